This design comes from an exercise in tuning for small area on the open sky130 flow, not from production work. At most, simulation tests tie the RTL to the original design; equivalence was not proved. The runs stand in the order in which they began. Some may have run side by side, so a run need not build on the results above it, and the first need not be the original design. The series may have gaps, and a smaller design here may also do less where the tests do not look. For runs 1 to 5, only the layout was checked, not whether the RTL still works. The flow treats the clock pin as an ideal source. Dropping or thinning the clock tree relies on that and would not hold on a real chip. Power and IR drop assume default switching activity.

[design/flow/design.v]
`timescale 1ns / 1ps
module Perceptron (
    input clk,
    input reset,
    input  [7:0] input1,
    input [7:0] input2,
    input  [7:0] weight1,
    input  [7:0] weight2,
    input [7:0] bias,
    output reg [15:0] output_neuron
);
    wire [15:0] product1, product2;
    reg  [15:0] sum;
    ApproxMultiplier mult1 (
        .A(input1),
        .B(weight1),
        .result(product1)
    );
    ApproxMultiplier mult2 (
        .A(input2),
        .B(weight2),
        .result(product2)
    );
    always @(posedge clk or posedge reset) begin
        if (reset) begin
            sum <= 16'd0;
            output_neuron <= 16'd0;
        end else begin
            sum <= product1 + product2 + bias;
            output_neuron <= log_sigmoid(sum);
        end
    end
    function [15:0] log_sigmoid;
        input [15:0] x;
        begin
            log_sigmoid = (x > 0) ? 16'd1 : 16'd0;
        end
    endfunction
endmodule
module ApproxMultiplier (
    input  [7:0] A,
    input  [7:0] B,
    output wire [15:0] result
);
    wire [3:0] AL_BL [0:3];
    wire [3:0] AH_BH [0:3];
	wire [3:0] AH_BL [0:3];
	wire [3:0] AL_BH [0:3];
    wire [7:0] result1;
    wire [7:0] result2;
    wire [7:0] result3;
    wire [7:0] result4;
    assign  AL_BL[0] =  A[3:0] & {4{B[0]}};
    assign  AL_BL[1] = A[3:0] & {4{B[1]}};
    assign  AL_BL[2] = A[3:0] & {4{B[2]}};
    assign  AL_BL[3] = A[3:0] & {4{B[3]}};
    assign  AH_BH[0] = A[7:4] & {4{B[4]}};
    assign  AH_BH[1] = A[7:4] & {4{B[5]}};
    assign  AH_BH[2] = A[7:4] & {4{B[6]}};
    assign  AH_BH[3] = A[7:4] & {4{B[7]}};
    assign  AL_BH[0] =  {A[3:0] & {4{B[4]}}};
    assign  AL_BH[1] = {A[3:0] & {4{B[5]}}};
    assign  AL_BH[2] = {A[3:0] & {4{B[6]}}};
    assign  AL_BH[3] = {A[3:0] & {4{B[7]}}};
    assign  AH_BL[0] =  {A[7:4] & {4{B[0]}}};
    assign  AH_BL[1] = {A[7:4] & {4{B[1]}}};
    assign  AH_BL[2] = {A[7:4] & {4{B[2]}}};
    assign  AH_BL[3] = {A[7:4] & {4{B[3]}}};
    assign result1[0] = AL_BL[0][0];
	assign result1[1] = AL_BL[1][0] | AL_BL[0][1];
	assign result1[2] = AL_BL[2][0] | AL_BL[1][1] | AL_BL[0][2] ;
	assign result1[3] = AL_BL[3][0] | AL_BL[2][1] | AL_BL[1][2] | AL_BL[0][3];
	assign result1[4] = AL_BL[3][1] | AL_BL[2][2] | AL_BL[1][3] ;
	assign result1[5] = AL_BL[2][3] ^ AL_BL[3][2] ^ (AL_BL[1][3] | AL_BL[3][1] & AL_BL[2][2]); 
    assign result1[6] =(AL_BL[3][3] & (~(AL_BL[2][2]))) | ((~(AL_BL[3][3]) & (AL_BL[2][2])) & (AL_BL[1][3] | AL_BL[3][1]));
    assign result1[7] = AL_BL[3][3] & AL_BL[2][2];    
    assign result2[7:0] = AH_BL[0][3:0] + {AH_BL[1][3:0] , 1'b0} + {AH_BL[2][3:0], 2'b0} + {AH_BL[3][3:0], 3'b0};
    assign result3[7:0] = AL_BH[0][3:0] + {AL_BH[1][3:0] , 1'b0} + {AL_BH[2][3:0], 2'b0} + {AL_BH[3][3:0], 3'b0};        
    assign result4[7:0] = AH_BH[0][3:0] + {AH_BH[1][3:0] , 1'b0} + {AH_BH[2][3:0], 2'b0} + {AH_BH[3][3:0], 3'b0};  
    assign result = { {result4[7:0] , 1'b0} + result3[7:3] + result2[7:3] , result1[6] | result2[2] | result3[2] , result1[5] | result2[1] | result3[1] , result1[4] | result2[0] | result3[0] , result1[3:0]};
endmodule
[design/flow/run.sh]
#!/bin/bash
# synth_recipe.tcl (not shown) runs the flow's synth.tcl, then flattens the netlist and writes it again
# the make line also repeats each setting of config.mk as NAME=value (left out here)
make -C /OpenROAD-flow-scripts/flow DESIGN_CONFIG=/design/flow/config.mk WORK_HOME=/design/flow/orfs CLKGATE_MAP_FILE= SYNTH_SCRIPT=/design/flow/synth_recipe.tcl finish
[design/flow/constraint.sdc]
create_clock -name core_clock -period 8.0 [get_ports {clk}]
set_input_delay 1.6000 -clock core_clock [delete_from_list [all_inputs] [get_ports {clk}]]
set_output_delay 1.6000 -clock core_clock [all_outputs]
set_load 0.01 [all_outputs]
[design/flow/config.mk]
export PLATFORM = sky130hd
export DESIGN_NAME = Perceptron
export DESIGN_NICKNAME = Perceptron
export VERILOG_FILES = /design/flow/design.v
export SDC_FILE = /design/flow/constraint.sdc
export NUM_CORES = 4
export LEC_CHECK = 0
export CAP_MARGIN = 20
export CORE_MARGIN = 2
export CORE_UTILIZATION = 40
export SLEW_MARGIN = 20
==> results.toml, run 1 <==
[status]
status = "finished clean"

[cts]
cts_resized = 0
clockBufferDepth = 2
clkTransAtPathRegs_ns = 0.05
htreeDepth = 1
cts-root-buf = "clkbuf_16"
cts_setup_buffers = 0
numCtsBuffers = 3
cts_tree = "built"
cts.sinks = 17
hold_buffers = 0
clk_latency_ns = 0.25

[grt]
grt_pass1_wl_mm = 17.5
grt_usage = 0.167
grt_pass1_vias = 3825
grt_overflow = 0
grt_max_degree = 18
antenna_found_initial = 0

[placement]
io_buffers = 42
gp_congestion = 0.845
place_worst_setup_slack_ns = 0.272
hpwlAfterDp_mm = 8.89

[critical_path]
worst_setup_path_start_kind = "primary input"
critPathKind = "primary input to flip-flop"
crit_fanout = 12
end_kind = "flip-flop"
ff2ff_setup_slack_ns = 7.03
worstPathArrival_ns = 7.62
required_ns = 8.17

[power_and_ir_drop]
clock_power_share = 0.054
p_int_w = 0.000933
ir_drop_mv = 0.291
power_frac_seq = 0.091
p_sw_frac = 0.478
power_density_mw_per_mm2 = 333
power_leakage_nw = 2.82
switching_power_w = 0.000855
pwr-share-comb = 0.855

[floorplanning]
die_w_um = 113
dieArea_mm2 = 0.0127
die_h_um = 113
start_util = 0.412
rows = 39
core_mm2 = 0.0115
pin_count = 58

[logic_synthesis]
synth_cell_types = 44
postSynthCellCount = 526
yosys_warnings = 2
ys_seq_elements = 17
yosysSeqAreaShare = 0.0901
syn_area_mm2 = 0.00472
syn_area_per_cell_um2 = 8.97

[timing]
clock.fmax_mhz = 134
tightest_slew_ns = 0.719
fin_crit_ns = 7.45
slew_headroom = 0.520
finalSetupTns_ns = 0
setup_viol = 0
finalHoldViolCount = 0
fin_worst_skew_ns = 0.00245
period_share = 0.932
timing.final.max_slew_violations = 0
rsz0062_at_grt = "no"
fin_ws_ns = 0.546

[finish]
seq_area_um2 = 425
n_antenna_cell = 0
fillers = 1111
multiInputGateArea_mm2 = 0.00402
drive_gt1_frac = 0.0404
fin_nets = 743
areaGrowthSynthToFinish_pct = 13.8

[route]
postRouteAntennaNets = 0
first_pass_iters = 5
drt_wl_total_mm = 10.0
num_vias = 3633
viasPerCell = 5.10
route.detailed.wl_per_inst_um = 14.0
drcViolationCount = 0
drtIter0Drc = 91

[worst_hold_path]
hold_path_class = "flip-flop to flip-flop"

[job]
maxCapViolCount = 0
[through the flow]
step           hold WS (ns)  instances  area [um^2]  utilization  total power [W]
2_1_floorplan         0.423        540         4770            -          0.00138
3_3_place_gp          0.440        709         5290        0.461          0.00167
3_5_place_dp          0.449        709         5290        0.461          0.00170
4_1_cts               0.459        713         5370        0.468          0.00181
5_1_grt               0.472        713         5370        0.468          0.00202
6_report              0.451        713         5370        0.468          0.00179
[layout by cell type (no fill, tap or decap), types with 5 or more instances in the layout]
cell             synthesis  final
fa_1                    49     49
nor2_1                   6      6
or2_2                    6      6
ha_1                    81     81
xnor2_1                 26     26
nor4_1                   6      6
xor2_1                  22     22
and2_1                  67     67
inv_1                   46     46
conb_1                   1     15
dfrtp_1                 17     17
buf_4                   15      9
a22oi_1                  5      5
nand2_1                 41     41
o21a_1                   5      5
nand3_1                  5      5
and3_1                   5      5
clkdlybuf4s50_1          0     42
o21ai_0                 10     10
a21o_1                  29     29
a211oi_1                 6      6
a21oi_1                 39     39
[Yosys cell counts (all sizes together)]
cell type	instances	area share
a221oi	1	0.0019
o211ai	1	0.0016
a211oi	6	0.0095
nor2	6	0.0048
inv	46	0.037
nand2	41	0.033
dfrtp	17	0.090
fa	49	0.21
a221o	1	0.0021
o31ai	1	0.0016
buf	15	0.024
a211o	1	0.0019
nand3b	1	0.0016
a21boi	1	0.0016
o21bai	3	0.0048
and2	68	0.090
a22o	1	0.0019
a311oi	1	0.0032
nor2b	3	0.0040
o22ai	2	0.0027
o21ai	10	0.011
conb	1	0.00079
or2	6	0.0080
a21o	30	0.048
and3	5	0.0066
o21a	5	0.0080
a31o	1	0.0019
nor3	2	0.0021
nand3	5	0.0053
a222oi	2	0.0042
a22oi	5	0.0080
o31a	1	0.0019
a31oi	1	0.0013
ha	81	0.21
xnor2	26	0.048
a21oi	39	0.041
nor4	6	0.0080
xor2	22	0.041
nand4	1	0.0013
xnor3	1	0.0048
clkbuf	10	0.0080
nor4b	1	0.0019
[worst max-delay path: stages]
cell	delay (ns)
clkdlybuf4s50_1	0.61
and2_1	0.25
ha_1	0.20
fa_1	0.41
xor2_1	0.18
fa_1	0.50
ha_1	0.24
fa_1	0.51
fa_1	0.42
ha_1	0.26
fa_1	0.41
a21o_1	0.17
a21oi_1	0.21
xnor2_1	0.16
ha_1	0.25
ha_1	0.38
a21oi_1	0.17
o22ai_1	0.11
o21a_1	0.19
a311oi_2	0.25
xor2_1	0.16
[kinds of logic (layout without fill, tap and decap cells)]
group / after synthesis / in the layout / synth area share
AO/OA/AOI/OAI: 113 / 113 / 0.158
buffers and inverters: 71 / 101 / 0.0684
XOR/XNOR: 49 / 49 / 0.0938
other: 1 / 15 / 0.000795
flip-flops: 17 / 17 / 0.0901
AND/OR/NAND/NOR: 145 / 145 / 0.166
adder cells (fa/ha/maj): 130 / 130 / 0.423
[final cells by class]
type                    instances  area share
clock buffers                   3      0.0140
flip-flops and latches         17      0.0792
multi-input cells             452       0.749
repair buffers                 51      0.0909
inverters                      46      0.0322
clock inverters                 1    0.000932
well taps                     143      0.0333
[flip-flops by register name, indices dropped and copies added (netlist names)]
signal	flops
output_neuron	1
sum	16
[per-layer routing]
layer / wire length (um) / track usage / up-vias
li1: - / - / 1845
met1: 4740 / 0.224 / 1721
met2: 4980 / 0.305 / 61
met3: 224 / 0.0103 / 6
met4: 66 / 0.0228 / 0
met5: 0 / 0 / -
[power by group through the flow]
stage                     sequential (W)  combinational [W]   clock, W
after CTS                       0.000163            0.00155   0.000100
after detailed placement        0.000164            0.00154          0
after global placement          0.000163            0.00151          0
after global routing            0.000166            0.00175   0.000105
after floorplan                 0.000161            0.00122          0
final                           0.000163            0.00153  0.0000972
[final timing paths]
kind / from / end / cells past startpoint
setup / recovery: weight1[1] / sum[15] / 21
hold / removal: sum[10] / output_neuron[0] / 2
setup reg to reg: sum[11] / output_neuron[0] / 2
hold reg to reg: sum[10] / output_neuron[0] / 2
max in group asynchronous: reset / sum[9] / 2
min in group asynchronous: reset / output_neuron[0] / 2
==> inputs of run 2 (changes only) <==
==> design/flow/design.v (replaced) <==
`timescale 1ns / 1ps
module Perceptron (
    input clk,
    input reset,
    input  [7:0] input1,
    input  [7:0] input2,
    input  [7:0] weight1,
    input  [7:0] weight2,
    input  [7:0] bias,
    output reg [15:0] output_neuron
);
    wire nz;
    reg  nz_q;
    wire t1, t2, t3, t4, g5, g6, g7, t8, t9, t10, s11, c12, g13, t14, t15, t16, t17, t18, t19, t20, t21, t22, t23, t24, g25, g26, g27, t28, t29, t30, s31, c32, g33, t34, t35, t36, t37, t38, t39, t40, t41, t42, t43, t44, t45, t46, t47, t48, t49, t50, t51, t52, t53, t54, t55, t56, t57, t58, t59, t60, t61, t62, t63, t64, t65, t66, t67, g68, g69, g70, t71, t72, t73, s74, c75, g76, t77, t78, t79, t80, t81, t82, t83, t84, t85, t86, t87, g88, g89, g90, t91, t92, t93, s94, c95, g96, t97, t98, t99, t100, t101, t102, t103, t104, t105, t106, t107, t108, t109, t110, t111, t112, t113, t114, t115, t116, t117, t118, t119, t120, t121, t122, t123, t124, t125, t126, t127, t128, t129, t130, t131, t132, t133, t134, s135, c136, s137, c138, s139, c140, s141, c142, s143, c144, s145, c146, s147, c148, s149, c150, s151, c152, s153, c154, s155, c156, s157, c158, s159, c160, s161, c162, s163, c164, s165, c166, s167, c168, s169, c170, s171, c172, s173, c174, s175, c176, s177, c178, s179, c180, s181, c182, s183, c184, s185, c186, s187, c188, s189, c190, s191, c192, s193, c194, s195, c196, s197, c198, s199, c200, s201, c202, s203, c204, s205, c206, s207, c208, s209, c210, s211, c212, s213, c214, s215, c216, s217, c218, s219, c220, s221, c222, s223, c224, s225, c226, s227, c228, s229, c230, s231, c232, s233, c234, s235, c236, s237, c238, s239, c240, s241, c242, s243, c244, s245, c246, s247, c248, s249, c250, s251, c252, s253, c254, s255, c256, s257, c258, s259, c260, s261, c262, s263, c264, s265, c266, s267, c268, s269, c270, s271, c272, s273, c274, s275, c276, s277, c278, s279, c280, s281, c282, s283, c284, s285, c286, s287, c288, s289, c290, s291, c292, s293, c294, s295, c296, s297, c298, s299, c300, o301, o302, o303, o304, o305, o306, o307, o308, o309, o310, o311, o312, o313, o314, o315, o316;
    assign t1 = ~((weight1[0] & input1[0]));
    assign t2 = ~(((weight1[1] & input1[0]) | (weight1[0] & input1[1])));
    assign t3 = ~(((weight1[2] & input1[0]) | (weight1[1] & input1[1]) | (weight1[0] & input1[2])));
    assign t4 = ~(((weight1[3] & input1[0]) | (weight1[2] & input1[1]) | (weight1[1] & input1[2]) | (weight1[0] & input1[3])));
    assign g5 = (weight1[0] & input1[4]);
    assign g6 = (weight1[0] & input1[5]) ^ (weight1[1] & input1[4]);
    assign g7 = (weight1[0] & input1[5]) & (weight1[1] & input1[4]);
    assign t8 = ~((weight1[0] & input1[6]));
    assign t9 = ~((weight1[1] & input1[5]));
    assign t10 = ~((weight1[2] & input1[4]));
    assign {c12, s11} = t8 + t9 + t10;
    assign g13 = ~s11 ^ g7;
    assign t14 = ~(~s11 & g7);
    assign t15 = ~((weight1[0] & input1[7]));
    assign t16 = ~((weight1[1] & input1[6]));
    assign t17 = ~((weight1[1] & input1[7]));
    assign t18 = ~((weight1[2] & input1[5]));
    assign t19 = ~((weight1[2] & input1[6]));
    assign t20 = ~((weight1[2] & input1[7]));
    assign t21 = ~((weight1[3] & input1[4]));
    assign t22 = ~((weight1[3] & input1[5]));
    assign t23 = ~((weight1[3] & input1[6]));
    assign t24 = ~((weight1[3] & input1[7]));
    assign g25 = (weight1[4] & input1[0]);
    assign g26 = (weight1[4] & input1[1]) ^ (weight1[5] & input1[0]);
    assign g27 = (weight1[4] & input1[1]) & (weight1[5] & input1[0]);
    assign t28 = ~((weight1[4] & input1[2]));
    assign t29 = ~((weight1[5] & input1[1]));
    assign t30 = ~((weight1[6] & input1[0]));
    assign {c32, s31} = t28 + t29 + t30;
    assign g33 = ~s31 ^ g27;
    assign t34 = ~(~s31 & g27);
    assign t35 = ~((weight1[4] & input1[3]));
    assign t36 = ~((weight1[5] & input1[2]));
    assign t37 = ~((weight1[5] & input1[3]));
    assign t38 = ~((weight1[6] & input1[1]));
    assign t39 = ~((weight1[6] & input1[2]));
    assign t40 = ~((weight1[6] & input1[3]));
    assign t41 = ~((weight1[7] & input1[0]));
    assign t42 = ~((weight1[7] & input1[1]));
    assign t43 = ~((weight1[7] & input1[2]));
    assign t44 = ~((weight1[7] & input1[3]));
    assign t45 = ~(((weight1[3] & input1[1]) | (weight1[2] & input1[2]) | (weight1[1] & input1[3])) | g5 | g25);
    assign t46 = ~(((weight1[2] & input1[3]) ^ (weight1[3] & input1[2]) ^ ((weight1[1] & input1[3]) | (weight1[3] & input1[1]) & (weight1[2] & input1[2]))) | g6 | g26);
    assign t47 = ~((((weight1[3] & input1[3]) & ~(weight1[2] & input1[2])) | (~(weight1[3] & input1[3]) & (weight1[2] & input1[2]) & ((weight1[1] & input1[3]) | (weight1[3] & input1[1])))) | g13 | g33);
    assign t48 = ~((weight1[4] & input1[4]));
    assign t49 = ~((weight1[4] & input1[5]));
    assign t50 = ~((weight1[4] & input1[6]));
    assign t51 = ~((weight1[4] & input1[7]));
    assign t52 = ~((weight1[5] & input1[4]));
    assign t53 = ~((weight1[5] & input1[5]));
    assign t54 = ~((weight1[5] & input1[6]));
    assign t55 = ~((weight1[5] & input1[7]));
    assign t56 = ~((weight1[6] & input1[4]));
    assign t57 = ~((weight1[6] & input1[5]));
    assign t58 = ~((weight1[6] & input1[6]));
    assign t59 = ~((weight1[6] & input1[7]));
    assign t60 = ~((weight1[7] & input1[4]));
    assign t61 = ~((weight1[7] & input1[5]));
    assign t62 = ~((weight1[7] & input1[6]));
    assign t63 = ~((weight1[7] & input1[7]));
    assign t64 = ~((weight2[0] & input2[0]));
    assign t65 = ~(((weight2[1] & input2[0]) | (weight2[0] & input2[1])));
    assign t66 = ~(((weight2[2] & input2[0]) | (weight2[1] & input2[1]) | (weight2[0] & input2[2])));
    assign t67 = ~(((weight2[3] & input2[0]) | (weight2[2] & input2[1]) | (weight2[1] & input2[2]) | (weight2[0] & input2[3])));
    assign g68 = (weight2[0] & input2[4]);
    assign g69 = (weight2[0] & input2[5]) ^ (weight2[1] & input2[4]);
    assign g70 = (weight2[0] & input2[5]) & (weight2[1] & input2[4]);
    assign t71 = ~((weight2[0] & input2[6]));
    assign t72 = ~((weight2[1] & input2[5]));
    assign t73 = ~((weight2[2] & input2[4]));
    assign {c75, s74} = t71 + t72 + t73;
    assign g76 = ~s74 ^ g70;
    assign t77 = ~(~s74 & g70);
    assign t78 = ~((weight2[0] & input2[7]));
    assign t79 = ~((weight2[1] & input2[6]));
    assign t80 = ~((weight2[1] & input2[7]));
    assign t81 = ~((weight2[2] & input2[5]));
    assign t82 = ~((weight2[2] & input2[6]));
    assign t83 = ~((weight2[2] & input2[7]));
    assign t84 = ~((weight2[3] & input2[4]));
    assign t85 = ~((weight2[3] & input2[5]));
    assign t86 = ~((weight2[3] & input2[6]));
    assign t87 = ~((weight2[3] & input2[7]));
    assign g88 = (weight2[4] & input2[0]);
    assign g89 = (weight2[4] & input2[1]) ^ (weight2[5] & input2[0]);
    assign g90 = (weight2[4] & input2[1]) & (weight2[5] & input2[0]);
    assign t91 = ~((weight2[4] & input2[2]));
    assign t92 = ~((weight2[5] & input2[1]));
    assign t93 = ~((weight2[6] & input2[0]));
    assign {c95, s94} = t91 + t92 + t93;
    assign g96 = ~s94 ^ g90;
    assign t97 = ~(~s94 & g90);
    assign t98 = ~((weight2[4] & input2[3]));
    assign t99 = ~((weight2[5] & input2[2]));
    assign t100 = ~((weight2[5] & input2[3]));
    assign t101 = ~((weight2[6] & input2[1]));
    assign t102 = ~((weight2[6] & input2[2]));
    assign t103 = ~((weight2[6] & input2[3]));
    assign t104 = ~((weight2[7] & input2[0]));
    assign t105 = ~((weight2[7] & input2[1]));
    assign t106 = ~((weight2[7] & input2[2]));
    assign t107 = ~((weight2[7] & input2[3]));
    assign t108 = ~(((weight2[3] & input2[1]) | (weight2[2] & input2[2]) | (weight2[1] & input2[3])) | g68 | g88);
    assign t109 = ~(((weight2[2] & input2[3]) ^ (weight2[3] & input2[2]) ^ ((weight2[1] & input2[3]) | (weight2[3] & input2[1]) & (weight2[2] & input2[2]))) | g69 | g89);
    assign t110 = ~((((weight2[3] & input2[3]) & ~(weight2[2] & input2[2])) | (~(weight2[3] & input2[3]) & (weight2[2] & input2[2]) & ((weight2[1] & input2[3]) | (weight2[3] & input2[1])))) | g76 | g96);
    assign t111 = ~((weight2[4] & input2[4]));
    assign t112 = ~((weight2[4] & input2[5]));
    assign t113 = ~((weight2[4] & input2[6]));
    assign t114 = ~((weight2[4] & input2[7]));
    assign t115 = ~((weight2[5] & input2[4]));
    assign t116 = ~((weight2[5] & input2[5]));
    assign t117 = ~((weight2[5] & input2[6]));
    assign t118 = ~((weight2[5] & input2[7]));
    assign t119 = ~((weight2[6] & input2[4]));
    assign t120 = ~((weight2[6] & input2[5]));
    assign t121 = ~((weight2[6] & input2[6]));
    assign t122 = ~((weight2[6] & input2[7]));
    assign t123 = ~((weight2[7] & input2[4]));
    assign t124 = ~((weight2[7] & input2[5]));
    assign t125 = ~((weight2[7] & input2[6]));
    assign t126 = ~((weight2[7] & input2[7]));
    assign t127 = ~(bias[0]);
    assign t128 = ~(bias[1]);
    assign t129 = ~(bias[2]);
    assign t130 = ~(bias[3]);
    assign t131 = ~(bias[4]);
    assign t132 = ~(bias[5]);
    assign t133 = ~(bias[6]);
    assign t134 = ~(bias[7]);
    assign {c136, s135} = c12 + t14 + t15;
    assign {c138, s137} = t16 + t18 + t21;
    assign {c140, s139} = c32 + t34 + t35;
    assign {c142, s141} = t36 + t38 + t41;
    assign {c144, s143} = c75 + t77 + t78;
    assign {c146, s145} = t79 + t81 + t84;
    assign {c148, s147} = c136 + c138 + c140;
    assign {c150, s149} = t17 + t19 + t22;
    assign {c152, s151} = t37 + t39 + t42;
    assign s153 = ~(t48 ^ t80);
    assign c154 = t48 | t80;
    assign {c156, s155} = t20 + t23 + t40;
    assign s157 = ~(t43 ^ t49);
    assign c158 = t43 | t49;
    assign {c160, s159} = c95 + t97 + t98;
    assign {c162, s161} = t99 + t101 + t104;
    assign {c164, s163} = c142 + c144 + c146;
    assign {c166, s165} = t82 + t85 + t100;
    assign {c168, s167} = t102 + t105 + t111;
    assign {c170, s169} = c148 + c150 + c152;
    assign {c172, s171} = c154 + t52 + t83;
    assign {c174, s173} = t86 + t103 + t106;
    assign s175 = ~(t112 ^ t115);
    assign c176 = t112 | t115;
    assign {c178, s177} = c156 + c158 + t24;
    assign {c180, s179} = t44 + t50 + t53;
    assign {c182, s181} = t56 + t87 + t107;
    assign s183 = ~(t113 ^ t116);
    assign c184 = t113 | t116;
    assign {c186, s185} = t51 + t54 + t57;
    assign s187 = ~(t60 ^ t114);
    assign c188 = t60 | t114;
    assign {c190, s189} = t134 + s135 + s137;
    assign s191 = ~(s139 ^ s141);
    assign c192 = s139 | s141;
    assign {c194, s193} = c160 + c162 + s147;
    assign {c196, s195} = s149 + s151 + s153;
    assign s197 = ~(s163 ^ s165);
    assign c198 = s163 | s165;
    assign {c200, s199} = c164 + c166 + c168;
    assign {c202, s201} = s155 + s157 + s169;
    assign {c204, s203} = s171 + s173 + s175;
    assign {c206, s205} = c170 + c172 + c174;
    assign {c208, s207} = c176 + t119 + s177;
    assign {c210, s209} = s179 + s181 + s183;
    assign {c212, s211} = c178 + c180 + c182;
    assign {c214, s213} = c184 + t117 + t120;
    assign {c216, s215} = t123 + s185 + s187;
    assign {c218, s217} = c186 + c188 + t55;
    assign {c220, s219} = t58 + t61 + t118;
    assign s221 = ~(t121 ^ t124);
    assign c222 = t121 | t124;
    assign s223 = ~(t59 ^ t62);
    assign c224 = t59 | t62;
    assign {c226, s225} = s143 + s145 + s159;
    assign {c228, s227} = c190 + c192 + s167;
    assign s229 = ~(s193 ^ s195);
    assign c230 = s193 | s195;
    assign {c232, s231} = c194 + c196 + c198;
    assign {c234, s233} = s199 + s201 + s203;
    assign {c236, s235} = c200 + c202 + c204;
    assign {c238, s237} = s205 + s207 + s209;
    assign {c240, s239} = c206 + c208 + c210;
    assign {c242, s241} = s211 + s213 + s215;
    assign {c244, s243} = c212 + c214 + c216;
    assign {c246, s245} = s217 + s219 + s221;
    assign {c248, s247} = c218 + c220 + c222;
    assign {c250, s249} = t122 + t125 + s223;
    assign s251 = ~(c224 ^ t63);
    assign c252 = c224 | t63;
    assign s253 = ~(s161 ^ s189);
    assign c254 = s161 | s189;
    assign {c256, s255} = c226 + s197 + s227;
    assign {c258, s257} = c228 + c230 + s231;
    assign {c260, s259} = c232 + c234 + s235;
    assign {c262, s261} = c236 + c238 + s239;
    assign {c264, s263} = c240 + c242 + s243;
    assign {c266, s265} = c244 + c246 + s247;
    assign {c268, s267} = c248 + c250 + t126;
    assign s269 = ~(t1 ^ t64);
    assign c270 = t1 | t64;
    assign {c272, s271} = t2 + t65 + t128;
    assign {c274, s273} = t3 + t66 + t129;
    assign {c276, s275} = t4 + t67 + t130;
    assign {c278, s277} = t45 + t108 + t131;
    assign {c280, s279} = t46 + t109 + t132;
    assign {c282, s281} = t47 + t110 + t133;
    assign {c284, s283} = s191 + s225 + s253;
    assign {c286, s285} = c254 + s229 + s255;
    assign {c288, s287} = c256 + s233 + s257;
    assign {c290, s289} = c258 + s237 + s259;
    assign {c292, s291} = c260 + s241 + s261;
    assign {c294, s293} = c262 + s245 + s263;
    assign {c296, s295} = c264 + s249 + s265;
    assign {c298, s297} = c266 + s251 + s267;
    assign s299 = ~(c268 ^ c252);
    assign c300 = c268 | c252;
    assign o301 = ~(t127 & s269);
    assign o302 = ~(c270 & s271);
    assign o303 = ~(c272 & s273);
    assign o304 = ~(c274 & s275);
    assign o305 = ~(c276 & s277);
    assign o306 = ~(c278 & s279);
    assign o307 = ~(c280 & s281);
    assign o308 = ~(c282 & s283);
    assign o309 = ~(c284 & s285);
    assign o310 = ~(c286 & s287);
    assign o311 = ~(c288 & s289);
    assign o312 = ~(c290 & s291);
    assign o313 = ~(c292 & s293);
    assign o314 = ~(c294 & s295);
    assign o315 = ~(c296 & s297);
    assign o316 = ~(c298 & s299);
    assign nz = ((t127 ^ s269) ^ 1'b0) | ((c270 ^ s271) ^ o301) | ((c272 ^ s273) ^ o302) | ((c274 ^ s275) ^ o303) | ((c276 ^ s277) ^ o304) | ((c278 ^ s279) ^ o305) | ((c280 ^ s281) ^ o306) | ((c282 ^ s283) ^ o307) | ((c284 ^ s285) ^ o308) | ((c286 ^ s287) ^ o309) | ((c288 ^ s289) ^ o310) | ((c290 ^ s291) ^ o311) | ((c292 ^ s293) ^ o312) | ((c294 ^ s295) ^ o313) | ((c296 ^ s297) ^ o314) | ((c298 ^ s299) ^ o315);
    always @(posedge clk or posedge reset) begin
        if (reset) begin
            nz_q <= 1'b0;
            output_neuron <= 16'd0;
        end else begin
            nz_q <= nz;
            output_neuron <= {15'd0, nz_q};
        end
    end
endmodule
==> results.toml, run 2 <==
[logic_synthesis]
syn_area_mm2 = 0.00355
synth_edf_count = 0
synthArstFlopShare = 1.00
postSynthCellCount = 382
ys_seq_elements = 2
ys_top_cells_by_count = "and2_1 (90), inv_1 (81), fa_1 (73)"
synth.area.top_cells = "fa_1 (41%), and2_1 (16%), ha_1 (13%), inv_1 (8.6%), buf_4 (3.8%)"
yosys_warnings = 1
synth_largest_area_cell = "fa_1"
synth_top_area_share = 0.412
syn_area_per_cell_um2 = 9.29
synth_most_common_cell = "and2_1"
synth_cell_types = 39
synth-main-ff-cell = "dfrtp_1"
yosysSeqAreaShare = 0.0141

[cts]
cts_resized = 0
cts.sinks = 2
hold_buffers = 0
cts-root-buf = "clkbuf_8"
clockBufferDepth = 2
clk_latency_ns = 0.21
htreeDepth = 1
clkTransAtPathRegs_ns = 0.03
cts_tree = "built"
cts_setup_buffers = 0
numCtsBuffers = 3

[finish]
finalInstanceArea_mm2 = 0.00407
areaGrowthSynthToFinish_pct = 14.8
multiInputGateArea_mm2 = 0.00307
reg_top3 = "nz_q x1, output_neuron x1"
n_antenna_cell = 0
fin_nets = 576
final_common_cell = "and2_1"
fillers = 859
fin_util = 0.469
seq_area_um2 = 50.0
drive_gt1_frac = 0.0426
final_cell_mix = "and2_1 (90), inv_1 (81), fa_1 (73)"

[placement]
io_buffers = 42
place_area_mm2 = 0.00403
gp_congestion = 0.899
hpwlAfterDp_mm = 7.07
place_worst_setup_slack_ns = 0.389

[timing]
setup_viol = 0
fin_ws_ns = 0.619
finalSetupTns_ns = 0
tightest_slew_ns = 0.507
fin_worst_skew_ns = 0.00341
slew_headroom = 0.662
rsz0062_at_grt = "no"
finalHoldViolCount = 0
period_share = 0.923
timing.final.max_slew_violations = 0
clock.fmax_mhz = 135
fin_crit_ns = 7.38

[route]
wl_met1_mm = 3.55
route.met3.wl_um = 289
viasPerCell = 4.88
postRouteAntennaNets = 0
drt_wl_total_mm = 8.15
top_layer_used = "met4"
wl_met2_mm = 4.26
route.detailed.wl_per_inst_um = 15.4
drcViolationCount = 0
first_pass_iters = 4
drtIter0Drc = 126
num_vias = 2593

[critical_path]
required_ns = 8.07
worst_setup_path_start_kind = "primary input"
crit_fanout = 11
cpPeakStageDelay_ns = 0.69
end_kind = "flip-flop"
critPathKind = "primary input to flip-flop"
worstPathArrival_ns = 7.45
timing.rr.start = "nz_q"
worstReg2RegEnd = "output_neuron[0]"
slowest_stage = "clkdlybuf4s50_1"
path_cells = "clkdlybuf4s50_1 -> and2_1 -> fa_1 -> ha_1 -> fa_1 -> fa_1 -> fa_1 -> fa_1 -> fa_1 -> inv_1 -> fa_1 -> inv_1 -> fa_1 -> inv_1 -> ha_1 -> xnor2_1 -> nor4_1 -> nand4_1"
critPathBufInv = 4
r2r.worst_path.cells = 0
critPathTopFamily = "adder cells"
crit_top_cell = "fa_1"
ff2ff_setup_slack_ns = 7.52

[worst_hold_path]
hold_path_end = "output_neuron[0]"
hold_depth = 0
hold_path_class = "flip-flop to flip-flop"
hold_path_startpoint = "nz_q"

[floorplanning]
pin_count = 58
core_mm2 = 0.00868
dieArea_mm2 = 0.00964
start_util = 0.409
die_h_um = 98.2
die_w_um = 98.2
rows = 34

[job]
maxCapViolCount = 0

[power_and_ir_drop]
power_leakage_nw = 2.03
power_density_mw_per_mm2 = 166
ir_drop_mv = 0.108

[status]
status = "finished clean"

[grt]
grt_overflow = 0
grt_usage = 0.180
grt_pass1_wl_mm = 13.9
grt_pass1_vias = 2723
grt_max_degree = 13
antenna_found_initial = 0
==> run 2: cell count changes in the layout (fill, tap and decap cells not counted), moves of 24 or more <==
cell | previous run | this run
fa_1 | 49 | 73
inv_1 | 46 | 81
a21o_1 | 29 | 0
ha_1 | 81 | 36
a21oi_1 | 39 | 2
nand2_1 | 41 | 15
==> run 2: through the flow <==
stage | cells | hold slack, ns | power, W
floorplan | 396 | 0.331 | 0.000482
global placement | 528 | 0.338 | 0.000624
detailed placement | 528 | 0.354 | 0.000637
CTS | 531 | 0.362 | 0.000685
global route | 531 | 0.368 | 0.000777
finish | 531 | 0.368 | 0.000675
==> run 2: how the worst max path moves through the flow <==
| stage | end | from | depth (start not counted) |
|---|---|---|---|
| 6_report | nz_q | weight1[2] | 18 |
| 5_1_grt | nz_q | weight1[2] | 21 |
| 4_1_cts | nz_q | weight1[2] | 18 |
| 3_5_place_dp | nz_q | weight1[2] | 18 |
| 3_3_place_gp | nz_q | weight1[2] | 18 |
| 2_1_floorplan | nz_q | weight1[2] | 18 |
==> run 2: cells by family after synthesis <==
| kind of cell | count (synthesis) | synth area share |
|---|---|---|
| and+or+nand+nor | 126 | 0.218 |
| DFF | 2 | 0.0141 |
| adders and majority gates | 109 | 0.539 |
| buffers and inverters | 106 | 0.135 |
| AOI/OAI and AO/OA | 20 | 0.0469 |
| xor gates and xnor gates | 17 | 0.0420 |
| other | 1 | 0.00106 |
| muxes | 1 | 0.00423 |
==> run 2: routing by layer <==
layer  up-vias  track usage
met4         0       0.0242
met2        55        0.323
li1       1210            -
met5         -            0
met3         2      0.00716
met1      1326        0.251
==> run 2: final cells by class <==
class | count | area share
Multi-Input combinational cell | 288 | 0.754
Timing Repair Buffer | 49 | 0.116
Inverter | 81 | 0.0746
Tap cell | 108 | 0.0332
Sequential cell | 2 | 0.0123
Clock buffer | 3 | 0.0101
==> run 2: power breakdown <==
part | internal (W) | switching (W) | total [W]
clock | 0.0000319 | 0.00000858 | 0.0000405
sequential | 0.0000102 | 0.00000000260 | 0.0000102
combinational | 0.000294 | 0.000331 | 0.000625
==> inputs of run 3 (changes only) <==
--- a/design/flow/design.v
+++ b/design/flow/design.v
@@ -12,5 +12,5 @@
     wire nz;
     reg  nz_q;
-    wire t1, t2, t3, t4, g5, g6, g7, t8, t9, t10, s11, c12, g13, t14, t15, t16, t17, t18, t19, t20, t21, t22, t23, t24, g25, g26, g27, t28, t29, t30, s31, c32, g33, t34, t35, t36, t37, t38, t39, t40, t41, t42, t43, t44, t45, t46, t47, t48, t49, t50, t51, t52, t53, t54, t55, t56, t57, t58, t59, t60, t61, t62, t63, t64, t65, t66, t67, g68, g69, g70, t71, t72, t73, s74, c75, g76, t77, t78, t79, t80, t81, t82, t83, t84, t85, t86, t87, g88, g89, g90, t91, t92, t93, s94, c95, g96, t97, t98, t99, t100, t101, t102, t103, t104, t105, t106, t107, t108, t109, t110, t111, t112, t113, t114, t115, t116, t117, t118, t119, t120, t121, t122, t123, t124, t125, t126, t127, t128, t129, t130, t131, t132, t133, t134, s135, c136, s137, c138, s139, c140, s141, c142, s143, c144, s145, c146, s147, c148, s149, c150, s151, c152, s153, c154, s155, c156, s157, c158, s159, c160, s161, c162, s163, c164, s165, c166, s167, c168, s169, c170, s171, c172, s173, c174, s175, c176, s177, c178, s179, c180, s181, c182, s183, c184, s185, c186, s187, c188, s189, c190, s191, c192, s193, c194, s195, c196, s197, c198, s199, c200, s201, c202, s203, c204, s205, c206, s207, c208, s209, c210, s211, c212, s213, c214, s215, c216, s217, c218, s219, c220, s221, c222, s223, c224, s225, c226, s227, c228, s229, c230, s231, c232, s233, c234, s235, c236, s237, c238, s239, c240, s241, c242, s243, c244, s245, c246, s247, c248, s249, c250, s251, c252, s253, c254, s255, c256, s257, c258, s259, c260, s261, c262, s263, c264, s265, c266, s267, c268, s269, c270, s271, c272, s273, c274, s275, c276, s277, c278, s279, c280, s281, c282, s283, c284, s285, c286, s287, c288, s289, c290, s291, c292, s293, c294, s295, c296, s297, c298, s299, c300, o301, o302, o303, o304, o305, o306, o307, o308, o309, o310, o311, o312, o313, o314, o315, o316;
+    wire t1, t2, t3, t4, g5, g6, g7, t8, t9, t10, s11, c12, g13, t14, t15, t16, t17, t18, t19, t20, t21, t22, t23, t24, g25, g26, g27, t28, t29, t30, s31, c32, g33, t34, t35, t36, t37, t38, t39, t40, t41, t42, t43, t44, t45, t46, t47, t48, t49, t50, t51, t52, t53, t54, t55, t56, t57, t58, t59, t60, t61, t62, t63, t64, t65, t66, t67, g68, g69, g70, t71, t72, t73, s74, c75, g76, t77, t78, t79, t80, t81, t82, t83, t84, t85, t86, t87, g88, g89, g90, t91, t92, t93, s94, c95, g96, t97, t98, t99, t100, t101, t102, t103, t104, t105, t106, t107, t108, t109, t110, t111, t112, t113, t114, t115, t116, t117, t118, t119, t120, t121, t122, t123, t124, t125, t126, t127, t128, t129, t130, t131, t132, t133, t134, s135, c136, s137, c138, s139, c140, s141, c142, s143, c144, s145, c146, s147, c148, s149, c150, s151, c152, s153, c154, s155, c156, s157, c158, s159, c160, s161, c162, s163, c164, s165, c166, s167, c168, s169, c170, s171, c172, s173, c174, s175, c176, s177, c178, s179, c180, s181, c182, s183, c184, s185, c186, s187, c188, s189, c190, s191, c192, s193, c194, s195, c196, s197, c198, s199, c200, s201, c202, s203, c204, s205, c206, s207, c208, s209, c210, s211, c212, s213, c214, s215, c216, s217, c218, s219, c220, s221, c222, s223, c224, s225, c226, s227, c228, s229, c230, s231, c232, s233, c234, s235, c236, s237, c238, s239, c240, s241, c242, s243, c244, s245, c246, s247, c248, s249, c250, s251, c252, s253, c254, s255, c256, s257, c258, s259, c260, s261, c262, s263, c264, s265, c266, s267, c268, s269, c270, s271, c272, s273, c274, s275, c276, s277, c278, s279, c280, s281, c282, s283, c284, s285, c286, s287, c288, s289, c290, s291, c292, s293, c294, s295, c296, s297, c298, s299, c300, s301, c302, s303, c304, s305, c306, s307, c308, s309, c310, s311, c312, s313, c314, s315, c316, s317, c318, s319, c320, s321, c322, s323, c324, s325, c326, s327, c328, s329, c330, s331, c332;
     assign t1 = ~((weight1[0] & input1[0]));
     assign t2 = ~(((weight1[1] & input1[0]) | (weight1[0] & input1[1])));
@@ -240,21 +240,22 @@
     assign s299 = ~(c268 ^ c252);
     assign c300 = c268 | c252;
-    assign o301 = ~(t127 & s269);
-    assign o302 = ~(c270 & s271);
-    assign o303 = ~(c272 & s273);
-    assign o304 = ~(c274 & s275);
-    assign o305 = ~(c276 & s277);
-    assign o306 = ~(c278 & s279);
-    assign o307 = ~(c280 & s281);
-    assign o308 = ~(c282 & s283);
-    assign o309 = ~(c284 & s285);
-    assign o310 = ~(c286 & s287);
-    assign o311 = ~(c288 & s289);
-    assign o312 = ~(c290 & s291);
-    assign o313 = ~(c292 & s293);
-    assign o314 = ~(c294 & s295);
-    assign o315 = ~(c296 & s297);
-    assign o316 = ~(c298 & s299);
-    assign nz = ((t127 ^ s269) ^ 1'b0) | ((c270 ^ s271) ^ o301) | ((c272 ^ s273) ^ o302) | ((c274 ^ s275) ^ o303) | ((c276 ^ s277) ^ o304) | ((c278 ^ s279) ^ o305) | ((c280 ^ s281) ^ o306) | ((c282 ^ s283) ^ o307) | ((c284 ^ s285) ^ o308) | ((c286 ^ s287) ^ o309) | ((c288 ^ s289) ^ o310) | ((c290 ^ s291) ^ o311) | ((c292 ^ s293) ^ o312) | ((c294 ^ s295) ^ o313) | ((c296 ^ s297) ^ o314) | ((c298 ^ s299) ^ o315);
+    assign s301 = ~(t127 ^ s269);
+    assign c302 = t127 | s269;
+    assign {c304, s303} = c270 + s271 + c302;
+    assign {c306, s305} = c272 + s273 + c304;
+    assign {c308, s307} = c274 + s275 + c306;
+    assign {c310, s309} = c276 + s277 + c308;
+    assign {c312, s311} = c278 + s279 + c310;
+    assign {c314, s313} = c280 + s281 + c312;
+    assign {c316, s315} = c282 + s283 + c314;
+    assign {c318, s317} = c284 + s285 + c316;
+    assign {c320, s319} = c286 + s287 + c318;
+    assign {c322, s321} = c288 + s289 + c320;
+    assign {c324, s323} = c290 + s291 + c322;
+    assign {c326, s325} = c292 + s293 + c324;
+    assign {c328, s327} = c294 + s295 + c326;
+    assign {c330, s329} = c296 + s297 + c328;
+    assign {c332, s331} = c298 + s299 + c330;
+    assign nz = ~s301 | ~s303 | ~s305 | ~s307 | ~s309 | ~s311 | ~s313 | ~s315 | ~s317 | ~s319 | ~s321 | ~s323 | ~s325 | ~s327 | ~s329 | ~s331;
     always @(posedge clk or posedge reset) begin
         if (reset) begin
==> results.toml, run 3 <==
[logic_synthesis]
synth.area.top_cells = "fa_1 (52%), and2_1 (17%), ha_1 (8.1%), inv_1 (5.5%), buf_4 (4.0%)"
synth_most_common_cell = "and2_1"
ys_seq_elements = 2
postSynthCellCount = 337
synth_top_area_share = 0.517
syn_area_mm2 = 0.00341
synth_cell_types = 35
synth-main-ff-cell = "dfrtp_1"
synth_edf_count = 0
syn_area_per_cell_um2 = 10.1
yosysSeqAreaShare = 0.0147
synthArstFlopShare = 1.00
yosys_warnings = 1
ys_top_cells_by_count = "and2_1 (90), fa_1 (88), inv_1 (50)"
synth_largest_area_cell = "fa_1"

[worst_hold_path]
hold_path_class = "flip-flop to flip-flop"

[cts]
cts.sinks = 2
clockBufferDepth = 2
hold_buffers = 0
cts_tree = "built"
clk_latency_ns = 0.22
clkTransAtPathRegs_ns = 0.03
htreeDepth = 1
cts-root-buf = "clkbuf_8"
numCtsBuffers = 3

[route]
route.detailed.wl_per_inst_um = 15.9
first_pass_iters = 4
drtIter0Drc = 99
postRouteAntennaNets = 0
drcViolationCount = 0
drt_wl_total_mm = 8.35
viasPerCell = 4.90
num_vias = 2566

[timing]
slew_headroom = 0.614
fin_ws_ns = -0.0104
tightest_slew_ns = 0.571
fin_crit_ns = 8.01
fin_worst_skew_ns = 0.00605
setup_viol = 1
clock.fmax_mhz = 125
finalHoldViolCount = 0
rsz0062_at_grt = "yes"
finalSetupTns_ns = -0.0104
timing.final.max_slew_violations = 0
fin_hold_ws_ns = 0.395
period_share = 1.00

[critical_path]
required_ns = 8.05
critPathTopFamily = "adder cells"
critPathKind = "primary input to flip-flop"
worst_setup_path_start_kind = "primary input"
end_kind = "flip-flop"
crit_top_cell = "fa_2"
slowest_stage = "fa_1"
crit_fanout = 2
worstPathArrival_ns = 8.06
critPathBufInv = 3
cpPeakStageDelay_ns = 0.52
path_cells = "buf_8 -> buf_6 -> a222oi_1 -> inv_1 -> fa_1 -> fa_2 -> fa_2 -> fa_2 -> fa_2 -> fa_2 -> fa_2 -> fa_2 -> fa_2 -> fa_2 -> fa_2 -> fa_2 -> fa_2 -> fa_2 -> xor2_1 -> xnor2_1 -> nand4_1"

[power_and_ir_drop]
p_sw_frac = 0.479
power_frac_seq = 0.014
power_leakage_nw = 2.04
power_density_mw_per_mm2 = 172
p_int_w = 0.000386
ir_drop_mv = 0.141
pwr-share-comb = 0.931
clock_power_share = 0.056
switching_power_w = 0.000355

[placement]
place_worst_setup_slack_ns = -0.703
gp_congestion = 0.873
io_buffers = 42
hpwlAfterDp_mm = 7.40
dp_cells = 512

[finish]
final_cell_mix = "and2_1 (83), fa_1 (68), inv_1 (48)"
finalNonFillerCells = 524
final_common_cell = "and2_1"
fin_util = 0.526
drive_gt1_frac = 0.236
fillers = 774
fin_nets = 573
reg_top3 = "nz_q x1, output_neuron x1"
n_antenna_cell = 0
areaGrowthSynthToFinish_pct = 26.9

[grt]
grt_max_degree = 10
grt_usage = 0.199
grt_pass1_vias = 2751
grt_overflow = 0
grt_pass1_wl_mm = 13.7
antenna_found_initial = 0

[floorplanning]
start_util = 0.414
rows = 33
core_mm2 = 0.00822
die_h_um = 96.3
dieArea_mm2 = 0.00927
pin_count = 58
die_w_um = 96.3

[status]
status = "complete, but fails checks"
violatedChecks = "negative setup slack"

[job]
maxCapViolCount = 0
## run 3: metal layers
layer / global-route usage / part of all wire / up-vias
met5: 0 / 0 / -
met2: 0.334 / 0.50 / 59
met3: 0.0282 / 0.045 / 8
met1: 0.283 / 0.44 / 1316
met4: 0.0262 / 0.0084 / 0
li1: - / - / 1183
## run 3: worst paths after layout
path	start	to	slack [ns]	depth (start not counted)
worst min register to register	nz_q	output_neuron[0]	0.40	0
min in group asynchronous	reset	nz_q	1.57	2
max in group asynchronous	reset	output_neuron[0]	6.29	2
worst max register to register	nz_q	output_neuron[0]	7.49	0
worst min-delay path	nz_q	output_neuron[0]	0.40	0
worst max-delay path	weight1[2]	nz_q	-0.01	21
## run 3: logic make-up after synthesis
| group | Yosys count | share of synthesized area |
|---|---|---|
| flops | 2 | 0.0147 |
| compound gates | 20 | 0.0470 |
| buf+inv | 74 | 0.105 |
| simple gates | 126 | 0.222 |
| mux | 1 | 0.00441 |
| other cells | 1 | 0.00110 |
| fa+ha+maj | 110 | 0.598 |
| xor+xnor | 3 | 0.00772 |
## run 3: timing repair
action,in CTS,in global routing
cloned,0,0
setup buffers,3,6
resized for setup,64,28
setup endpoints to repair,1,1
pin swaps,38,19
## run 3: cell type report
| type | instances | area [um^2] | share of cell area |
|---|---|---|---|
| Timing Repair Buffer | 89 | 783 | 0.181 |
| Clock buffer | 3 | 41.3 | 0.00955 |
| Inverter | 50 | 188 | 0.0434 |
| Multi-Input combinational cell | 275 | 3130 | 0.724 |
| Sequential cell | 2 | 50.0 | 0.0116 |
| Tap cell | 105 | 131 | 0.0304 |
## run 3: power groups by stage
| stage | Combinational (W) | Clock [W] | Sequential, W |
|---|---|---|---|
| 2_1_floorplan | 0.000499 | 0 | 0.0000103 |
| 3_3_place_gp | 0.000658 | 0 | 0.0000103 |
| 3_5_place_dp | 0.000690 | 0 | 0.0000103 |
| 4_1_cts | 0.000702 | 0.0000422 | 0.0000102 |
| 5_1_grt | 0.000799 | 0.0000428 | 0.0000102 |
| 6_report | 0.000690 | 0.0000412 | 0.0000102 |
## run 3: through the flow
step	total power (W)	cell area [um^2]
after floorplan	0.000510	3500
after global placement	0.000668	4170
after detailed placement	0.000700	4170
after CTS	0.000754	4250
after global routing	0.000852	4320
final	0.000742	4320
==> inputs of run 4 (changes only) <==
==> design/flow/design.v (replaced) <==
`timescale 1ns / 1ps
module Perceptron (
    input clk,
    input reset,
    input  [7:0] input1,
    input  [7:0] input2,
    input  [7:0] weight1,
    input  [7:0] weight2,
    input  [7:0] bias,
    output reg [15:0] output_neuron
);
    wire nz;
    reg  nz_q;
    wire t1, t2, t3, t4, g5, g6, g7, t8, t9, t10, s11, c12, g13, t14, t15, t16, t17, t18, t19, t20, t21, t22, t23, t24, g25, g26, g27, t28, t29, t30, s31, c32, g33, t34, t35, t36, t37, t38, t39, t40, t41, t42, t43, t44, t45, t46, t47, t48, t49, t50, t51, t52, t53, t54, t55, t56, t57, t58, t59, t60, t61, t62, t63, t64, t65, t66, t67, g68, g69, g70, t71, t72, t73, s74, c75, g76, t77, t78, t79, t80, t81, t82, t83, t84, t85, t86, t87, g88, g89, g90, t91, t92, t93, s94, c95, g96, t97, t98, t99, t100, t101, t102, t103, t104, t105, t106, t107, t108, t109, t110, t111, t112, t113, t114, t115, t116, t117, t118, t119, t120, t121, t122, t123, t124, t125, t126, t127, t128, t129, t130, t131, t132, t133, t134, s135, c136, s137, c138, s139, c140, s141, c142, s143, c144, s145, c146, s147, c148, s149, c150, s151, c152, s153, c154, s155, c156, s157, c158, s159, c160, s161, c162, s163, c164, s165, c166, s167, c168, s169, c170, s171, c172, s173, c174, s175, c176, s177, c178, s179, c180, s181, c182, s183, c184, s185, c186, s187, c188, s189, c190, s191, c192, s193, c194, s195, c196, s197, c198, s199, c200, s201, c202, s203, c204, s205, c206, s207, c208, s209, c210, s211, c212, s213, c214, s215, c216, s217, c218, s219, c220, s221, c222, s223, c224, s225, c226, s227, c228, s229, c230, s231, c232, s233, c234, s235, c236, s237, c238, s239, c240, s241, c242, s243, c244, s245, c246, s247, c248, s249, c250, s251, c252, s253, c254, s255, c256, s257, c258, s259, c260, s261, c262, s263, c264, s265, c266, s267, c268, s269, c270, s271, c272, s273, c274, s275, c276, s277, c278, s279, c280, s281, c282, s283, c284, s285, c286, s287, c288, s289, c290, s291, c292, s293, c294, s295, c296, s297, c298, s299, c300, o301, o302, o303, o304, o305, o306, o307, o308, o309, o310, o311, o312, o313, o314, o315, o316;
    assign t1 = ~((weight1[0] & input1[0]));
    assign t2 = ~(((weight1[1] & input1[0]) | (weight1[0] & input1[1])));
    assign t3 = ~(((weight1[2] & input1[0]) | (weight1[1] & input1[1]) | (weight1[0] & input1[2])));
    assign t4 = ~(((weight1[3] & input1[0]) | (weight1[2] & input1[1]) | (weight1[1] & input1[2]) | (weight1[0] & input1[3])));
    assign g5 = (weight1[0] & input1[4]);
    assign g6 = (weight1[0] & input1[5]) ^ (weight1[1] & input1[4]);
    assign g7 = (weight1[0] & input1[5]) & (weight1[1] & input1[4]);
    assign t8 = ~((weight1[0] & input1[6]));
    assign t9 = ~((weight1[1] & input1[5]));
    assign t10 = ~((weight1[2] & input1[4]));
    FullAdder us11 (.a(t8), .b(t9), .ci(t10), .s(s11), .co(c12));
    assign g13 = ~s11 ^ g7;
    assign t14 = ~(~s11 & g7);
    assign t15 = ~((weight1[0] & input1[7]));
    assign t16 = ~((weight1[1] & input1[6]));
    assign t17 = ~((weight1[1] & input1[7]));
    assign t18 = ~((weight1[2] & input1[5]));
    assign t19 = ~((weight1[2] & input1[6]));
    assign t20 = ~((weight1[2] & input1[7]));
    assign t21 = ~((weight1[3] & input1[4]));
    assign t22 = ~((weight1[3] & input1[5]));
    assign t23 = ~((weight1[3] & input1[6]));
    assign t24 = ~((weight1[3] & input1[7]));
    assign g25 = (weight1[4] & input1[0]);
    assign g26 = (weight1[4] & input1[1]) ^ (weight1[5] & input1[0]);
    assign g27 = (weight1[4] & input1[1]) & (weight1[5] & input1[0]);
    assign t28 = ~((weight1[4] & input1[2]));
    assign t29 = ~((weight1[5] & input1[1]));
    assign t30 = ~((weight1[6] & input1[0]));
    FullAdder us31 (.a(t28), .b(t29), .ci(t30), .s(s31), .co(c32));
    assign g33 = ~s31 ^ g27;
    assign t34 = ~(~s31 & g27);
    assign t35 = ~((weight1[4] & input1[3]));
    assign t36 = ~((weight1[5] & input1[2]));
    assign t37 = ~((weight1[5] & input1[3]));
    assign t38 = ~((weight1[6] & input1[1]));
    assign t39 = ~((weight1[6] & input1[2]));
    assign t40 = ~((weight1[6] & input1[3]));
    assign t41 = ~((weight1[7] & input1[0]));
    assign t42 = ~((weight1[7] & input1[1]));
    assign t43 = ~((weight1[7] & input1[2]));
    assign t44 = ~((weight1[7] & input1[3]));
    assign t45 = ~(((weight1[3] & input1[1]) | (weight1[2] & input1[2]) | (weight1[1] & input1[3])) | g5 | g25);
    assign t46 = ~(((weight1[2] & input1[3]) ^ (weight1[3] & input1[2]) ^ ((weight1[1] & input1[3]) | (weight1[3] & input1[1]) & (weight1[2] & input1[2]))) | g6 | g26);
    assign t47 = ~((((weight1[3] & input1[3]) & ~(weight1[2] & input1[2])) | (~(weight1[3] & input1[3]) & (weight1[2] & input1[2]) & ((weight1[1] & input1[3]) | (weight1[3] & input1[1])))) | g13 | g33);
    assign t48 = ~((weight1[4] & input1[4]));
    assign t49 = ~((weight1[4] & input1[5]));
    assign t50 = ~((weight1[4] & input1[6]));
    assign t51 = ~((weight1[4] & input1[7]));
    assign t52 = ~((weight1[5] & input1[4]));
    assign t53 = ~((weight1[5] & input1[5]));
    assign t54 = ~((weight1[5] & input1[6]));
    assign t55 = ~((weight1[5] & input1[7]));
    assign t56 = ~((weight1[6] & input1[4]));
    assign t57 = ~((weight1[6] & input1[5]));
    assign t58 = ~((weight1[6] & input1[6]));
    assign t59 = ~((weight1[6] & input1[7]));
    assign t60 = ~((weight1[7] & input1[4]));
    assign t61 = ~((weight1[7] & input1[5]));
    assign t62 = ~((weight1[7] & input1[6]));
    assign t63 = ~((weight1[7] & input1[7]));
    assign t64 = ~((weight2[0] & input2[0]));
    assign t65 = ~(((weight2[1] & input2[0]) | (weight2[0] & input2[1])));
    assign t66 = ~(((weight2[2] & input2[0]) | (weight2[1] & input2[1]) | (weight2[0] & input2[2])));
    assign t67 = ~(((weight2[3] & input2[0]) | (weight2[2] & input2[1]) | (weight2[1] & input2[2]) | (weight2[0] & input2[3])));
    assign g68 = (weight2[0] & input2[4]);
    assign g69 = (weight2[0] & input2[5]) ^ (weight2[1] & input2[4]);
    assign g70 = (weight2[0] & input2[5]) & (weight2[1] & input2[4]);
    assign t71 = ~((weight2[0] & input2[6]));
    assign t72 = ~((weight2[1] & input2[5]));
    assign t73 = ~((weight2[2] & input2[4]));
    FullAdder us74 (.a(t71), .b(t72), .ci(t73), .s(s74), .co(c75));
    assign g76 = ~s74 ^ g70;
    assign t77 = ~(~s74 & g70);
    assign t78 = ~((weight2[0] & input2[7]));
    assign t79 = ~((weight2[1] & input2[6]));
    assign t80 = ~((weight2[1] & input2[7]));
    assign t81 = ~((weight2[2] & input2[5]));
    assign t82 = ~((weight2[2] & input2[6]));
    assign t83 = ~((weight2[2] & input2[7]));
    assign t84 = ~((weight2[3] & input2[4]));
    assign t85 = ~((weight2[3] & input2[5]));
    assign t86 = ~((weight2[3] & input2[6]));
    assign t87 = ~((weight2[3] & input2[7]));
    assign g88 = (weight2[4] & input2[0]);
    assign g89 = (weight2[4] & input2[1]) ^ (weight2[5] & input2[0]);
    assign g90 = (weight2[4] & input2[1]) & (weight2[5] & input2[0]);
    assign t91 = ~((weight2[4] & input2[2]));
    assign t92 = ~((weight2[5] & input2[1]));
    assign t93 = ~((weight2[6] & input2[0]));
    FullAdder us94 (.a(t91), .b(t92), .ci(t93), .s(s94), .co(c95));
    assign g96 = ~s94 ^ g90;
    assign t97 = ~(~s94 & g90);
    assign t98 = ~((weight2[4] & input2[3]));
    assign t99 = ~((weight2[5] & input2[2]));
    assign t100 = ~((weight2[5] & input2[3]));
    assign t101 = ~((weight2[6] & input2[1]));
    assign t102 = ~((weight2[6] & input2[2]));
    assign t103 = ~((weight2[6] & input2[3]));
    assign t104 = ~((weight2[7] & input2[0]));
    assign t105 = ~((weight2[7] & input2[1]));
    assign t106 = ~((weight2[7] & input2[2]));
    assign t107 = ~((weight2[7] & input2[3]));
    assign t108 = ~(((weight2[3] & input2[1]) | (weight2[2] & input2[2]) | (weight2[1] & input2[3])) | g68 | g88);
    assign t109 = ~(((weight2[2] & input2[3]) ^ (weight2[3] & input2[2]) ^ ((weight2[1] & input2[3]) | (weight2[3] & input2[1]) & (weight2[2] & input2[2]))) | g69 | g89);
    assign t110 = ~((((weight2[3] & input2[3]) & ~(weight2[2] & input2[2])) | (~(weight2[3] & input2[3]) & (weight2[2] & input2[2]) & ((weight2[1] & input2[3]) | (weight2[3] & input2[1])))) | g76 | g96);
    assign t111 = ~((weight2[4] & input2[4]));
    assign t112 = ~((weight2[4] & input2[5]));
    assign t113 = ~((weight2[4] & input2[6]));
    assign t114 = ~((weight2[4] & input2[7]));
    assign t115 = ~((weight2[5] & input2[4]));
    assign t116 = ~((weight2[5] & input2[5]));
    assign t117 = ~((weight2[5] & input2[6]));
    assign t118 = ~((weight2[5] & input2[7]));
    assign t119 = ~((weight2[6] & input2[4]));
    assign t120 = ~((weight2[6] & input2[5]));
    assign t121 = ~((weight2[6] & input2[6]));
    assign t122 = ~((weight2[6] & input2[7]));
    assign t123 = ~((weight2[7] & input2[4]));
    assign t124 = ~((weight2[7] & input2[5]));
    assign t125 = ~((weight2[7] & input2[6]));
    assign t126 = ~((weight2[7] & input2[7]));
    assign t127 = ~(bias[0]);
    assign t128 = ~(bias[1]);
    assign t129 = ~(bias[2]);
    assign t130 = ~(bias[3]);
    assign t131 = ~(bias[4]);
    assign t132 = ~(bias[5]);
    assign t133 = ~(bias[6]);
    assign t134 = ~(bias[7]);
    FullAdder us135 (.a(c12), .b(t14), .ci(t15), .s(s135), .co(c136));
    FullAdder us137 (.a(t16), .b(t18), .ci(t21), .s(s137), .co(c138));
    FullAdder us139 (.a(c32), .b(t34), .ci(t35), .s(s139), .co(c140));
    FullAdder us141 (.a(t36), .b(t38), .ci(t41), .s(s141), .co(c142));
    FullAdder us143 (.a(c75), .b(t77), .ci(t78), .s(s143), .co(c144));
    FullAdder us145 (.a(t79), .b(t81), .ci(t84), .s(s145), .co(c146));
    FullAdder us147 (.a(c136), .b(c138), .ci(c140), .s(s147), .co(c148));
    FullAdder us149 (.a(t17), .b(t19), .ci(t22), .s(s149), .co(c150));
    FullAdder us151 (.a(t37), .b(t39), .ci(t42), .s(s151), .co(c152));
    Xnor2 us153 (.a(t48), .b(t80), .y(s153));
    Or2 uc154 (.a(t48), .b(t80), .y(c154));
    FullAdder us155 (.a(t20), .b(t23), .ci(t40), .s(s155), .co(c156));
    Xnor2 us157 (.a(t43), .b(t49), .y(s157));
    Or2 uc158 (.a(t43), .b(t49), .y(c158));
    FullAdder us159 (.a(c95), .b(t97), .ci(t98), .s(s159), .co(c160));
    FullAdder us161 (.a(t99), .b(t101), .ci(t104), .s(s161), .co(c162));
    FullAdder us163 (.a(c142), .b(c144), .ci(c146), .s(s163), .co(c164));
    FullAdder us165 (.a(t82), .b(t85), .ci(t100), .s(s165), .co(c166));
    FullAdder us167 (.a(t102), .b(t105), .ci(t111), .s(s167), .co(c168));
    FullAdder us169 (.a(c148), .b(c150), .ci(c152), .s(s169), .co(c170));
    FullAdder us171 (.a(c154), .b(t52), .ci(t83), .s(s171), .co(c172));
    FullAdder us173 (.a(t86), .b(t103), .ci(t106), .s(s173), .co(c174));
    Xnor2 us175 (.a(t112), .b(t115), .y(s175));
    Or2 uc176 (.a(t112), .b(t115), .y(c176));
    FullAdder us177 (.a(c156), .b(c158), .ci(t24), .s(s177), .co(c178));
    FullAdder us179 (.a(t44), .b(t50), .ci(t53), .s(s179), .co(c180));
    FullAdder us181 (.a(t56), .b(t87), .ci(t107), .s(s181), .co(c182));
    Xnor2 us183 (.a(t113), .b(t116), .y(s183));
    Or2 uc184 (.a(t113), .b(t116), .y(c184));
    FullAdder us185 (.a(t51), .b(t54), .ci(t57), .s(s185), .co(c186));
    Xnor2 us187 (.a(t60), .b(t114), .y(s187));
    Or2 uc188 (.a(t60), .b(t114), .y(c188));
    FullAdder us189 (.a(t134), .b(s135), .ci(s137), .s(s189), .co(c190));
    Xnor2 us191 (.a(s139), .b(s141), .y(s191));
    Or2 uc192 (.a(s139), .b(s141), .y(c192));
    FullAdder us193 (.a(c160), .b(c162), .ci(s147), .s(s193), .co(c194));
    FullAdder us195 (.a(s149), .b(s151), .ci(s153), .s(s195), .co(c196));
    Xnor2 us197 (.a(s163), .b(s165), .y(s197));
    Or2 uc198 (.a(s163), .b(s165), .y(c198));
    FullAdder us199 (.a(c164), .b(c166), .ci(c168), .s(s199), .co(c200));
    FullAdder us201 (.a(s155), .b(s157), .ci(s169), .s(s201), .co(c202));
    FullAdder us203 (.a(s171), .b(s173), .ci(s175), .s(s203), .co(c204));
    FullAdder us205 (.a(c170), .b(c172), .ci(c174), .s(s205), .co(c206));
    FullAdder us207 (.a(c176), .b(t119), .ci(s177), .s(s207), .co(c208));
    FullAdder us209 (.a(s179), .b(s181), .ci(s183), .s(s209), .co(c210));
    FullAdder us211 (.a(c178), .b(c180), .ci(c182), .s(s211), .co(c212));
    FullAdder us213 (.a(c184), .b(t117), .ci(t120), .s(s213), .co(c214));
    FullAdder us215 (.a(t123), .b(s185), .ci(s187), .s(s215), .co(c216));
    FullAdder us217 (.a(c186), .b(c188), .ci(t55), .s(s217), .co(c218));
    FullAdder us219 (.a(t58), .b(t61), .ci(t118), .s(s219), .co(c220));
    Xnor2 us221 (.a(t121), .b(t124), .y(s221));
    Or2 uc222 (.a(t121), .b(t124), .y(c222));
    Xnor2 us223 (.a(t59), .b(t62), .y(s223));
    Or2 uc224 (.a(t59), .b(t62), .y(c224));
    FullAdder us225 (.a(s143), .b(s145), .ci(s159), .s(s225), .co(c226));
    FullAdder us227 (.a(c190), .b(c192), .ci(s167), .s(s227), .co(c228));
    Xnor2 us229 (.a(s193), .b(s195), .y(s229));
    Or2 uc230 (.a(s193), .b(s195), .y(c230));
    FullAdder us231 (.a(c194), .b(c196), .ci(c198), .s(s231), .co(c232));
    FullAdder us233 (.a(s199), .b(s201), .ci(s203), .s(s233), .co(c234));
    FullAdder us235 (.a(c200), .b(c202), .ci(c204), .s(s235), .co(c236));
    FullAdder us237 (.a(s205), .b(s207), .ci(s209), .s(s237), .co(c238));
    FullAdder us239 (.a(c206), .b(c208), .ci(c210), .s(s239), .co(c240));
    FullAdder us241 (.a(s211), .b(s213), .ci(s215), .s(s241), .co(c242));
    FullAdder us243 (.a(c212), .b(c214), .ci(c216), .s(s243), .co(c244));
    FullAdder us245 (.a(s217), .b(s219), .ci(s221), .s(s245), .co(c246));
    FullAdder us247 (.a(c218), .b(c220), .ci(c222), .s(s247), .co(c248));
    FullAdder us249 (.a(t122), .b(t125), .ci(s223), .s(s249), .co(c250));
    Xnor2 us251 (.a(c224), .b(t63), .y(s251));
    Or2 uc252 (.a(c224), .b(t63), .y(c252));
    Xnor2 us253 (.a(s161), .b(s189), .y(s253));
    Or2 uc254 (.a(s161), .b(s189), .y(c254));
    FullAdder us255 (.a(c226), .b(s197), .ci(s227), .s(s255), .co(c256));
    FullAdder us257 (.a(c228), .b(c230), .ci(s231), .s(s257), .co(c258));
    FullAdder us259 (.a(c232), .b(c234), .ci(s235), .s(s259), .co(c260));
    FullAdder us261 (.a(c236), .b(c238), .ci(s239), .s(s261), .co(c262));
    FullAdder us263 (.a(c240), .b(c242), .ci(s243), .s(s263), .co(c264));
    FullAdder us265 (.a(c244), .b(c246), .ci(s247), .s(s265), .co(c266));
    FullAdder us267 (.a(c248), .b(c250), .ci(t126), .s(s267), .co(c268));
    Xnor2 us269 (.a(t1), .b(t64), .y(s269));
    Or2 uc270 (.a(t1), .b(t64), .y(c270));
    FullAdder us271 (.a(t2), .b(t65), .ci(t128), .s(s271), .co(c272));
    FullAdder us273 (.a(t3), .b(t66), .ci(t129), .s(s273), .co(c274));
    FullAdder us275 (.a(t4), .b(t67), .ci(t130), .s(s275), .co(c276));
    FullAdder us277 (.a(t45), .b(t108), .ci(t131), .s(s277), .co(c278));
    FullAdder us279 (.a(t46), .b(t109), .ci(t132), .s(s279), .co(c280));
    FullAdder us281 (.a(t47), .b(t110), .ci(t133), .s(s281), .co(c282));
    FullAdder us283 (.a(s191), .b(s225), .ci(s253), .s(s283), .co(c284));
    FullAdder us285 (.a(c254), .b(s229), .ci(s255), .s(s285), .co(c286));
    FullAdder us287 (.a(c256), .b(s233), .ci(s257), .s(s287), .co(c288));
    FullAdder us289 (.a(c258), .b(s237), .ci(s259), .s(s289), .co(c290));
    FullAdder us291 (.a(c260), .b(s241), .ci(s261), .s(s291), .co(c292));
    FullAdder us293 (.a(c262), .b(s245), .ci(s263), .s(s293), .co(c294));
    FullAdder us295 (.a(c264), .b(s249), .ci(s265), .s(s295), .co(c296));
    FullAdder us297 (.a(c266), .b(s251), .ci(s267), .s(s297), .co(c298));
    Xnor2 us299 (.a(c268), .b(c252), .y(s299));
    Or2 uc300 (.a(c268), .b(c252), .y(c300));
    assign o301 = ~(t127 & s269);
    assign o302 = ~(c270 & s271);
    assign o303 = ~(c272 & s273);
    assign o304 = ~(c274 & s275);
    assign o305 = ~(c276 & s277);
    assign o306 = ~(c278 & s279);
    assign o307 = ~(c280 & s281);
    assign o308 = ~(c282 & s283);
    assign o309 = ~(c284 & s285);
    assign o310 = ~(c286 & s287);
    assign o311 = ~(c288 & s289);
    assign o312 = ~(c290 & s291);
    assign o313 = ~(c292 & s293);
    assign o314 = ~(c294 & s295);
    assign o315 = ~(c296 & s297);
    assign o316 = ~(c298 & s299);
    assign nz = ((t127 ^ s269) ^ 1'b0) | ((c270 ^ s271) ^ o301) | ((c272 ^ s273) ^ o302) | ((c274 ^ s275) ^ o303) | ((c276 ^ s277) ^ o304) | ((c278 ^ s279) ^ o305) | ((c280 ^ s281) ^ o306) | ((c282 ^ s283) ^ o307) | ((c284 ^ s285) ^ o308) | ((c286 ^ s287) ^ o309) | ((c288 ^ s289) ^ o310) | ((c290 ^ s291) ^ o311) | ((c292 ^ s293) ^ o312) | ((c294 ^ s295) ^ o313) | ((c296 ^ s297) ^ o314) | ((c298 ^ s299) ^ o315);
    always @(posedge clk or posedge reset) begin
        if (reset) begin
            nz_q <= 1'b0;
            output_neuron <= 16'd0;
        end else begin
            nz_q <= nz;
            output_neuron <= {15'd0, nz_q};
        end
    end
endmodule
module FullAdder (input a, input b, input ci, output s, output co);
    assign {co, s} = a + b + ci;
endmodule
module Xnor2 (input a, input b, output y);
    assign y = ~(a ^ b);
endmodule
module Or2 (input a, input b, output y);
    assign y = a | b;
endmodule
module HalfAdder (input a, input b, output s, output co);
    assign {co, s} = a + b;
endmodule
--- a/design/flow/config.mk
+++ b/design/flow/config.mk
@@ -9,3 +9,5 @@
 export CORE_MARGIN = 2
 export CORE_UTILIZATION = 40
+export CTS_BUF_LIST = sky130_fd_sc_hd__clkbuf_1
 export SLEW_MARGIN = 20
+export SYNTH_HIERARCHICAL = 1
==> results.toml, run 4 <==
[status]
status = "finished clean"

[finish]
n_antenna_cell = 0
final_common_cell = "nand2_1"
fin_nets = 508
fin_util = 0.466
fillers = 761
finalInstanceArea_mm2 = 0.00358
final_cell_mix = "nand2_1 (94), fa_1 (73), clkdlybuf4s50_1 (42)"
drive_gt1_frac = 0.0380
areaGrowthSynthToFinish_pct = 13.0
reg_top3 = "nz_q x1, output_neuron x1"

[grt]
grt_max_degree = 13
antenna_found_initial = 0
grt_overflow = 0
grt_usage = 0.186
grt_pass1_wl_mm = 12.7
grt_pass1_vias = 2559

[floorplanning]
rows = 32
core_mm2 = 0.00769
pin_count = 58
start_util = 0.413
die_h_um = 93.0
die_w_um = 93.0
dieArea_mm2 = 0.00866

[job]
maxCapViolCount = 0

[route]
drt_wl_total_mm = 7.36
viasPerCell = 5.00
drtIter0Drc = 154
drcViolationCount = 0
postRouteAntennaNets = 0
route.detailed.wl_per_inst_um = 15.7
num_vias = 2348
first_pass_iters = 4

[logic_synthesis]
yosysSeqAreaShare = 0.0158
synthArstFlopShare = 1.00
postSynthCellCount = 343
syn_area_mm2 = 0.00317
yosys_warnings = 7
synth.area.top_cells = "fa_1 (46%), nand2_1 (11%), ha_1 (9.1%), xnor2_1 (7.2%), buf_4 (4.3%)"
ys_seq_elements = 2
synth-main-ff-cell = "dfrtp_1"
syn_area_per_cell_um2 = 9.25
synth_most_common_cell = "nand2_1"
synth_cell_types = 33
ys_top_cells_by_count = "nand2_1 (94), fa_1 (73), xnor2_1 (26)"
synth_largest_area_cell = "fa_1"
synth_top_area_share = 0.461
synth_edf_count = 0

[timing]
finalSetupTns_ns = 0
fin_hold_ws_ns = 0.342
timing.final.max_slew_violations = 0
setup_viol = 0
clock.fmax_mhz = 138
slew_headroom = 0.617
fin_crit_ns = 7.25
tightest_slew_ns = 0.570
period_share = 0.906
rsz0062_at_grt = "no"
fin_worst_skew_ns = 0.00430
finalHoldViolCount = 0

[worst_hold_path]
hold_path_class = "flip-flop to flip-flop"
hold_depth = 0
hold_path_end = "output_neuron[0]"
hold_path_startpoint = "nz_q"

[critical_path]
crit_start = "input1[2]"
ff2ff_setup_slack_ns = 7.54
end_kind = "flip-flop"
critPathKind = "primary input to flip-flop"
worstReg2RegEnd = "output_neuron[0]"
r2r.worst_path.cells = 0
crit_fanout = 11
timing.rr.start = "nz_q"
worst_setup_path_start_kind = "primary input"
worstPathArrival_ns = 7.31
required_ns = 8.07

[cts]
cts_tree = "built"
cts_setup_buffers = 0
clockBufferDepth = 2
cts.sinks = 2
numCtsBuffers = 3
hold_buffers = 0
cts_resized = 0
htreeDepth = 1
cts-root-buf = "clkbuf_1"
clkTransAtPathRegs_ns = 0.05
clk_latency_ns = 0.21

[power_and_ir_drop]
power_w = 0.000619
power_leakage_nw = 1.32
ir_drop_mv = 0.134
power_density_mw_per_mm2 = 173

[placement]
io_buffers = 42
hpwlAfterDp_mm = 6.43
gp_congestion = 0.897
place_area_mm2 = 0.00357
## run 4: cell types whose count changed after synthesis, sizes merged, moves of 5 or more
cell,previous run,this run
and2,90,8
fa,88,73
clkbuf,1,12
xnor2,1,26
or2,0,13
nor4,2,7
inv,50,18
nand2,13,96
nand3,9,3
## run 4: cell families after synthesis
| kind of cell | count (synthesis) | synth area share |
|---|---|---|
| simple gates | 138 | 0.204 |
| fa+ha+maj | 96 | 0.551 |
| buf+inv | 57 | 0.0962 |
| xor+xnor | 30 | 0.0828 |
| compound gates | 19 | 0.0481 |
| flops | 2 | 0.0158 |
| other cells | 1 | 0.00118 |
## run 4: final cells by class
class | instances | area [um^2] | share of cell area
multi-input cells | 298 | 2870 | 0.801
flip-flops and latches | 2 | 50.0 | 0.0140
clock buffers | 3 | 11.3 | 0.00314
well taps | 102 | 128 | 0.0356
repair buffers | 47 | 458 | 0.128
inverters | 18 | 67.6 | 0.0189
## run 4: power breakdown
part	leakage [nW]	total [W]	internal (W)	switching [W]
combinational	1.30	0.000597	0.000295	0.000302
sequential	0.0175	0.0000102	0.0000102	0.00000000155
clock	0.00354	0.0000119	0.00000611	0.00000578
## run 4: worst max-delay path, cell delays in order
cell and delay (ns):
clkdlybuf4s50_1 0.73, nand2_1 0.14, fa_1 0.48, inv_1 0.06
ha_1 0.14, inv_1 0.05, fa_1 0.42, fa_1 0.41
fa_1 0.57, fa_1 0.44, fa_1 0.43, fa_1 0.54
fa_1 0.41, ha_1 0.30, xor2_1 0.15, nand4_1 0.11
nor4_1 0.19, nand4_1 0.13
## run 4: per-layer routing
metal	routed length (um)	GRT usage	up-vias
li1	-	-	1103
met1	3140	0.263	1182
met2	3840	0.326	59
met3	306	0.0145	4
met4	68	0.0196	0
met5	0	0	-
## run 4: how the worst max path moves through the flow
stage	to	slack, ns	cells past startpoint
2_1_floorplan	nz_q	1.27	18
3_3_place_gp	nz_q	0.69	17
3_5_place_dp	nz_q	0.56	18
4_1_cts	nz_q	0.79	18
5_1_grt	nz_q	0.49	18
6_report	nz_q	0.75	18
## run 4: per-module statistics from Yosys, one instance, submodules excluded
module      flops+latches  cells inside
FullAdder               0             1
Perceptron              2           243
Or2                     0             1
Xnor2                   0             1
## run 4: stage by stage
stage | setup WS (ns) | std cells
after CTS | 0.794 | 470
after detailed placement | 0.563 | 467
after global routing | 0.494 | 470
after floorplan | 1.27 | 357
after global placement | 0.692 | 467
final | 0.755 | 470
==> inputs of run 5 (changes only) <==
--- a/design/flow/config.mk
+++ b/design/flow/config.mk
@@ -9,5 +9,4 @@
 export CORE_MARGIN = 2
 export CORE_UTILIZATION = 40
-export CTS_BUF_LIST = sky130_fd_sc_hd__clkbuf_1
 export SLEW_MARGIN = 20
 export SYNTH_HIERARCHICAL = 1
==> results.toml, run 5 <==
[placement]
dp_cells = 467
hpwlAfterDp_mm = 6.43
io_buffers = 42
gp_congestion = 0.897

[logic_synthesis]
synth_top_family_by_area = "adder cells"
synth_xor_area_frac = 0.0828
synth_most_common_cell = "nand2_1"
synth.area.mux_share = 0
synth_cell_types = 33
synth-main-ff-cell = "dfrtp_1"
synthArstFlopShare = 1.00
syn_area_per_cell_um2 = 9.25
syn_area_mm2 = 0.00317
synthAdderAreaFrac = 0.551
synth_compound_area_frac = 0.0481
synth_edf_count = 0
synth_largest_area_cell = "fa_1"
postSynthCellCount = 343
ys_seq_elements = 2
ys_top_cells_by_count = "nand2_1 (94), fa_1 (73), xnor2_1 (26)"
synth_simple_gate_area_frac = 0.204
yosysSeqAreaShare = 0.0158
yosys_warnings = 7
synth_top_area_share = 0.461
synth.area.top_cells = "fa_1 (46%), nand2_1 (11%), ha_1 (9.1%), xnor2_1 (7.2%), buf_4 (4.3%)"

[grt]
grt_pass1_wl_mm = 12.7
grt_max_degree = 13
grt_overflow = 0
grt_usage = 0.188
grt_pass1_vias = 2570
antenna_found_initial = 0

[finish]
fin_nets = 508
areaGrowthSynthToFinish_pct = 13.9
n_antenna_cell = 0
drive_gt1_frac = 0.0462
final_common_cell = "nand2_1"
final_cell_mix = "nand2_1 (94), fa_1 (73), clkdlybuf4s50_1 (42)"
finalNonFillerCells = 470
seq_area_um2 = 50.0
reg_top3 = "nz_q x1, output_neuron x1"
fillers = 753
multiInputGateArea_mm2 = 0.00287

[floorplanning]
pin_count = 58
die_h_um = 93.0
dieArea_mm2 = 0.00866
core_mm2 = 0.00769
die_w_um = 93.0
rows = 32
start_util = 0.413

[cts]
hold_buffers = 0
numCtsBuffers = 3
clkTransAtPathRegs_ns = 0.03
cts-root-buf = "clkbuf_8"
htreeDepth = 1
clk_latency_ns = 0.21
clockBufferDepth = 2
cts_setup_buffers = 0
cts_resized = 0
cts.sinks = 2
cts_tree = "built"

[critical_path]
ff2ff_setup_slack_ns = 7.54
end_kind = "flip-flop"
worstPathArrival_ns = 7.31
worst_setup_path_start_kind = "primary input"
crit_fanout = 11
critPathKind = "primary input to flip-flop"
required_ns = 8.06

[worst_hold_path]
hold_path_class = "flip-flop to flip-flop"

[timing]
setup_viol = 0
fin_crit_ns = 7.24
tightest_slew_ns = 0.569
clock.fmax_mhz = 138
timing.final.max_slew_violations = 0
rsz0062_at_grt = "no"
fin_hold_ws_ns = 0.339
finalHoldViolCount = 0
fin_worst_skew_ns = 0.00286
slew_headroom = 0.617
finalSetupTns_ns = 0
period_share = 0.905

[route]
postRouteAntennaNets = 0
num_vias = 2347
viasPerCell = 4.99
drtIter0Drc = 153
drcViolationCount = 0
drt_wl_total_mm = 7.38
first_pass_iters = 4
route.detailed.wl_per_inst_um = 15.7

[power_and_ir_drop]
power_frac_seq = 0.016
p_sw_frac = 0.481
power_leakage_nw = 1.34
ir_drop_mv = 0.136
p_int_w = 0.000337
clock_power_share = 0.060
power_density_mw_per_mm2 = 180
switching_power_w = 0.000313
pwr-share-comb = 0.924

[status]
status = "finished clean"

[job]
maxCapViolCount = 0
==> run 5: path summary, 6_finish.rpt <==
kind                                 from  cells past startpoint          endpoint
worst max-delay path            input1[2]                     18              nz_q
worst min-delay path                 nz_q                      0  output_neuron[0]
worst max register to register       nz_q                      0  output_neuron[0]
worst min register to register       nz_q                      0  output_neuron[0]
max in group asynchronous           reset                      2              nz_q
min in group asynchronous           reset                      2  output_neuron[0]
==> run 5: cell families (layout without fill, tap and decap cells) <==
logic type               after synthesis  after routing
AND/OR/NAND/NOR                      138            138
other                                  1             15
adder cells (fa/ha/maj)               96             96
flip-flops                             2              2
buffers and inverters                 57             68
AO/OA/AOI/OAI                         19             19
XOR/XNOR                              30             30
==> run 5: worst max-delay path: stages <==
cell and delay (ns):
clkdlybuf4s50_1 0.73, nand2_1 0.14, fa_1 0.48, inv_1 0.06
ha_1 0.14, inv_1 0.06, fa_1 0.42, fa_1 0.41
fa_1 0.56, fa_1 0.44, fa_1 0.43, fa_1 0.54
fa_1 0.41, ha_1 0.30, xor2_1 0.15, nand4_1 0.10
nor4_1 0.19, nand4_1 0.13
==> run 5: power by group through the flow <==
stage	combinational (W)	sequential [W]	clock [W]
final	0.000601	0.0000102	0.0000392
after global routing	0.000689	0.0000102	0.0000419
after CTS	0.000609	0.0000102	0.0000405
after detailed placement	0.000600	0.0000103	0
after global placement	0.000581	0.0000103	0
after floorplan	0.000461	0.0000103	0
==> run 5: layout make-up <==
type	instances	share of cell area
clock buffer	3	0.0114
multi-input combinational	298	0.794
tap	102	0.0353
inverter	18	0.0187
timing repair buffer	47	0.127
sequential	2	0.0139
==> run 5: per-stage QoR <==
stage	power [W]	instance area, um^2	setup WS, ns	util
after global placement	0.000591	3570	0.692	0.465
after global routing	0.000741	3610	0.446	0.470
after CTS	0.000660	3610	0.774	0.470
after detailed placement	0.000610	3570	0.563	0.465
final	0.000650	3610	0.760	0.470
after floorplan	0.000471	3220	1.27	-
==> run 5: Yosys stat by module, one instance, submodules excluded <==
module	area, um^2	times used
Xnor2	8.76	14
Perceptron	1510	1
Or2	6.26	13
FullAdder	20.0	73
==> run 5: layer usage <==
| metal | track usage | vias up | wire, um |
|---|---|---|---|
| met5 | 0 | - | 0 |
| met4 | 0.0233 | 0 | 68 |
| met3 | 0.0145 | 4 | 251 |
| met2 | 0.328 | 52 | 3840 |
| met1 | 0.264 | 1186 | 3210 |
| li1 | - | 1105 | - |
==> inputs of run 6 (changes only) <==
==> design/flow/design.v (replaced) <==
`timescale 1ns / 1ps
module Perceptron (
    input clk,
    input reset,
    input  [7:0] input1,
    input  [7:0] input2,
    input  [7:0] weight1,
    input  [7:0] weight2,
    input  [7:0] bias,
    output reg [15:0] output_neuron
);
    wire nz;
    reg  nz_q;
    wire t1, t2, t3, t4, g5, g6, g7, t8, t9, t10, s11, c12, g13, t14, t15, t16, t17, t18, t19, t20, t21, t22, t23, t24, g25, g26, g27, t28, t29, t30, s31, c32, g33, t34, t35, t36, t37, t38, t39, t40, t41, t42, t43, t44, t45, t46, t47, t48, t49, t50, t51, t52, t53, t54, t55, t56, t57, t58, t59, t60, t61, t62, t63, t64, t65, t66, t67, g68, g69, g70, t71, t72, t73, s74, c75, g76, t77, t78, t79, t80, t81, t82, t83, t84, t85, t86, t87, g88, g89, g90, t91, t92, t93, s94, c95, g96, t97, t98, t99, t100, t101, t102, t103, t104, t105, t106, t107, t108, t109, t110, t111, t112, t113, t114, t115, t116, t117, t118, t119, t120, t121, t122, t123, t124, t125, t126, t127, t128, t129, t130, t131, t132, t133, t134, s135, c136, s137, c138, s139, c140, s141, c142, s143, c144, s145, c146, s147, c148, s149, c150, s151, c152, s153, c154, s155, c156, s157, c158, s159, c160, s161, c162, s163, c164, s165, c166, s167, c168, s169, c170, s171, c172, s173, c174, s175, c176, s177, c178, s179, c180, s181, c182, s183, c184, s185, c186, s187, c188, s189, c190, s191, c192, s193, c194, s195, c196, s197, c198, s199, c200, s201, c202, s203, c204, s205, c206, s207, c208, s209, c210, s211, c212, s213, c214, s215, c216, s217, c218, s219, c220, s221, c222, s223, c224, s225, c226, s227, c228, s229, c230, s231, c232, s233, c234, s235, c236, s237, c238, s239, c240, s241, c242, s243, c244, s245, c246, s247, c248, s249, c250, s251, c252, s253, c254, s255, c256, s257, c258, s259, c260, s261, c262, s263, c264, s265, c266, s267, c268, s269, c270, s271, c272, s273, c274, s275, c276, s277, c278, o279, o280, o281, o282, o283, o284, o285, o286, o287, o288, o289, o290, o291, o292, o293, o294;
    assign t1 = ~((weight1[0] & input1[0]));
    assign t2 = ~(((weight1[1] & input1[0]) | (weight1[0] & input1[1])));
    assign t3 = ~(((weight1[2] & input1[0]) | (weight1[1] & input1[1]) | (weight1[0] & input1[2])));
    assign t4 = ~(((weight1[3] & input1[0]) | (weight1[2] & input1[1]) | (weight1[1] & input1[2]) | (weight1[0] & input1[3])));
    assign g5 = (weight1[0] & input1[4]);
    assign g6 = (weight1[0] & input1[5]) ^ (weight1[1] & input1[4]);
    assign g7 = (weight1[0] & input1[5]) & (weight1[1] & input1[4]);
    assign t8 = ~((weight1[0] & input1[6]));
    assign t9 = ~((weight1[1] & input1[5]));
    assign t10 = ~((weight1[2] & input1[4]));
    FullAdder us11 (.a(t8), .b(t9), .ci(t10), .s(s11), .co(c12));
    assign g13 = ~s11 ^ g7;
    assign t14 = ~(~s11 & g7);
    assign t15 = ~((weight1[0] & input1[7]));
    assign t16 = ~((weight1[1] & input1[6]));
    assign t17 = ~((weight1[1] & input1[7]));
    assign t18 = ~((weight1[2] & input1[5]));
    assign t19 = ~((weight1[2] & input1[6]));
    assign t20 = ~((weight1[2] & input1[7]));
    assign t21 = ~((weight1[3] & input1[4]));
    assign t22 = ~((weight1[3] & input1[5]));
    assign t23 = ~((weight1[3] & input1[6]));
    assign t24 = ~((weight1[3] & input1[7]));
    assign g25 = (weight1[4] & input1[0]);
    assign g26 = (weight1[4] & input1[1]) ^ (weight1[5] & input1[0]);
    assign g27 = (weight1[4] & input1[1]) & (weight1[5] & input1[0]);
    assign t28 = ~((weight1[4] & input1[2]));
    assign t29 = ~((weight1[5] & input1[1]));
    assign t30 = ~((weight1[6] & input1[0]));
    FullAdder us31 (.a(t28), .b(t29), .ci(t30), .s(s31), .co(c32));
    assign g33 = ~s31 ^ g27;
    assign t34 = ~(~s31 & g27);
    assign t35 = ~((weight1[4] & input1[3]));
    assign t36 = ~((weight1[5] & input1[2]));
    assign t37 = ~((weight1[5] & input1[3]));
    assign t38 = ~((weight1[6] & input1[1]));
    assign t39 = ~((weight1[6] & input1[2]));
    assign t40 = ~((weight1[6] & input1[3]));
    assign t41 = ~((weight1[7] & input1[0]));
    assign t42 = ~((weight1[7] & input1[1]));
    assign t43 = ~((weight1[7] & input1[2]));
    assign t44 = ~((weight1[7] & input1[3]));
    assign t45 = ~(((weight1[3] & input1[1]) | (weight1[2] & input1[2]) | (weight1[1] & input1[3])) | g5 | g25);
    assign t46 = ~(((weight1[2] & input1[3]) ^ (weight1[3] & input1[2]) ^ ((weight1[1] & input1[3]) | (weight1[3] & input1[1]) & (weight1[2] & input1[2]))) | g6 | g26);
    assign t47 = ~((((weight1[3] & input1[3]) & ~(weight1[2] & input1[2])) | (~(weight1[3] & input1[3]) & (weight1[2] & input1[2]) & ((weight1[1] & input1[3]) | (weight1[3] & input1[1])))) | g13 | g33);
    assign t48 = ~((weight1[4] & input1[4]));
    assign t49 = ~((weight1[4] & input1[5]));
    assign t50 = ~((weight1[4] & input1[6]));
    assign t51 = ~((weight1[4] & input1[7]));
    assign t52 = ~((weight1[5] & input1[4]));
    assign t53 = ~((weight1[5] & input1[5]));
    assign t54 = ~((weight1[5] & input1[6]));
    assign t55 = ~((weight1[5] & input1[7]));
    assign t56 = ~((weight1[6] & input1[4]));
    assign t57 = ~((weight1[6] & input1[5]));
    assign t58 = ~((weight1[6] & input1[6]));
    assign t59 = ~((weight1[6] & input1[7]));
    assign t60 = ~((weight1[7] & input1[4]));
    assign t61 = ~((weight1[7] & input1[5]));
    assign t62 = ~((weight1[7] & input1[6]));
    assign t63 = ~((weight1[7] & input1[7]));
    assign t64 = ~((weight2[0] & input2[0]));
    assign t65 = ~(((weight2[1] & input2[0]) | (weight2[0] & input2[1])));
    assign t66 = ~(((weight2[2] & input2[0]) | (weight2[1] & input2[1]) | (weight2[0] & input2[2])));
    assign t67 = ~(((weight2[3] & input2[0]) | (weight2[2] & input2[1]) | (weight2[1] & input2[2]) | (weight2[0] & input2[3])));
    assign g68 = (weight2[0] & input2[4]);
    assign g69 = (weight2[0] & input2[5]) ^ (weight2[1] & input2[4]);
    assign g70 = (weight2[0] & input2[5]) & (weight2[1] & input2[4]);
    assign t71 = ~((weight2[0] & input2[6]));
    assign t72 = ~((weight2[1] & input2[5]));
    assign t73 = ~((weight2[2] & input2[4]));
    FullAdder us74 (.a(t71), .b(t72), .ci(t73), .s(s74), .co(c75));
    assign g76 = ~s74 ^ g70;
    assign t77 = ~(~s74 & g70);
    assign t78 = ~((weight2[0] & input2[7]));
    assign t79 = ~((weight2[1] & input2[6]));
    assign t80 = ~((weight2[1] & input2[7]));
    assign t81 = ~((weight2[2] & input2[5]));
    assign t82 = ~((weight2[2] & input2[6]));
    assign t83 = ~((weight2[2] & input2[7]));
    assign t84 = ~((weight2[3] & input2[4]));
    assign t85 = ~((weight2[3] & input2[5]));
    assign t86 = ~((weight2[3] & input2[6]));
    assign t87 = ~((weight2[3] & input2[7]));
    assign g88 = (weight2[4] & input2[0]);
    assign g89 = (weight2[4] & input2[1]) ^ (weight2[5] & input2[0]);
    assign g90 = (weight2[4] & input2[1]) & (weight2[5] & input2[0]);
    assign t91 = ~((weight2[4] & input2[2]));
    assign t92 = ~((weight2[5] & input2[1]));
    assign t93 = ~((weight2[6] & input2[0]));
    FullAdder us94 (.a(t91), .b(t92), .ci(t93), .s(s94), .co(c95));
    assign g96 = ~s94 ^ g90;
    assign t97 = ~(~s94 & g90);
    assign t98 = ~((weight2[4] & input2[3]));
    assign t99 = ~((weight2[5] & input2[2]));
    assign t100 = ~((weight2[5] & input2[3]));
    assign t101 = ~((weight2[6] & input2[1]));
    assign t102 = ~((weight2[6] & input2[2]));
    assign t103 = ~((weight2[6] & input2[3]));
    assign t104 = ~((weight2[7] & input2[0]));
    assign t105 = ~((weight2[7] & input2[1]));
    assign t106 = ~((weight2[7] & input2[2]));
    assign t107 = ~((weight2[7] & input2[3]));
    assign t108 = ~(((weight2[3] & input2[1]) | (weight2[2] & input2[2]) | (weight2[1] & input2[3])) | g68 | g88);
    assign t109 = ~(((weight2[2] & input2[3]) ^ (weight2[3] & input2[2]) ^ ((weight2[1] & input2[3]) | (weight2[3] & input2[1]) & (weight2[2] & input2[2]))) | g69 | g89);
    assign t110 = ~((((weight2[3] & input2[3]) & ~(weight2[2] & input2[2])) | (~(weight2[3] & input2[3]) & (weight2[2] & input2[2]) & ((weight2[1] & input2[3]) | (weight2[3] & input2[1])))) | g76 | g96);
    assign t111 = ~((weight2[4] & input2[4]));
    assign t112 = ~((weight2[4] & input2[5]));
    assign t113 = ~((weight2[4] & input2[6]));
    assign t114 = ~((weight2[4] & input2[7]));
    assign t115 = ~((weight2[5] & input2[4]));
    assign t116 = ~((weight2[5] & input2[5]));
    assign t117 = ~((weight2[5] & input2[6]));
    assign t118 = ~((weight2[5] & input2[7]));
    assign t119 = ~((weight2[6] & input2[4]));
    assign t120 = ~((weight2[6] & input2[5]));
    assign t121 = ~((weight2[6] & input2[6]));
    assign t122 = ~((weight2[6] & input2[7]));
    assign t123 = ~((weight2[7] & input2[4]));
    assign t124 = ~((weight2[7] & input2[5]));
    assign t125 = ~((weight2[7] & input2[6]));
    assign t126 = ~((weight2[7] & input2[7]));
    assign t127 = ~(bias[0]);
    assign t128 = ~(bias[1]);
    assign t129 = ~(bias[2]);
    assign t130 = ~(bias[3]);
    assign t131 = ~(bias[4]);
    assign t132 = ~(bias[5]);
    assign t133 = ~(bias[6]);
    assign t134 = ~(bias[7]);
    FullAdder us135 (.a(t1), .b(t64), .ci(t127), .s(s135), .co(c136));
    FullAdder us137 (.a(t128), .b(t2), .ci(t65), .s(s137), .co(c138));
    FullAdder us139 (.a(t129), .b(t3), .ci(t66), .s(s139), .co(c140));
    FullAdder us141 (.a(t130), .b(t4), .ci(t67), .s(s141), .co(c142));
    FullAdder us143 (.a(t131), .b(t45), .ci(t108), .s(s143), .co(c144));
    FullAdder us145 (.a(t132), .b(t46), .ci(t109), .s(s145), .co(c146));
    FullAdder us147 (.a(t133), .b(t47), .ci(t110), .s(s147), .co(c148));
    FullAdder us149 (.a(t14), .b(t15), .ci(t16), .s(s149), .co(c150));
    FullAdder us151 (.a(t18), .b(t21), .ci(t34), .s(s151), .co(c152));
    FullAdder us153 (.a(t35), .b(t36), .ci(t38), .s(s153), .co(c154));
    FullAdder us155 (.a(t41), .b(t77), .ci(t78), .s(s155), .co(c156));
    FullAdder us157 (.a(t79), .b(t81), .ci(t84), .s(s157), .co(c158));
    FullAdder us159 (.a(t97), .b(t98), .ci(t99), .s(s159), .co(c160));
    FullAdder us161 (.a(t101), .b(t104), .ci(t134), .s(s161), .co(c162));
    FullAdder us163 (.a(c12), .b(c32), .ci(c75), .s(s163), .co(c164));
    FullAdder us165 (.a(c95), .b(s149), .ci(s151), .s(s165), .co(c166));
    FullAdder us167 (.a(s153), .b(s155), .ci(s157), .s(s167), .co(c168));
    FullAdder us169 (.a(s159), .b(s161), .ci(c148), .s(s169), .co(c170));
    FullAdder us171 (.a(s163), .b(s165), .ci(s167), .s(s171), .co(c172));
    FullAdder us173 (.a(t17), .b(t19), .ci(t22), .s(s173), .co(c174));
    FullAdder us175 (.a(t37), .b(t39), .ci(t42), .s(s175), .co(c176));
    FullAdder us177 (.a(t48), .b(t80), .ci(t82), .s(s177), .co(c178));
    FullAdder us179 (.a(t85), .b(t100), .ci(t102), .s(s179), .co(c180));
    FullAdder us181 (.a(t105), .b(t111), .ci(c150), .s(s181), .co(c182));
    FullAdder us183 (.a(c152), .b(c154), .ci(c156), .s(s183), .co(c184));
    FullAdder us185 (.a(c158), .b(c160), .ci(c162), .s(s185), .co(c186));
    FullAdder us187 (.a(s173), .b(s175), .ci(s177), .s(s187), .co(c188));
    FullAdder us189 (.a(s179), .b(c164), .ci(c166), .s(s189), .co(c190));
    FullAdder us191 (.a(c168), .b(s181), .ci(s183), .s(s191), .co(c192));
    FullAdder us193 (.a(s185), .b(s187), .ci(c170), .s(s193), .co(c194));
    FullAdder us195 (.a(s189), .b(s191), .ci(c172), .s(s195), .co(c196));
    FullAdder us197 (.a(t20), .b(t23), .ci(t40), .s(s197), .co(c198));
    FullAdder us199 (.a(t43), .b(t49), .ci(t52), .s(s199), .co(c200));
    FullAdder us201 (.a(t83), .b(t86), .ci(t103), .s(s201), .co(c202));
    FullAdder us203 (.a(t106), .b(t112), .ci(t115), .s(s203), .co(c204));
    FullAdder us205 (.a(c174), .b(c176), .ci(c178), .s(s205), .co(c206));
    FullAdder us207 (.a(c180), .b(s197), .ci(s199), .s(s207), .co(c208));
    FullAdder us209 (.a(s201), .b(s203), .ci(c182), .s(s209), .co(c210));
    FullAdder us211 (.a(c184), .b(c186), .ci(c188), .s(s211), .co(c212));
    FullAdder us213 (.a(s205), .b(s207), .ci(c190), .s(s213), .co(c214));
    FullAdder us215 (.a(c192), .b(s209), .ci(s211), .s(s215), .co(c216));
    FullAdder us217 (.a(c194), .b(s213), .ci(c196), .s(s217), .co(c218));
    FullAdder us219 (.a(t24), .b(t44), .ci(t50), .s(s219), .co(c220));
    FullAdder us221 (.a(t53), .b(t56), .ci(t87), .s(s221), .co(c222));
    FullAdder us223 (.a(t107), .b(t113), .ci(t116), .s(s223), .co(c224));
    FullAdder us225 (.a(t119), .b(c198), .ci(c200), .s(s225), .co(c226));
    FullAdder us227 (.a(c202), .b(c204), .ci(s219), .s(s227), .co(c228));
    FullAdder us229 (.a(s221), .b(s223), .ci(c206), .s(s229), .co(c230));
    FullAdder us231 (.a(c208), .b(s225), .ci(s227), .s(s231), .co(c232));
    FullAdder us233 (.a(c210), .b(c212), .ci(s229), .s(s233), .co(c234));
    FullAdder us235 (.a(s231), .b(c214), .ci(c216), .s(s235), .co(c236));
    FullAdder us237 (.a(s233), .b(c218), .ci(s235), .s(s237), .co(c238));
    FullAdder us239 (.a(t51), .b(t54), .ci(t57), .s(s239), .co(c240));
    FullAdder us241 (.a(t60), .b(t114), .ci(t117), .s(s241), .co(c242));
    FullAdder us243 (.a(t120), .b(t123), .ci(c220), .s(s243), .co(c244));
    FullAdder us245 (.a(c222), .b(c224), .ci(s239), .s(s245), .co(c246));
    FullAdder us247 (.a(s241), .b(c226), .ci(c228), .s(s247), .co(c248));
    FullAdder us249 (.a(s243), .b(s245), .ci(c230), .s(s249), .co(c250));
    FullAdder us251 (.a(s247), .b(c232), .ci(s249), .s(s251), .co(c252));
    FullAdder us253 (.a(c234), .b(c236), .ci(s251), .s(s253), .co(c254));
    FullAdder us255 (.a(t55), .b(t58), .ci(t61), .s(s255), .co(c256));
    FullAdder us257 (.a(t118), .b(t121), .ci(t124), .s(s257), .co(c258));
    FullAdder us259 (.a(c240), .b(c242), .ci(s255), .s(s259), .co(c260));
    FullAdder us261 (.a(s257), .b(c244), .ci(c246), .s(s261), .co(c262));
    FullAdder us263 (.a(s259), .b(c248), .ci(s261), .s(s263), .co(c264));
    FullAdder us265 (.a(c250), .b(s263), .ci(c252), .s(s265), .co(c266));
    FullAdder us267 (.a(t59), .b(t62), .ci(t122), .s(s267), .co(c268));
    FullAdder us269 (.a(t125), .b(c256), .ci(c258), .s(s269), .co(c270));
    FullAdder us271 (.a(s267), .b(c260), .ci(s269), .s(s271), .co(c272));
    FullAdder us273 (.a(c262), .b(s271), .ci(c264), .s(s273), .co(c274));
    FullAdder us275 (.a(t63), .b(t126), .ci(c268), .s(s275), .co(c276));
    FullAdder us277 (.a(c270), .b(s275), .ci(c272), .s(s277), .co(c278));
    assign o279 = ~s135;
    assign o280 = ~(c136 & s137);
    assign o281 = ~(c138 & s139);
    assign o282 = ~(c140 & s141);
    assign o283 = ~(c142 & s143);
    assign o284 = ~(c144 & s145);
    assign o285 = ~(c146 & s147);
    assign o286 = ~(s169 & s171);
    assign o287 = ~(s193 & s195);
    assign o288 = ~(s215 & s217);
    assign o289 = ~s237;
    assign o290 = ~(c238 & s253);
    assign o291 = ~(c254 & s265);
    assign o292 = ~(c266 & s273);
    assign o293 = ~(c274 & s277);
    assign o294 = ~(c276 & c278);
    assign nz = (~s135 ^ 1'b0) | ((c136 ^ s137) ^ o279) | ((c138 ^ s139) ^ o280) | ((c140 ^ s141) ^ o281) | ((c142 ^ s143) ^ o282) | ((c144 ^ s145) ^ o283) | ((c146 ^ s147) ^ o284) | ((s169 ^ s171) ^ o285) | ((s193 ^ s195) ^ o286) | ((s215 ^ s217) ^ o287) | (~s237 ^ o288) | ((c238 ^ s253) ^ o289) | ((c254 ^ s265) ^ o290) | ((c266 ^ s273) ^ o291) | ((c274 ^ s277) ^ o292) | ((c276 ^ c278) ^ o293);
    always @(posedge clk or posedge reset) begin
        if (reset) begin
            nz_q <= 1'b0;
            output_neuron <= 16'd0;
        end else begin
            nz_q <= nz;
            output_neuron <= {15'd0, nz_q};
        end
    end
endmodule
module FullAdder (input a, input b, input ci, output s, output co);
    assign {co, s} = a + b + ci;
endmodule
module Xnor2 (input a, input b, output y);
    assign y = ~(a ^ b);
endmodule
module Or2 (input a, input b, output y);
    assign y = a | b;
endmodule
module HalfAdder (input a, input b, output s, output co);
    assign {co, s} = a + b;
endmodule
==> design/flow/flow/run.sh (new file) <==
#!/bin/bash
# Layout flow: the standard ORFS flow, with two changes to how the layout
# is made:
#  - the port buffers that global placement inserts are the smallest buffer
#    (sky130_fd_sc_hd__buf_1) instead of the delay buffer buffer_ports picks;
#  - the tie-low cell that drives the constant outputs is not duplicated for
#    every port.
# Everything else (synthesis, floorplan, power grid, taps, CTS, routing) is
# standard.sh unchanged. make's full output goes to flow_make.log here; ORFS's
# per-step logs stay under orfs/logs.
set -euo pipefail
bash standard.sh \
  "BUFFER_PORTS_ARGS=-buffer_cell sky130_fd_sc_hd__buf_1" \
  SKIP_REPAIR_TIE_FANOUT=1 \
  finish > flow_make.log 2>&1
==> design/flow/standard.sh (new file) <==
#!/bin/bash
# synth_recipe.tcl (not shown) runs the flow's synth.tcl, then flattens the netlist and writes it again
# the make line also repeats each setting of config.mk as NAME=value (left out here)
make -C /OpenROAD-flow-scripts/flow DESIGN_CONFIG=/design/flow/config.mk WORK_HOME=/design/flow/orfs CLKGATE_MAP_FILE= SYNTH_SCRIPT=/design/flow/synth_recipe.tcl "${@:-finish}"
--- a/design/flow/config.mk
+++ b/design/flow/config.mk
@@ -9,4 +9,5 @@
 export CORE_MARGIN = 2
 export CORE_UTILIZATION = 40
+export CTS_BUF_LIST = sky130_fd_sc_hd__clkbuf_1
 export SLEW_MARGIN = 20
 export SYNTH_HIERARCHICAL = 1
removed: design/flow/run.sh
==> results.toml, run 6 <==
[finish]
drive_gt1_frac = 0.0277
areaGrowthSynthToFinish_pct = 1.84
final_common_cell = "nand2_1"
n_antenna_cell = 0
finalNonFillerCells = 424
final_cell_mix = "nand2_1 (96), fa_1 (76), buf_1 (42)"
finalInstanceArea_mm2 = 0.00305
fin_nets = 466
reg_top3 = "nz_q x1, output_neuron x1"
fillers = 740

[floorplanning]
core_mm2 = 0.00725
start_util = 0.413
pin_count = 58
die_h_um = 90.6
dieArea_mm2 = 0.00820
die_w_um = 90.6
rows = 31

[placement]
place_worst_setup_slack_ns = 1.41
dp_cells = 421
hpwlAfterDp_mm = 5.89
place_area_mm2 = 0.00304
gp_congestion = 0.813
io_buffers = 42

[timing]
timing.final.max_slew_violations = 0
slew_headroom = 0.601
period_share = 0.793
setup_viol = 0
tightest_slew_ns = 0.599
fin_hold_ws_ns = 0.368
fin_ws_ns = 1.66
fin_crit_ns = 6.34
rsz0062_at_grt = "no"
clock.fmax_mhz = 158
finalSetupTns_ns = 0
finalHoldViolCount = 0
fin_worst_skew_ns = 0.00676

[cts]
cts_setup_buffers = 0
numCtsBuffers = 3
cts_resized = 0
htreeDepth = 1
hold_buffers = 0
cts-root-buf = "clkbuf_1"
clockBufferDepth = 2
cts.sinks = 2
clkTransAtPathRegs_ns = 0.06
clk_latency_ns = 0.21
cts_tree = "built"

[logic_synthesis]
synth-main-ff-cell = "dfrtp_1"
synth_cell_types = 35
synthArstFlopShare = 1.00
syn_area_per_cell_um2 = 9.39
synth.area.top_cells = "fa_1 (51%), nand2_1 (12%), ha_1 (8.8%), buf_4 (4.5%), xor2_1 (2.9%)"
postSynthCellCount = 319
synth_edf_count = 0
synth_top_area_share = 0.508
yosys_warnings = 7
synth_largest_area_cell = "fa_1"
yosysSeqAreaShare = 0.0167
syn_area_mm2 = 0.00300
synth_most_common_cell = "nand2_1"
ys_seq_elements = 2
ys_top_cells_by_count = "nand2_1 (96), fa_1 (76), ha_1 (21)"

[route]
route.detailed.wl_per_inst_um = 16.0
num_vias = 2231
viasPerCell = 5.26
first_pass_iters = 5
drt_wl_total_mm = 6.78
drtIter0Drc = 73
postRouteAntennaNets = 0
drcViolationCount = 0

[grt]
grt_busiest_layer = "met2"
grt_usage = 0.172
grt_max_degree = 16
grt_pass1_wl_mm = 11.2
met3_usage = 0.00501
grt_pass1_vias = 2217
grt_overflow = 0
gr-usage-met1 = 0.244
antenna_found_initial = 0
met2_usage = 0.308

[critical_path]
r2r.worst_path.cells = 0
required_ns = 8.09
crit_fanout = 11
end_kind = "flip-flop"
worstPathArrival_ns = 6.43
worst_setup_path_start_kind = "primary input"
critPathKind = "primary input to flip-flop"

[job]
maxCapViolCount = 0

[power_and_ir_drop]
ir_drop_mv = 0.138
power_leakage_nw = 1.13
power_density_mw_per_mm2 = 182

[worst_hold_path]
hold_path_class = "flip-flop to flip-flop"
hold_depth = 0

[status]
status = "finished clean"
## run 6: through the flow
step                 util  total power [W]
floorplan               -         0.000418
global placement    0.419         0.000521
detailed placement  0.419         0.000544
CTS                 0.421         0.000564
global route        0.421         0.000634
finish              0.421         0.000554
## run 6: cells by family (layout without fill, tap and decap cells)
group / after synthesis / count (layout) / share of synthesized area
AND/OR/NAND/NOR: 129 / 129 / 0.194
adder cells (fa/ha/maj): 97 / 97 / 0.595
buffers and inverters: 57 / 63 / 0.102
AO/OA/AOI/OAI: 20 / 20 / 0.0526
XOR/XNOR: 13 / 13 / 0.0380
flip-flops: 2 / 2 / 0.0167
other: 1 / 1 / 0.00125
## run 6: power by group
part,switching [W],internal (W)
clock network,0.00000622,0.00000613
logic,0.000295,0.000237
registers,0.00000000197,0.0000102
## run 6: final cells by class
cell class | instances | area (um^2) | share of cell area
Multi-Input combinational cell | 260 | 2640 | 0.866
Timing Repair Buffer | 42 | 158 | 0.0517
Tap cell | 99 | 124 | 0.0406
Inverter | 18 | 67.6 | 0.0221
Sequential cell | 2 | 50.0 | 0.0164
Clock buffer | 3 | 11.3 | 0.00369
## run 6: final timing paths
kind	from	end	slack [ns]
worst max register to register	nz_q	output_neuron[0]	7.52
worst max-delay path	input1[2]	nz_q	1.66
worst min register to register	nz_q	output_neuron[0]	0.37
worst min-delay path	nz_q	output_neuron[0]	0.37
max in group asynchronous	reset	output_neuron[0]	6.69
min in group asynchronous	reset	nz_q	1.20
## run 6: worst max-delay path: stages
cell and delay, ns:
buf_1 0.43, nand2_1 0.17, fa_1 0.56, inv_1 0.04, ha_1 0.19, inv_1 0.06
fa_1 0.44, fa_1 0.41, fa_1 0.39, fa_1 0.41, fa_1 0.43, fa_1 0.40
ha_1 0.32, xor2_1 0.20, nand4_1 0.11, nor3_1 0.19, nand3_1 0.10
## run 6: layer usage
layer,vias up,part of all wire,wire (um)
met5,-,0,0
met4,0,0,0
met3,0,0.044,300
met2,70,0.54,3690
met1,1159,0.41,2800
li1,1002,-,-
## run 6: modules after synthesis (local to each module, per instance)
module	cell area (um^2)	flip-flops and latches	cells inside
FullAdder	20.0	0	1
Perceptron	1480	2	243
==> inputs of run 7 (changes only) <==
==> design/flow/run.sh (new file) <==
#!/bin/bash
# synth_recipe.tcl (not shown) runs the flow's synth.tcl, then flattens the netlist and writes it again
# the make line also repeats each setting of config.mk as NAME=value (left out here)
make -C /OpenROAD-flow-scripts/flow DESIGN_CONFIG=/design/flow/config.mk WORK_HOME=/design/flow/orfs CLKGATE_MAP_FILE= SYNTH_SCRIPT=/design/flow/synth_recipe.tcl finish
removed: design/flow/flow/run.sh
removed: design/flow/standard.sh
==> results.toml, run 7 <==
[finish]
final_common_cell = "nand2_1"
final_cell_mix = "nand2_1 (96), fa_1 (76), clkdlybuf4s50_1 (42)"
fin_nets = 481
multiInputGateArea_mm2 = 0.00269
drive_gt1_frac = 0.0294
reg_top3 = "nz_q x1, output_neuron x1"
fillers = 722
areaGrowthSynthToFinish_pct = 12.6
n_antenna_cell = 0
finalNonFillerCells = 439
seq_area_um2 = 50.0

[status]
status = "finished clean"

[cts]
cts.sinks = 2
hold_buffers = 0
htreeDepth = 1
cts-root-buf = "clkbuf_1"
numCtsBuffers = 3
clockBufferDepth = 2
cts_resized = 0
cts_tree = "built"
clkTransAtPathRegs_ns = 0.05
cts_setup_buffers = 0
clk_latency_ns = 0.22

[timing]
fin_worst_skew_ns = 0.00303
rsz0062_at_grt = "no"
finalSetupTns_ns = 0
tightest_slew_ns = 0.536
timing.final.max_slew_violations = 0
setup_viol = 0
slew_headroom = 0.643
fin_crit_ns = 6.66
fin_ws_ns = 1.34
finalHoldViolCount = 0
clock.fmax_mhz = 150
period_share = 0.832
fin_hold_ws_ns = 0.351

[route]
route.detailed.wl_per_inst_um = 15.7
first_pass_iters = 4
drcViolationCount = 0
drt_wl_total_mm = 6.87
drtIter0Drc = 93
num_vias = 2243
postRouteAntennaNets = 0
viasPerCell = 5.11

[grt]
grt_usage = 0.174
antenna_found_initial = 0
grt_pass1_vias = 2252
grt_overflow = 0
grt_pass1_wl_mm = 11.3
grt_max_degree = 13

[logic_synthesis]
synth.area.top_cells = "fa_1 (51%), nand2_1 (12%), ha_1 (8.8%), buf_4 (4.5%), xor2_1 (2.9%)"
postSynthCellCount = 319
synth-main-ff-cell = "dfrtp_1"
synth_edf_count = 0
syn_area_per_cell_um2 = 9.39
synthArstFlopShare = 1.00
yosys_warnings = 7
synth_largest_area_cell = "fa_1"
synth_cell_types = 35
syn_area_mm2 = 0.00300
ys_top_cells_by_count = "nand2_1 (96), fa_1 (76), ha_1 (21)"
yosysSeqAreaShare = 0.0167
synth_top_area_share = 0.508
synth_most_common_cell = "nand2_1"
ys_seq_elements = 2

[floorplanning]
pin_count = 58
die_h_um = 90.6
core_mm2 = 0.00725
die_w_um = 90.6
start_util = 0.413
rows = 31
dieArea_mm2 = 0.00820

[placement]
hpwlAfterDp_mm = 5.92
dp_cells = 436
gp_congestion = 0.942
place_worst_setup_slack_ns = 1.15
io_buffers = 42

[power_and_ir_drop]
power_density_mw_per_mm2 = 166
ir_drop_mv = 0.179
power_leakage_nw = 1.29

[critical_path]
required_ns = 8.09
end_kind = "flip-flop"
worst_setup_path_start_kind = "primary input"
worstPathArrival_ns = 6.75
crit_fanout = 11
critPathKind = "primary input to flip-flop"

[worst_hold_path]
hold_path_class = "flip-flop to flip-flop"

[job]
maxCapViolCount = 0
run 7: logic make-up after synthesis:
family,after synthesis,synth area share
compound gates,20,0.0526
simple gates,129,0.194
fa+ha+maj,97,0.595
other cells,1,0.00125
buf+inv,57,0.102
xor+xnor,13,0.0380
flops,2,0.0167
run 7: worst paths after layout:
check	end	from	slack, ns	depth (start not counted)
hold reg to reg	output_neuron[0]	nz_q	0.35	0
hold / removal	output_neuron[0]	nz_q	0.35	0
min in group asynchronous	nz_q	reset	1.53	2
max in group asynchronous	output_neuron[0]	reset	6.36	2
setup / recovery	nz_q	input1[2]	1.34	17
setup reg to reg	output_neuron[0]	nz_q	7.53	0
run 7: final cells by class:
| class | count | area share |
|---|---|---|
| Clock buffer | 3 | 0.00334 |
| Inverter | 18 | 0.0200 |
| Multi-Input combinational cell | 274 | 0.798 |
| Sequential cell | 2 | 0.0148 |
| Tap cell | 99 | 0.0367 |
| Timing Repair Buffer | 43 | 0.127 |
run 7: power breakdown:
group / switching, W / internal, W
clock: 0.00000636 / 0.00000611
sequential: 0.00000000148 / 0.0000102
combinational: 0.000288 / 0.000248
total: 0.000295 / 0.000264
run 7: per-layer routing:
metal	vias to the layer above	global-route usage	part of all wire
met3	0	0.0242	0.049
met1	1154	0.242	0.42
li1	1017	-	-
met5	-	0	0
met2	72	0.307	0.53
met4	0	0.00385	0
run 7: metrics by stage:
stage | util | total power, W | area, um^2
after floorplan | - | 0.000418 | 3050
after global placement | 0.464 | 0.000536 | 3360
after detailed placement | 0.464 | 0.000548 | 3360
final | 0.465 | 0.000559 | 3370
after global routing | 0.465 | 0.000638 | 3370
after CTS | 0.465 | 0.000565 | 3370
run 7: modules after synthesis (local to each module, per instance):
module      area (um^2)  copies in the design
FullAdder          20.0                    76
Perceptron         1480                     1
run 7: critical path: stages:
cell and delay (ns):
clkdlybuf4s50_1 0.76, nand2_1 0.15, fa_1 0.49, inv_1 0.07, ha_1 0.14, inv_1 0.05, fa_1 0.40, fa_1 0.46
fa_1 0.52, fa_1 0.40, fa_1 0.40, fa_1 0.40, ha_1 0.32, xor2_1 0.21, nand4_1 0.11, nor3_1 0.19
nand3_1 0.10
==> inputs of run 8 (changes only) <==
--- a/design/flow/design.v
+++ b/design/flow/design.v
@@ -12,5 +12,5 @@
     wire nz;
     reg  nz_q;
-    wire t1, t2, t3, t4, g5, g6, g7, t8, t9, t10, s11, c12, g13, t14, t15, t16, t17, t18, t19, t20, t21, t22, t23, t24, g25, g26, g27, t28, t29, t30, s31, c32, g33, t34, t35, t36, t37, t38, t39, t40, t41, t42, t43, t44, t45, t46, t47, t48, t49, t50, t51, t52, t53, t54, t55, t56, t57, t58, t59, t60, t61, t62, t63, t64, t65, t66, t67, g68, g69, g70, t71, t72, t73, s74, c75, g76, t77, t78, t79, t80, t81, t82, t83, t84, t85, t86, t87, g88, g89, g90, t91, t92, t93, s94, c95, g96, t97, t98, t99, t100, t101, t102, t103, t104, t105, t106, t107, t108, t109, t110, t111, t112, t113, t114, t115, t116, t117, t118, t119, t120, t121, t122, t123, t124, t125, t126, t127, t128, t129, t130, t131, t132, t133, t134, s135, c136, s137, c138, s139, c140, s141, c142, s143, c144, s145, c146, s147, c148, s149, c150, s151, c152, s153, c154, s155, c156, s157, c158, s159, c160, s161, c162, s163, c164, s165, c166, s167, c168, s169, c170, s171, c172, s173, c174, s175, c176, s177, c178, s179, c180, s181, c182, s183, c184, s185, c186, s187, c188, s189, c190, s191, c192, s193, c194, s195, c196, s197, c198, s199, c200, s201, c202, s203, c204, s205, c206, s207, c208, s209, c210, s211, c212, s213, c214, s215, c216, s217, c218, s219, c220, s221, c222, s223, c224, s225, c226, s227, c228, s229, c230, s231, c232, s233, c234, s235, c236, s237, c238, s239, c240, s241, c242, s243, c244, s245, c246, s247, c248, s249, c250, s251, c252, s253, c254, s255, c256, s257, c258, s259, c260, s261, c262, s263, c264, s265, c266, s267, c268, s269, c270, s271, c272, s273, c274, s275, c276, s277, c278, o279, o280, o281, o282, o283, o284, o285, o286, o287, o288, o289, o290, o291, o292, o293, o294;
+    wire t1, t2, t3, t4, g5, g6, t7, t8, t9, s10, c11, g12, g13, t14, t15, t16, t17, t18, t19, t20, t21, t22, t23, t24, g25, g26, t27, t28, t29, s30, c31, g32, g33, t34, t35, t36, t37, t38, t39, t40, t41, t42, t43, t44, t45, t46, t47, t48, t49, t50, t51, t52, t53, t54, t55, t56, t57, t58, t59, t60, t61, t62, t63, t64, t65, t66, t67, g68, g69, t70, t71, t72, s73, c74, g75, g76, t77, t78, t79, t80, t81, t82, t83, t84, t85, t86, t87, g88, g89, t90, t91, t92, s93, c94, g95, g96, t97, t98, t99, t100, t101, t102, t103, t104, t105, t106, t107, t108, t109, t110, t111, t112, t113, t114, t115, t116, t117, t118, t119, t120, t121, t122, t123, t124, t125, t126, t127, t128, t129, t130, t131, t132, t133, t134, s135, c136, s137, c138, s139, c140, s141, c142, s143, c144, s145, c146, s147, c148, s149, c150, s151, c152, s153, c154, s155, c156, s157, c158, s159, c160, s161, c162, s163, c164, s165, c166, s167, c168, s169, c170, s171, c172, s173, c174, s175, c176, s177, c178, s179, c180, s181, c182, s183, c184, s185, c186, s187, c188, s189, c190, s191, c192, s193, c194, s195, c196, s197, c198, s199, c200, s201, c202, s203, c204, s205, c206, s207, c208, s209, c210, s211, c212, s213, c214, s215, c216, s217, c218, s219, c220, s221, c222, s223, c224, s225, c226, s227, c228, s229, c230, s231, c232, s233, c234, s235, c236, s237, c238, s239, c240, s241, c242, s243, c244, s245, c246, s247, c248, s249, c250, s251, c252, s253, c254, s255, c256, s257, c258, s259, c260, s261, c262, s263, c264, s265, c266, s267, c268, s269, c270, s271, c272, s273, c274, s275, c276, s277, c278, o279, o280, o281, o282, o283, o284, o285, o286, o287, o288, o289, o290, o291, o292, o293, o294;
     assign t1 = ~((weight1[0] & input1[0]));
     assign t2 = ~(((weight1[1] & input1[0]) | (weight1[0] & input1[1])));
@@ -19,11 +19,11 @@
     assign g5 = (weight1[0] & input1[4]);
     assign g6 = (weight1[0] & input1[5]) ^ (weight1[1] & input1[4]);
-    assign g7 = (weight1[0] & input1[5]) & (weight1[1] & input1[4]);
-    assign t8 = ~((weight1[0] & input1[6]));
-    assign t9 = ~((weight1[1] & input1[5]));
-    assign t10 = ~((weight1[2] & input1[4]));
-    FullAdder us11 (.a(t8), .b(t9), .ci(t10), .s(s11), .co(c12));
-    assign g13 = ~s11 ^ g7;
-    assign t14 = ~(~s11 & g7);
+    assign t7 = ~((weight1[0] & input1[6]));
+    assign t8 = ~((weight1[1] & input1[5]));
+    assign t9 = ~((weight1[2] & input1[4]));
+    FullAdder us10 (.a(t7), .b(t8), .ci(t9), .s(s10), .co(c11));
+    Nand4 ug12 (.a(weight1[0]), .b(input1[5]), .c(weight1[1]), .d(input1[4]), .y(g12));
+    Xor2 ug13 (.a(s10), .b(g12), .y(g13));
+    Or2 ut14 (.a(s10), .b(g12), .y(t14));
     assign t15 = ~((weight1[0] & input1[7]));
     assign t16 = ~((weight1[1] & input1[6]));
@@ -38,11 +38,11 @@
     assign g25 = (weight1[4] & input1[0]);
     assign g26 = (weight1[4] & input1[1]) ^ (weight1[5] & input1[0]);
-    assign g27 = (weight1[4] & input1[1]) & (weight1[5] & input1[0]);
-    assign t28 = ~((weight1[4] & input1[2]));
-    assign t29 = ~((weight1[5] & input1[1]));
-    assign t30 = ~((weight1[6] & input1[0]));
-    FullAdder us31 (.a(t28), .b(t29), .ci(t30), .s(s31), .co(c32));
-    assign g33 = ~s31 ^ g27;
-    assign t34 = ~(~s31 & g27);
+    assign t27 = ~((weight1[4] & input1[2]));
+    assign t28 = ~((weight1[5] & input1[1]));
+    assign t29 = ~((weight1[6] & input1[0]));
+    FullAdder us30 (.a(t27), .b(t28), .ci(t29), .s(s30), .co(c31));
+    Nand4 ug32 (.a(weight1[4]), .b(input1[1]), .c(weight1[5]), .d(input1[0]), .y(g32));
+    Xor2 ug33 (.a(s30), .b(g32), .y(g33));
+    Or2 ut34 (.a(s30), .b(g32), .y(t34));
     assign t35 = ~((weight1[4] & input1[3]));
     assign t36 = ~((weight1[5] & input1[2]));
@@ -80,11 +80,11 @@
     assign g68 = (weight2[0] & input2[4]);
     assign g69 = (weight2[0] & input2[5]) ^ (weight2[1] & input2[4]);
-    assign g70 = (weight2[0] & input2[5]) & (weight2[1] & input2[4]);
-    assign t71 = ~((weight2[0] & input2[6]));
-    assign t72 = ~((weight2[1] & input2[5]));
-    assign t73 = ~((weight2[2] & input2[4]));
-    FullAdder us74 (.a(t71), .b(t72), .ci(t73), .s(s74), .co(c75));
-    assign g76 = ~s74 ^ g70;
-    assign t77 = ~(~s74 & g70);
+    assign t70 = ~((weight2[0] & input2[6]));
+    assign t71 = ~((weight2[1] & input2[5]));
+    assign t72 = ~((weight2[2] & input2[4]));
+    FullAdder us73 (.a(t70), .b(t71), .ci(t72), .s(s73), .co(c74));
+    Nand4 ug75 (.a(weight2[0]), .b(input2[5]), .c(weight2[1]), .d(input2[4]), .y(g75));
+    Xor2 ug76 (.a(s73), .b(g75), .y(g76));
+    Or2 ut77 (.a(s73), .b(g75), .y(t77));
     assign t78 = ~((weight2[0] & input2[7]));
     assign t79 = ~((weight2[1] & input2[6]));
@@ -99,11 +99,11 @@
     assign g88 = (weight2[4] & input2[0]);
     assign g89 = (weight2[4] & input2[1]) ^ (weight2[5] & input2[0]);
-    assign g90 = (weight2[4] & input2[1]) & (weight2[5] & input2[0]);
-    assign t91 = ~((weight2[4] & input2[2]));
-    assign t92 = ~((weight2[5] & input2[1]));
-    assign t93 = ~((weight2[6] & input2[0]));
-    FullAdder us94 (.a(t91), .b(t92), .ci(t93), .s(s94), .co(c95));
-    assign g96 = ~s94 ^ g90;
-    assign t97 = ~(~s94 & g90);
+    assign t90 = ~((weight2[4] & input2[2]));
+    assign t91 = ~((weight2[5] & input2[1]));
+    assign t92 = ~((weight2[6] & input2[0]));
+    FullAdder us93 (.a(t90), .b(t91), .ci(t92), .s(s93), .co(c94));
+    Nand4 ug95 (.a(weight2[4]), .b(input2[1]), .c(weight2[5]), .d(input2[0]), .y(g95));
+    Xor2 ug96 (.a(s93), .b(g95), .y(g96));
+    Or2 ut97 (.a(s93), .b(g95), .y(t97));
     assign t98 = ~((weight2[4] & input2[3]));
     assign t99 = ~((weight2[5] & input2[2]));
@@ -150,15 +150,15 @@
     FullAdder us145 (.a(t132), .b(t46), .ci(t109), .s(s145), .co(c146));
     FullAdder us147 (.a(t133), .b(t47), .ci(t110), .s(s147), .co(c148));
-    FullAdder us149 (.a(t14), .b(t15), .ci(t16), .s(s149), .co(c150));
-    FullAdder us151 (.a(t18), .b(t21), .ci(t34), .s(s151), .co(c152));
-    FullAdder us153 (.a(t35), .b(t36), .ci(t38), .s(s153), .co(c154));
-    FullAdder us155 (.a(t41), .b(t77), .ci(t78), .s(s155), .co(c156));
-    FullAdder us157 (.a(t79), .b(t81), .ci(t84), .s(s157), .co(c158));
-    FullAdder us159 (.a(t97), .b(t98), .ci(t99), .s(s159), .co(c160));
-    FullAdder us161 (.a(t101), .b(t104), .ci(t134), .s(s161), .co(c162));
-    FullAdder us163 (.a(c12), .b(c32), .ci(c75), .s(s163), .co(c164));
-    FullAdder us165 (.a(c95), .b(s149), .ci(s151), .s(s165), .co(c166));
-    FullAdder us167 (.a(s153), .b(s155), .ci(s157), .s(s167), .co(c168));
-    FullAdder us169 (.a(s159), .b(s161), .ci(c148), .s(s169), .co(c170));
+    FullAdder us149 (.a(t15), .b(t16), .ci(t18), .s(s149), .co(c150));
+    FullAdder us151 (.a(t21), .b(t35), .ci(t36), .s(s151), .co(c152));
+    FullAdder us153 (.a(t38), .b(t41), .ci(t78), .s(s153), .co(c154));
+    FullAdder us155 (.a(t79), .b(t81), .ci(t84), .s(s155), .co(c156));
+    FullAdder us157 (.a(t98), .b(t99), .ci(t101), .s(s157), .co(c158));
+    FullAdder us159 (.a(t104), .b(t134), .ci(c11), .s(s159), .co(c160));
+    FullAdder us161 (.a(c31), .b(c74), .ci(c94), .s(s161), .co(c162));
+    FullAdder us163 (.a(s149), .b(s151), .ci(s153), .s(s163), .co(c164));
+    FullAdder us165 (.a(s155), .b(s157), .ci(t14), .s(s165), .co(c166));
+    FullAdder us167 (.a(t34), .b(t77), .ci(t97), .s(s167), .co(c168));
+    FullAdder us169 (.a(c148), .b(s159), .ci(s161), .s(s169), .co(c170));
     FullAdder us171 (.a(s163), .b(s165), .ci(s167), .s(s171), .co(c172));
     FullAdder us173 (.a(t17), .b(t19), .ci(t22), .s(s173), .co(c174));
@@ -168,10 +168,10 @@
     FullAdder us181 (.a(t105), .b(t111), .ci(c150), .s(s181), .co(c182));
     FullAdder us183 (.a(c152), .b(c154), .ci(c156), .s(s183), .co(c184));
-    FullAdder us185 (.a(c158), .b(c160), .ci(c162), .s(s185), .co(c186));
-    FullAdder us187 (.a(s173), .b(s175), .ci(s177), .s(s187), .co(c188));
-    FullAdder us189 (.a(s179), .b(c164), .ci(c166), .s(s189), .co(c190));
-    FullAdder us191 (.a(c168), .b(s181), .ci(s183), .s(s191), .co(c192));
-    FullAdder us193 (.a(s185), .b(s187), .ci(c170), .s(s193), .co(c194));
-    FullAdder us195 (.a(s189), .b(s191), .ci(c172), .s(s195), .co(c196));
+    FullAdder us185 (.a(c158), .b(s173), .ci(s175), .s(s185), .co(c186));
+    FullAdder us187 (.a(s177), .b(s179), .ci(c160), .s(s187), .co(c188));
+    FullAdder us189 (.a(c162), .b(c164), .ci(s181), .s(s189), .co(c190));
+    FullAdder us191 (.a(s183), .b(s185), .ci(c166), .s(s191), .co(c192));
+    FullAdder us193 (.a(c168), .b(c170), .ci(s187), .s(s193), .co(c194));
+    FullAdder us195 (.a(s189), .b(c172), .ci(s191), .s(s195), .co(c196));
     FullAdder us197 (.a(t20), .b(t23), .ci(t40), .s(s197), .co(c198));
     FullAdder us199 (.a(t43), .b(t49), .ci(t52), .s(s199), .co(c200));
@@ -181,7 +181,7 @@
     FullAdder us207 (.a(c180), .b(s197), .ci(s199), .s(s207), .co(c208));
     FullAdder us209 (.a(s201), .b(s203), .ci(c182), .s(s209), .co(c210));
-    FullAdder us211 (.a(c184), .b(c186), .ci(c188), .s(s211), .co(c212));
-    FullAdder us213 (.a(s205), .b(s207), .ci(c190), .s(s213), .co(c214));
-    FullAdder us215 (.a(c192), .b(s209), .ci(s211), .s(s215), .co(c216));
+    FullAdder us211 (.a(c184), .b(c186), .ci(s205), .s(s211), .co(c212));
+    FullAdder us213 (.a(s207), .b(c188), .ci(c190), .s(s213), .co(c214));
+    FullAdder us215 (.a(s209), .b(s211), .ci(c192), .s(s215), .co(c216));
     FullAdder us217 (.a(c194), .b(s213), .ci(c196), .s(s217), .co(c218));
     FullAdder us219 (.a(t24), .b(t44), .ci(t50), .s(s219), .co(c220));
@@ -193,6 +193,6 @@
     FullAdder us231 (.a(c208), .b(s225), .ci(s227), .s(s231), .co(c232));
     FullAdder us233 (.a(c210), .b(c212), .ci(s229), .s(s233), .co(c234));
-    FullAdder us235 (.a(s231), .b(c214), .ci(c216), .s(s235), .co(c236));
-    FullAdder us237 (.a(s233), .b(c218), .ci(s235), .s(s237), .co(c238));
+    FullAdder us235 (.a(s231), .b(c214), .ci(s233), .s(s235), .co(c236));
+    FullAdder us237 (.a(c216), .b(s235), .ci(c218), .s(s237), .co(c238));
     FullAdder us239 (.a(t51), .b(t54), .ci(t57), .s(s239), .co(c240));
     FullAdder us241 (.a(t60), .b(t114), .ci(t117), .s(s241), .co(c242));
@@ -201,5 +201,5 @@
     FullAdder us247 (.a(s241), .b(c226), .ci(c228), .s(s247), .co(c248));
     FullAdder us249 (.a(s243), .b(s245), .ci(c230), .s(s249), .co(c250));
-    FullAdder us251 (.a(s247), .b(c232), .ci(s249), .s(s251), .co(c252));
+    FullAdder us251 (.a(c232), .b(s247), .ci(s249), .s(s251), .co(c252));
     FullAdder us253 (.a(c234), .b(c236), .ci(s251), .s(s253), .co(c254));
     FullAdder us255 (.a(t55), .b(t58), .ci(t61), .s(s255), .co(c256));
@@ -251,4 +251,10 @@
     assign y = a | b;
 endmodule
+module Xor2 (input a, input b, output y);
+    assign y = a ^ b;
+endmodule
+module Nand4 (input a, input b, input c, input d, output y);
+    assign y = ~(a & b & c & d);
+endmodule
 module HalfAdder (input a, input b, output s, output co);
     assign {co, s} = a + b;
==> design/flow/flow/run.sh (new file) <==
#!/bin/bash
# Layout flow: the standard ORFS flow, with two changes to how the layout
# is made:
#  - the port buffers that global placement inserts are the smallest buffer
#    (sky130_fd_sc_hd__buf_1) instead of the delay buffer buffer_ports picks;
#  - the tie-low cell that drives the constant outputs is not duplicated for
#    every port.
# Everything else (synthesis, floorplan, power grid, taps, CTS, routing) is
# standard.sh unchanged. make's full output goes to flow_make.log here; ORFS's
# per-step logs stay under orfs/logs.
set -euo pipefail
bash standard.sh \
  "BUFFER_PORTS_ARGS=-buffer_cell sky130_fd_sc_hd__buf_1" \
  SKIP_REPAIR_TIE_FANOUT=1 \
  finish > flow_make.log 2>&1
==> design/flow/standard.sh (new file) <==
#!/bin/bash
# synth_recipe.tcl (not shown) runs the flow's synth.tcl, then flattens the netlist and writes it again
# the make line also repeats each setting of config.mk as NAME=value (left out here)
make -C /OpenROAD-flow-scripts/flow DESIGN_CONFIG=/design/flow/config.mk WORK_HOME=/design/flow/orfs CLKGATE_MAP_FILE= SYNTH_SCRIPT=/design/flow/synth_recipe.tcl "${@:-finish}"
removed: design/flow/run.sh
==> results.toml, run 8 <==
[logic_synthesis]
synth_compound_area_frac = 0.0507
ys_seq_elements = 2
synth.area.top_cells = "fa_1 (50%), nand2_1 (13%), ha_1 (5.4%), buf_4 (5.2%), xor2_1 (4.6%)"
synth_most_common_cell = "nand2_1"
syn_area_per_cell_um2 = 9.28
synth_top_area_share = 0.501
synth_edf_count = 0
ys_top_cells_by_count = "nand2_1 (102), fa_1 (76), buf_4 (21)"
yosysSeqAreaShare = 0.0165
synth-main-ff-cell = "dfrtp_1"
synthAdderAreaFrac = 0.555
syn_area_mm2 = 0.00304
synth_cell_types = 35
synth_xor_area_frac = 0.0606
synth_top_family_by_area = "adder cells"
synthArstFlopShare = 1.00
postSynthCellCount = 327
synth_largest_area_cell = "fa_1"
synth.area.mux_share = 0
yosys_warnings = 7
synth_simple_gate_area_frac = 0.200

[worst_hold_path]
hold_path_class = "flip-flop to flip-flop"
hold_depth = 0

[finish]
areaGrowthSynthToFinish_pct = -0.824
fin_nets = 458
reg_top3 = "nz_q x1, output_neuron x1"
final_cell_mix = "nand2_1 (102), fa_1 (76), buf_1 (42)"
final_common_cell = "nand2_1"
n_antenna_cell = 0
drive_gt1_frac = 0.0154
fin_util = 0.413

[placement]
hpwlAfterDp_mm = 5.99
place_worst_setup_slack_ns = 2.00
gp_congestion = 0.889
io_buffers = 42

[critical_path]
critPathBufInv = 1
critPathTopFamily = "adder cells"
worst_setup_path_start_kind = "primary input"
required_ns = 8.09
r2r.worst_path.cells = 0
worstPathArrival_ns = 5.85
crit_top_cell = "fa_1"
end_kind = "flip-flop"
crit_fanout = 9
slowest_stage = "fa_1"
cpPeakStageDelay_ns = 0.59
critPathKind = "primary input to flip-flop"
ff2ff_setup_slack_ns = 7.54
path_depth = 15
path_cells = "buf_1 -> nand2_1 -> fa_1 -> xor2_1 -> nor4_1 -> fa_1 -> fa_1 -> fa_1 -> fa_1 -> fa_1 -> ha_1 -> xor2_1 -> nand4_1 -> nor3_1 -> nand3_1"

[floorplanning]
core_mm2 = 0.00729
rows = 31
dieArea_mm2 = 0.00830
start_util = 0.416
die_w_um = 91.1
pin_count = 58
die_h_um = 91.1

[route]
first_pass_iters = 4
viasPerCell = 5.19
drt_wl_total_mm = 6.98
drcViolationCount = 0
drtIter0Drc = 109
num_vias = 2199
postRouteAntennaNets = 0
route.detailed.wl_per_inst_um = 16.5

[power_and_ir_drop]
power_density_mw_per_mm2 = 193
ir_drop_mv = 0.195
power_leakage_nw = 1.06

[grt]
grt_usage = 0.179
grt_pass1_wl_mm = 11.7
grt_pass1_vias = 2332
antenna_found_initial = 0
grt_overflow = 0
grt_max_degree = 16

[cts]
clkTransAtPathRegs_ns = 0.05
numCtsBuffers = 3
cts_resized = 0
clk_latency_ns = 0.22
cts_setup_buffers = 0
cts-root-buf = "clkbuf_1"
cts_tree = "built"
clockBufferDepth = 2
htreeDepth = 1
cts.sinks = 2
hold_buffers = 0

[timing]
finalHoldViolCount = 0
timing.final.max_slew_violations = 0
finalSetupTns_ns = 0
fin_ws_ns = 2.25
setup_viol = 0
rsz0062_at_grt = "no"
slew_headroom = 0.642
tightest_slew_ns = 0.537
fin_crit_ns = 5.75
fin_worst_skew_ns = 0.00105
fin_hold_ws_ns = 0.343
period_share = 0.719
clock.fmax_mhz = 174

[job]
maxCapViolCount = 0

[status]
status = "finished clean"
[run 8: report_power, final]
| part | total, W | internal (W) | switching, W |
|---|---|---|---|
| logic | 0.000558 | 0.000253 | 0.000305 |
| clock network | 0.0000123 | 0.00000610 | 0.00000623 |
| registers | 0.0000102 | 0.0000102 | 0.00000000156 |
[run 8: path summary, 6_finish.rpt]
check / startpoint / endpoint
min in group asynchronous: reset / output_neuron[0]
max in group asynchronous: reset / nz_q
min reg2reg: nz_q / output_neuron[0]
min: nz_q / output_neuron[0]
max: weight2[4] / nz_q
max reg2reg: nz_q / output_neuron[0]
[run 8: modules after synthesis (local to each module, per instance)]
module,area [um^2],copies in the design,flops+latches,cells
Perceptron,1430,1,2,239
Or2,6.26,4,0,1
Xor2,8.76,4,0,1
FullAdder,20.0,76,0,1
Nand4,6.26,4,0,1
[run 8: cells by family (layout without fill, tap and decap cells)]
kind of cell | count (synthesis) | in the layout
AOI/OAI and AO/OA | 22 | 22
xor gates and xnor gates | 21 | 21
adders and majority gates | 89 | 89
buffers and inverters | 56 | 54
DFF | 2 | 2
other | 1 | 1
and+or+nand+nor | 136 | 136
[run 8: final cells by class]
| cell class | count | area [um^2] |
|---|---|---|
| Clock buffer | 3 | 11.3 |
| Fill cell | 767 | 4280 |
| Inverter | 9 | 33.8 |
| Multi-Input combinational cell | 269 | 2630 |
| Sequential cell | 2 | 50.0 |
| Tap cell | 99 | 124 |
| Timing Repair Buffer | 42 | 158 |
[run 8: stage by stage]
stage          total power [W]  instances  area [um^2]
2_1_floorplan         0.000450        327         3040
3_3_place_gp          0.000557        421         3000
3_5_place_dp          0.000571        421         3000
4_1_cts               0.000589        424         3010
5_1_grt               0.000670        424         3010
6_report              0.000580        424         3010
[run 8: per-layer routing]
layer	GRT usage	wire, um
met1	0.243	2840
met2	0.330	3900
met5	0	0
met3	0.00996	214
met4	0.0101	27
==> inputs of run 9 (changes only) <==
==> design/flow/flow/run.sh (replaced) <==
#!/bin/bash
# Layout flow: the standard ORFS flow (standard.sh), with four changes to
# how the layout is made:
#  - the port buffers that global placement inserts are the smallest buffer
#    (sky130_fd_sc_hd__buf_1) instead of the delay buffer buffer_ports picks;
#  - the tie-low cell that drives the constant outputs is not duplicated for
#    every port;
#  - after floorplan, flow/downsize.tcl gives logic cells that synthesis sized
#    up the smallest drive strength of their function;
#  - after global placement, flow/rename.tcl renames port buffers whose
#    instance name equals a port name (input1, input2).
# Synthesis, floorplan, power grid, taps, CTS and routing are otherwise
# standard.sh unchanged. make's full output goes to flow_make.log in this
# folder; ORFS's per-step logs stay under orfs/logs.
set -euo pipefail
here=$(pwd)
bash standard.sh \
  "BUFFER_PORTS_ARGS=-buffer_cell sky130_fd_sc_hd__buf_1" \
  SKIP_REPAIR_TIE_FANOUT=1 \
  "POST_FLOORPLAN_TCL=$here/flow/downsize.tcl" \
  "POST_GLOBAL_PLACE_TCL=$here/flow/rename.tcl" \
  finish > flow_make.log 2>&1
==> design/flow/flow/downsize.tcl (new file) <==
# Give each logic cell the smallest drive strength of its function: Yosys's
# ABC sizes some gates up for speed, and the design has timing to spare.
# Flip-flops, tie cells and buffers are left as they are; later timing repair
# still sizes up whatever it needs.
set db [ord::get_db]
set block [ord::get_db_block]
set n 0
foreach inst [$block getInsts] {
  set m [$inst getMaster]
  if {![regexp {^(sky130_fd_sc_hd__[a-z0-9]+)_([0-9]+)$} [$m getName] -> base drv]} { continue }
  if {[regexp {__(df|dl|sdf|conb|tap|fill|decap|clk|buf|probe|lpflow)} $base]} { continue }
  set best $m
  set barea [expr {[$m getWidth] * [$m getHeight]}]
  foreach d {0 1 2} {
    if {$d >= $drv} { break }
    set c [$db findMaster ${base}_$d]
    if {$c eq "NULL" || $c eq ""} { continue }
    set a [expr {[$c getWidth] * [$c getHeight]}]
    if {$a < $barea} { set best $c; set barea $a }
  }
  if {$best ne $m} {
    $inst swapMaster $best
    incr n
  }
}
puts "downsize.tcl: $n cells given a smaller drive strength"
==> design/flow/flow/rename.tcl (new file) <==
# buffer_ports names its buffers input1, input2, ...; two of those names are
# also port names of this design (input1, input2), which makes the netlist
# written from the layout unreadable by Yosys. Give any instance whose name is
# a port name a distinct one.
set block [ord::get_db_block]
set ports {}
foreach bt [$block getBTerms] { dict set ports [$bt getName] 1 }
set n 0
foreach inst [$block getInsts] {
  set name [$inst getName]
  if {[dict exists $ports $name]} {
    set new "portbuf_$name"
    while {[$block findInst $new] ne "NULL"} { append new "_" }
    $inst rename $new
    incr n
  }
}
puts "rename.tcl: $n instances renamed"
==> results.toml, run 9 <==
[status]
status = "finished clean"

[logic_synthesis]
synth_edf_count = 0
postSynthCellCount = 327
synth.area.top_cells = "fa_1 (50%), nand2_1 (13%), ha_1 (5.4%), buf_4 (5.2%), xor2_1 (4.6%)"
ys_seq_elements = 2
yosys_warnings = 7
ys_top_cells_by_count = "nand2_1 (102), fa_1 (76), buf_4 (21)"
synth_most_common_cell = "nand2_1"
syn_area_per_cell_um2 = 9.28
syn_area_mm2 = 0.00304
synth_largest_area_cell = "fa_1"
synth_cell_types = 35
synthArstFlopShare = 1.00
synth-main-ff-cell = "dfrtp_1"
yosysSeqAreaShare = 0.0165
synth_top_area_share = 0.501

[grt]
grt_usage = 0.174
antenna_found_initial = 0
grt_pass1_wl_mm = 11.5
grt_pass1_vias = 2263
grt_overflow = 0
grt_max_degree = 16

[timing]
slew_headroom = 0.670
tightest_slew_ns = 0.490
period_share = 0.721
timing.final.max_slew_violations = 0
finalHoldViolCount = 0
fin_hold_ws_ns = 0.366
rsz0062_at_grt = "no"
fin_worst_skew_ns = 0.00740
setup_viol = 0
finalSetupTns_ns = 0
clock.fmax_mhz = 173
fin_crit_ns = 5.77

[cts]
clkTransAtPathRegs_ns = 0.05
cts-root-buf = "clkbuf_1"
numCtsBuffers = 3
cts_tree = "built"
cts_resized = 0
htreeDepth = 1
clk_latency_ns = 0.21
hold_buffers = 0
cts_setup_buffers = 0
clockBufferDepth = 2
cts.sinks = 2

[power_and_ir_drop]
clock_power_share = 0.020
p_int_w = 0.000269
pwr-share-comb = 0.962
switching_power_w = 0.000310
p_sw_frac = 0.536
power_density_mw_per_mm2 = 194
ir_drop_mv = 0.187
power_frac_seq = 0.018
power_leakage_nw = 1.04
power_w = 0.000579

[floorplanning]
die_h_um = 91.1
core_mm2 = 0.00729
rows = 31
start_util = 0.416
pin_count = 58
dieArea_mm2 = 0.00830
die_w_um = 91.1

[route]
drcViolationCount = 0
drt_wl_total_mm = 6.71
viasPerCell = 5.19
postRouteAntennaNets = 0
num_vias = 2200
route.detailed.wl_per_inst_um = 15.8
first_pass_iters = 4
drtIter0Drc = 120

[critical_path]
cpPeakStageDelay_ns = 0.58
critPathBufInv = 1
required_ns = 8.09
worstPathArrival_ns = 5.85
crit_fanout = 12
critPathKind = "primary input to flip-flop"
crit_top_cell = "fa_1"
path_cells = "buf_1 -> nand2_1 -> fa_1 -> xor2_1 -> nor4_1 -> fa_1 -> fa_1 -> fa_1 -> fa_1 -> fa_1 -> ha_1 -> xor2_1 -> nand4_1 -> nor3_1 -> nand3_1"
critPathTopFamily = "adder cells"
worst_setup_path_start_kind = "primary input"
slowest_stage = "fa_1"
end_kind = "flip-flop"

[finish]
seq_area_um2 = 50.0
fillers = 818
n_antenna_cell = 0
final_common_cell = "nand2_1"
reg_top3 = "nz_q x1, output_neuron x1"
drive_gt1_frac = 0
final_cell_mix = "nand2_1 (106), fa_1 (76), buf_1 (42)"
fin_nets = 458
multiInputGateArea_mm2 = 0.00260
areaGrowthSynthToFinish_pct = -1.85

[placement]
hpwlAfterDp_mm = 5.88
io_buffers = 42

[job]
maxCapViolCount = 0

[worst_hold_path]
hold_path_class = "flip-flop to flip-flop"
==> run 9: cell counts after synthesis <==
No cell type changed its count.
==> run 9: power groups by stage <==
stage / clock (W) / sequential, W / combinational, W
CTS: 0.0000124 / 0.0000102 / 0.000561
global placement: 0 / 0.0000103 / 0.000544
finish: 0.0000118 / 0.0000102 / 0.000557
floorplan: 0 / 0.0000103 / 0.000439
detailed placement: 0 / 0.0000103 / 0.000553
global route: 0.0000140 / 0.0000102 / 0.000636
==> run 9: cell families after synthesis <==
| family | synth area share |
|---|---|
| flip-flops | 0.0165 |
| other | 0.00124 |
| adder cells (fa/ha/maj) | 0.555 |
| buffers and inverters | 0.116 |
| XOR/XNOR | 0.0606 |
| AND/OR/NAND/NOR | 0.200 |
| AO/OA/AOI/OAI | 0.0507 |
==> run 9: worst paths after layout <==
path / start / endpoint / cells after the start / slack [ns]
setup / recovery: weight1[1] / nz_q / 15 / 2.23
hold / removal: nz_q / output_neuron[0] / 0 / 0.37
setup reg to reg: nz_q / output_neuron[0] / 0 / 7.52
hold reg to reg: nz_q / output_neuron[0] / 0 / 0.37
max in group asynchronous: reset / output_neuron[0] / 2 / 6.67
min in group asynchronous: reset / nz_q / 2 / 1.21
==> run 9: modules after synthesis (local to each module, per instance) <==
module	copies in the design	area [um^2]
FullAdder	76	20.0
Nand4	4	6.26
Or2	4	6.26
Perceptron	1	1430
Xor2	4	8.76
==> run 9: per-stage QoR <==
step / util / instance area [um^2] / std cells / setup WS, ns
after CTS: 0.409 / 2980 / 424 / 2.24
after global placement: 0.407 / 2970 / 421 / 2.11
after global routing: 0.409 / 2980 / 424 / 1.97
final: 0.409 / 2980 / 424 / 2.23
after detailed placement: 0.407 / 2970 / 421 / 2.02
after floorplan: - / 3040 / 327 / 2.43
==> run 9: layer usage <==
| layer | share of wire | global-route usage |
|---|---|---|
| met2 | 0.53 | 0.312 |
| met4 | 0 | 0.00758 |
| met1 | 0.42 | 0.246 |
| met3 | 0.041 | 0.0108 |
| met5 | 0 | 0 |
==> run 9: area by class of cell <==
cell class              count  area share
clock buffers               3     0.00378
inverters                   9      0.0113
multi-input cells         269       0.874
flip-flops and latches      2      0.0168
well taps                  99      0.0416
repair buffers             42      0.0529
==> inputs of run 10 (changes only) <==
--- a/design/flow/flow/rename.tcl
+++ b/design/flow/flow/rename.tcl
@@ -5,5 +5,9 @@
 set block [ord::get_db_block]
 set ports {}
-foreach bt [$block getBTerms] { dict set ports [$bt getName] 1 }
+foreach bt [$block getBTerms] {
+  # a bus port input1[3] takes the name input1 in Verilog
+  regsub {\[[0-9]+\]$} [$bt getName] {} base
+  dict set ports $base 1
+}
 set n 0
 foreach inst [$block getInsts] {
==> results.toml, run 10 <==
[grt]
grt_pass1_wl_mm = 11.5
grt_max_degree = 16
grt_pass1_vias = 2265
grt_usage = 0.175
grt_overflow = 0
antenna_found_initial = 0

[timing]
finalHoldViolCount = 0
fin_worst_skew_ns = 0.00704
slew_headroom = 0.654
period_share = 0.715
setup_viol = 0
finalSetupTns_ns = 0
tightest_slew_ns = 0.519
timing.final.max_slew_violations = 0
fin_ws_ns = 2.28
clock.fmax_mhz = 175
rsz0062_at_grt = "no"
fin_crit_ns = 5.72

[route]
drt_wl_total_mm = 6.70
viasPerCell = 5.11
drtIter0Drc = 114
postRouteAntennaNets = 0
drcViolationCount = 0
first_pass_iters = 6
route.detailed.wl_per_inst_um = 15.8
num_vias = 2167

[power_and_ir_drop]
power_leakage_nw = 1.04
pwr-share-comb = 0.959
p_sw_frac = 0.536
clock_power_share = 0.023
power_frac_seq = 0.018
switching_power_w = 0.000310
p_int_w = 0.000268
ir_drop_mv = 0.153
power_density_mw_per_mm2 = 194
power_w = 0.000578

[finish]
reg_top3 = "nz_q x1, output_neuron x1"
drive_gt1_frac = 0
fin_nets = 458
areaGrowthSynthToFinish_pct = -1.85
final_cell_mix = "nand2_1 (106), fa_1 (76), buf_1 (42)"
final_common_cell = "nand2_1"
fin_util = 0.409
n_antenna_cell = 0
finalInstanceArea_mm2 = 0.00298

[cts]
cts.sinks = 2
numCtsBuffers = 3
cts-root-buf = "clkbuf_1"
clk_latency_ns = 0.23
cts_setup_buffers = 0
clockBufferDepth = 2
cts_resized = 0
clkTransAtPathRegs_ns = 0.06
cts_tree = "built"
htreeDepth = 1
hold_buffers = 0

[logic_synthesis]
ys_seq_elements = 2
synth-main-ff-cell = "dfrtp_1"
synth_cell_types = 35
synth_most_common_cell = "nand2_1"
synth_top_area_share = 0.501
postSynthCellCount = 327
synthArstFlopShare = 1.00
synth_largest_area_cell = "fa_1"
synth_edf_count = 0
ys_top_cells_by_count = "nand2_1 (102), fa_1 (76), buf_4 (21)"
syn_area_mm2 = 0.00304
synth.area.top_cells = "fa_1 (50%), nand2_1 (13%), ha_1 (5.4%), buf_4 (5.2%), xor2_1 (4.6%)"
yosys_warnings = 7
syn_area_per_cell_um2 = 9.28
yosysSeqAreaShare = 0.0165

[critical_path]
end_kind = "flip-flop"
crit_start = "weight1[4]"
ff2ff_setup_slack_ns = 7.54
critPathKind = "primary input to flip-flop"
crit_fanout = 9
required_ns = 8.10
worstPathArrival_ns = 5.82
timing.rr.start = "nz_q"
worst_setup_path_start_kind = "primary input"

[placement]
place_worst_setup_slack_ns = 2.01
place_area_mm2 = 0.00297
hpwlAfterDp_mm = 5.90
io_buffers = 42

[status]
status = "finished clean"

[worst_hold_path]
hold_path_class = "flip-flop to flip-flop"
hold_path_startpoint = "nz_q"

[floorplanning]
core_mm2 = 0.00729
rows = 31
die_w_um = 91.1
die_h_um = 91.1
dieArea_mm2 = 0.00830
pin_count = 58
start_util = 0.416

[job]
maxCapViolCount = 0
-- run 10: stage by stage --
| step | hold WS [ns] | std cells |
|---|---|---|
| 2_1_floorplan | 0.331 | 327 |
| 3_3_place_gp | 0.343 | 421 |
| 3_5_place_dp | 0.345 | 421 |
| 4_1_cts | 0.353 | 424 |
| 5_1_grt | 0.363 | 424 |
| 6_report | 0.351 | 424 |
-- run 10: worst max-delay path: stages --
cell and delay [ns]:
buf_1 0.35, nand2_1 0.15, fa_1 0.58, xor2_1 0.16, nor4_1 0.10, fa_1 0.43, fa_1 0.45, fa_1 0.43
fa_1 0.46, fa_1 0.38, ha_1 0.21, xor2_1 0.14, nand4_1 0.09, nor3_1 0.19, nand3_1 0.10
-- run 10: cell type report --
cell class / count / area (um^2)
fill: 792 / 4310
multi-input combinational: 269 / 2600
timing repair buffer: 42 / 158
tap: 99 / 124
sequential: 2 / 50.0
inverter: 9 / 33.8
clock buffer: 3 / 11.3
-- run 10: per-layer routing --
| layer | GRT usage | vias to the layer above | wire length (um) |
|---|---|---|---|
| met5 | 0 | - | 0 |
| met4 | 0.0114 | 0 | 0 |
| met3 | 0.0141 | 0 | 236 |
| met2 | 0.317 | 61 | 3600 |
| met1 | 0.241 | 1098 | 2860 |
| li1 | - | 1008 | - |
-- run 10: power by group through the flow --
stage / registers [W] / clock network, W / logic, W
after global placement: 0.0000103 / 0 / 0.000544
after CTS: 0.0000102 / 0.0000137 / 0.000562
after detailed placement: 0.0000103 / 0 / 0.000555
after global routing: 0.0000101 / 0.0000153 / 0.000636
final: 0.0000102 / 0.0000134 / 0.000554
after floorplan: 0.0000103 / 0 / 0.000439
-- run 10: path summary, 6_finish.rpt --
kind	endpoint	cells past startpoint
setup / recovery	nz_q	15
hold / removal	output_neuron[0]	0
setup reg to reg	output_neuron[0]	0
hold reg to reg	output_neuron[0]	0
max in group asynchronous	nz_q	2
min in group asynchronous	output_neuron[0]	2
-- run 10: cell families (layout without fill, tap and decap cells) --
group,after synthesis,count (layout),synth area share
xor gates and xnor gates,21,21,0.0606
AOI/OAI and AO/OA,22,22,0.0507
and+or+nand+nor,136,136,0.200
DFF,2,2,0.0165
other,1,1,0.00124
buffers and inverters,56,54,0.116
adders and majority gates,89,89,0.555
-- run 10: per-module statistics from Yosys (local to each module, per instance) --
module      area (um^2)  cells
Perceptron         1430    239
FullAdder          20.0      1
Xor2               8.76      1
Nand4              6.26      1
Or2                6.26      1
==> inputs of run 11 (changes only) <==
==> design/flow/flow/run.sh (replaced) <==
#!/bin/bash
# Layout flow: the standard ORFS flow (standard.sh), with these changes to
# how the layout is made:
#  - after the standard synthesis, flow/remap.sh maps the combinational logic
#    again with an area-oriented ABC script (adders, flip-flops and tie cells
#    are kept as the standard synthesis made them, with the same names);
#  - the port buffers that global placement inserts are the smallest buffer
#    (sky130_fd_sc_hd__buf_1) instead of the delay buffer buffer_ports picks;
#  - the tie-low cell that drives the constant outputs is not duplicated for
#    every port;
#  - after floorplan, flow/downsize.tcl gives logic cells that are sized up
#    the smallest drive strength of their function;
#  - after global placement, flow/rename.tcl renames port buffers whose
#    instance name equals a port name (input1, input2).
# Floorplan, power grid, taps, CTS and routing are otherwise standard.sh
# unchanged. Each tool's full output goes to a log here: flow_synth.log
# (standard synthesis), flow_remap.log (Yosys re-mapping), flow_make.log (the
# rest); ORFS's per-step logs stay under orfs/logs.
set -euo pipefail
here=$(pwd)
res=$here/orfs/results/${FLOW_PLATFORM:-sky130hd}/Perceptron/base
bash standard.sh synth > flow_synth.log 2>&1
cp "$res/1_2_yosys.v" "$here/flow_standard_synth.v"
bash flow/remap.sh "$here/flow_standard_synth.v" "$res/1_2_yosys.v" "$here/flow_remap.log"
bash standard.sh \
  "BUFFER_PORTS_ARGS=-buffer_cell sky130_fd_sc_hd__buf_1" \
  SKIP_REPAIR_TIE_FANOUT=1 \
  "POST_FLOORPLAN_TCL=$here/flow/downsize.tcl" \
  "POST_GLOBAL_PLACE_TCL=$here/flow/rename.tcl" \
  finish > flow_make.log 2>&1
==> design/flow/flow/remap.abc (new file) <==
&get -n
&st
&dch -f
&nf -a
&put
strash
dch -f
map -a
&get -n
&st
&dch
&nf -a
&put
topo
==> design/flow/flow/remap.sh (new file) <==
#!/bin/bash
# Re-map the standard synthesis's combinational logic with an area-oriented
# ABC script (flow/remap.abc). Full adders, half adders, flip-flops and tie
# cells are kept as they are (black boxes); everything else is flattened to
# gates and mapped again. Register names and cell types do not change.
# usage: remap.sh in.v out.v log
set -euo pipefail
in=$1; out=$2; log=$3
lib=$FLOW_HOME/platforms/sky130hd/lib/sky130_fd_sc_hd__tt_025C_1v80.lib
here=$(cd "$(dirname "$0")" && pwd)
du=$(grep -o 'cell ("sky130_fd_sc_hd__\(lpflow\|probe\)[a-z0-9_]*")' $lib | sed 's/cell ("\(.*\)")/-dont_use \1/' | tr '\n' ' ')
cat > remap.ys <<EOS
read_verilog $in
read_liberty -ignore_miss_func $lib
blackbox sky130_fd_sc_hd__fa_1 sky130_fd_sc_hd__ha_1 sky130_fd_sc_hd__dfrtp_1 sky130_fd_sc_hd__conb_1
hierarchy -top ${FLOW_TOP:-Perceptron}
flatten
opt_clean
opt -fast
abc -liberty $lib $du -script $here/remap.abc
opt_clean -purge
rename -hide w:*.* c:*.*
stat -liberty $lib
select -module ${FLOW_TOP:-Perceptron}
write_verilog -noattr -nohex -nodec -selected $out
EOS
yosys -l $log remap.ys > /dev/null
==> results.toml, run 11 <==
[floorplanning]
dieArea_mm2 = 0.00732
start_util = 0.416
core_mm2 = 0.00639
die_w_um = 85.5
rows = 29
die_h_um = 85.5
pin_count = 58

[worst_hold_path]
hold_path_class = "flip-flop to flip-flop"

[timing]
tightest_slew_ns = 0.665
fin_ws_ns = 2.01
fin_crit_ns = 5.99
clock.fmax_mhz = 167
fin_worst_skew_ns = 0.0167
timing.final.max_slew_violations = 0
period_share = 0.749
finalSetupTns_ns = 0
rsz0062_at_grt = "no"
slew_headroom = 0.557
setup_viol = 0
finalHoldViolCount = 0

[finish]
finalInstanceArea_mm2 = 0.00292
multiInputGateArea_mm2 = 0.00257
fin_nets = 447
areaGrowthSynthToFinish_pct = 9.98
drive_gt1_frac = 0
final_common_cell = "nand2_1"
n_antenna_cell = 0
fin_util = 0.458
final_cell_mix = "nand2_1 (99), fa_1 (76), buf_1 (42)"
seq_area_um2 = 50.0
fillers = 647
reg_top3 = "nz_q x1, output_neuron x1"

[route]
drcViolationCount = 0
postRouteAntennaNets = 0
drtIter0Drc = 161
route.detailed.wl_per_inst_um = 17.8
drt_wl_total_mm = 6.96
first_pass_iters = 4
viasPerCell = 5.84
num_vias = 2282

[placement]
place_area_mm2 = 0.00291
place_worst_setup_slack_ns = 1.78
hpwlAfterDp_mm = 6.04
io_buffers = 42

[logic_synthesis]
postSynthCellCount = 269
syn_area_mm2 = 0.00266
syn_area_per_cell_um2 = 9.88
yosys_warnings = 7

[power_and_ir_drop]
ir_drop_mv = 0.157
p_sw_frac = 0.520
power_leakage_nw = 0.987
switching_power_w = 0.000297
pwr-share-comb = 0.961
p_int_w = 0.000274
power_density_mw_per_mm2 = 196
power_frac_seq = 0.018
power_w = 0.000572
clock_power_share = 0.022

[critical_path]
critPathKind = "primary input to flip-flop"
required_ns = 8.08
worstReg2RegEnd = "output_neuron[0]"
ff2ff_setup_slack_ns = 7.51
end_kind = "flip-flop"
crit_fanout = 9
endpoint = "nz_q"
worst_setup_path_start_kind = "primary input"
r2r.worst_path.cells = 0
worstPathArrival_ns = 6.07
crit_start = "weight1[4]"
timing.rr.start = "nz_q"

[cts]
htreeDepth = 1
clk_latency_ns = 0.22
numCtsBuffers = 3
cts.sinks = 2
clkTransAtPathRegs_ns = 0.07
clockBufferDepth = 2
cts_setup_buffers = 0
hold_buffers = 0
cts_tree = "built"
cts-root-buf = "clkbuf_1"
cts_resized = 0

[grt]
grt_pass1_wl_mm = 11.9
grt_max_degree = 16
grt_overflow = 0
grt_usage = 0.209
antenna_found_initial = 0
grt_pass1_vias = 2346

[status]
status = "finished clean"

[job]
maxCapViolCount = 0
[run 11: cell type report]
| type | instances | share of cell area |
|---|---|---|
| Multi-Input combinational cell | 257 | 0.879 |
| Clock buffer | 3 | 0.00385 |
| Sequential cell | 2 | 0.0171 |
| Inverter | 10 | 0.0128 |
| Timing Repair Buffer | 42 | 0.0539 |
| Tap cell | 77 | 0.0329 |
[run 11: stage by stage]
step / cells / hold slack (ns)
6_report: 391 / 0.376
5_1_grt: 391 / 0.392
4_1_cts: 391 / 0.383
3_5_place_dp: 388 / 0.336
3_3_place_gp: 388 / 0.355
2_1_floorplan: 269 / 0.331
[run 11: worst min-delay path by stage]
stage | start | end | cells after the start
2_1_floorplan | nz_q | output_neuron[0] | 0
6_report | nz_q | output_neuron[0] | 0
4_1_cts | nz_q | output_neuron[0] | 0
5_1_grt | nz_q | output_neuron[0] | 0
3_5_place_dp | nz_q | output_neuron[0] | 0
3_3_place_gp | nz_q | output_neuron[0] | 0
[run 11: power groups by stage]
stage | combinational, W | clock (W) | sequential, W
5_1_grt | 0.000646 | 0.0000142 | 0.0000102
4_1_cts | 0.000557 | 0.0000134 | 0.0000102
6_report | 0.000549 | 0.0000123 | 0.0000102
3_5_place_dp | 0.000551 | 0 | 0.0000103
2_1_floorplan | 0.000410 | 0 | 0.0000103
3_3_place_gp | 0.000550 | 0 | 0.0000103
[run 11: routing by layer]
metal	global-route usage	vias to the layer above	routed length, um
met5	0	-	0
met3	0.0346	10	510
met4	0.0519	0	195
met1	0.304	1162	2780
li1	-	1008	-
met2	0.332	102	3470
[run 11: worst max-delay path: stages]
cell       delay (ns)
buf_1            0.32
nand2_1          0.14
fa_1             0.58
xor2_1           0.16
a311oi_1         0.07
a21boi_0         0.22
fa_1             0.46
fa_1             0.45
fa_1             0.43
fa_1             0.44
fa_1             0.37
ha_1             0.22
a22oi_1          0.16
nand2_1          0.06
nor4_1           0.22
o2111ai_1        0.16
==> inputs of run 12 (changes only) <==
--- a/design/flow/flow/run.sh
+++ b/design/flow/flow/run.sh
@@ -12,5 +12,7 @@
 #    the smallest drive strength of their function;
 #  - after global placement, flow/rename.tcl renames port buffers whose
-#    instance name equals a port name (input1, input2).
+#    instance name equals a port name (input1, input2);
+#  - after CTS, flow/cts_trim.tcl drives both flip-flops from the clock root
+#    buffer and removes the two buffers CTS put under it.
 # Floorplan, power grid, taps, CTS and routing are otherwise standard.sh
 # unchanged. Each tool's full output goes to a log here: flow_synth.log
@@ -28,3 +30,4 @@
   "POST_FLOORPLAN_TCL=$here/flow/downsize.tcl" \
   "POST_GLOBAL_PLACE_TCL=$here/flow/rename.tcl" \
+  "POST_CTS_TCL=$here/flow/cts_trim.tcl" \
   finish > flow_make.log 2>&1
==> design/flow/flow/cts_trim.tcl (new file) <==
# The clock tree of this design has two flip-flops; CTS builds a root buffer
# and one buffer per flip-flop under it. When the root buffer's fanout is
# only a few clock buffers, each driving only flip-flops, connect those
# flip-flops to the root buffer's net and remove the buffers under it: every
# flip-flop then gets its clock through the same single buffer.
set block [ord::get_db_block]
set port [$block findBTerm clk]
set cnet [$port getNet]
set roots {}
foreach it [$cnet getITerms] { lappend roots [$it getInst] }
if {[llength $roots] != 1} {
  puts "cts_trim.tcl: clock port drives [llength $roots] cells, left as it is"
  return
}
set root [lindex $roots 0]
set onet ""
foreach it [$root getITerms] { if {[$it isOutputSignal]} { set onet [$it getNet] } }
set leaves {}
set sinks 0
set ok 1
foreach it [$onet getITerms] {
  set inst [$it getInst]
  if {$inst eq $root} { continue }
  if {![string match "sky130_fd_sc_hd__clkbuf_*" [[$inst getMaster] getName]]} { set ok 0; break }
  set lnet ""
  foreach lit [$inst getITerms] { if {[$lit isOutputSignal]} { set lnet [$lit getNet] } }
  foreach sit [$lnet getITerms] {
    if {[$sit getInst] eq $inst} { continue }
    if {![string match "sky130_fd_sc_hd__df*" [[[$sit getInst] getMaster] getName]]} { set ok 0 }
    incr sinks
  }
  lappend leaves [list $inst $lnet]
}
if {!$ok || $sinks > 4 || [llength $leaves] == 0} {
  puts "cts_trim.tcl: clock tree left as it is"
  return
}
foreach l $leaves {
  lassign $l inst lnet
  foreach sit [$lnet getITerms] {
    if {[$sit getInst] eq $inst} { continue }
    $sit disconnect
    $sit connect $onet
  }
  odb::dbInst_destroy $inst
  odb::dbNet_destroy $lnet
}
puts "cts_trim.tcl: removed [llength $leaves] clock buffers; $sinks flip-flops now on [$onet getName]"
==> results.toml, run 12 <==
[status]
status = "finished clean"

[timing]
tightest_slew_ns = 0.677
setup_viol = 0
fin_worst_skew_ns = 0.0000435
finalSetupTns_ns = 0
fin_crit_ns = 6.11
timing.final.max_slew_violations = 0
fin_hold_ws_ns = 0.359
finalHoldViolCount = 0
clock.fmax_mhz = 164
rsz0062_at_grt = "no"
period_share = 0.764
slew_headroom = 0.548

[finish]
drive_gt1_frac = 0
final_common_cell = "nand2_1"
fin_nets = 445
reg_top3 = "nz_q x1, output_neuron x1"
finalInstanceArea_mm2 = 0.00292
n_antenna_cell = 0
areaGrowthSynthToFinish_pct = 9.69
fillers = 647
final_cell_mix = "nand2_1 (99), fa_1 (76), buf_1 (42)"

[critical_path]
slowest_stage = "fa_1"
critPathTopFamily = "adder cells"
cpPeakStageDelay_ns = 0.58
crit_fanout = 9
crit_top_cell = "fa_1"
required_ns = 7.95
worst_setup_path_start_kind = "primary input"
critPathBufInv = 1
worstReg2RegEnd = "output_neuron[0]"
r2r.worst_path.cells = 0
ff2ff_setup_slack_ns = 7.53
path_cells = "buf_1 -> nand2_1 -> fa_1 -> xor2_1 -> a311oi_1 -> a21boi_0 -> fa_1 -> fa_1 -> fa_1 -> fa_1 -> fa_1 -> ha_1 -> a22oi_1 -> nand2_1 -> nor4_1 -> o2111ai_1"
crit_start = "weight1[4]"
critPathKind = "primary input to flip-flop"
worstPathArrival_ns = 6.06
timing.rr.start = "nz_q"
end_kind = "flip-flop"

[cts]
cts.sinks = 2
clk_latency_ns = 0.09
clkTransAtPathRegs_ns = 0.08

[route]
route.detailed.wl_per_inst_um = 17.8
postRouteAntennaNets = 0
drt_wl_total_mm = 6.91
drcViolationCount = 0
num_vias = 2295
viasPerCell = 5.90
drtIter0Drc = 167
first_pass_iters = 7

[floorplanning]
dieArea_mm2 = 0.00732
pin_count = 58
die_w_um = 85.5
rows = 29
core_mm2 = 0.00639
start_util = 0.416
die_h_um = 85.5

[worst_hold_path]
hold_path_end = "output_neuron[0]"
hold_path_class = "flip-flop to flip-flop"
hold_path_startpoint = "nz_q"
hold_depth = 0

[job]
maxCapViolCount = 0

[power_and_ir_drop]
pwr-share-comb = 0.974
ir_drop_mv = 0.155
clock_power_share = 0.008
power_leakage_nw = 0.984
switching_power_w = 0.000293
power_density_mw_per_mm2 = 193
power_frac_seq = 0.018
p_int_w = 0.000270
p_sw_frac = 0.520

[logic_synthesis]
yosys_warnings = 7
postSynthCellCount = 269
syn_area_per_cell_um2 = 9.88
syn_area_mm2 = 0.00266

[grt]
antenna_found_initial = 0
grt_max_degree = 16
grt_pass1_wl_mm = 11.9
grt_busiest_layer = "met2"
met3_usage = 0.0260
gr-usage-met1 = 0.304
met2_usage = 0.334
grt_usage = 0.208
grt_pass1_vias = 2330
grt_overflow = 0

[placement]
place_area_mm2 = 0.00291
io_buffers = 42
hpwlAfterDp_mm = 6.04
## run 12: power by group through the flow
stage                       clock, W  combinational [W]  sequential, W
after floorplan                    0           0.000410      0.0000103
after global placement             0           0.000550      0.0000103
after detailed placement           0           0.000551      0.0000103
after global routing      0.00000512           0.000646      0.0000101
final                     0.00000445           0.000548      0.0000102
## run 12: per-layer routing
metal  routed length (um)  up-vias
li1                     -     1006
met1                 2780     1182
met3                  494       10
met5                    0        -
met2                 3430       97
met4                  197        0
## run 12: final cells by class
type / count / area, um^2 / share of cell area
Inverter: 10 / 37.5 / 0.0129
Multi-Input combinational cell: 257 / 2570 / 0.882
Sequential cell: 2 / 50.0 / 0.0172
Timing Repair Buffer: 42 / 158 / 0.0541
Clock buffer: 1 / 3.75 / 0.00129
Tap cell: 77 / 96.3 / 0.0330
## run 12: worst max-delay path by stage
stage | endpoint | slack (ns) | cells after the start
after global placement | nz_q | 1.91 | 16
final | nz_q | 1.89 | 16
after detailed placement | nz_q | 1.78 | 16
after global routing | nz_q | 1.62 | 14
after floorplan | nz_q | 2.50 | 14
## run 12: through the flow
step                      setup slack [ns]  utilization  power, W  cells
after floorplan                       2.50            -  0.000420    269
after global placement                1.91        0.456  0.000560    388
after detailed placement              1.78        0.456  0.000562    388
after global routing                  1.62        0.457  0.000662    389
final                                 1.89        0.457  0.000563    389
==> inputs of run 13 (changes only) <==
--- a/design/flow/design.v
+++ b/design/flow/design.v
@@ -245,7 +245,4 @@
     assign {co, s} = a + b + ci;
 endmodule
-module Xnor2 (input a, input b, output y);
-    assign y = ~(a ^ b);
-endmodule
 module Or2 (input a, input b, output y);
     assign y = a | b;
@@ -257,5 +254,2 @@
     assign y = ~(a & b & c & d);
 endmodule
-module HalfAdder (input a, input b, output s, output co);
-    assign {co, s} = a + b;
-endmodule
==> results.toml, run 13 <==
[route]
route.detailed.wl_per_inst_um = 17.8
viasPerCell = 5.90
drt_wl_total_mm = 6.91
drtIter0Drc = 167
num_vias = 2295
first_pass_iters = 7
postRouteAntennaNets = 0
drcViolationCount = 0

[placement]
dp_cells = 388
hpwlAfterDp_mm = 6.04
io_buffers = 42
place_area_mm2 = 0.00291

[logic_synthesis]
syn_area_mm2 = 0.00266
syn_area_per_cell_um2 = 9.88
yosys_warnings = 7
postSynthCellCount = 269

[timing]
setup_viol = 0
fin_worst_skew_ns = 0.0000435
clock.fmax_mhz = 164
finalSetupTns_ns = 0
fin_hold_ws_ns = 0.359
fin_crit_ns = 6.11
rsz0062_at_grt = "no"
finalHoldViolCount = 0
period_share = 0.764
tightest_slew_ns = 0.677
slew_headroom = 0.548
timing.final.max_slew_violations = 0

[floorplanning]
die_h_um = 85.5
die_w_um = 85.5
pin_count = 58
start_util = 0.416
dieArea_mm2 = 0.00732
core_mm2 = 0.00639
rows = 29

[grt]
grt_overflow = 0
grt_pass1_vias = 2330
antenna_found_initial = 0
grt_max_degree = 16
grt_usage = 0.208
grt_pass1_wl_mm = 11.9

[critical_path]
cpPeakStageDelay_ns = 0.58
critPathKind = "primary input to flip-flop"
crit_top_cell = "fa_1"
slowest_stage = "fa_1"
worstPathArrival_ns = 6.06
required_ns = 7.95
path_cells = "buf_1 -> nand2_1 -> fa_1 -> xor2_1 -> a311oi_1 -> a21boi_0 -> fa_1 -> fa_1 -> fa_1 -> fa_1 -> fa_1 -> ha_1 -> a22oi_1 -> nand2_1 -> nor4_1 -> o2111ai_1"
crit_fanout = 9
worst_setup_path_start_kind = "primary input"
end_kind = "flip-flop"

[finish]
n_antenna_cell = 0
finalInstanceArea_mm2 = 0.00292
fin_nets = 445
final_cell_mix = "nand2_1 (99), fa_1 (76), buf_1 (42)"
finalNonFillerCells = 389
drive_gt1_frac = 0
final_common_cell = "nand2_1"
reg_top3 = "nz_q x1, output_neuron x1"
areaGrowthSynthToFinish_pct = 9.69

[cts]
clkTransAtPathRegs_ns = 0.08
clk_latency_ns = 0.09
cts.sinks = 2

[worst_hold_path]
hold_path_class = "flip-flop to flip-flop"

[power_and_ir_drop]
power_density_mw_per_mm2 = 193
power_leakage_nw = 0.984
ir_drop_mv = 0.155

[job]
maxCapViolCount = 0

[status]
status = "finished clean"
==> run 13: final cells by class <==
type	instances	area (um^2)
timing repair buffer	42	158
tap	77	96.3
inverter	10	37.5
fill	647	3470
sequential	2	50.0
clock buffer	1	3.75
multi-input combinational	257	2570
==> run 13: critical path, delay by kind of cell <==
family	cells	cell delay (ns)
buffers and inverters	1	0.31
and+or+nand+nor	3	0.42
xor gates and xnor gates	1	0.16
adders and majority gates	7	2.95
AOI/OAI and AO/OA	4	0.61
==> run 13: power breakdown <==
| part | switching [W] | internal, W | total, W |
|---|---|---|---|
| Combinational | 0.000290 | 0.000258 | 0.000548 |
| Clock | 0.00000229 | 0.00000216 | 0.00000445 |
| Sequential | 0.00000000486 | 0.0000101 | 0.0000102 |
==> run 13: path summary, 6_finish.rpt <==
path                                     to  cells after the start  startpoint  slack, ns
setup / recovery                       nz_q                     16  weight1[4]       1.89
max in group asynchronous              nz_q                      2       reset       6.60
setup reg to reg           output_neuron[0]                      0        nz_q       7.53
min in group asynchronous  output_neuron[0]                      2       reset       1.31
hold reg to reg            output_neuron[0]                      0        nz_q       0.36
hold / removal             output_neuron[0]                      0        nz_q       0.36
==> run 13: metrics by stage <==
step | worst slack (ns) | util | power, W
floorplan | 2.50 | - | 0.000420
global placement | 1.91 | 0.456 | 0.000560
detailed placement | 1.78 | 0.456 | 0.000562
global route | 1.62 | 0.457 | 0.000662
finish | 1.89 | 0.457 | 0.000563
==> run 13: metal layers <==
metal | GRT usage | part of all wire
met5 | 0 | 0
met4 | 0.0476 | 0.029
met3 | 0.0260 | 0.072
met2 | 0.334 | 0.50
met1 | 0.304 | 0.40
==> inputs of run 14 (changes only) <==
==> design/flow/run.sh (new file) <==
#!/bin/bash
# synth_recipe.tcl (not shown) runs the flow's synth.tcl, then flattens the netlist and writes it again
# the make line also repeats each setting of config.mk as NAME=value (left out here)
make -C /OpenROAD-flow-scripts/flow DESIGN_CONFIG=/design/flow/config.mk WORK_HOME=/design/flow/orfs CLKGATE_MAP_FILE= SYNTH_SCRIPT=/design/flow/synth_recipe.tcl finish
removed: design/flow/flow/run.sh
removed: design/flow/flow/cts_trim.tcl
removed: design/flow/flow/downsize.tcl
removed: design/flow/flow/remap.abc
removed: design/flow/flow/remap.sh
removed: design/flow/flow/rename.tcl
removed: design/flow/standard.sh
==> results.toml, run 14 <==
[timing]
finalHoldViolCount = 0
fin_worst_skew_ns = 0.00146
period_share = 0.763
finalSetupTns_ns = 0
rsz0062_at_grt = "no"
timing.final.max_slew_violations = 0
slew_headroom = 0.660
tightest_slew_ns = 0.505
clock.fmax_mhz = 164
setup_viol = 0
fin_crit_ns = 6.11

[floorplanning]
dieArea_mm2 = 0.00830
core_mm2 = 0.00729
die_w_um = 91.1
die_h_um = 91.1
rows = 31
start_util = 0.416
pin_count = 58

[route]
drt_wl_total_mm = 6.85
viasPerCell = 5.07
num_vias = 2221
drcViolationCount = 0
drtIter0Drc = 107
first_pass_iters = 4
postRouteAntennaNets = 0
route.detailed.wl_per_inst_um = 15.6

[cts]
cts.sinks = 2
cts_setup_buffers = 0
clkTransAtPathRegs_ns = 0.05
cts-root-buf = "clkbuf_1"
clk_latency_ns = 0.20
numCtsBuffers = 3
cts_resized = 0
htreeDepth = 1
clockBufferDepth = 2
hold_buffers = 0
cts_tree = "built"

[critical_path]
crit_start = "weight1[1]"
r2r.worst_path.cells = 0
timing.rr.start = "nz_q"
required_ns = 8.08
critPathKind = "primary input to flip-flop"
critPathBufInv = 1
crit_fanout = 12
crit_top_cell = "fa_1"
path_cells = "clkdlybuf4s50_1 -> nand2_1 -> fa_1 -> xor2_1 -> nor4_1 -> fa_1 -> fa_1 -> fa_1 -> fa_1 -> fa_1 -> ha_1 -> xor2_1 -> nand4_1 -> nor3_1 -> nand3_1"
end_kind = "flip-flop"
worst_setup_path_start_kind = "primary input"
cpPeakStageDelay_ns = 0.73
slowest_stage = "clkdlybuf4s50_1"
worstPathArrival_ns = 6.18
path_depth = 15
critPathTopFamily = "adder cells"

[placement]
gp_congestion = 0.847
hpwlAfterDp_mm = 5.91
place_area_mm2 = 0.00331
io_buffers = 42

[logic_synthesis]
synth_edf_count = 0
synth-main-ff-cell = "dfrtp_1"
syn_area_per_cell_um2 = 9.28
yosysSeqAreaShare = 0.0165
synth_most_common_cell = "nand2_1"
syn_area_mm2 = 0.00304
postSynthCellCount = 327
synthArstFlopShare = 1.00
yosys_warnings = 7
synth_cell_types = 35
ys_seq_elements = 2
synth_top_area_share = 0.501
synth.area.top_cells = "fa_1 (50%), nand2_1 (13%), ha_1 (5.4%), buf_4 (5.2%), xor2_1 (4.6%)"
ys_top_cells_by_count = "nand2_1 (102), fa_1 (76), buf_4 (21)"
synth_largest_area_cell = "fa_1"

[grt]
grt_pass1_vias = 2351
grt_max_degree = 13
antenna_found_initial = 0
grt_usage = 0.179
grt_pass1_wl_mm = 11.7
grt_overflow = 0

[power_and_ir_drop]
power_density_mw_per_mm2 = 176
power_leakage_nw = 1.22
ir_drop_mv = 0.160

[worst_hold_path]
hold_path_startpoint = "nz_q"
hold_depth = 0
hold_path_class = "flip-flop to flip-flop"

[finish]
finalInstanceArea_mm2 = 0.00333
areaGrowthSynthToFinish_pct = 9.56
n_antenna_cell = 0
reg_top3 = "nz_q x1, output_neuron x1"
fin_nets = 472
fin_util = 0.456
drive_gt1_frac = 0.0147
final_common_cell = "nand2_1"
final_cell_mix = "nand2_1 (102), fa_1 (76), clkdlybuf4s50_1 (42)"

[job]
maxCapViolCount = 0

[status]
status = "finished clean"
==> run 14: metrics by stage <==
step	hold WS (ns)	setup WS (ns)	power, W	cells
finish	0.353	1.89	0.000584	438
floorplan	0.331	2.43	0.000450	341
global placement	0.341	1.79	0.000565	435
CTS	0.343	1.91	0.000590	438
detailed placement	0.340	1.69	0.000572	435
global route	0.392	1.66	0.000681	438
==> run 14: logic make-up (layout without fill, tap and decap cells) <==
group,after synthesis,count (layout),synth area share
DFF,2,2,0.0165
adders and majority gates,89,89,0.555
and+or+nand+nor,136,136,0.200
other,1,15,0.00124
buffers and inverters,56,54,0.116
xor gates and xnor gates,21,21,0.0606
AOI/OAI and AO/OA,22,22,0.0507
==> run 14: worst paths after layout <==
check,to,slack [ns]
min in group asynchronous,output_neuron[0],1.55
min,output_neuron[0],0.35
min reg2reg,output_neuron[0],0.35
max,nz_q,1.89
max in group asynchronous,nz_q,6.34
max reg2reg,output_neuron[0],7.53
==> run 14: modules after synthesis (local to each module, per instance) <==
| module | cells | flops+latches |
|---|---|---|
| FullAdder | 1 | 0 |
| Nand4 | 1 | 0 |
| Or2 | 1 | 0 |
| Perceptron | 239 | 2 |
| Xor2 | 1 | 0 |
==> run 14: layout make-up <==
class	count	area, um^2
Clock buffer	3	11.3
Sequential cell	2	50.0
Fill cell	750	3970
Tap cell	99	124
Inverter	9	33.8
Timing Repair Buffer	42	420
Multi-Input combinational cell	283	2690
==> run 14: power by group <==
group           total, W  internal (W)   switching, W  leakage, nW
clock network  0.0000118    0.00000613     0.00000572      0.00354
registers      0.0000102     0.0000102  0.00000000182       0.0175
logic           0.000562      0.000262       0.000301         1.20
total           0.000584      0.000278       0.000306         1.22
==> run 14: per-layer routing <==
layer  track usage  share of wire  routed length [um]  vias up
met4       0.00758              0                   0        0
li1              -              -                   -     1028
met5             0              0                   0        -
met2         0.331           0.55                3740       62
met3        0.0166          0.038                 263        0
met1         0.239           0.42                2850     1131

[separate check: timing with driven ports]
No port has a modelled driver above. Below, the same layouts with a new extraction and two added sets of constraints. Step 1 sets driving cells, clkbuf_16 on the clock port and buf_2 on the other inputs (assumed; they add their load-dependent delay and slew). Step 2 times the ports against the registers' clock, not the clock port: input delays grow and output delays shrink by t, the midpoint of the rising clock arrivals with the driver on. a / b / c = no drivers / after step 1 / after step 2; a / b = the first two.
run	t, ns	setup WS [ns]	worst setup path at the end	cell pins on the clock port's net
run 1	0.274	0.546 / 0.555 / 0.281	input to register	1
run 2	0.230	0.619 / 0.615 / 0.385	input to register	1
run 3	0.243	-0.010 / -0.020 / -0.263	input to register	1
run 4	0.224	0.755 / 0.750 / 0.526	input to register	1
run 5	0.229	0.760 / 0.758 / 0.530	input to register	1
run 6	0.226	1.657 / 1.645 / 1.420	input to register	1
run 7	0.236	1.340 / 1.329 / 1.092	input to register	1
run 8	0.234	2.245 / 2.239 / 2.006	input to register	1
run 9	0.225	2.233 / 2.223 / 1.999	input to register	1
run 10	0.247	2.279 / 2.268 / 2.021	input to register	1
run 11	0.226	2.007 / 1.998 / 1.772	input to register	1
run 12	0.104	1.891 / 1.884 / 1.780	input to register	1
run 13	0.104	1.891 / 1.884 / 1.780	input to register	1
run 14	0.220	1.894 / 1.884 / 1.664	input to register	1
The setup slack of run 1, which loses most, moves by +0.009 ns with the drivers and by -0.265 ns with both steps.
